What follows belongs to an exercise in optimizing a design on an open flow for small area, a short achievable clock period and few clock cycles per item; a production flow would make more cautious choices.
At most, simulation tests tie the RTL to the original design; equivalence was not proved.
Runs are listed by start time; runs that overlapped did not see each other's results, and the first one shown may already differ from the original design.
Some runs may be left out. An edit can pass the tests and still lose a function that they never use.
Only the layout flow was run in runs 2 to 4 and 8; the RTL was not checked for function there.
Power figures rest on the tool's default switching activity, not on a simulated workload.

`flow/design.v`:
```
module edge_function (
    input  wire signed [10:0] v0_x,   
    input  wire signed [10:0] v0_y,   
    input  wire signed [10:0] v1_x,   
    input  wire signed [10:0] v1_y,   
    input  wire signed [10:0] px,     
    input  wire signed [10:0] py,     
    output reg signed [21:0]  result  
);
wire signed [10:0] dy = v0_y - v1_y;   
wire signed [10:0] dx = v1_x - v0_x;   
wire signed [21:0] term1 = dy * px;            
wire signed [21:0] term2 = dx * py;            
wire signed [21:0] term3 = v0_x * v1_y;        
wire signed [21:0] term4 = v1_x * v0_y;        
always @(*) begin
    result = term1 + term2 + term3 - term4;
end
endmodule
module rasterizer (
    input  wire        clk,
    input  wire        rst_n,
    input  wire [9:0]  v0_x,
    input  wire [9:0]  v0_y,
    input  wire [9:0]  v1_x,
    input  wire [9:0]  v1_y,
    input  wire [9:0]  v2_x,
    input  wire [9:0]  v2_y,
    input  wire [23:0] color,
    input  wire        start,       
    output reg         busy,        
    output reg         done,        
    output reg  [18:0] fb_addr,
    output reg  [23:0] fb_data,
    output reg         fb_write
);
localparam IDLE       = 3'd0;
localparam CALC_BBOX  = 3'd1;
localparam RASTER     = 3'd2;
localparam WRITE_PIX  = 3'd3;
localparam DONE_STATE = 3'd4;
reg [2:0] state;
reg [9:0] min_x, max_x;
reg [9:0] min_y, max_y;
reg [9:0] curr_x, curr_y;
wire signed [21:0] e0, e1, e2;
wire inside_tri;
wire signed [10:0] sv0_x = {1'b0, v0_x};
wire signed [10:0] sv0_y = {1'b0, v0_y};
wire signed [10:0] sv1_x = {1'b0, v1_x};
wire signed [10:0] sv1_y = {1'b0, v1_y};
wire signed [10:0] sv2_x = {1'b0, v2_x};
wire signed [10:0] sv2_y = {1'b0, v2_y};
wire signed [10:0] scurr_x = {1'b0, curr_x};
wire signed [10:0] scurr_y = {1'b0, curr_y};
edge_function edge0 (
    .v0_x(sv0_x), .v0_y(sv0_y),
    .v1_x(sv1_x), .v1_y(sv1_y),
    .px(scurr_x), .py(scurr_y),
    .result(e0)
);
edge_function edge1 (
    .v0_x(sv1_x), .v0_y(sv1_y),
    .v1_x(sv2_x), .v1_y(sv2_y),
    .px(scurr_x), .py(scurr_y),
    .result(e1)
);
edge_function edge2 (
    .v0_x(sv2_x), .v0_y(sv2_y),
    .v1_x(sv0_x), .v1_y(sv0_y),
    .px(scurr_x), .py(scurr_y),
    .result(e2)
);
assign inside_tri = ((e0 >= 0) && (e1 >= 0) && (e2 >= 0)) ||
                ((e0 <= 0) && (e1 <= 0) && (e2 <= 0));
function [9:0] min3;
    input [9:0] a, b, c;
    begin
        min3 = (a < b) ? ((a < c) ? a : c) : ((b < c) ? b : c);
    end
endfunction
function [9:0] max3;
    input [9:0] a, b, c;
    begin
        max3 = (a > b) ? ((a > c) ? a : c) : ((b > c) ? b : c);
    end
endfunction
function [9:0] clamp_x;
    input [9:0] a;
    begin
        clamp_x = (a > 10'd639) ? 10'd639 : a;
    end
endfunction
function [9:0] clamp_y;
    input [9:0] a;
    begin
        clamp_y = (a > 10'd479) ? 10'd479 : a;
    end
endfunction
always @(posedge clk or negedge rst_n) begin
    if (!rst_n) begin
        state    <= IDLE;
        busy     <= 1'b0;
        done     <= 1'b0;
        fb_write <= 1'b0;
        curr_x   <= 10'd0;
        curr_y   <= 10'd0;
        min_x    <= 10'd0;
        max_x    <= 10'd0;
        min_y    <= 10'd0;
        max_y    <= 10'd0;
        fb_addr  <= 19'd0;
        fb_data  <= 24'd0;
    end else begin
        case (state)
            IDLE: begin
                done <= 1'b0;
                fb_write <= 1'b0;
                if (start) begin
                    busy <= 1'b1;
                    state <= CALC_BBOX;
                end
            end
            CALC_BBOX: begin
                min_x <= clamp_x(min3(v0_x, v1_x, v2_x));
                max_x <= clamp_x(max3(v0_x, v1_x, v2_x));
                min_y <= clamp_y(min3(v0_y, v1_y, v2_y));
                max_y <= clamp_y(max3(v0_y, v1_y, v2_y));
                curr_x <= clamp_x(min3(v0_x, v1_x, v2_x));
                curr_y <= clamp_y(min3(v0_y, v1_y, v2_y));
                state <= RASTER;
            end
            RASTER: begin
                if (inside_tri) begin
                    fb_addr <= curr_y * 10'd640 + curr_x;
                    fb_data <= color;
                    state <= WRITE_PIX;
                end else begin
                    if (curr_x >= max_x) begin
                        curr_x <= min_x;
                        if (curr_y >= max_y) begin
                            state <= DONE_STATE;
                        end else begin
                            curr_y <= curr_y + 10'd1;
                        end
                    end else begin
                        curr_x <= curr_x + 10'd1;
                    end
                end
            end
            WRITE_PIX: begin
                fb_write <= 1'b1;
                if (curr_x >= max_x) begin
                    curr_x <= min_x;
                    if (curr_y >= max_y) begin
                        state <= DONE_STATE;
                    end else begin
                        curr_y <= curr_y + 10'd1;
                        state <= RASTER;
                    end
                end else begin
                    curr_x <= curr_x + 10'd1;
                    state <= RASTER;
                end
            end
            DONE_STATE: begin
                fb_write <= 1'b0;
                busy <= 1'b0;
                done <= 1'b1;
                state <= IDLE;
            end
            default: state <= IDLE;
        endcase
    end
end
endmodule
```
`flow/constraint.sdc`:
```
create_clock -name core_clock -period 16.0 [get_ports {clk}]
set_input_delay 3.2000 -clock core_clock [delete_from_list [all_inputs] [get_ports {clk}]]
set_output_delay 3.2000 -clock core_clock [all_outputs]
set_load 0.01 [all_outputs]
```
`flow/config.mk`:
```
export PLATFORM = sky130hd
export DESIGN_NAME = rasterizer
export DESIGN_NICKNAME = rasterizer
export VERILOG_FILES = /design/flow/design.v
export SDC_FILE = /design/flow/constraint.sdc
export NUM_CORES = 8
export LEC_CHECK = 0
export CAP_MARGIN = 20
export CORE_MARGIN = 2
export CORE_UTILIZATION = 40
export SLEW_MARGIN = 20
```
`flow/run.sh`:
```
#!/bin/bash
# synth_recipe.tcl (not shown) runs the flow's synth.tcl, then flattens the netlist and writes it again
# the make line also repeats each setting of config.mk as NAME=value (left out here)
make -C /OpenROAD-flow-scripts/flow DESIGN_CONFIG=/design/flow/config.mk WORK_HOME=/design/flow/orfs CLKGATE_MAP_FILE= SYNTH_SCRIPT=/design/flow/synth_recipe.tcl finish
```
==> qor.yml, run 1 <==
drive_gt1_share_pct: 9.29
gp_congestion: 0.982
fin_crit_ns: 15.60
die_w_um: 383
grtUsageMet2_pct: 43.4
grtUsageMet3_pct: 3.70
syn_inst: 6344
cts.sinks: 99
synth_area_per_cell_um2: 9.05
netlist_area_um2: 57400
worstSetupStartpointType: "input pin"
wirelength_mm: 191
reg2reg_slack_ns: 6.25
synth-edff-count: 0
grt_pass1_wl_mm: 293
ys_warn_count: 2
synth_most_common_cell: "inv_1"
seqCellArea_um2: 2480
cts_buffers: 9
grt_pass1_vias: 48000
gr-total-overflow: 0
syn_to_final_growth_pct: 13.0
cts_tree: "done"
multi_input_area_um2: 49100
cts_root_buf: "clkbuf_16"
synth_top_area_cell: "fa_1"
insertion_delay_ns: 0.40
path_clk_slew_ns: 0.09
fp.dieH_um: 383
crit_path_max_incr_delay_ns: 0.57
worst_path_most_repeated_cell: "fa_1"
path_delay_family: "adder cells"
met1_usage_pct: 36.0
drtPass1Iterations: 6
initial_core_util_pct: 40.2
crit_path_max_fanout: 7
detailed_place.area_um2: 64200
worst_slew_pin_slew_ns: 1.24
layout.nets: 8794
grt-busiest-layer: "met2"
syn_nets: 8364
finalCritPeriodShare_pct: 97.5
crit_buf_inv: 12
crit_arrival_ns: 15.86
drt_iter0_drc: 2996
end_kind: "flop"
ys_top_cells_by_count: "inv_1 (1363), fa_1 (1235), ha_1 (698)"
grtUsageTotal_pct: 26.5
fmax_mhz: 64.1
clock_skew_ns: 0.0302
critPathKind: "in2reg"
viasPerCell: 5.25
ant_nets: 0
final-setup-viol-count: 0
ys_ff_latch: 99
cp_slowest_cell: "fa_1"
coreArea_um2: 143000
status: "timing/DRC/antenna clean"
netlist.area_leader.share_pct: 43.1
remaining_drc_errors: 0
critPathRequiredTime_ns: 16.26
vias: 45600
h-tree-depth: 3
n_fill_cell: 14000
num_rows: 139
synth-main-ff-cell: "dfrtp_1"
drv_slew: 0
wl_per_cell_um: 22.0
holdCritPathClass: "reg2reg"
synthTopCellsByArea: "fa_1 (43%), ha_1 (15%), inv_1 (8.9%), and2_1 (5.4%), dfrtp_1 (4.3%)"
ys_seq_area_share_pct: 4.31
port_buffers: 132
final_hold_viol_count: 0
final_cell_area_um2: 64900
die_area_um2: 147000
ios: 133
clock_path_buffers: 2
yosysUniqueCellTypes: 74
grt_max_degree: 55
drv_cap: 0
antenna_found_initial: 10
slew_headroom_pct: 17.0
async_flop_share_pct: 100
dpl.hpwl_mm: 164
==> stage by stage <==
stage	setup TNS [ns]	hold WS, ns	instances	setup WS (ns)	util, %
final	0	0.485	8685	0.402	45.4
after global routing	-0.235	0.500	8682	-0.0281	45.4
after CTS	0	0.487	8675	0.00996	45.2
after detailed placement	-27.83	0.467	8654	-0.514	44.9
after global placement	-25.98	0.460	8654	-0.478	44.9
after floorplan	0	0.441	6344	0.291	-
==> routing by layer <==
| metal | routed length, um | up-vias |
|---|---|---|
| li1 | - | 20300 |
| met1 | 81000 | 23400 |
| met2 | 89100 | 1507 |
| met3 | 13000 | 333 |
| met4 | 8310 | 2 |
| met5 | 12 | - |
==> sequential cells by signal (all words and copies together), names as in the netlist <==
name / cells
curr_y: 10
curr_x: 10
min_x: 10
busy: 1
max_x: 10
state: 3
done: 1
fb_write: 1
fb_addr: 19
max_y: 10
fb_data: 24
==> timing repair <==
action,CTS,global route
gates cloned,1,3
resized for setup,14,69
pin swaps,8,45
hold buffers,0,0
setup buffers,4,6
endpoints found under the setup margin,46,66
==> cell type report <==
class                      count  area share (%)
multi-input combinational   4645            75.7
inverter                    1386            8.03
antenna                        3          0.0116
clock inverter                 7           0.137
sequential                    99            3.82
clock buffer                   9           0.347
timing repair buffer         633            8.28
tap                         1903            3.67
==> cells by family (layout without fill, tap and decap cells) <==
| logic type | count (synthesis) | count (layout) | share of synthesized area, % |
|---|---|---|---|
| and+or+nand+nor | 1785 | 1786 | 15.1 |
| muxes | 55 | 55 | 1.06 |
| adders and majority gates | 1933 | 1933 | 58.3 |
| xor gates and xnor gates | 228 | 228 | 3.48 |
| DFF | 99 | 99 | 4.31 |
| other | 0 | 3 | 0 |
| AOI/OAI and AO/OA | 643 | 643 | 7.28 |
| buffers and inverters | 1601 | 2035 | 10.5 |
==> cell usage in the layout (no fill, tap or decap), types with 12 or more instances in the layout <==
master / Yosys / layout
o21a_1: 26 / 26
o21ai_1: 2 / 12
o221ai_1: 13 / 13
mux2_2: 45 / 41
nand3_1: 33 / 33
xor2_1: 73 / 72
buf_12: 0 / 15
nand4_1: 15 / 15
nand2_1: 362 / 362
and3_1: 13 / 13
o211ai_1: 31 / 31
buf_4: 2 / 476
nor3b_1: 13 / 12
ha_1: 698 / 696
dfrtp_1: 99 / 97
clkdlybuf4s50_1: 0 / 125
o22ai_1: 18 / 18
o21bai_1: 26 / 25
nor2b_1: 75 / 74
inv_1: 1363 / 1357
a21boi_0: 16 / 12
nor3_1: 45 / 45
nand2b_1: 40 / 40
clkinv_1: 23 / 21
nand3b_1: 13 / 13
a211oi_1: 16 / 15
or3_1: 17 / 16
nor2_1: 627 / 624
and2_1: 495 / 495
o21ai_0: 131 / 120
xnor2_1: 155 / 154
a31oi_1: 36 / 35
a21o_1: 53 / 53
fa_1: 1235 / 1229
a21oi_1: 168 / 162
==> tightest hold or removal path, stage by stage (launching register included) <==
cell and delay [ns]:
dfrtp_1 0.35, nand2_1 0.05, o31ai_1 0.05
==> worst paths after layout <==
check,depth (start not counted),end,start
min in group asynchronous,1,fb_data[0]$_DFFE_PN0P_,rst_n
min reg2reg,2,max_x[7]$_DFFE_PN0P_,max_x[7]$_DFFE_PN0P_
min,2,max_x[7]$_DFFE_PN0P_,max_x[7]$_DFFE_PN0P_
max,46,curr_x[9]$_DFFE_PN0P_,v0_x[3]
max in group asynchronous,2,curr_x[1]$_DFFE_PN0P_,rst_n
max reg2reg,27,curr_x[9]$_DFFE_PN0P_,curr_x[2]$_DFFE_PN0P_
Testbench counts, summed over its fixed seeds: cycles 1,918,835, triangles 2,400.
Power of run 1 is left out: the tool's default activity adds up to more than one toggle a clock period on the data nets, which glitch-free logic cannot reach.
==> run 2: changes to the inputs <==
==> flow/design.v (replaced) <==
module edge_function (
    input  wire signed [21:0] s,       
    input  wire        [1:0]  op1sel,  
    input  wire signed [10:0] x,       
    input  wire               inv,     
    input  wire               cin,     
    output wire signed [21:0] sum
);
    wire [21:0] a = (op1sel == 2'd0) ? s : (op1sel == 2'd1) ? {s[20:0], 1'b0} : 22'd0;
    wire [21:0] xe = {{11{x[10]}}, x};
    wire [21:0] b = inv ? ~xe : xe;
    wire [22:0] t = {a, 1'b1} + {b, cin};
    assign sum = t[22:1];
endmodule
module rasterizer (
    input  wire        clk,
    input  wire        rst_n,
    input  wire [9:0]  v0_x,
    input  wire [9:0]  v0_y,
    input  wire [9:0]  v1_x,
    input  wire [9:0]  v1_y,
    input  wire [9:0]  v2_x,
    input  wire [9:0]  v2_y,
    input  wire [23:0] color,
    input  wire        start,
    output reg         busy,
    output reg         done,
    output reg  [18:0] fb_addr,
    output reg  [23:0] fb_data,
    output reg         fb_write
);
localparam [3:0] P_IDLE  = 4'd0,
                 P_S1    = 4'd1,
                 P_HORN  = 4'd2,
                 P_BIAS  = 4'd3,
                 P_WALKL = 4'd4,
                 P_WALKU = 4'd5,
                 P_EVAL  = 4'd6,
                 P_SWEEP = 4'd7,
                 P_DOWN  = 4'd8,
                 P_SEEK  = 4'd9;
reg [3:0] phase;
reg signed [10:0] A0, A1, A2, B0, B1, Bn2;
reg signed [21:0] S0, S1, S2;
reg [9:0] x, y, X1, Y1;
reg [3:0] k;
reg       first;
reg [2:0] tsel;      
reg       o;         
reg       d;         
reg       out;       
reg       nomove;    
always @(posedge clk) begin
    fb_data <= color;
    A0  <= {1'b0, v0_y} - {1'b0, v1_y};
    A1  <= {1'b0, v1_y} - {1'b0, v2_y};
    A2  <= {1'b0, v2_y} - {1'b0, v0_y};
    B0  <= {1'b0, v1_x} - {1'b0, v0_x};
    B1  <= {1'b0, v2_x} - {1'b0, v1_x};
    Bn2 <= {1'b0, v2_x} - {1'b0, v0_x};
end
wire zA0 = (A0 == 11'd0);
wire zA1 = (A1 == 11'd0);
wire zA2 = (A2 == 11'd0);
wire lt01 = A0[10] | (zA0 & ~B0[10]);      
wire lt12 = A1[10] | (zA1 & ~B1[10]);      
wire lt20 = A2[10] | (zA2 & Bn2[10]);      
wire t0 = lt01 & ~lt20;
wire t1 = lt12 & ~lt01;
wire t2 = lt20 & ~lt12;
wire mx01 = ~B0[10];                        
wire [9:0] maxx = mx01 ? (B1[10] ? v1_x : v2_x) : (Bn2[10] ? v0_x : v2_x);
wire my01 = A0[10];                         
wire [9:0] maxy = my01 ? (A1[10] ? v2_y : v1_y) : (A2[10] ? v0_y : v2_y);
wire [9:0] maxx_c = (maxx[9] & (maxx[8] | maxx[7])) ? 10'd639 : maxx;
wire [9:0] maxy_c = (maxy[9] | (maxy[8] & maxy[7] & maxy[6] & maxy[5])) ? 10'd479 : maxy;
wire [9:0] xt = ({10{t0}} & v0_x) | ({10{t1}} & v1_x) | ({10{t2}} & v2_x);
wire [9:0] yt = ({10{t0}} & v0_y) | ({10{t1}} & v1_y) | ({10{t2}} & v2_y);
wire [9:0] hb = (B0[9:0] ^ {10{B0[10]}}) | (Bn2[9:0] ^ {10{Bn2[10]}});
reg  [3:0] k0;
always @(*) begin
    k0 = 4'd0;
    if (hb[0]) k0 = 4'd1;
    if (hb[1]) k0 = 4'd2;
    if (hb[2]) k0 = 4'd3;
    if (hb[3]) k0 = 4'd4;
    if (hb[4]) k0 = 4'd5;
    if (hb[5]) k0 = 4'd6;
    if (hb[6]) k0 = 4'd7;
    if (hb[7]) k0 = 4'd8;
    if (hb[8]) k0 = 4'd9;
    if (hb[9]) k0 = 4'd10;
end
wire hb1 = B0[k];
wire hb2 = Bn2[k];
wire [10:0] hm = (hb1 & ~hb2) ? A2 : (~hb1 & hb2) ? A0 : (hb1 & hb2) ? A1 : 11'd0;
wire hneg = (hb1 & hb2) ^ first;
wire op_horn  = (phase == P_HORN);
wire op_bias  = (phase == P_BIAS);
wire op_down  = (phase == P_DOWN);
wire op_up    = (phase == P_WALKU);
wire op_hold  = (phase == P_EVAL);
wire op_left  = (phase == P_WALKL) | (((phase == P_SWEEP) | (phase == P_SEEK)) & ~d);
wire op_right = ((phase == P_SWEEP) | (phase == P_SEEK)) & d;
wire op_a     = op_left | op_right;
wire op_b     = op_down | op_up;
wire [1:0] op1sel = op_horn ? (first ? 2'd2 : 2'd1) : 2'd0;
wire bias_o = S0[21] | S1[21] | S2[21];
wire signed [21:0] T0, T1, T2;
edge_function ef0 (
    .s(S0), .op1sel(op1sel),
    .x(op_a ? A0 : op_b ? B0 : (op_horn & t2) ? hm : 11'd0),
    .inv(op_left | op_up | (op_horn & t2 & hneg) | (op_bias & bias_o)),
    .cin(op_left | op_up | (op_horn & t2 & hneg)),
    .sum(T0));
edge_function ef1 (
    .s(S1), .op1sel(op1sel),
    .x(op_a ? A1 : op_b ? B1 : (op_horn & t0) ? hm : 11'd0),
    .inv(op_left | op_up | (op_horn & t0 & hneg) | (op_bias & bias_o)),
    .cin(op_left | op_up | (op_horn & t0 & hneg)),
    .sum(T1));
edge_function ef2 (
    .s(S2), .op1sel(op1sel),
    .x(op_a ? A2 : op_b ? Bn2 : (op_horn & t1) ? hm : 11'd0),
    .inv(op_left | op_down | (op_horn & t1 & hneg) | (op_bias & bias_o)),
    .cin(op_left | op_down | (op_horn & t1 & hneg)),
    .sum(T2));
wire v0 = T0[21] ^ o;
wire v1 = T1[21] ^ o;
wire v2 = T2[21] ^ o;
wire insT = ~(v0 | v1 | v2);
wire wr0 = A0[10] == o, wr1 = A1[10] == o, wr2 = A2[10] == o;    
wire rT = (v0 & ~zA0 & wr0) | (v1 & ~zA1 & wr1) | (v2 & ~zA2 & wr2);
wire lT = (v0 & ~zA0 & ~wr0) | (v1 & ~zA1 & ~wr1) | (v2 & ~zA2 & ~wr2);
wire zT = (v0 & zA0) | (v1 & zA1) | (v2 & zA2);
wire insS = ((S0[21] ^ o) | (S1[21] ^ o) | (S2[21] ^ o)) == 1'b0;
wire atX1 = (x == X1);
wire atY1 = (y == Y1);
reg en;            
reg [3:0] phase_n;
reg d_n, out_n, fin;
always @(*) begin
    en = 1'b0;
    phase_n = phase;
    d_n = d;
    out_n = out;
    fin = 1'b0;
    case (phase)
        P_IDLE:  if (start) phase_n = P_S1;
        P_S1:    phase_n = P_HORN;
        P_HORN:  begin en = 1'b1; if (k == 4'd0) phase_n = P_BIAS; end
        P_BIAS:  begin
            en = 1'b1; d_n = 1'b1; out_n = 1'b0;
            if (x[9] & (x[8] | x[7])) phase_n = P_WALKL;
            else if (y[9] | (y[8] & y[7] & y[6] & y[5])) phase_n = P_WALKU;
            else phase_n = P_SWEEP;
        end
        P_WALKL: begin
            en = 1'b1;
            if (x == 10'd640) phase_n = (y[9] | (y[8] & y[7] & y[6] & y[5])) ? P_WALKU : P_EVAL;
        end
        P_WALKU: begin
            en = 1'b1;
            if (y == 10'd480) phase_n = P_EVAL;
        end
        P_SWEEP: begin
            if (insT & ~nomove & ~(d & atX1)) en = 1'b1;
            else if (out) begin d_n = ~d; out_n = 1'b0; end
            else if (atY1) fin = 1'b1;
            else phase_n = P_DOWN;
        end
        P_DOWN: begin
            if (atY1) fin = 1'b1;
            else begin
                en = 1'b1;
                if (insT) begin phase_n = P_SWEEP; out_n = 1'b1; end
                else if ((rT & lT) | zT) phase_n = P_DOWN;
                else begin phase_n = P_SEEK; d_n = rT; end
            end
        end
        P_EVAL: begin
            if (insT) phase_n = P_SWEEP;
            else if ((rT & lT) | zT | nomove) phase_n = P_DOWN;
            else begin phase_n = P_SEEK; d_n = rT; end
        end
        P_SEEK: begin
            if (nomove | (d & atX1)) phase_n = P_DOWN;
            else begin
                en = 1'b1;
                if (insT) begin phase_n = P_SWEEP; out_n = 1'b0; end
                else if (zT | (d ? lT : rT)) phase_n = P_DOWN;
            end
        end
        default: phase_n = P_IDLE;
    endcase
    if (fin) phase_n = P_IDLE;
end
wire trav = (phase == P_SWEEP) | (phase == P_DOWN) | (phase == P_SEEK) | (phase == P_EVAL);
always @(posedge clk or negedge rst_n) begin
    if (!rst_n) begin
        phase    <= P_IDLE;
        busy     <= 1'b0;
        done     <= 1'b0;
        fb_write <= 1'b0;
    end else begin
        phase    <= phase_n;
        done     <= fin;
        busy     <= (phase == P_IDLE) ? start : ~fin;
        fb_write <= trav & insS;
    end
end
always @(posedge clk) begin
    fb_addr <= {y, 9'd0} + {2'd0, y, 7'd0} + {9'd0, x};
    d   <= d_n;
    out <= out_n;
    if (en) begin
        S0 <= T0;
        S1 <= T1;
        S2 <= T2;
    end
    case (phase)
        P_S1: begin
            tsel  <= {t2, t1, t0};
            k     <= k0;
            first <= 1'b1;
            x     <= xt;
            y     <= yt;
            X1    <= maxx_c;
            Y1    <= maxy_c;
            nomove <= 1'b0;
        end
        P_HORN: begin
            k <= k - 4'd1;
            first <= 1'b0;
        end
        P_BIAS: begin
            o <= bias_o;
        end
        P_WALKL: x <= x - 10'd1;
        P_WALKU: begin y <= y - 10'd1; nomove <= 1'b1; end
        P_DOWN: if (!atY1) y <= y + 10'd1;
        P_SWEEP, P_SEEK: if (en) x <= d ? x + 10'd1 : x - 10'd1;
        default: ;
    endcase
end
endmodule
==> qor.yml, run 2 <==
antennaDiodeCount: 0  # was 3
crit_buf_inv: 2  # was 12
cts_buffers: 28  # was 9
syn_nets: 2188  # was 8364
path_clk_slew_ns: 0.07  # was 0.09 ns
grt_setup_unrepaired: "no"
reg2reg_to: "S2[2]$_DFFE_PP_"  # was curr_x[9]$_DFFE_PN0P_
syn_to_final_growth_pct: 16.3  # was 13.0%
post-place-ws_ns: 8.02  # was -0.514 ns
finalCritPeriodShare_pct: 49.2  # was 97.5%
clock_path_buffers: 3  # was 2
synth_most_common_cell: "nand2_1"  # was inv_1
layout.nets: 2281  # was 8794
yosysUniqueCellTypes: 94  # was 74
antenna_found_initial: 0  # was 10
layout_commonest_cell: "nand2_1"  # was inv_1
wirelength_mm: 51.7  # was 191 mm
ys_ff_latch: 231  # was 99
ys_warn_count: 1  # was 2
layout.cells.non_filler: 2635  # was 8685
h-tree-depth: 1  # was 3
synth-edff-count: 115  # was 0
die_area_um2: 45500  # was 147000 um^2
netlist_area_um2: 17500  # was 57400 um^2
initial_core_util_pct: 40.6  # was 40.2%
crit_arrival_ns: 8.06  # was 15.86 ns
synthTopCellsByArea: "edfxtp_1 (20%), dfxtp_1 (12%), ha_1 (11%), xnor2_1 (5.1%), nand2_1 (5.0%)"  # was fa_1 (43%), ha_1 (15%), inv_1 (8.9%), and2_1 (5.4%), dfrtp_1 (4.3%)
synth_top_area_cell: "edfxtp_1"  # was fa_1
mostFrequentLayoutCells: "nand2_1 (233), ha_1 (154), clkdlybuf4s50_1 (132), edfxtp_1 (115), a21oi_1 (111)"  # was inv_1 (1357), fa_1 (1229), ha_1 (696), nor2_1 (624), and2_1 (495)
end_kind: "flop"  # unchanged
ios: 133  # unchanged
worstSetupStartpointType: "flop"  # was input pin
worst_slew_pin_slew_ns: 1.05  # was 1.24 ns
grt_pass1_wl_mm: 80.8  # was 293 mm
reg2reg_slack_ns: 8.13  # was 6.25 ns
top_register: "fb_data"  # unchanged
fmax_mhz: 127  # was 64.1 MHz
cts_root_buf: "clkbuf_16"  # unchanged
grt_pass1_vias: 14500  # was 48.0k
insertion_delay_ns: 0.60  # was 0.40 ns
drt_iter0_drc: 1319  # was 2996
viasPerCell: 5.63  # was 5.25
wl_per_cell_um: 19.6  # was 22.0 um
coreArea_um2: 43200  # was 143000 um^2
final-setup-viol-count: 0  # unchanged
reg2regPathDepth: 22  # was 27
num_rows: 76  # was 139
path_delay_family: "compound AO/OA/AOI/OAI gates"  # was adder cells
synth-main-ff-cell: "edfxtp_1"  # was dfrtp_1
ys_seq_area_share_pct: 33.2  # was 4.31%
port_buffers: 132  # unchanged
crit_path_max_incr_delay_ns: 0.78  # was 0.57 ns
fin_crit_ns: 7.87  # was 15.60 ns
drv_slew: 0  # unchanged
slew_headroom_pct: 30.3  # was 17.0%
tns_ns: 0  # unchanged
setup_ws_ns: 8.13  # was 0.402 ns
n_fill_cell: 4212  # was 14.0k
ant_nets: 0  # unchanged
cts_post_setup_buffers_inserted: 0  # was 4
crit_end: "S2[2]$_DFFE_PP_"  # was curr_x[9]$_DFFE_PN0P_
remaining_drc_errors: 0  # unchanged
gr-total-overflow: 0  # unchanged
cts_hold_buffers: 0  # unchanged
drv_cap: 0  # unchanged
fp.dieH_um: 213  # was 383 um
timing.hold.ws_ns: 0.576  # was 0.485 ns
largest_reg_flops: 24  # unchanged
cp_slowest_cell: "edfxtp_1"  # was fa_1
timing.rr.start: "k[0]$_DFFE_PP_"  # was curr_x[2]$_DFFE_PN0P_
netlist.area_leader.share_pct: 19.7  # was 43.1%
grt_max_degree: 75  # was 55
ys_top_cells_by_count: "nand2_1 (233), ha_1 (154), edfxtp_1 (115)"  # was inv_1 (1363), fa_1 (1235), ha_1 (698)
grtUsageTotal_pct: 22.7  # was 26.5%
cts.sinks: 231  # was 99
crit_start: "k[0]$_DFFE_PP_"  # was v0_x[3]
die_w_um: 213  # was 383 um
synth_area_per_cell_um2: 9.05  # about the same
critPathRequiredTime_ns: 16.19  # was 16.26 ns
gp_congestion: 0.920  # was 0.982
crit_path_cell_trace: "mux2i_1, mux4_2, o21a_1, and3_1, nand2_1, o21ai_0, a222oi_1, xor2_1, fa_1, a21o_1, a21oi_1, o21ai_0, a31o_2, a21oi_1, o21ai_0, a221oi_1, xor3_2, nor4_1, a21oi_1, buf_4, o31ai_4, buf_4"
dpl.hpwl_mm: 38.8  # was 164 mm
vias: 14800  # was 45.6k
critPathKind: "reg2reg"  # was in2reg
crit_cells: 22  # was 46
status: "timing/DRC/antenna clean"  # unchanged
crit_path_max_fanout: 66  # was 7
syn_inst: 1935  # was 6344
clock_skew_ns: 0.0411  # was 0.0302 ns
drive_gt1_share_pct: 5.41  # was 9.29%
cts_resized: 0  # was 14
holdCritPathClass: "reg2reg"  # unchanged
final_hold_viol_count: 0  # unchanged
drtPass1Iterations: 8  # was 6
async_flop_share_pct: 3.03  # was 100%
cts_tree: "done"  # unchanged
dp.cells: 2582  # was 8654
run 2: changes by cell type in the layout (fill, tap and decap cells not counted), moves of 115 or more:
cell,change
ha_1,-542
nor2_1,-534
and2_1,-488
buf_4,-460
inv_1,-1249
fa_1,-1217
edfxtp_1,+115
nand2_1,-129
run 2: metal layers:
layer / global-route usage, % / routed length [um]
met1: 29.8 / 22500
met3: 3.65 / 3150
met5: 0 / 0
met2: 37.8 / 24300
met4: 7.81 / 1690
run 2: per-stage QoR:
stage	cell area [um^2]	utilization (%)
3_5_place_dp	19400	44.9
3_3_place_gp	19400	44.9
2_1_floorplan	17500	-
4_1_cts	20300	47.1
5_1_grt	20400	47.2
6_report	20400	47.2
run 2: layout make-up:
cell class | instances | area (um^2) | share of cell area [%]
Sequential cell | 231 | 5810 | 28.5
Multi-Input combinational cell | 1508 | 11000 | 54.0
Clock inverter | 18 | 149 | 0.731
Inverter | 110 | 413 | 2.03
Clock buffer | 34 | 818 | 4.02
Tap cell | 585 | 732 | 3.59
Timing Repair Buffer | 149 | 1460 | 7.15
run 2: kinds of logic after synthesis:
kind of cell               after synthesis  synth area share (%)
and+or+nand+nor                        586                  16.9
AOI/OAI and AO/OA                      512                  20.3
muxes                                   47                  2.96
adders and majority gates              166                  12.4
xor gates and xnor gates               196                  9.98
other                                    1                0.0214
DFF                                    231                  33.2
buffers and inverters                  196                  4.33
run 2: worst min path at each step:
stage	from	to	slack (ns)	cells after the start
final	x[4]$_DFFE_PP_	fb_addr[4]$_DFF_P_	0.58	0
after global routing	x[4]$_DFFE_PP_	fb_addr[4]$_DFF_P_	0.61	0
after global placement	x[4]$_DFFE_PP_	fb_addr[4]$_DFF_P_	0.57	0
after CTS	x[4]$_DFFE_PP_	fb_addr[4]$_DFF_P_	0.58	0
after floorplan	x[2]$_DFFE_PP_	fb_addr[2]$_DFF_P_	0.35	0
after detailed placement	x[1]$_DFFE_PP_	fb_addr[1]$_DFF_P_	0.58	0
Power of run 2 is not shown: the default activity estimate is doubtful for this run.
==> run 3: changes to the inputs <==
==> flow/design.v (replaced) <==
module edge_function (
    input  wire signed [21:0] s,       
    input  wire        [1:0]  op1sel,  
    input  wire signed [11:0] x,       
    input  wire               inv,     
    input  wire               cin,     
    output wire signed [21:0] sum
);
    wire [21:0] a = (op1sel == 2'd0) ? s : (op1sel == 2'd1) ? {s[20:0], 1'b0} : 22'd0;
    wire [21:0] xe = {{10{x[11]}}, x};
    wire [21:0] b = inv ? ~xe : xe;
    wire [22:0] t = {a, 1'b1} + {b, cin};
    assign sum = t[22:1];
endmodule
module rasterizer (
    input  wire        clk,
    input  wire        rst_n,
    input  wire [9:0]  v0_x,
    input  wire [9:0]  v0_y,
    input  wire [9:0]  v1_x,
    input  wire [9:0]  v1_y,
    input  wire [9:0]  v2_x,
    input  wire [9:0]  v2_y,
    input  wire [23:0] color,
    input  wire        start,
    output reg         busy,
    output reg         done,
    output reg  [18:0] fb_addr,
    output reg  [23:0] fb_data,
    output reg         fb_write
);
localparam [2:0] P_IDLE  = 3'd0,
                 P_S1    = 3'd1,
                 P_HORN  = 3'd2,
                 P_BIAS  = 3'd3,
                 P_WALKL = 3'd4,
                 P_WALKU = 3'd5,
                 P_TRAV  = 3'd6;
localparam [2:0] K_SWEEP = 3'd0,    
                 K_OUT   = 3'd1,    
                 K_END   = 3'd2,    
                 K_REV   = 3'd3,    
                 K_SEEK  = 3'd4,    
                 K_DOWN  = 3'd5;    
reg [2:0] phase, kind;
reg signed [10:0] A0, A1, A2, B0, B1, Bn2;
reg signed [21:0] S0, S1, S2;       
reg [9:0] x, y, X1, Y1;
reg [3:0] k;
reg       hb1, hb2, first;          
reg [2:0] tsel;                     
reg       o;                        
reg       d;                        
reg       nomove;                   
reg       atX1, prevX1;
always @(posedge clk) begin
    fb_data <= color;
    A0  <= {1'b0, v0_y} - {1'b0, v1_y};
    A1  <= {1'b0, v1_y} - {1'b0, v2_y};
    A2  <= {1'b0, v2_y} - {1'b0, v0_y};
    B0  <= {1'b0, v1_x} - {1'b0, v0_x};
    B1  <= {1'b0, v2_x} - {1'b0, v1_x};
    Bn2 <= {1'b0, v2_x} - {1'b0, v0_x};
end
wire zA0 = (A0 == 11'd0);
wire zA1 = (A1 == 11'd0);
wire zA2 = (A2 == 11'd0);
wire lt01 = A0[10] | (zA0 & ~B0[10]);      
wire lt12 = A1[10] | (zA1 & ~B1[10]);      
wire lt20 = A2[10] | (zA2 & Bn2[10]);      
wire t0 = lt01 & ~lt20;
wire t1 = lt12 & ~lt01;
wire t2 = lt20 & ~lt12;
wire mx01 = ~B0[10];
wire [9:0] maxx = mx01 ? (B1[10] ? v1_x : v2_x) : (Bn2[10] ? v0_x : v2_x);
wire my01 = A0[10];
wire [9:0] maxy = my01 ? (A1[10] ? v2_y : v1_y) : (A2[10] ? v0_y : v2_y);
wire [9:0] maxx_c = (maxx[9] & (maxx[8] | maxx[7])) ? 10'd639 : maxx;
wire [9:0] maxy_c = (maxy[9] | (maxy[8] & maxy[7] & maxy[6] & maxy[5])) ? 10'd479 : maxy;
wire [9:0] xt = ({10{t0}} & v0_x) | ({10{t1}} & v1_x) | ({10{t2}} & v2_x);
wire [9:0] yt = ({10{t0}} & v0_y) | ({10{t1}} & v1_y) | ({10{t2}} & v2_y);
wire [9:0] hb = (B0[9:0] ^ {10{B0[10]}}) | (Bn2[9:0] ^ {10{Bn2[10]}});
reg  [3:0] k0;
always @(*) begin
    k0 = 4'd0;
    if (hb[0]) k0 = 4'd1;
    if (hb[1]) k0 = 4'd2;
    if (hb[2]) k0 = 4'd3;
    if (hb[3]) k0 = 4'd4;
    if (hb[4]) k0 = 4'd5;
    if (hb[5]) k0 = 4'd6;
    if (hb[6]) k0 = 4'd7;
    if (hb[7]) k0 = 4'd8;
    if (hb[8]) k0 = 4'd9;
    if (hb[9]) k0 = 4'd10;
end
wire [3:0] kn = (phase == P_S1) ? k0 : k - 4'd1;
wire [10:0] hm = (hb1 & ~hb2) ? A2 : (~hb1 & hb2) ? A0 : (hb1 & hb2) ? A1 : 11'd0;
wire hneg = (hb1 & hb2) ^ first;
wire [9:0] xp1 = x + 10'd1;
wire is_trav = (phase == P_TRAV);
wire k_inside = (kind == K_SWEEP) | (kind == K_OUT);
wire blocked  = nomove | (d & atX1);
wire st_fwd  = is_trav & ((k_inside & ~blocked) | ((kind == K_SEEK) & ~blocked));
wire st_rev1 = is_trav & (kind == K_OUT) & blocked & ~nomove;            
wire st_rev2 = is_trav & (kind == K_REV);                                  
wire st_down = is_trav & (((kind == K_SWEEP) & blocked) | (kind == K_END) |
                          (kind == K_DOWN) | ((kind == K_SEEK) & blocked) |
                          ((kind == K_OUT) & nomove));
wire rev_two = ~(~d & prevX1);
wire op_a  = st_fwd | st_rev1 | st_rev2 | (phase == P_WALKL);
wire a_neg = (st_fwd & ~d) | (st_rev1 & d) | (st_rev2 & d) | (phase == P_WALKL);
wire a_two = st_rev2 & rev_two;
wire op_b  = st_down | (phase == P_WALKU);
wire b_neg = (phase == P_WALKU);
wire op_horn = (phase == P_HORN);
wire op_bias = (phase == P_BIAS);
wire [1:0] op1sel = op_horn ? (first ? 2'd2 : 2'd1) : 2'd0;
wire bias_o = S0[21] | S1[21] | S2[21];
function [11:0] opnd;
    input [10:0] a, b, m;
    input opa, two, opb, opm;
    begin
        opnd = opa ? (two ? {a, 1'b0} : {a[10], a}) :
               opb ? {b[10], b} :
               opm ? {m[10], m} : 12'd0;
    end
endfunction
wire [11:0] X0 = opnd(A0, B0,  hm, op_a, a_two, op_b, op_horn & tsel[2]);
wire [11:0] X1v = opnd(A1, B1,  hm, op_a, a_two, op_b, op_horn & tsel[0]);
wire [11:0] X2 = opnd(A2, Bn2, hm, op_a, a_two, op_b, op_horn & tsel[1]);
wire n0 = (op_a & a_neg) | (op_b & b_neg) | (op_horn & tsel[2] & hneg);
wire n1 = (op_a & a_neg) | (op_b & b_neg) | (op_horn & tsel[0] & hneg);
wire n2 = (op_a & a_neg) | (op_b & ~b_neg) | (op_horn & tsel[1] & hneg);
wire bi = op_bias & bias_o;
wire signed [21:0] T0, T1, T2;
edge_function ef0 (.s(S0), .op1sel(op1sel), .x(X0),  .inv(n0 | bi), .cin(n0), .sum(T0));
edge_function ef1 (.s(S1), .op1sel(op1sel), .x(X1v), .inv(n1 | bi), .cin(n1), .sum(T1));
edge_function ef2 (.s(S2), .op1sel(op1sel), .x(X2),  .inv(n2 | bi), .cin(n2), .sum(T2));
wire v0 = T0[21] ^ o;
wire v1 = T1[21] ^ o;
wire v2 = T2[21] ^ o;
wire insT = ~(v0 | v1 | v2);
wire wr0 = A0[10] == o, wr1 = A1[10] == o, wr2 = A2[10] == o;    
wire rT = (v0 & ~zA0 & wr0) | (v1 & ~zA1 & wr1) | (v2 & ~zA2 & wr2);
wire lT = (v0 & ~zA0 & ~wr0) | (v1 & ~zA1 & ~wr1) | (v2 & ~zA2 & ~wr2);
wire zT = (v0 & zA0) | (v1 & zA1) | (v2 & zA2);
wire atY1 = (y == Y1);
wire insS = ((S0[21] ^ o) | (S1[21] ^ o) | (S2[21] ^ o)) == 1'b0;
reg [2:0] phase_n, kind_n;
reg d_n, fin;
always @(*) begin
    phase_n = phase;
    kind_n = kind;
    d_n = d;
    fin = 1'b0;
    case (phase)
        P_IDLE:  if (start) phase_n = P_S1;
        P_S1:    phase_n = P_HORN;
        P_HORN:  if (k == 4'd0) phase_n = P_BIAS;
        P_BIAS:  begin
            d_n = 1'b1;
            kind_n = K_SWEEP;
            if (x[9] & (x[8] | x[7])) phase_n = P_WALKL;
            else if (y[9] | (y[8] & y[7] & y[6] & y[5])) phase_n = P_WALKU;
            else phase_n = P_TRAV;
        end
        P_WALKL, P_WALKU: begin
            if ((phase == P_WALKL) ? (x == 10'd640 && !(y[9] | (y[8] & y[7] & y[6] & y[5])))
                                   : (y == 10'd480)) begin
                phase_n = P_TRAV;
                if (insT) kind_n = K_SWEEP;
                else if ((rT & lT) | zT | nomove | (phase == P_WALKU)) kind_n = K_DOWN;
                else begin kind_n = K_SEEK; d_n = rT; end
            end else if (phase == P_WALKL && x == 10'd640) phase_n = P_WALKU;
        end
        P_TRAV: begin
            if (st_down) begin
                if (atY1) fin = 1'b1;
                else if (insT) kind_n = K_OUT;
                else if ((rT & lT) | zT) kind_n = K_DOWN;
                else begin kind_n = K_SEEK; d_n = rT; end
            end else if (st_rev1 | st_rev2) begin
                d_n = ~d;
                if (insT) kind_n = K_SWEEP;
                else if (atY1) fin = 1'b1;
                else kind_n = K_END;
            end else if (kind == K_SEEK) begin
                if (insT) kind_n = K_SWEEP;
                else if (zT | (d ? lT : rT)) begin
                    if (atY1) fin = 1'b1; else kind_n = K_DOWN;
                end
            end else begin  
                if (!insT) begin
                    if (kind == K_OUT) kind_n = K_REV;
                    else if (atY1) fin = 1'b1;
                    else kind_n = K_END;
                end
            end
        end
        default: phase_n = P_IDLE;
    endcase
    if (fin) phase_n = P_IDLE;
end
wire [9:0] x_n = op_a ? (a_neg ? (a_two ? x - 10'd2 : x - 10'd1) : (a_two ? x + 10'd2 : xp1)) : x;
always @(posedge clk or negedge rst_n) begin
    if (!rst_n) begin
        phase    <= P_IDLE;
        busy     <= 1'b0;
        done     <= 1'b0;
        fb_write <= 1'b0;
    end else begin
        phase    <= phase_n;
        done     <= fin;
        busy     <= (phase == P_IDLE) ? start : ~fin;
        fb_write <= is_trav & insS;
    end
end
always @(posedge clk) begin
    fb_addr <= {y, 9'd0} + {2'd0, y, 7'd0} + {9'd0, x};
    kind <= kind_n;
    d    <= d_n;
    S0 <= T0;
    S1 <= T1;
    S2 <= T2;
    x <= x_n;
    atX1 <= (x_n == X1);
    prevX1 <= atX1;
    X1 <= maxx_c;
    Y1 <= maxy_c;
    tsel <= {t2, t1, t0};
    hb1 <= B0[kn];
    hb2 <= Bn2[kn];
    case (phase)
        P_S1: begin
            k     <= k0;
            first <= 1'b1;
            x     <= xt;
            atX1  <= 1'b0;
            y     <= yt;
            nomove <= 1'b0;
        end
        P_HORN: begin
            k <= k - 4'd1;
            first <= 1'b0;
        end
        P_BIAS: o <= bias_o;
        P_WALKU: begin y <= y - 10'd1; nomove <= 1'b1; end
        P_TRAV: if (st_down) y <= y + 10'd1;
        default: ;
    endcase
end
endmodule
==> qor.yml, run 3 <==
status: "timing/DRC/antenna clean"  # unchanged
drv_slew: 0  # unchanged
final-setup-viol-count: 0  # unchanged
path_delay_family: "simple AND/OR/NAND/NOR gates"  # was compound AO/OA/AOI/OAI gates
dp.cells: 2604  # was 2582
p_sw_w: 0.00109
ios: 133  # unchanged
ys_warn_count: 1  # unchanged
hp-start: "x[6]$_DFF_P_"  # was x[4]$_DFFE_PP_
synth_top_area_cell: "dfxtp_1"  # was edfxtp_1
layout_commonest_cell: "dfxtp_1"  # was nand2_1
power.density_nw_per_um2: 145
critPathRequiredTime_ns: 16.23  # was 16.19 ns
coreArea_um2: 42000  # was 43200 um^2
final_cell_area_um2: 19900  # was 20400 um^2
async_flop_share_pct: 2.51  # was 3.03%
fp.dieH_um: 210  # was 213 um
synth-edff-count: 21  # was 115
cts_post_setup_buffers_inserted: 0  # unchanged
wirelength_mm: 47.7  # was 51.7 mm
die_w_um: 210  # was 213 um
synth_most_common_cell: "dfxtp_1"  # was nand2_1
comb_power_share_pct: 45.2
power_leakage_nw: 9.07
crit_path_cell_trace: "or3b_1, o211ai_2, nand2_1, a31o_2, xnor2_1, ha_1, nand4_1, or4b_2, a21boi_0, a211oi_1, xor2_1, inv_2, and4_1, or2_1, a211o_1, a41oi_1"  # was mux2i_1, mux4_2, o21a_1, and3_1, nand2_1, o21ai_0, a222oi_1, xor2_1, fa_1, a21o_1, a21oi_1, o21ai_0, a31o_2, a21oi_1, o21ai_0, a221oi_1, xor3_2, nor4_1, a21oi_1, buf_4, o31ai_4, buf_4
clock_skew_ns: 0.0119  # was 0.0411 ns
syn_to_final_growth_pct: 16.7  # was 16.3%
gr-total-overflow: 0  # unchanged
gp_congestion: 0.932  # was 0.920
fmax_mhz: 143  # was 127 MHz
ys_top_cells_by_count: "dfxtp_1 (212), nand2_1 (167), ha_1 (156)"  # was nand2_1 (233), ha_1 (154), edfxtp_1 (115)
cts.sinks: 239  # was 231
grt_pass1_wl_mm: 76.2  # was 80.8 mm
num_rows: 75  # was 76
p_seq_share_pct: 30.1
insertion_delay_ns: 0.58  # was 0.60 ns
die_area_um2: 44300  # was 45500 um^2
timing.hold.ws_ns: 0.426  # was 0.576 ns
cts_buffers: 29  # was 28
dpl.hpwl_mm: 37.1  # was 38.8 mm
final_util_pct: 47.3  # was 47.2%
path_clk_slew_ns: 0.06  # was 0.07 ns
yosysUniqueCellTypes: 83  # was 94
reg2reg_to: "kind[0]$_DFFE_PP_"  # was S2[2]$_DFFE_PP_
largest_reg_flops: 24  # unchanged
crit_path_max_incr_delay_ns: 0.80  # was 0.78 ns
finalCritPeriodShare_pct: 43.7  # was 49.2%
worst_slew_pin_slew_ns: 1.19  # was 1.05 ns
reg2reg_slack_ns: 9.01  # was 8.13 ns
fin_crit_ns: 6.99  # was 7.87 ns
drv_cap: 0  # unchanged
vias: 14600  # was 14.8k
top_register: "fb_data"  # unchanged
cp_slowest_cell: "xnor2_1"  # was edfxtp_1
layout.nets: 2351  # was 2281
h-tree-depth: 1  # unchanged
worstSetupStartpointType: "flop"  # unchanged
antennaDiodeCount: 0  # unchanged
synthTopCellsByArea: "dfxtp_1 (25%), ha_1 (11%), xnor2_1 (6.0%), xor2_1 (4.6%), o21ai_0 (4.1%)"  # was edfxtp_1 (20%), dfxtp_1 (12%), ha_1 (11%), xnor2_1 (5.1%), nand2_1 (5.0%)
hold_depth: 0  # unchanged
cts_resized: 0  # unchanged
grtUsageTotal_pct: 21.4  # was 22.7%
reg2regPathDepth: 16  # was 22
mostFrequentLayoutCells: "dfxtp_1 (212), nand2_1 (167), ha_1 (156), o21ai_0 (140), a21oi_1 (135)"  # was nand2_1 (233), ha_1 (154), clkdlybuf4s50_1 (132), edfxtp_1 (115), a21oi_1 (111)
end_kind: "flop"  # unchanged
layout.cells.non_filler: 2657  # was 2635
grt_max_degree: 103  # was 75
final_hold_viol_count: 0  # unchanged
clkPwrFrac_pct: 24.7
critPathKind: "reg2reg"  # unchanged
clock_path_buffers: 3  # unchanged
antenna_found_initial: 0  # unchanged
crit_path_max_fanout: 33  # was 66
syn_inst: 1998  # was 1935
viasPerCell: 5.49  # was 5.63
cts_hold_buffers: 0  # unchanged
cts_tree: "done"  # unchanged
synth-main-ff-cell: "dfxtp_1"  # was edfxtp_1
drive_gt1_share_pct: 5.38  # was 5.41%
cts_root_buf: "clkbuf_16"  # unchanged
ys_seq_area_share_pct: 29.5  # was 33.2%
ant_nets: 0  # unchanged
initial_core_util_pct: 40.6  # about the same
detailed_place.area_um2: 18800  # was 19400 um^2
tns_ns: 0  # unchanged
port_buffers: 132  # unchanged
p_int_w: 0.00178
netlist_area_um2: 17100  # was 17500 um^2
netlist.area_leader.share_pct: 24.9  # was 19.7%
grt_setup_unrepaired: "no"  # unchanged
crit_arrival_ns: 7.22  # was 8.06 ns
whs_endpoint: "fb_addr[6]$_DFF_P_"  # was fb_addr[4]$_DFF_P_
grt_pass1_vias: 14400  # was 14.5k
wl_per_cell_um: 18.0  # was 19.6 um
slew_headroom_pct: 20.2  # was 30.3%
remaining_drc_errors: 0  # unchanged
drt_iter0_drc: 949  # was 1319
drtPass1Iterations: 8  # unchanged
syn_nets: 2253  # was 2188
holdCritPathClass: "reg2reg"  # unchanged
ir_drop_uv: 88.0
timing.rr.start: "phase[2]$_DFFE_PN0P_"  # was k[0]$_DFFE_PP_
ys_ff_latch: 239  # was 231
sw_frac_of_total_pct: 38.0
crit_buf_inv: 1  # was 2
synth_area_per_cell_um2: 8.54  # was 9.05 um^2
[run 3: changes by cell type in the layout (fill, tap and decap cells not counted), sizes merged, moves of 61 or more]
cell    delta
nand2b    +67
nand3b    -61
dfxtp    +103
edfxtp    -94
nand2     -66
[run 3: layout make-up]
type	count	area, um^2
inverter	111	423
clock buffer	39	910
sequential	239	5020
clock inverter	14	139
multi-input combinational	1571	11300
tap	539	674
fill	4109	22100
timing repair buffer	144	1410
[run 3: through the flow]
stage          worst slack [ns]  total power (W)
6_report                   9.01          0.00288
3_5_place_dp               8.99          0.00217
5_1_grt                    8.47          0.00311
3_3_place_gp               9.13          0.00215
2_1_floorplan             10.61          0.00187
4_1_cts                    8.94          0.00290
[run 3: how the worst max path moves through the flow]
| stage | to | start | slack [ns] | cells past startpoint |
|---|---|---|---|---|
| 2_1_floorplan | kind[0]$_DFFE_PP_ | kind[1]$_DFFE_PP_ | 10.61 | 18 |
| 3_3_place_gp | kind[0]$_DFFE_PP_ | phase[2]$_DFFE_PN0P_ | 9.13 | 16 |
| 3_5_place_dp | kind[1]$_DFFE_PP_ | phase[2]$_DFFE_PN0P_ | 8.99 | 16 |
| 4_1_cts | kind[0]$_DFFE_PP_ | phase[2]$_DFFE_PN0P_ | 8.94 | 16 |
| 5_1_grt | kind[0]$_DFFE_PP_ | phase[2]$_DFFE_PN0P_ | 8.47 | 16 |
| 6_report | kind[0]$_DFFE_PP_ | phase[2]$_DFFE_PN0P_ | 9.01 | 16 |
[run 3: metal layers]
metal	routed length [um]	vias to the layer above	track usage [%]
met4	1600	0	7.53
li1	-	7302	-
met1	21600	6727	29.0
met2	21300	458	34.7
met5	0	-	0
met3	3250	101	3.19
[run 3: cell families after synthesis]
| group | count (synthesis) | share of synthesized area, % |
|---|---|---|
| mux | 87 | 5.24 |
| buf+inv | 188 | 4.28 |
| flops | 239 | 29.5 |
| other cells | 1 | 0.0220 |
| xor+xnor | 209 | 11.0 |
| simple gates | 541 | 15.7 |
| fa+ha+maj | 168 | 12.9 |
| compound gates | 565 | 21.4 |
[run 3: power by group through the flow]
stage                     clock, W  combinational, W  sequential (W)
final                     0.000712           0.00130        0.000865
after global routing      0.000749           0.00148        0.000882
after CTS                 0.000725           0.00131        0.000865
after detailed placement         0           0.00129        0.000877
after global placement           0           0.00128        0.000874
after floorplan                  0           0.00103        0.000835
==> run 4: changes to the inputs <==
==> flow/design.v (replaced) <==
module edge_function (
    input  wire [21:0] s,       
    input  wire        dbl,     
    input  wire        clr,     
    input  wire [10:0] a,       
    input  wire [10:0] b,       
    input  wire [10:0] m,       
    input  wire        sa,      
    input  wire        sa2,     
    input  wire        sb,      
    input  wire        sm,      
    input  wire        inv,     
    input  wire        cin,     
    output wire [21:0] sum
);
    wire [21:0] p = clr ? 22'd0 : dbl ? {s[20:0], 1'b0} : s;
    wire [11:0] x = ({12{sa}} & {a[10], a}) | ({12{sa2}} & {a, 1'b0}) |
                    ({12{sb}} & {b[10], b}) | ({12{sm}}  & {m[10], m});
    wire [11:0] q = inv ? ~x : x;
    wire [12:0] lo = {1'b0, p[11:0]} + {1'b0, q} + {12'd0, cin};
    wire c  = lo[12];
    wire qs = q[11];
    wire [9:0] ph = p[21:12];
    wire [9:0] hi = (c & ~qs) ? ph + 10'd1 : (~c & qs) ? ph - 10'd1 : ph;
    assign sum = {hi, lo[11:0]};
endmodule
module rasterizer (
    input  wire        clk,
    input  wire        rst_n,
    input  wire [9:0]  v0_x,
    input  wire [9:0]  v0_y,
    input  wire [9:0]  v1_x,
    input  wire [9:0]  v1_y,
    input  wire [9:0]  v2_x,
    input  wire [9:0]  v2_y,
    input  wire [23:0] color,
    input  wire        start,
    output reg         busy,
    output reg         done,
    output reg  [18:0] fb_addr,
    output reg  [23:0] fb_data,
    output reg         fb_write
);
reg [10:0] A0, A1, A2, B0, B1, Bn2;
reg [5:0]  cA, cB;      
function [6:0] sublo;    
    input [9:0] a, b;
    sublo = {1'b0, a[5:0]} + {1'b0, ~b[5:0]} + 7'd1;
endfunction
function [4:0] subhi;    
    input [9:0] a, b;
    input c;
    subhi = {1'b0, a[9:6]} + {1'b1, ~b[9:6]} + {4'd0, c};
endfunction
wire [6:0] lA0 = sublo(v0_y, v1_y), lA1 = sublo(v1_y, v2_y), lA2 = sublo(v2_y, v0_y);
wire [6:0] lB0 = sublo(v1_x, v0_x), lB1 = sublo(v2_x, v1_x), lB2 = sublo(v2_x, v0_x);
always @(posedge clk) begin
    fb_data <= color;
    A0[5:0] <= lA0[5:0];  cA[0] <= lA0[6];  A0[10:6] <= subhi(v0_y, v1_y, cA[0]);
    A1[5:0] <= lA1[5:0];  cA[1] <= lA1[6];  A1[10:6] <= subhi(v1_y, v2_y, cA[1]);
    A2[5:0] <= lA2[5:0];  cA[2] <= lA2[6];  A2[10:6] <= subhi(v2_y, v0_y, cA[2]);
    B0[5:0] <= lB0[5:0];  cB[0] <= lB0[6];  B0[10:6] <= subhi(v1_x, v0_x, cB[0]);
    B1[5:0] <= lB1[5:0];  cB[1] <= lB1[6];  B1[10:6] <= subhi(v2_x, v1_x, cB[1]);
    Bn2[5:0] <= lB2[5:0]; cB[2] <= lB2[6];  Bn2[10:6] <= subhi(v2_x, v0_x, cB[2]);
end
reg ph_s0, ph_s1, ph_horn, ph_bias, ph_walkl, ph_walku, ph_trav;
reg k_sweep;    
reg k_out;      
reg k_end;      
reg k_rev;      
reg k_seek;     
reg k_down;     
reg s_fwd, s_seek, s_rev, s_down, s_walkl, s_walku;
reg [21:0] S0, S1, S2;              
reg [9:0] x, y, X1, Y1;
reg [3:0] k;
reg       hb1, hb2, first;          
reg       o;                        
reg       d;                        
reg       nomove;                   
reg       atX1;
reg [2:0] wR, wL, zA;               
reg [2:0] c_a, c_a2, c_b, c_m, c_inv, c_cin;
reg       c_dbl, c_clr, c_bias;
wire zA0 = (A0 == 11'd0);
wire zA1 = (A1 == 11'd0);
wire zA2 = (A2 == 11'd0);
wire lt01 = A0[10] | (zA0 & ~B0[10]);      
wire lt12 = A1[10] | (zA1 & ~B1[10]);      
wire lt20 = A2[10] | (zA2 & Bn2[10]);      
wire t0 = lt01 & ~lt20;
wire t1 = lt12 & ~lt01;
wire t2 = lt20 & ~lt12;
wire mx01 = ~B0[10];
wire [9:0] maxx = mx01 ? (B1[10] ? v1_x : v2_x) : (Bn2[10] ? v0_x : v2_x);
wire my01 = A0[10];
wire [9:0] maxy = my01 ? (A1[10] ? v2_y : v1_y) : (A2[10] ? v0_y : v2_y);
wire [9:0] maxx_c = (maxx[9] & (maxx[8] | maxx[7])) ? 10'd639 : maxx;
wire [9:0] maxy_c = (maxy[9] | (maxy[8] & maxy[7] & maxy[6] & maxy[5])) ? 10'd479 : maxy;
wire [9:0] xt = ({10{t0}} & v0_x) | ({10{t1}} & v1_x) | ({10{t2}} & v2_x);
wire [9:0] yt = ({10{t0}} & v0_y) | ({10{t1}} & v1_y) | ({10{t2}} & v2_y);
wire [9:0] hb = (B0[9:0] ^ {10{B0[10]}}) | (Bn2[9:0] ^ {10{Bn2[10]}});
reg  [3:0] k0;
always @(*) begin
    k0 = 4'd0;
    if (hb[0]) k0 = 4'd1;
    if (hb[1]) k0 = 4'd2;
    if (hb[2]) k0 = 4'd3;
    if (hb[3]) k0 = 4'd4;
    if (hb[4]) k0 = 4'd5;
    if (hb[5]) k0 = 4'd6;
    if (hb[6]) k0 = 4'd7;
    if (hb[7]) k0 = 4'd8;
    if (hb[8]) k0 = 4'd9;
    if (hb[9]) k0 = 4'd10;
end
wire [3:0] kn = ph_s1 ? k0 : k - 4'd1;
wire [10:0] hm = ({11{hb1 & ~hb2}} & A2) | ({11{~hb1 & hb2}} & A0) | ({11{hb1 & hb2}} & A1);
wire hneg = (hb1 & hb2) ^ first;
wire bias_o = S0[21] | S1[21] | S2[21];
wire bi = c_bias & bias_o;
wire [21:0] T0, T1, T2;
edge_function ef0 (.s(S0), .dbl(c_dbl), .clr(c_clr), .a(A0), .b(B0),  .m(hm),
    .sa(c_a[0]), .sa2(c_a2[0]), .sb(c_b[0]), .sm(c_m[0] & (hb1 | hb2)),
    .inv(c_inv[0] | (c_m[0] & hneg) | bi), .cin(c_cin[0] | (c_m[0] & hneg)), .sum(T0));
edge_function ef1 (.s(S1), .dbl(c_dbl), .clr(c_clr), .a(A1), .b(B1),  .m(hm),
    .sa(c_a[1]), .sa2(c_a2[1]), .sb(c_b[1]), .sm(c_m[1] & (hb1 | hb2)),
    .inv(c_inv[1] | (c_m[1] & hneg) | bi), .cin(c_cin[1] | (c_m[1] & hneg)), .sum(T1));
edge_function ef2 (.s(S2), .dbl(c_dbl), .clr(c_clr), .a(A2), .b(Bn2), .m(hm),
    .sa(c_a[2]), .sa2(c_a2[2]), .sb(c_b[2]), .sm(c_m[2] & (hb1 | hb2)),
    .inv(c_inv[2] | (c_m[2] & hneg) | bi), .cin(c_cin[2] | (c_m[2] & hneg)), .sum(T2));
wire v0 = T0[21] ^ o;
wire v1 = T1[21] ^ o;
wire v2 = T2[21] ^ o;
wire insT = ~(v0 | v1 | v2);
wire rT = (v0 & wR[0]) | (v1 & wR[1]) | (v2 & wR[2]);
wire lT = (v0 & wL[0]) | (v1 & wL[1]) | (v2 & wL[2]);
wire zT = (v0 & zA[0]) | (v1 & zA[1]) | (v2 & zA[2]);
wire atY1 = (y == Y1);
wire insS = ((S0[21] ^ o) | (S1[21] ^ o) | (S2[21] ^ o)) == 1'b0;
wire [9:0] x_n = s_walkl ? x - 10'd1 :
                 (s_fwd | s_seek | s_rev) ? (c_inv[0] ? (c_a2[0] ? x - 10'd2 : x - 10'd1)
                                                      : (c_a2[0] ? x + 10'd2 : x + 10'd1)) : x;
wire atX1_n = (x_n == X1);
wire ylim = y[9] | (y[8] & y[7] & y[6] & y[5]);
wire walkl_last = ph_walkl & (x == 10'd640);
wire walku_last = ph_walku & (y == 10'd480);
wire walk_done = (walkl_last & ~ylim) | walku_last;
reg nk_sweep, nk_out, nk_end, nk_rev, nk_seek, nk_down, d_n, fin;
always @(*) begin
    nk_sweep = 1'b0; nk_out = 1'b0; nk_end = 1'b0; nk_rev = 1'b0; nk_seek = 1'b0; nk_down = 1'b0;
    d_n = d;
    fin = 1'b0;
    if (ph_bias) begin
        d_n = 1'b1;
        nk_sweep = 1'b1;
    end else if (walk_done) begin
        if (insT) nk_sweep = 1'b1;
        else if ((rT & lT) | zT | nomove | ph_walku) nk_down = 1'b1;
        else begin nk_seek = 1'b1; d_n = rT; end
    end else if (ph_trav) begin
        if (s_down) begin
            if (atY1) fin = 1'b1;
            else if (insT) nk_out = 1'b1;
            else if ((rT & lT) | zT) nk_down = 1'b1;
            else begin nk_seek = 1'b1; d_n = rT; end
        end else if (s_rev) begin
            d_n = ~d;
            if (insT) nk_sweep = 1'b1;
            else if (atY1) fin = 1'b1;
            else nk_end = 1'b1;
        end else if (s_seek) begin
            if (insT) nk_sweep = 1'b1;
            else if (zT | (d ? lT : rT)) begin
                if (atY1) fin = 1'b1; else nk_down = 1'b1;
            end else nk_seek = 1'b1;
        end else begin  
            if (insT) begin nk_sweep = k_sweep; nk_out = k_out; end
            else if (k_out) nk_rev = 1'b1;
            else if (atY1) fin = 1'b1;
            else nk_end = 1'b1;
        end
    end
end
wire nph_s0    = ~busy & start;
wire nph_horn  = ph_s1 | (ph_horn & (k != 4'd0));
wire nph_bias  = ph_horn & (k == 4'd0);
wire bias_wl   = x[9] & (x[8] | x[7]);
wire nph_walkl = (ph_bias & bias_wl) | (ph_walkl & ~(x == 10'd640));
wire nph_walku = (ph_bias & ~bias_wl & ylim) | (walkl_last & ylim) | (ph_walku & ~walku_last);
wire nph_trav  = ((ph_bias & ~bias_wl & ~ylim) | walk_done | ph_trav) & ~fin;
wire nomove_n  = ph_walku | (nomove & ~ph_s1);
wire blocked_n = nomove_n | (d_n & atX1_n);
wire ns_fwd    = nph_trav & (nk_sweep | nk_out | nk_seek) & ~blocked_n;
wire ns_fwdi   = nph_trav & (nk_sweep | nk_out) & ~blocked_n;
wire ns_seek   = nph_trav & nk_seek & ~blocked_n;
wire ns_rev1   = nph_trav & nk_out & blocked_n & ~nomove_n;
wire ns_rev2   = nph_trav & nk_rev;
wire ns_down   = nph_trav & ((nk_sweep & blocked_n) | nk_end | nk_down | (nk_seek & blocked_n) |
                             (nk_out & nomove_n));
wire ns_aneg   = (ns_fwd & ~d_n) | ((ns_rev1 | ns_rev2) & d_n) | nph_walkl;
wire ns_a      = ns_fwd | ns_rev1 | ns_rev2 | nph_walkl;
wire ns_two    = ns_rev2 & ~(~d_n & atX1);
always @(posedge clk or negedge rst_n) begin
    if (!rst_n) begin
        busy     <= 1'b0;
        done     <= 1'b0;
        fb_write <= 1'b0;
        ph_s0 <= 1'b0; ph_s1 <= 1'b0; ph_horn <= 1'b0; ph_bias <= 1'b0;
        ph_walkl <= 1'b0; ph_walku <= 1'b0; ph_trav <= 1'b0;
    end else begin
        done     <= fin;
        busy     <= busy ? ~fin : start;
        fb_write <= ph_trav & insS;
        ph_s0 <= nph_s0; ph_s1 <= ph_s0; ph_horn <= nph_horn; ph_bias <= nph_bias;
        ph_walkl <= nph_walkl; ph_walku <= nph_walku; ph_trav <= nph_trav;
    end
end
always @(posedge clk) begin
    k_sweep <= nk_sweep; k_out <= nk_out; k_end <= nk_end;
    k_rev <= nk_rev; k_seek <= nk_seek; k_down <= nk_down;
    s_fwd  <= ns_fwdi;
    s_seek <= ns_seek;
    s_rev  <= ns_rev1 | ns_rev2;
    s_down <= ns_down;
    s_walkl <= nph_walkl;
    s_walku <= nph_walku;
    c_a   <= {3{ns_a & ~ns_two}};
    c_a2  <= {3{ns_two}};
    c_b   <= {3{ns_down | nph_walku}};
    c_inv <= {3{ns_aneg}} | {ns_down, {2{nph_walku}}};
    c_cin <= {3{ns_aneg}} | {ns_down, {2{nph_walku}}};
    c_m   <= {3{nph_horn}} & {t1, t0, t2};
    c_dbl <= nph_horn & ~ph_s1;
    c_clr <= ph_s1;
    c_bias <= nph_bias;
    fb_addr <= {y, 9'd0} + {2'd0, y, 7'd0} + {9'd0, x};
    d    <= d_n;
    S0 <= T0;
    S1 <= T1;
    S2 <= T2;
    x <= x_n;
    atX1 <= atX1_n;
    X1 <= maxx_c;
    Y1 <= maxy_c;
    hb1 <= B0[kn];
    hb2 <= Bn2[kn];
    nomove <= nomove_n;
    if (ph_bias) begin
        o  <= bias_o;
        wR <= {~zA2 & (A2[10] == bias_o), ~zA1 & (A1[10] == bias_o), ~zA0 & (A0[10] == bias_o)};
        wL <= {~zA2 & (A2[10] != bias_o), ~zA1 & (A1[10] != bias_o), ~zA0 & (A0[10] != bias_o)};
        zA <= {zA2, zA1, zA0};
    end
    if (ph_s1) begin
        k     <= k0;
        x     <= xt;
        atX1  <= 1'b0;
        y     <= yt;
    end
    if (ph_horn) k <= k - 4'd1;
    first <= ph_s1;
    if (s_walku) y <= y - 10'd1;
    if (s_down) y <= y + 10'd1;
end
endmodule
==> qor.yml, run 4 <==
status: "timing/DRC/antenna clean"  # unchanged
grt_setup_unrepaired: "no"  # unchanged
crit_path_max_fanout: 20  # was 33
grt_pass1_wl_mm: 77.7  # was 76.2 mm
drv_cap: 0  # unchanged
worst_slew_pin_slew_ns: 1.06  # was 1.19 ns
final_hold_viol_count: 0  # unchanged
die_area_um2: 45300  # was 44300 um^2
top_register: "fb_data"  # unchanged
ys_seq_area_share_pct: 32.5  # was 29.5%
grt_max_degree: 54  # was 103
syn_nets: 2197  # was 2253
netlist.area_leader.share_pct: 27.0  # was 24.9%
cts_post_setup_buffers_inserted: 0  # unchanged
final-setup-viol-count: 0  # unchanged
cts_buffers: 34  # was 29
end_kind: "flop"  # unchanged
port_buffers: 132  # unchanged
layout.nets: 2289  # was 2351
post-place-ws_ns: 9.61  # was 8.99 ns
m1WireLength_mm: 22.5  # was 21.6 mm
ys_ff_latch: 269  # was 239
critPathRequiredTime_ns: 16.49  # was 16.23 ns
cts_hold_buffers: 0  # unchanged
antenna_found_initial: 0  # unchanged
drv_slew: 0  # unchanged
remaining_drc_errors: 0  # unchanged
wl_per_cell_um: 18.6  # was 18.0 um
final_util_pct: 47.3  # about the same
path_clk_slew_ns: 0.06  # about the same
insertion_delay_ns: 0.55  # was 0.58 ns
finalCritPeriodShare_pct: 40.6  # was 43.7%
synthTopCellsByArea: "dfxtp_1 (27%), ha_1 (8.7%), xnor2_1 (5.6%), mux2i_1 (5.3%), edfxtp_1 (4.1%)"  # was dfxtp_1 (25%), ha_1 (11%), xnor2_1 (6.0%), xor2_1 (4.6%), o21ai_0 (4.1%)
mostFrequentLayoutCells: "dfxtp_1 (233), inv_1 (161), nand2_1 (137), clkdlybuf4s50_1 (132), nor2_1 (130)"  # was dfxtp_1 (212), nand2_1 (167), ha_1 (156), o21ai_0 (140), a21oi_1 (135)
dr_wl_met3_mm: 3.09  # was 3.25 mm
yosysUniqueCellTypes: 96  # was 83
netlist_area_um2: 17400  # was 17100 um^2
cp_slowest_cell: "dfxtp_1"  # was xnor2_1
async_flop_share_pct: 3.72  # was 2.51%
worst_path_most_repeated_cell: "fa_1"
layout.cells.non_filler: 2664  # was 2657
crit_buf_inv: 1  # unchanged
multi_input_area_um2: 10800  # was 11300 um^2
worstSetupStartpointType: "flop"  # unchanged
syn_to_final_growth_pct: 16.7  # about the same
gp_congestion: 0.905  # was 0.932
num_rows: 76  # was 75
viasPerCell: 5.50  # was 5.49
setup_ws_ns: 9.51  # was 9.01 ns
cts_tree: "done"  # unchanged
tns_ns: 0  # unchanged
ios: 133  # unchanged
ys_warn_count: 1  # unchanged
drive_gt1_share_pct: 6.30  # was 5.38%
synth-edff-count: 24  # was 21
synth_most_common_cell: "dfxtp_1"  # unchanged
fin_crit_ns: 6.49  # was 6.99 ns
largest_reg_flops: 24  # unchanged
fmax_mhz: 154  # was 143 MHz
crit_arrival_ns: 6.98  # was 7.22 ns
drt_iter0_drc: 1222  # was 949
drtPass1Iterations: 9  # was 8
seqCellArea_um2: 5680  # was 5020 um^2
grtUsageTotal_pct: 21.9  # was 21.4%
cts_root_buf: "clkbuf_16"  # unchanged
clock_skew_ns: 0.0334  # was 0.0119 ns
top_layer: "met4"  # unchanged
slew_headroom_pct: 29.5  # was 20.2%
h-tree-depth: 2  # was 1
synth_area_per_cell_um2: 8.89  # was 8.54 um^2
ant_nets: 0  # unchanged
fp.dieH_um: 213  # was 210 um
holdCritPathClass: "reg2reg"  # unchanged
crit_path_max_incr_delay_ns: 0.86  # was 0.80 ns
layout_commonest_cell: "dfxtp_1"  # unchanged
coreArea_um2: 43100  # was 42000 um^2
clock_path_buffers: 3  # unchanged
wl_met2_mm: 22.3  # was 21.3 mm
n_fill_cell: 4087  # was 4109
antennaDiodeCount: 0  # unchanged
path_delay_family: "compound AO/OA/AOI/OAI gates"  # was simple AND/OR/NAND/NOR gates
initial_core_util_pct: 40.5  # was 40.6%
syn_inst: 1962  # was 1998
cts.sinks: 269  # was 239
dp.cells: 2603  # was 2604
critPathKind: "reg2reg"  # unchanged
cts_resized: 0  # unchanged
dpl.hpwl_mm: 37.5  # was 37.1 mm
synth_top_area_cell: "dfxtp_1"  # unchanged
grt_pass1_vias: 14100  # was 14.4k
crit_path_cell_trace: "nor2b_1, a22o_1, a222oi_1, xnor2_1, fa_1, fa_1, a21oi_1, nor2_1, o31a_1, a221o_1, mux2i_2, xnor2_4, o221a_1, o22ai_1, o311ai_1, o221ai_1, nand2_1, inv_2, mux2_4, nand3_1"  # was or3b_1, o211ai_2, nand2_1, a31o_2, xnor2_1, ha_1, nand4_1, or4b_2, a21boi_0, a211oi_1, xor2_1, inv_2, and4_1, or2_1, a211o_1, a41oi_1
vias: 14600  # about the same
gr-total-overflow: 0  # unchanged
ys_top_cells_by_count: "dfxtp_1 (235), inv_1 (161), nand2_1 (137)"  # was dfxtp_1 (212), nand2_1 (167), ha_1 (156)
wirelength_mm: 49.5  # was 47.7 mm
die_w_um: 213  # was 210 um
synth-main-ff-cell: "dfxtp_1"  # unchanged
-- run 4: kinds of logic (layout without fill, tap and decap cells) --
kind of cell | after synthesis | count (layout) | synth area share (%)
compound gates | 496 | 496 | 19.4
xor+xnor | 195 | 195 | 10.2
fa+ha+maj | 150 | 150 | 11.8
buf+inv | 254 | 371 | 5.68
flops | 269 | 269 | 32.5
mux | 115 | 115 | 6.94
other cells | 1 | 1 | 0.0215
simple gates | 482 | 482 | 13.4
-- run 4: worst register-to-register path, cell delays in order, from the launching register on --
cell	delay, ns
dfxtp_1	0.86
nor2b_1	0.66
a22o_1	0.30
a222oi_1	0.11
xnor2_1	0.17
fa_1	0.45
fa_1	0.42
a21oi_1	0.19
nor2_1	0.09
o31a_1	0.28
a221o_1	0.44
mux2i_2	0.44
xnor2_4	0.19
o221a_1	0.25
o22ai_1	0.46
o311ai_1	0.22
o221ai_1	0.28
nand2_1	0.13
inv_2	0.10
mux2_4	0.31
nand3_1	0.09
-- run 4: final timing paths --
kind / slack (ns) / end / depth (start not counted) / from
setup / recovery: 9.51 / c_cin[2]$_DFF_P_ / 20 / hb1$_DFF_P_
hold / removal: 0.35 / ph_s1$_DFF_PN0_ / 0 / ph_s0$_DFF_PN0_
setup reg to reg: 9.51 / c_cin[2]$_DFF_P_ / 20 / hb1$_DFF_P_
hold reg to reg: 0.35 / ph_s1$_DFF_PN0_ / 0 / ph_s0$_DFF_PN0_
max in group asynchronous: 12.58 / ph_walku$_DFF_PN0_ / 1 / rst_n
min in group asynchronous: 3.03 / ph_walkl$_DFF_PN0_ / 1 / rst_n
-- run 4: per-stage QoR --
step / hold WS (ns) / instance area (um^2)
floorplan: 0.331 / 17400
global placement: 0.337 / 19300
detailed placement: 0.344 / 19300
CTS: 0.350 / 20400
global route: 0.358 / 20400
finish: 0.348 / 20400
-- run 4: area by class of cell --
class / instances / area share (%)
sequential: 269 / 27.9
inverter: 163 / 3.01
clock buffer: 47 / 4.83
multi-input combinational: 1439 / 53.0
tap: 585 / 3.60
timing repair buffer: 147 / 7.04
clock inverter: 14 / 0.602
-- run 4: layer usage --
| metal | vias up | GRT usage [%] |
|---|---|---|
| met2 | 464 | 35.3 |
| met1 | 6903 | 29.8 |
| li1 | 7179 | - |
| met5 | - | 0 |
| met4 | 0 | 7.81 |
| met3 | 103 | 3.16 |
Power of run 4 is not shown: the default activity estimate is doubtful for this run.
==> run 5: changes to the inputs <==
==> flow/design.v (replaced) <==
module edge_function (
    input  wire        [21:0] s,       
    input  wire               dbl,     
    input  wire               clr,     
    input  wire        [11:0] x,       
    input  wire               inv,     
    input  wire               cin,     
    output wire        [21:0] sum
);
    wire [21:0] a = clr ? 22'd0 : dbl ? {s[20:0], 1'b0} : s;
    wire [11:0] b = inv ? ~x : x;
    wire [12:0] lo = {1'b0, a[11:0]} + {1'b0, b} + {12'd0, cin};
    wire c  = lo[12];
    wire bs = b[11];
    wire [9:0] ahi = a[21:12];
    wire [9:0] hi = (c & ~bs) ? ahi + 10'd1 : (~c & bs) ? ahi - 10'd1 : ahi;
    assign sum = {hi, lo[11:0]};
endmodule
module rasterizer (
    input  wire        clk,
    input  wire        rst_n,
    input  wire [9:0]  v0_x,
    input  wire [9:0]  v0_y,
    input  wire [9:0]  v1_x,
    input  wire [9:0]  v1_y,
    input  wire [9:0]  v2_x,
    input  wire [9:0]  v2_y,
    input  wire [23:0] color,
    input  wire        start,
    output reg         busy,
    output reg         done,
    output reg  [18:0] fb_addr,
    output reg  [23:0] fb_data,
    output reg         fb_write
);
localparam [2:0] P_IDLE  = 3'd0,
                 P_S0    = 3'd1,
                 P_S1    = 3'd2,
                 P_HORN  = 3'd3,
                 P_BIAS  = 3'd4,
                 P_WALKL = 3'd5,
                 P_WALKU = 3'd6,
                 P_TRAV  = 3'd7;
localparam [2:0] K_SWEEP = 3'd0,    
                 K_OUT   = 3'd1,    
                 K_END   = 3'd2,    
                 K_REV   = 3'd3,    
                 K_SEEK  = 3'd4,    
                 K_DOWN  = 3'd5;    
reg [2:0] phase, kind;
reg [10:0] A0, A1, A2, B0, B1, Bn2;
reg [5:0]  cA, cB;      
function [6:0] sublo;    
    input [9:0] a, b;
    sublo = {1'b0, a[5:0]} + {1'b0, ~b[5:0]} + 7'd1;
endfunction
function [4:0] subhi;    
    input [9:0] a, b;
    input c;
    subhi = {1'b0, a[9:6]} + {1'b1, ~b[9:6]} + {4'd0, c};
endfunction
wire [6:0] lA0 = sublo(v0_y, v1_y), lA1 = sublo(v1_y, v2_y), lA2 = sublo(v2_y, v0_y);
wire [6:0] lB0 = sublo(v1_x, v0_x), lB1 = sublo(v2_x, v1_x), lB2 = sublo(v2_x, v0_x);
always @(posedge clk) begin
    fb_data <= color;
    A0[5:0] <= lA0[5:0];  cA[0] <= lA0[6];  A0[10:6] <= subhi(v0_y, v1_y, cA[0]);
    A1[5:0] <= lA1[5:0];  cA[1] <= lA1[6];  A1[10:6] <= subhi(v1_y, v2_y, cA[1]);
    A2[5:0] <= lA2[5:0];  cA[2] <= lA2[6];  A2[10:6] <= subhi(v2_y, v0_y, cA[2]);
    B0[5:0] <= lB0[5:0];  cB[0] <= lB0[6];  B0[10:6] <= subhi(v1_x, v0_x, cB[0]);
    B1[5:0] <= lB1[5:0];  cB[1] <= lB1[6];  B1[10:6] <= subhi(v2_x, v1_x, cB[1]);
    Bn2[5:0] <= lB2[5:0]; cB[2] <= lB2[6];  Bn2[10:6] <= subhi(v2_x, v0_x, cB[2]);
end
reg [21:0] S0, S1, S2;              
reg [9:0] x, y, X1, Y1;
reg [3:0] k;
reg       hb1, hb2, first;          
reg [2:0] tsel;                     
reg       o;                        
reg       d;                        
reg       nomove;                   
reg       atX1, prevX1;
reg       op_a, a_neg, a_two, op_b, b_neg, op_horn, op_bias;
wire zA0 = (A0 == 11'd0);
wire zA1 = (A1 == 11'd0);
wire zA2 = (A2 == 11'd0);
wire lt01 = A0[10] | (zA0 & ~B0[10]);      
wire lt12 = A1[10] | (zA1 & ~B1[10]);      
wire lt20 = A2[10] | (zA2 & Bn2[10]);      
wire t0 = lt01 & ~lt20;
wire t1 = lt12 & ~lt01;
wire t2 = lt20 & ~lt12;
wire mx01 = ~B0[10];
wire [9:0] maxx = mx01 ? (B1[10] ? v1_x : v2_x) : (Bn2[10] ? v0_x : v2_x);
wire my01 = A0[10];
wire [9:0] maxy = my01 ? (A1[10] ? v2_y : v1_y) : (A2[10] ? v0_y : v2_y);
wire [9:0] maxx_c = (maxx[9] & (maxx[8] | maxx[7])) ? 10'd639 : maxx;
wire [9:0] maxy_c = (maxy[9] | (maxy[8] & maxy[7] & maxy[6] & maxy[5])) ? 10'd479 : maxy;
wire [9:0] xt = ({10{t0}} & v0_x) | ({10{t1}} & v1_x) | ({10{t2}} & v2_x);
wire [9:0] yt = ({10{t0}} & v0_y) | ({10{t1}} & v1_y) | ({10{t2}} & v2_y);
wire [9:0] hb = (B0[9:0] ^ {10{B0[10]}}) | (Bn2[9:0] ^ {10{Bn2[10]}});
reg  [3:0] k0;
always @(*) begin
    k0 = 4'd0;
    if (hb[0]) k0 = 4'd1;
    if (hb[1]) k0 = 4'd2;
    if (hb[2]) k0 = 4'd3;
    if (hb[3]) k0 = 4'd4;
    if (hb[4]) k0 = 4'd5;
    if (hb[5]) k0 = 4'd6;
    if (hb[6]) k0 = 4'd7;
    if (hb[7]) k0 = 4'd8;
    if (hb[8]) k0 = 4'd9;
    if (hb[9]) k0 = 4'd10;
end
wire [3:0] kn = (phase == P_S1) ? k0 : k - 4'd1;
wire [10:0] hm = (hb1 & ~hb2) ? A2 : (~hb1 & hb2) ? A0 : (hb1 & hb2) ? A1 : 11'd0;
wire hneg = (hb1 & hb2) ^ first;
wire bias_o = S0[21] | S1[21] | S2[21];
function [11:0] opnd;
    input [10:0] a, b, m;
    input opa, two, opb, opm;
    begin
        opnd = opa ? (two ? {a, 1'b0} : {a[10], a}) :
               opb ? {b[10], b} :
               opm ? {m[10], m} : 12'd0;
    end
endfunction
wire hm0 = op_horn & tsel[2], hm1 = op_horn & tsel[0], hm2 = op_horn & tsel[1];
wire [11:0] X0 = opnd(A0, B0,  hm, op_a, a_two, op_b, hm0);
wire [11:0] X1v = opnd(A1, B1,  hm, op_a, a_two, op_b, hm1);
wire [11:0] X2 = opnd(A2, Bn2, hm, op_a, a_two, op_b, hm2);
wire n0 = (op_a & a_neg) | (op_b & b_neg) | (hm0 & hneg);
wire n1 = (op_a & a_neg) | (op_b & b_neg) | (hm1 & hneg);
wire n2 = (op_a & a_neg) | (op_b & ~b_neg) | (hm2 & hneg);
wire bi = op_bias & bias_o;
wire dbl = op_horn & ~first;
wire clr = op_horn & first;
wire [21:0] T0, T1, T2;
edge_function ef0 (.s(S0), .dbl(dbl), .clr(clr), .x(X0),  .inv(n0 | bi), .cin(n0), .sum(T0));
edge_function ef1 (.s(S1), .dbl(dbl), .clr(clr), .x(X1v), .inv(n1 | bi), .cin(n1), .sum(T1));
edge_function ef2 (.s(S2), .dbl(dbl), .clr(clr), .x(X2),  .inv(n2 | bi), .cin(n2), .sum(T2));
wire v0 = T0[21] ^ o;
wire v1 = T1[21] ^ o;
wire v2 = T2[21] ^ o;
wire insT = ~(v0 | v1 | v2);
wire wr0 = A0[10] == o, wr1 = A1[10] == o, wr2 = A2[10] == o;    
wire rT = (v0 & ~zA0 & wr0) | (v1 & ~zA1 & wr1) | (v2 & ~zA2 & wr2);
wire lT = (v0 & ~zA0 & ~wr0) | (v1 & ~zA1 & ~wr1) | (v2 & ~zA2 & ~wr2);
wire zT = (v0 & zA0) | (v1 & zA1) | (v2 & zA2);
wire atY1 = (y == Y1);
wire insS = ((S0[21] ^ o) | (S1[21] ^ o) | (S2[21] ^ o)) == 1'b0;
wire is_trav  = (phase == P_TRAV);
wire k_inside = (kind == K_SWEEP) | (kind == K_OUT);
wire blocked  = nomove | (d & atX1);
wire st_rev2  = is_trav & (kind == K_REV);
wire st_rev1  = is_trav & (kind == K_OUT) & blocked & ~nomove;
wire st_down  = is_trav & (((kind == K_SWEEP) & blocked) | (kind == K_END) |
                           (kind == K_DOWN) | ((kind == K_SEEK) & blocked) |
                           ((kind == K_OUT) & nomove));
wire [9:0] x_n = op_a ? (a_neg ? (a_two ? x - 10'd2 : x - 10'd1) : (a_two ? x + 10'd2 : x + 10'd1)) : x;
wire atX1_n = (x_n == X1);
reg [2:0] phase_n, kind_n;
reg d_n, fin;
always @(*) begin
    phase_n = phase;
    kind_n = kind;
    d_n = d;
    fin = 1'b0;
    case (phase)
        P_IDLE:  if (start) phase_n = P_S0;
        P_S0:    phase_n = P_S1;
        P_S1:    phase_n = P_HORN;
        P_HORN:  if (k == 4'd0) phase_n = P_BIAS;
        P_BIAS:  begin
            d_n = 1'b1;
            kind_n = K_SWEEP;
            if (x[9] & (x[8] | x[7])) phase_n = P_WALKL;
            else if (y[9] | (y[8] & y[7] & y[6] & y[5])) phase_n = P_WALKU;
            else phase_n = P_TRAV;
        end
        P_WALKL, P_WALKU: begin
            if ((phase == P_WALKL) ? (x == 10'd640 && !(y[9] | (y[8] & y[7] & y[6] & y[5])))
                                   : (y == 10'd480)) begin
                phase_n = P_TRAV;
                if (insT) kind_n = K_SWEEP;
                else if ((rT & lT) | zT | nomove | (phase == P_WALKU)) kind_n = K_DOWN;
                else begin kind_n = K_SEEK; d_n = rT; end
            end else if (phase == P_WALKL && x == 10'd640) phase_n = P_WALKU;
        end
        P_TRAV: begin
            if (st_down) begin
                if (atY1) fin = 1'b1;
                else if (insT) kind_n = K_OUT;
                else if ((rT & lT) | zT) kind_n = K_DOWN;
                else begin kind_n = K_SEEK; d_n = rT; end
            end else if (st_rev1 | st_rev2) begin
                d_n = ~d;
                if (insT) kind_n = K_SWEEP;
                else if (atY1) fin = 1'b1;
                else kind_n = K_END;
            end else if (kind == K_SEEK) begin
                if (insT) kind_n = K_SWEEP;
                else if (zT | (d ? lT : rT)) begin
                    if (atY1) fin = 1'b1; else kind_n = K_DOWN;
                end
            end else begin  
                if (!insT) begin
                    if (kind == K_OUT) kind_n = K_REV;
                    else if (atY1) fin = 1'b1;
                    else kind_n = K_END;
                end
            end
        end
        default: phase_n = P_IDLE;
    endcase
    if (fin) phase_n = P_IDLE;
end
wire nomove_n = (phase == P_WALKU) | (nomove & (phase != P_S1));
wire blocked_n = nomove_n | (d_n & atX1_n);
wire kin_n = (kind_n == K_SWEEP) | (kind_n == K_OUT);
wire trav_n = (phase_n == P_TRAV);
wire fwd_n  = trav_n & (((kin_n | (kind_n == K_SEEK)) & ~blocked_n));
wire rev1_n = trav_n & (kind_n == K_OUT) & blocked_n & ~nomove_n;
wire rev2_n = trav_n & (kind_n == K_REV);
wire down_n = trav_n & (((kind_n == K_SWEEP) & blocked_n) | (kind_n == K_END) |
                        (kind_n == K_DOWN) | ((kind_n == K_SEEK) & blocked_n) |
                        ((kind_n == K_OUT) & nomove_n));
always @(posedge clk or negedge rst_n) begin
    if (!rst_n) begin
        phase    <= P_IDLE;
        busy     <= 1'b0;
        done     <= 1'b0;
        fb_write <= 1'b0;
        op_a     <= 1'b0;
        op_b     <= 1'b0;
        op_horn  <= 1'b0;
        op_bias  <= 1'b0;
    end else begin
        phase    <= phase_n;
        done     <= fin;
        busy     <= (phase == P_IDLE) ? start : ~fin;
        fb_write <= is_trav & insS;
        op_a     <= fwd_n | rev1_n | rev2_n | (phase_n == P_WALKL);
        op_b     <= down_n | (phase_n == P_WALKU);
        op_horn  <= (phase_n == P_HORN);
        op_bias  <= (phase_n == P_BIAS);
    end
end
always @(posedge clk) begin
    a_neg <= (fwd_n & ~d_n) | (rev1_n & d_n) | (rev2_n & d_n) | (phase_n == P_WALKL);
    a_two <= rev2_n & ~(~d_n & atX1);
    b_neg <= (phase_n == P_WALKU);
    fb_addr <= {y, 9'd0} + {2'd0, y, 7'd0} + {9'd0, x};
    kind <= kind_n;
    d    <= d_n;
    S0 <= T0;
    S1 <= T1;
    S2 <= T2;
    x <= x_n;
    atX1 <= atX1_n;
    X1 <= maxx_c;
    Y1 <= maxy_c;
    tsel <= {t2, t1, t0};
    hb1 <= B0[kn];
    hb2 <= Bn2[kn];
    nomove <= nomove_n;
    case (phase)
        P_S1: begin
            k     <= k0;
            first <= 1'b1;
            x     <= xt;
            atX1  <= 1'b0;
            y     <= yt;
        end
        P_HORN: begin
            k <= k - 4'd1;
            first <= 1'b0;
        end
        P_BIAS: o <= bias_o;
        P_WALKU: y <= y - 10'd1;
        P_TRAV: if (op_b) y <= y + 10'd1;
        default: ;
    endcase
end
endmodule
==> qor.yml, run 5 <==
setup_ws_ns: 9.62  # was 9.51 ns
status: "timing/DRC/antenna clean"  # unchanged
ir_drop_uv: 159
cts_post_setup_buffers_inserted: 0  # unchanged
grt_max_degree: 71  # was 54
syn_nets: 2175  # was 2197
fmax_mhz: 157  # was 154 MHz
drive_gt1_share_pct: 6.13  # was 6.30%
ys_ff_latch: 251  # was 269
crit_arrival_ns: 6.80  # was 6.98 ns
wl_per_cell_um: 18.9  # was 18.6 um
power.density_nw_per_um2: 230
largest_reg_flops: 24  # unchanged
clock_path_buffers: 3  # unchanged
grt_setup_unrepaired: "no"  # unchanged
initial_core_util_pct: 40.8  # was 40.5%
coreArea_um2: 42100  # was 43100 um^2
cts_root_buf: "clkbuf_16"  # unchanged
final_util_pct: 47.4  # was 47.3%
worst_slew_pin_slew_ns: 1.02  # was 1.06 ns
grt_pass1_vias: 14000  # was 14.1k
dpl.hpwl_mm: 37.8  # was 37.5 mm
h-tree-depth: 1  # was 2
hold_depth: 0  # unchanged
insertion_delay_ns: 0.59  # was 0.55 ns
synth_most_common_cell: "dfxtp_1"  # unchanged
syn_inst: 1935  # was 1962
cts_hold_buffers: 0  # unchanged
port_buffers: 132  # unchanged
end_kind: "flop"  # unchanged
slew_headroom_pct: 31.8  # was 29.5%
p_seq_share_pct: 24.5
final-setup-viol-count: 0  # unchanged
comb_power_share_pct: 60.1
clock_skew_ns: 0.0217  # was 0.0334 ns
ys_seq_area_share_pct: 30.5  # was 32.5%
synth-edff-count: 16  # was 24
cts_tree: "done"  # unchanged
remaining_drc_errors: 0  # unchanged
antenna_found_initial: 0  # unchanged
synth_area_per_cell_um2: 8.88  # was 8.89 um^2
crit_path_max_incr_delay_ns: 0.65  # was 0.86 ns
synth_top_area_cell: "dfxtp_1"  # unchanged
power_leakage_nw: 8.66
netlist.area_leader.share_pct: 26.2  # was 27.0%
syn_to_final_growth_pct: 16.3  # was 16.7%
viasPerCell: 5.59  # was 5.50
netlist_area_um2: 17200  # was 17400 um^2
p_int_w: 0.00254
crit_path_max_fanout: 70  # was 20
die_w_um: 211  # was 213 um
grt_pass1_wl_mm: 77.1  # was 77.7 mm
drv_slew: 0  # unchanged
post-place-ws_ns: 9.72  # was 9.61 ns
cts.sinks: 251  # was 269
grtUsageTotal_pct: 21.8  # was 21.9%
worst_path_most_repeated_cell: "nand2_1"  # was fa_1
ant_nets: 0  # unchanged
layout.nets: 2272  # was 2289
vias: 14500  # was 14.6k
cts_buffers: 30  # was 34
ys_warn_count: 1  # unchanged
holdCritPathClass: "reg2reg"  # unchanged
critPathKind: "reg2reg"  # unchanged
drv_cap: 0  # unchanged
num_rows: 75  # was 76
critPathRequiredTime_ns: 16.42  # was 16.49 ns
finalCritPeriodShare_pct: 39.9  # was 40.6%
mostFrequentLayoutCells: "dfxtp_1 (224), a21oi_1 (172), inv_1 (156), clkdlybuf4s50_1 (132), ha_1 (126)"  # was dfxtp_1 (233), inv_1 (161), nand2_1 (137), clkdlybuf4s50_1 (132), nor2_1 (130)
clkPwrFrac_pct: 15.4
synthTopCellsByArea: "dfxtp_1 (26%), ha_1 (9.2%), xnor2_1 (6.0%), a21oi_1 (5.0%), xor2_1 (4.0%)"  # was dfxtp_1 (27%), ha_1 (8.7%), xnor2_1 (5.6%), mux2i_1 (5.3%), edfxtp_1 (4.1%)
final_hold_viol_count: 0  # unchanged
drt_iter0_drc: 1385  # was 1222
drtPass1Iterations: 7  # was 9
cts_resized: 0  # unchanged
crit_path_cell_trace: "buf_4, clkinv_1, nor2_1, nand2_1, o21ai_0, xor2_1, fa_1, fa_1, a211oi_1, nor2_1, o211ai_1, a211oi_1, mux2_4, xnor2_2, or4_4, nand2_1, nor4b_1, o32ai_1, nand2_1, nand4_1, o211ai_1"  # was nor2b_1, a22o_1, a222oi_1, xnor2_1, fa_1, fa_1, a21oi_1, nor2_1, o31a_1, a221o_1, mux2i_2, xnor2_4, o221a_1, o22ai_1, o311ai_1, o221ai_1, nand2_1, inv_2, mux2_4, nand3_1
worstSetupStartpointType: "flop"  # unchanged
path_clk_slew_ns: 0.06  # about the same
fp.dieH_um: 211  # was 213 um
n_fill_cell: 4032  # was 4087
top_register: "fb_data"  # unchanged
fin_crit_ns: 6.38  # was 6.49 ns
ys_top_cells_by_count: "dfxtp_1 (225), a21oi_1 (172), inv_1 (156)"  # was dfxtp_1 (235), inv_1 (161), nand2_1 (137)
async_flop_share_pct: 3.98  # was 3.72%
sw_frac_of_total_pct: 44.8
p_sw_w: 0.00206
yosysUniqueCellTypes: 102  # was 96
ios: 133  # unchanged
die_area_um2: 44600  # was 45300 um^2
tns_ns: 0  # unchanged
reg2regPathDepth: 21  # was 20
layout_commonest_cell: "dfxtp_1"  # unchanged
cp_slowest_cell: "o32ai_1"  # was dfxtp_1
gr-total-overflow: 0  # unchanged
gp_congestion: 0.949  # was 0.905
synth-main-ff-cell: "dfxtp_1"  # unchanged
wirelength_mm: 49.1  # was 49.5 mm
-- run 5: cell types whose count changed after synthesis, moves of 12 or more --
cell	before	now
a21oi_1	127	172
a221oi_1	6	28
a222oi_1	43	21
a22o_1	3	45
mux2i_1	92	60
nand2_1	137	109
nor2_1	130	105
o21ai_0	92	80
-- run 5: cell type report --
class | count | area (um^2) | share of cell area (%)
antenna | 1 | 2.50 | 0.0125
clock buffer | 43 | 891 | 4.46
sequential | 251 | 5240 | 26.2
tap | 539 | 674 | 3.38
timing repair buffer | 152 | 1470 | 7.37
multi-input combinational | 1437 | 10900 | 54.8
clock inverter | 13 | 156 | 0.783
inverter | 160 | 606 | 3.03
-- run 5: logic make-up (layout without fill, tap and decap cells) --
family	Yosys count	in the layout	synth area share, %
and+or+nand+nor	445	445	13.5
xor gates and xnor gates	202	202	10.8
other	1	2	0.0218
DFF	251	251	30.5
buffers and inverters	247	368	5.90
adders and majority gates	155	155	12.4
AOI/OAI and AO/OA	557	557	22.2
muxes	77	77	4.69
-- run 5: worst max-delay path, delay by kind of cell (launching register included) --
family / cells / cell delay (ns)
AO/OA/AOI/OAI: 6 / 1.47
multiplexers: 1 / 0.31
flip-flops: 1 / 0.35
adder cells (fa/ha/maj): 2 / 0.89
buffers and inverters: 2 / 1.09
AND/OR/NAND/NOR: 8 / 1.79
XOR/XNOR: 2 / 0.31
-- run 5: final timing paths --
| check | start | endpoint | slack (ns) |
|---|---|---|---|
| max in group asynchronous | rst_n | op_a$_DFF_PN0_ | 12.65 |
| max | op_a$_DFF_PN0_ | op_a$_DFF_PN0_ | 9.62 |
| max reg2reg | op_a$_DFF_PN0_ | op_a$_DFF_PN0_ | 9.62 |
| min in group asynchronous | rst_n | op_horn$_DFF_PN0_ | 2.96 |
| min reg2reg | x[0]$_DFF_P_ | fb_addr[0]$_DFF_P_ | 0.40 |
| min | x[0]$_DFF_P_ | fb_addr[0]$_DFF_P_ | 0.40 |
-- run 5: per-stage QoR --
| stage | hold slack (ns) | cells | total power [W] | cell area (um^2) |
|---|---|---|---|---|
| finish | 0.401 | 2596 | 0.00460 | 20000 |
| global route | 0.431 | 2595 | 0.00500 | 20000 |
| CTS | 0.403 | 2595 | 0.00462 | 20000 |
| detailed placement | 0.396 | 2539 | 0.00388 | 18900 |
| global placement | 0.394 | 2539 | 0.00383 | 18900 |
| floorplan | 0.326 | 1935 | 0.00324 | 17200 |
-- run 5: power groups by stage --
stage               Combinational [W]  Clock (W)  Sequential [W]
global placement              0.00270          0         0.00113
CTS                           0.00277   0.000726         0.00113
global route                  0.00309   0.000750         0.00116
floorplan                     0.00220          0         0.00104
detailed placement            0.00274          0         0.00114
finish                        0.00276   0.000709         0.00113
-- run 5: layer usage --
layer | share of wire (%) | track usage, % | up-vias
met2 | 46 | 36.0 | 437
met3 | 5.9 | 3.11 | 77
met4 | 2.6 | 6.00 | 0
met5 | 0 | 0 | -
met1 | 45 | 29.5 | 6864
li1 | - | - | 7137
Testbench counts for the RTL of run 5, summed over its fixed seeds: cycles 550,682, triangles 2,400.
==> run 6: changes to the inputs <==
==> flow/design.v (replaced) <==
module edge_function (
    input  wire [21:0] s,
    input  wire [10:0] a,
    input  wire [10:0] b,
    input  wire [10:0] m,
    input  wire        sa,      
    input  wire        sa2,     
    input  wire        sb,      
    input  wire        sm,      
    input  wire        inv,     
    input  wire        cin,     
    input  wire        o,       
    output wire [21:0] sum,
    output wire        c,       
    output wire        vc1,     
    output wire        vc0      
);
    wire [11:0] x = ({12{sa}} & {a[10], a}) | ({12{sa2}} & {a, 1'b0}) |
                    ({12{sb}} & {b[10], b}) | ({12{sm}} & {m[10], m});
    wire [11:0] q = {12{inv}} ^ x;
    wire [12:0] lo = {1'b0, s[11:0]} + {1'b0, q} + {12'd0, cin};
    wire qs = q[11];
    wire [9:0] sh = s[21:12];
    wire lc = lo[12];
    wire [9:0] hi = (lc & ~qs) ? sh + 10'd1 : (~lc & qs) ? sh - 10'd1 : sh;
    assign sum = {hi, lo[11:0]};
    wire [11:0] g = s[11:0] & q;
    wire [11:0] p = s[11:0] | q;
    wire [5:0] g1, p1;
    genvar i;
    generate for (i = 0; i < 6; i = i + 1) begin : l1
        assign g1[i] = g[2*i+1] | (p[2*i+1] & g[2*i]);
        assign p1[i] = p[2*i+1] & p[2*i];
    end endgenerate
    wire [2:0] g2, p2;
    generate for (i = 0; i < 3; i = i + 1) begin : l2
        assign g2[i] = g1[2*i+1] | (p1[2*i+1] & g1[2*i]);
        assign p2[i] = p1[2*i+1] & p1[2*i];
    end endgenerate
    wire g3 = g2[2] | (p2[2] & g2[1]) | (p2[2] & p2[1] & g2[0]);
    wire p3 = p2[2] & p2[1] & p2[0];
    assign c = g3 | (p3 & cin);
    wire one = &sh;
    wire zer = ~|sh;
    assign vc1 = o ^ (qs ? sh[9] : (sh[9] & ~one));
    assign vc0 = o ^ (qs ? (sh[9] | zer) : sh[9]);
endmodule
module late_sel #(parameter N = 1) (
    input  wire [2:0]   c,
    input  wire [2:0]   vc1,
    input  wire [2:0]   vc0,
    input  wire [2:0]   wR,       
    input  wire [2:0]   wL,       
    input  wire [2:0]   zA,       
    input  wire         d,
    input  wire         sdl,      
    input  wire         ssk,      
    input  wire [N-1:0] f_in,
    input  wire [N-1:0] f_c,
    input  wire [N-1:0] f_r,
    input  wire [N-1:0] f_l,
    output wire [N-1:0] f
);
    wire [2:0] v = (c & vc1) | (~c & vc0);
    wire ins = ~|v;
    wire r = |(v & wR);
    wire l = |(v & wL);
    wire z = |(v & zA);
    wire cf = (sdl & ((r & l) | z)) | (ssk & (z | (d ? l : r)));
    assign f = ins ? f_in : cf ? f_c : r ? f_r : f_l;
endmodule
module rasterizer (
    input  wire        clk,
    input  wire        rst_n,
    input  wire [9:0]  v0_x,
    input  wire [9:0]  v0_y,
    input  wire [9:0]  v1_x,
    input  wire [9:0]  v1_y,
    input  wire [9:0]  v2_x,
    input  wire [9:0]  v2_y,
    input  wire [23:0] color,
    input  wire        start,
    output reg         busy,
    output reg         done,
    output reg  [18:0] fb_addr,
    output reg  [23:0] fb_data,
    output reg         fb_write
);
reg [10:0] A0, A1, A2, B0, B1, Bn2;
reg [5:0]  cA, cB;      
function [6:0] sublo;    
    input [9:0] a, b;
    sublo = {1'b0, a[5:0]} + {1'b0, ~b[5:0]} + 7'd1;
endfunction
function [4:0] subhi;    
    input [9:0] a, b;
    input c;
    subhi = {1'b0, a[9:6]} + {1'b1, ~b[9:6]} + {4'd0, c};
endfunction
wire [6:0] lA0 = sublo(v0_y, v1_y), lA1 = sublo(v1_y, v2_y), lA2 = sublo(v2_y, v0_y);
wire [6:0] lB0 = sublo(v1_x, v0_x), lB1 = sublo(v2_x, v1_x), lB2 = sublo(v2_x, v0_x);
always @(posedge clk) begin
    fb_data <= color;
    A0[5:0] <= lA0[5:0];  cA[0] <= lA0[6];  A0[10:6] <= subhi(v0_y, v1_y, cA[0]);
    A1[5:0] <= lA1[5:0];  cA[1] <= lA1[6];  A1[10:6] <= subhi(v1_y, v2_y, cA[1]);
    A2[5:0] <= lA2[5:0];  cA[2] <= lA2[6];  A2[10:6] <= subhi(v2_y, v0_y, cA[2]);
    B0[5:0] <= lB0[5:0];  cB[0] <= lB0[6];  B0[10:6] <= subhi(v1_x, v0_x, cB[0]);
    B1[5:0] <= lB1[5:0];  cB[1] <= lB1[6];  B1[10:6] <= subhi(v2_x, v1_x, cB[1]);
    Bn2[5:0] <= lB2[5:0]; cB[2] <= lB2[6];  Bn2[10:6] <= subhi(v2_x, v0_x, cB[2]);
end
reg ph_s0, ph_s1, ph_horn, ph_bias, ph_walkl, ph_walku, ph_trav;
reg k_sweep;    
reg k_out;      
reg k_end;      
reg k_rev;      
reg k_seek;     
reg k_down;     
reg s_fwd, s_seek, s_rev, s_down;
reg o_sa, o_sa2, o_sb, o_neg01, o_neg2;
reg [2:0] o_sm;
reg [21:0] S0, S1, S2;              
reg [9:0] x, y, X1, Y1;
reg [3:0] k;
reg [10:0] hm;                      
reg       o;                        
reg       d;                        
reg       nomove;                   
reg       atX1;
reg [2:0] wR, wL, zA;               
wire zA0 = (A0 == 11'd0);
wire zA1 = (A1 == 11'd0);
wire zA2 = (A2 == 11'd0);
wire lt01 = A0[10] | (zA0 & ~B0[10]);      
wire lt12 = A1[10] | (zA1 & ~B1[10]);      
wire lt20 = A2[10] | (zA2 & Bn2[10]);      
wire t0 = lt01 & ~lt20;
wire t1 = lt12 & ~lt01;
wire t2 = lt20 & ~lt12;
wire mx01 = ~B0[10];
wire [9:0] maxx = mx01 ? (B1[10] ? v1_x : v2_x) : (Bn2[10] ? v0_x : v2_x);
wire my01 = A0[10];
wire [9:0] maxy = my01 ? (A1[10] ? v2_y : v1_y) : (A2[10] ? v0_y : v2_y);
wire [9:0] maxx_c = (maxx[9] & (maxx[8] | maxx[7])) ? 10'd639 : maxx;
wire [9:0] maxy_c = (maxy[9] | (maxy[8] & maxy[7] & maxy[6] & maxy[5])) ? 10'd479 : maxy;
wire [9:0] xt = ({10{t0}} & v0_x) | ({10{t1}} & v1_x) | ({10{t2}} & v2_x);
wire [9:0] yt = ({10{t0}} & v0_y) | ({10{t1}} & v1_y) | ({10{t2}} & v2_y);
wire [9:0] hb = (B0[9:0] ^ {10{B0[10]}}) | (Bn2[9:0] ^ {10{Bn2[10]}});
reg  [3:0] k0;
always @(*) begin
    k0 = 4'd0;
    if (hb[0]) k0 = 4'd1;
    if (hb[1]) k0 = 4'd2;
    if (hb[2]) k0 = 4'd3;
    if (hb[3]) k0 = 4'd4;
    if (hb[4]) k0 = 4'd5;
    if (hb[5]) k0 = 4'd6;
    if (hb[6]) k0 = 4'd7;
    if (hb[7]) k0 = 4'd8;
    if (hb[8]) k0 = 4'd9;
    if (hb[9]) k0 = 4'd10;
end
wire [3:0] kn = ph_s1 ? k0 : k - 4'd1;
wire nb1 = B0[kn], nb2 = Bn2[kn];
wire nhneg = (nb1 & nb2) ^ ph_s1;
wire [10:0] nhm = ({11{nb1 & ~nb2}} & A2) | ({11{~nb1 & nb2}} & A0) | ({11{nb1 & nb2}} & A1);
wire bias_o = S0[21] | S1[21] | S2[21];
wire cb = ~bias_o;
wire c01 = ph_bias ? cb : o_neg01;
wire c2  = ph_bias ? cb : o_neg2;
wire [21:0] T0, T1, T2;
wire [2:0] cc, vc1, vc0;
edge_function ef0 (.s(S0), .a(A0), .b(B0), .m(hm), .sa(o_sa), .sa2(o_sa2), .sb(o_sb), .sm(o_sm[0]),
    .inv(o_neg01), .cin(c01), .o(o), .sum(T0), .c(cc[0]), .vc1(vc1[0]), .vc0(vc0[0]));
edge_function ef1 (.s(S1), .a(A1), .b(B1), .m(hm), .sa(o_sa), .sa2(o_sa2), .sb(o_sb), .sm(o_sm[1]),
    .inv(o_neg01), .cin(c01), .o(o), .sum(T1), .c(cc[1]), .vc1(vc1[1]), .vc0(vc0[1]));
edge_function ef2 (.s(S2), .a(A2), .b(Bn2), .m(hm), .sa(o_sa), .sa2(o_sa2), .sb(o_sb), .sm(o_sm[2]),
    .inv(o_neg2), .cin(c2), .o(o), .sum(T2), .c(cc[2]), .vc1(vc1[2]), .vc0(vc0[2]));
wire insS = ((S0[21] ^ o) | (S1[21] ^ o) | (S2[21] ^ o)) == 1'b0;
wire atY1 = (y == Y1);
wire s_a = o_sa | o_sa2;
wire [9:0] x_n = s_a ? (o_neg01 ? (o_sa2 ? x - 10'd2 : x - 10'd1) : (o_sa2 ? x + 10'd2 : x + 10'd1)) : x;
wire atX1_n = (x_n == X1);
wire ylim = y[9] | (y[8] & y[7] & y[6] & y[5]);
wire walkl_last = ph_walkl & (x == 10'd640);
wire walku_last = ph_walku & (y == 10'd480);
wire walk_done = (walkl_last & ~ylim) | walku_last;
wire bias_wl   = x[9] & (x[8] | x[7]);
wire nph_s0    = ~busy & start;
wire nph_horn  = ph_s1 | (ph_horn & (k != 4'd0));
wire nph_bias  = ph_horn & (k == 4'd0);
wire nph_walkl = (ph_bias & bias_wl) | (ph_walkl & ~(x == 10'd640));
wire nph_walku = (ph_bias & ~bias_wl & ylim) | (walkl_last & ylim) | (ph_walku & ~walku_last);
wire nomove_n  = ph_walku | (nomove & ~ph_s1);
localparam NF = 18;
wire hn = nph_horn & nhneg;
function [NF-1:0] nxt;
    input hin, hcf, hr;
    reg nk_sweep, nk_out, nk_end, nk_rev, nk_seek, nk_down, d_n, fin, ntrav;
    reg blocked_n, ns_fwdi, ns_seek, ns_rev1, ns_rev2, ns_down, ns_aneg, ns_two;
    begin
        nk_sweep = 1'b0; nk_out = 1'b0; nk_end = 1'b0; nk_rev = 1'b0; nk_seek = 1'b0; nk_down = 1'b0;
        d_n = d;
        fin = 1'b0;
        if (ph_bias) begin
            d_n = 1'b1;
            nk_sweep = 1'b1;
        end else if (walk_done) begin
            if (hin) nk_sweep = 1'b1;
            else if (hcf | nomove | ph_walku) nk_down = 1'b1;
            else begin nk_seek = 1'b1; d_n = hr; end
        end else if (ph_trav) begin
            if (s_down) begin
                if (atY1) fin = 1'b1;
                else if (hin) nk_out = 1'b1;
                else if (hcf) nk_down = 1'b1;
                else begin nk_seek = 1'b1; d_n = hr; end
            end else if (s_rev) begin
                d_n = ~d;
                if (hin) nk_sweep = 1'b1;
                else if (atY1) fin = 1'b1;
                else nk_end = 1'b1;
            end else if (s_seek) begin
                if (hin) nk_sweep = 1'b1;
                else if (hcf) begin
                    if (atY1) fin = 1'b1; else nk_down = 1'b1;
                end else nk_seek = 1'b1;
            end else begin
                if (hin) begin nk_sweep = k_sweep; nk_out = k_out; end
                else if (k_out) nk_rev = 1'b1;
                else if (atY1) fin = 1'b1;
                else nk_end = 1'b1;
            end
        end
        ntrav = ((ph_bias & ~bias_wl & ~ylim) | walk_done | ph_trav) & ~fin;
        blocked_n = nomove_n | (d_n & atX1_n);
        ns_fwdi = ntrav & (nk_sweep | nk_out) & ~blocked_n;
        ns_seek = ntrav & nk_seek & ~blocked_n;
        ns_rev1 = ntrav & nk_out & blocked_n & ~nomove_n;
        ns_rev2 = ntrav & nk_rev;
        ns_down = ntrav & ((nk_sweep & blocked_n) | nk_end | nk_down | (nk_seek & blocked_n) |
                           (nk_out & nomove_n));
        ns_aneg = ((ns_fwdi | ns_seek) & ~d_n) | ((ns_rev1 | ns_rev2) & d_n) | nph_walkl;
        ns_two  = ns_rev2 & ~(~d_n & atX1);
        nxt = {ns_aneg | nph_walku | hn | nph_bias,
               ns_aneg | ns_down | hn | nph_bias,
               ntrav, fin, d_n,
               nk_down, nk_seek, nk_rev, nk_end, nk_out, nk_sweep,
               ns_fwdi, ns_seek, ns_rev1 | ns_rev2, ns_down,
               (ns_fwdi | ns_seek | ns_rev1 | ns_rev2 | nph_walkl) & ~ns_two,
               ns_two,
               ns_down | nph_walku};
    end
endfunction
wire [NF-1:0] f;
late_sel #(.N(NF)) ls (.c(cc), .vc1(vc1), .vc0(vc0), .wR(wR), .wL(wL), .zA(zA), .d(d),
    .sdl(s_down | walk_done), .ssk(s_seek & ph_trav),
    .f_in(nxt(1'b1, 1'b0, 1'b0)), .f_c(nxt(1'b0, 1'b1, 1'b0)),
    .f_r(nxt(1'b0, 1'b0, 1'b1)), .f_l(nxt(1'b0, 1'b0, 1'b0)), .f(f));
wire n_trav = f[15], fin = f[14], d_n = f[13];
always @(posedge clk or negedge rst_n) begin
    if (!rst_n) begin
        busy     <= 1'b0;
        done     <= 1'b0;
        fb_write <= 1'b0;
        ph_s0 <= 1'b0; ph_s1 <= 1'b0; ph_horn <= 1'b0; ph_bias <= 1'b0;
        ph_walkl <= 1'b0; ph_walku <= 1'b0; ph_trav <= 1'b0;
    end else begin
        done     <= fin;
        busy     <= busy ? ~fin : start;
        fb_write <= ph_trav & insS;
        ph_s0 <= nph_s0; ph_s1 <= ph_s0; ph_horn <= nph_horn; ph_bias <= nph_bias;
        ph_walkl <= nph_walkl; ph_walku <= nph_walku; ph_trav <= n_trav;
    end
end
always @(posedge clk) begin
    {k_down, k_seek, k_rev, k_end, k_out, k_sweep} <= f[12:7];
    {s_fwd, s_seek, s_rev, s_down} <= f[6:3];
    o_sa  <= f[2];
    o_sa2 <= f[1];
    o_sb  <= f[0];
    o_neg01 <= f[17];
    o_neg2  <= f[16];
    o_sm  <= {3{nph_horn & (nb1 | nb2)}} & {t1, t0, t2};
    d     <= d_n;
    fb_addr <= {y, 9'd0} + {2'd0, y, 7'd0} + {9'd0, x};
    if (ph_s1) begin
        S0 <= 22'd0; S1 <= 22'd0; S2 <= 22'd0;
    end else if (ph_horn & (k != 4'd0)) begin
        S0 <= {T0[20:0], 1'b0}; S1 <= {T1[20:0], 1'b0}; S2 <= {T2[20:0], 1'b0};
    end else begin
        S0 <= T0; S1 <= T1; S2 <= T2;
    end
    x <= x_n;
    atX1 <= atX1_n;
    X1 <= maxx_c;
    Y1 <= maxy_c;
    nomove <= nomove_n;
    hm <= nhm;
    if (ph_bias) begin
        o  <= bias_o;
        wR <= {~zA2 & (A2[10] == bias_o), ~zA1 & (A1[10] == bias_o), ~zA0 & (A0[10] == bias_o)};
        wL <= {~zA2 & (A2[10] != bias_o), ~zA1 & (A1[10] != bias_o), ~zA0 & (A0[10] != bias_o)};
        zA <= {zA2, zA1, zA0};
    end
    if (ph_s1) begin
        k     <= k0;
        x     <= xt;
        atX1  <= 1'b0;
        y     <= yt;
    end
    if (ph_horn) k <= k - 4'd1;
    if (ph_walku) y <= y - 10'd1;
    if (s_down) y <= y + 10'd1;
end
endmodule
==> qor.yml, run 6 <==
worstSetupStartpointType: "flop"  # unchanged
grtUsageTotal_pct: 23.4  # was 21.8%
vias: 16100  # was 14.5k
remaining_drc_errors: 0  # unchanged
drv_slew: 0  # unchanged
h-tree-depth: 2  # was 1
cts_resized: 0  # unchanged
grt_pass1_wl_mm: 88.1  # was 77.1 mm
insertion_delay_ns: 0.55  # was 0.59 ns
fp.dieH_um: 219  # was 211 um
comb_power_share_pct: 52.8  # was 60.1%
drv_cap: 0  # unchanged
post-place-ws_ns: 10.14  # was 9.72 ns
finalCritPeriodShare_pct: 37.0  # was 39.9%
clock_path_buffers: 3  # unchanged
status: "timing/DRC/antenna clean"  # unchanged
syn_to_final_growth_pct: 16.2  # was 16.3%
crit_arrival_ns: 6.35  # was 6.80 ns
synth_xor_xnor_area_share_pct: 9.08  # was 10.8%
ys_warn_count: 1  # unchanged
clkPwrFrac_pct: 19.3  # was 15.4%
synth_top_family_by_area: "compound AO/OA/AOI/OAI gates"  # unchanged
power_leakage_nw: 9.33  # was 8.66 nW
worst_slew_pin_slew_ns: 1.03  # was 1.02 ns
mostFrequentLayoutCells: "dfxtp_1 (237), inv_1 (229), nand2_1 (214), ha_1 (159), nor2_1 (145)"  # was dfxtp_1 (224), a21oi_1 (172), inv_1 (156), clkdlybuf4s50_1 (132), ha_1 (126)
cts_buffers: 34  # was 30
wl_per_cell_um: 19.1  # was 18.9 um
gp_congestion: 0.945  # was 0.949
drt_iter0_drc: 1301  # was 1385
holdCritPathClass: "reg2reg"  # unchanged
critPathRequiredTime_ns: 16.43  # was 16.42 ns
drtPass1Iterations: 7  # unchanged
synth-adder-area-share_pct: 13.7  # was 12.4%
coreArea_um2: 45400  # was 42100 um^2
port_buffers: 132  # unchanged
antenna_found_initial: 1  # was 0
timing.hold.ws_ns: 0.358  # was 0.401 ns
grt_setup_unrepaired: "no"  # unchanged
drive_gt1_share_pct: 5.14  # was 6.13%
die_area_um2: 47800  # was 44600 um^2
cts_hold_buffers: 0  # unchanged
netlist.area_leader.share_pct: 25.9  # was 26.2%
sw_frac_of_total_pct: 43.5  # was 44.8%
ir_drop_uv: 120  # was 159 uV
dpl.hpwl_mm: 41.8  # was 37.8 mm
layout.cells.non_filler: 2913  # was 2596
ios: 133  # unchanged
synthTopCellsByArea: "dfxtp_1 (26%), ha_1 (11%), xnor2_1 (5.8%), inv_1 (4.7%), nand2_1 (4.4%)"  # was dfxtp_1 (26%), ha_1 (9.2%), xnor2_1 (6.0%), a21oi_1 (5.0%), xor2_1 (4.0%)
yosysUniqueCellTypes: 88  # was 102
grt_max_degree: 60  # was 71
cts_post_setup_buffers_inserted: 0  # unchanged
synth-main-ff-cell: "dfxtp_1"  # unchanged
ys_seq_area_share_pct: 31.1  # was 30.5%
largest_reg_flops: 24  # unchanged
num_rows: 78  # was 75
synth_top_area_cell: "dfxtp_1"  # unchanged
power.density_nw_per_um2: 197  # was 230 nW/um^2
fmax_mhz: 169  # was 157 MHz
power_w: 0.00421  # was 0.00460 W
async_flop_share_pct: 3.68  # was 3.98%
fin_crit_ns: 5.92  # was 6.38 ns
end_kind: "flop"  # unchanged
cts_root_buf: "clkbuf_16"  # unchanged
netlist_area_um2: 18400  # was 17200 um^2
grt_pass1_vias: 16300  # was 14.0k
initial_core_util_pct: 40.6  # was 40.8%
wirelength_mm: 55.5  # was 49.1 mm
path_clk_slew_ns: 0.06  # about the same
ys_top_cells_by_count: "dfxtp_1 (238), inv_1 (229), nand2_1 (215)"  # was dfxtp_1 (225), a21oi_1 (172), inv_1 (156)
final_hold_viol_count: 0  # unchanged
syn_inst: 2203  # was 1935
gr-total-overflow: 0  # unchanged
clock_skew_ns: 0.0222  # was 0.0217 ns
synth_most_common_cell: "dfxtp_1"  # unchanged
cts_tree: "done"  # unchanged
p_sw_w: 0.00183  # was 0.00206 W
synth-edff-count: 24  # was 16
antennaDiodeCount: 0  # was 1
critPathKind: "reg2reg"  # unchanged
synth-simple-area-share_pct: 16.9  # was 13.5%
die_w_um: 219  # was 211 um
ys_ff_latch: 272  # was 251
viasPerCell: 5.53  # was 5.59
dp.cells: 2854  # was 2539
layout_commonest_cell: "dfxtp_1"  # unchanged
p_int_w: 0.00238  # was 0.00254 W
n_fill_cell: 4400  # was 4032
cts.sinks: 272  # was 251
synth.area.mux_share_pct: 3.61  # was 4.69%
p_seq_share_pct: 27.9  # was 24.5%
slew_headroom_pct: 30.7  # was 31.8%
crit_path_max_fanout: 23  # was 70
synth_area_per_cell_um2: 8.36  # was 8.88 um^2
synth_compound_area_share_pct: 18.8  # was 22.2%
setup_ws_ns: 10.08  # was 9.62 ns
layout.nets: 2562  # was 2272
final-setup-viol-count: 0  # unchanged
ant_nets: 0  # unchanged
tns_ns: 0  # unchanged
syn_nets: 2475  # was 2175
top_register: "fb_data"  # unchanged
-- run 6: cells by family (layout without fill, tap and decap cells) --
kind of cell               count (synthesis)  count (layout)
adders and majority gates                186             186
other                                      1               1
AOI/OAI and AO/OA                        524             524
muxes                                     60              60
DFF                                      272             272
buffers and inverters                    328             438
xor gates and xnor gates                 188             188
and+or+nand+nor                          644             644
-- run 6: layout make-up --
type	instances	area (um^2)	share of cell area, %
multi-input combinational	1603	11400	53.5
sequential	272	5740	26.8
timing repair buffer	147	1430	6.70
clock buffer	41	928	4.34
inverter	232	873	4.08
tap	600	751	3.51
clock inverter	18	231	1.08
-- run 6: per-layer routing --
layer	track usage (%)	vias to the layer above	share of wire, %
met5	0	-	0
met4	10.8	0	4.1
met3	3.30	129	6.0
met2	38.1	559	45
met1	30.7	7596	45
li1	-	7817	-
-- run 6: power by group through the flow --
stage	clock, W	sequential [W]	combinational (W)
2_1_floorplan	0	0.00106	0.00173
3_3_place_gp	0	0.00118	0.00215
3_5_place_dp	0	0.00118	0.00220
4_1_cts	0.000834	0.00117	0.00222
5_1_grt	0.000861	0.00120	0.00251
6_report	0.000815	0.00117	0.00222
-- run 6: path summary, 6_finish.rpt --
| check | end | from | depth (start not counted) | slack, ns |
|---|---|---|---|---|
| max in group asynchronous | ph_s1$_DFF_PN0_ | rst_n | 1 | 12.36 |
| hold reg to reg | ph_s1$_DFF_PN0_ | ph_s0$_DFF_PN0_ | 0 | 0.36 |
| setup / recovery | o_neg2$_DFF_P_ | o_neg01$_DFF_P_ | 16 | 10.08 |
| hold / removal | ph_s1$_DFF_PN0_ | ph_s0$_DFF_PN0_ | 0 | 0.36 |
| min in group asynchronous | busy$_DFF_PN0_ | rst_n | 1 | 3.11 |
| setup reg to reg | o_neg2$_DFF_P_ | o_neg01$_DFF_P_ | 16 | 10.08 |
-- run 6: critical path: stages (launching register included) --
cell and delay, ns:
dfxtp_1 0.86, inv_2 0.54, xnor2_2 0.56, inv_1 0.19, ha_1 0.24, or4_1 0.44
nand2b_1 0.17, a311oi_1 0.26, a2111oi_0 0.15, nor4_2 0.51, nor2_1 0.16, and3_1 0.21
a21oi_1 0.51, inv_1 0.30, a311oi_1 0.31, o311ai_1 0.15, or2_1 0.23
-- run 6: metrics by stage --
| stage | area (um^2) | utilization, % |
|---|---|---|
| 2_1_floorplan | 18400 | - |
| 3_3_place_gp | 20200 | 44.6 |
| 3_5_place_dp | 20200 | 44.6 |
| 4_1_cts | 21400 | 47.1 |
| 5_1_grt | 21400 | 47.2 |
| 6_report | 21400 | 47.2 |
Testbench counts for the RTL of run 6, summed over its fixed seeds: cycles 550,682, triangles 2,400.
==> run 7: changes to the inputs <==
--- a/flow/config.mk
+++ b/flow/config.mk
@@ -9,3 +9,3 @@
 export CORE_MARGIN = 2
 export CORE_UTILIZATION = 40
-export SLEW_MARGIN = 20
+export SLEW_MARGIN = 70
==> qor.yml, run 7 <==
fin_crit_ns: 5.26  # was 5.92 ns
critPathRequiredTime_ns: 16.43  # about the same
drtPass1Iterations: 7  # unchanged
synth_most_common_cell: "dfxtp_1"  # unchanged
cts_buffers: 34  # unchanged
power_w: 0.00420  # was 0.00421 W
ys_top_cells_by_count: "dfxtp_1 (238), inv_1 (229), nand2_1 (215)"  # unchanged
critPathKind: "reg2reg"  # unchanged
met1_usage_pct: 31.0  # was 30.7%
layout.cells.non_filler: 2934  # was 2913
drive_gt1_share_pct: 7.50  # was 5.14%
grt_setup_unrepaired: "no"  # unchanged
timing.rr.start: "o_sa$_DFF_P_"  # was o_neg01$_DFF_P_
power_leakage_nw: 9.39  # was 9.33 nW
h-tree-depth: 2  # unchanged
hp-start: "ph_s0$_DFF_PN0_"  # unchanged
hold_depth: 0  # unchanged
coreArea_um2: 45400  # unchanged
syn_to_final_growth_pct: 17.9  # was 16.2%
grtUsageMet2_pct: 38.4  # was 38.1%
final_hold_viol_count: 0  # unchanged
layout.nets: 2581  # was 2562
clock_skew_ns: 0.0204  # was 0.0222 ns
cts_resized: 0  # unchanged
gp_congestion: 0.945  # unchanged
ys_ff_latch: 272  # unchanged
drt_iter0_drc: 1239  # was 1301
syn_nets: 2475  # unchanged
syn_inst: 2203  # unchanged
worstSetupStartpointType: "flop"  # unchanged
layout_commonest_cell: "inv_1"  # was dfxtp_1
antenna_found_initial: 1  # unchanged
holdCritPathClass: "reg2reg"  # unchanged
power.density_nw_per_um2: 194  # was 197 nW/um^2
cts_hold_buffers: 0  # unchanged
reg2reg_to: "o_neg2$_DFF_P_"  # unchanged
yosysUniqueCellTypes: 88  # unchanged
crit_path_max_fanout: 42  # was 23
path_clk_slew_ns: 0.06  # about the same
grt_pass1_vias: 16300  # about the same
dp.cells: 2867  # was 2854
whs_endpoint: "ph_s1$_DFF_PN0_"  # unchanged
crit_arrival_ns: 5.69  # was 6.35 ns
antennaDiodeCount: 0  # unchanged
dpl.hpwl_mm: 42.1  # was 41.8 mm
vias: 16200  # was 16.1k
reg2regPathDepth: 19  # was 16
die_area_um2: 47800  # unchanged
wirelength_mm: 55.8  # was 55.5 mm
synth_area_per_cell_um2: 8.36  # unchanged
largest_reg_flops: 24  # unchanged
top_register: "fb_data"  # unchanged
fmax_mhz: 190  # was 169 MHz
finalCritPeriodShare_pct: 32.9  # was 37.0%
drv_slew: 0  # unchanged
ys_warn_count: 1  # unchanged
tns_ns: 0  # unchanged
grtUsageMet3_pct: 3.55  # was 3.30%
grt-busiest-layer: "met2"  # unchanged
viasPerCell: 5.54  # was 5.53
wl_per_cell_um: 19.0  # was 19.1 um
synth_top_area_cell: "dfxtp_1"  # unchanged
remaining_drc_errors: 0  # unchanged
ys_seq_area_share_pct: 31.1  # unchanged
initial_core_util_pct: 40.6  # unchanged
cts_tree: "done"  # unchanged
ios: 133  # unchanged
end_kind: "flop"  # unchanged
netlist.area_leader.share_pct: 25.9  # unchanged
die_w_um: 219  # unchanged
mostFrequentLayoutCells: "inv_1 (229), dfxtp_1 (220), nand2_1 (210), ha_1 (159), nor2_1 (144)"  # was dfxtp_1 (237), inv_1 (229), nand2_1 (214), ha_1 (159), nor2_1 (145)
netlist_area_um2: 18400  # unchanged
grt_max_degree: 60  # unchanged
ant_nets: 0  # unchanged
grtUsageTotal_pct: 23.6  # was 23.4%
async_flop_share_pct: 3.68  # unchanged
cts_root_buf: "clkbuf_16"  # unchanged
synthTopCellsByArea: "dfxtp_1 (26%), ha_1 (11%), xnor2_1 (5.8%), inv_1 (4.7%), nand2_1 (4.4%)"  # unchanged
final-setup-viol-count: 0  # unchanged
cts.sinks: 272  # unchanged
reg2reg_slack_ns: 10.74  # was 10.08 ns
gr-total-overflow: 0  # unchanged
crit_start: "o_sa$_DFF_P_"  # was o_neg01$_DFF_P_
cts_post_setup_buffers_inserted: 0  # unchanged
insertion_delay_ns: 0.55  # about the same
ir_drop_uv: 118  # was 120 uV
drv_cap: 0  # unchanged
fp.dieH_um: 219  # unchanged
num_rows: 78  # unchanged
status: "timing/DRC/antenna clean"  # unchanged
port_buffers: 132  # unchanged
clock_path_buffers: 3  # unchanged
synth-edff-count: 24  # unchanged
synth-main-ff-cell: "dfxtp_1"  # unchanged
grt_pass1_wl_mm: 88.8  # was 88.1 mm
[run 7: cell counts after synthesis]
Identical to the previous run, type by type.
[run 7: logic make-up (layout without fill, tap and decap cells)]
kind of cell             Yosys count  after routing  synth area share, %
buffers and inverters            328            459                 6.78
AND/OR/NAND/NOR                  644            644                 16.9
flip-flops                       272            272                 31.1
multiplexers                      60             60                 3.61
XOR/XNOR                         188            188                 9.08
adder cells (fa/ha/maj)          186            186                 13.7
AO/OA/AOI/OAI                    524            524                 18.8
other                              1              1               0.0204
[run 7: worst max-delay path: stages, from the launching register on]
cell       delay (ns)
dfxtp_1          0.31
buf_6            0.19
or2_1            0.40
a21o_1           0.30
xnor2_4          0.32
inv_1            0.17
ha_1             0.24
or4_1            0.43
nand2b_1         0.16
a311oi_1         0.31
a2111oi_2        0.09
buf_1            0.13
nor4_4           0.41
nor2_1           0.15
and3_1           0.22
a21oi_2          0.33
inv_1            0.23
a311oi_1         0.30
o311ai_1         0.17
or2_1            0.23
[run 7: worst max path at each step]
stage	cells past startpoint	to	slack (ns)
finish	19	o_neg2$_DFF_P_	10.74
CTS	19	o_neg2$_DFF_P_	10.75
global route	19	o_neg2$_DFF_P_	10.40
detailed placement	9	B0[5]$_DFF_P_	10.71
global placement	16	o_neg2$_DFF_P_	10.45
floorplan	19	o_sb$_DFF_P_	11.23
[run 7: routing by layer]
layer | wire length, um | vias up
met1 | 25300 | 7704
met2 | 25200 | 553
met4 | 2190 | 2
met3 | 3080 | 123
met5 | 13 | -
li1 | - | 7863
[run 7: final cells by class]
type	count	area, um^2
fillers	4456	23700
repair buffers	166	1580
well taps	600	751
multi-input cells	1603	11700
clock buffers	46	927
clock inverters	15	124
inverters	232	878
flip-flops and latches	272	5770
[run 7: where the power goes]
part	leakage [nW]	internal (W)	total [W]	switching (W)
Clock	0.504	0.000427	0.000744	0.000317
Sequential	2.35	0.000920	0.00119	0.000269
Combinational	6.53	0.00100	0.00227	0.00127
[run 7: stage by stage]
step | util [%] | hold slack, ns | cell area [um^2] | setup slack, ns
after floorplan | - | 0.329 | 18400 | 11.23
after global placement | 44.6 | 0.337 | 20200 | 10.45
after detailed placement | 45.3 | 0.347 | 20600 | 10.71
after CTS | 47.6 | 0.357 | 21600 | 10.75
after global routing | 47.8 | 0.356 | 21700 | 10.40
final | 47.8 | 0.351 | 21700 | 10.74
==> run 8: changes to the inputs <==
--- a/flow/design.v
+++ b/flow/design.v
@@ -50,23 +50,11 @@
     input  wire [2:0]   vc1,
     input  wire [2:0]   vc0,
-    input  wire [2:0]   wR,       
-    input  wire [2:0]   wL,       
-    input  wire [2:0]   zA,       
-    input  wire         d,
-    input  wire         sdl,      
-    input  wire         ssk,      
     input  wire [N-1:0] f_in,
-    input  wire [N-1:0] f_c,
-    input  wire [N-1:0] f_r,
-    input  wire [N-1:0] f_l,
+    input  wire [N-1:0] f_out,
     output wire [N-1:0] f
 );
     wire [2:0] v = (c & vc1) | (~c & vc0);
     wire ins = ~|v;
-    wire r = |(v & wR);
-    wire l = |(v & wL);
-    wire z = |(v & zA);
-    wire cf = (sdl & ((r & l) | z)) | (ssk & (z | (d ? l : r)));
-    assign f = ins ? f_in : cf ? f_c : r ? f_r : f_l;
+    assign f = ins ? f_in : f_out;
 endmodule
 module rasterizer (
@@ -115,8 +103,10 @@
 reg k_rev;      
 reg k_seek;     
+reg k_srev;     
 reg k_down;     
-reg s_fwd, s_seek, s_rev, s_down;
+reg s_fwd, s_seek, s_rev, s_srev, s_down;
 reg o_sa, o_sa2, o_sb, o_neg01, o_neg2;
 reg [2:0] o_sm;
+reg g;
 reg [21:0] S0, S1, S2;              
 reg [9:0] x, y, X1, Y1;
@@ -176,5 +166,11 @@
 edge_function ef2 (.s(S2), .a(A2), .b(Bn2), .m(hm), .sa(o_sa), .sa2(o_sa2), .sb(o_sb), .sm(o_sm[2]),
     .inv(o_neg2), .cin(c2), .o(o), .sum(T2), .c(cc[2]), .vc1(vc1[2]), .vc0(vc0[2]));
-wire insS = ((S0[21] ^ o) | (S1[21] ^ o) | (S2[21] ^ o)) == 1'b0;
+wire [2:0] vS = {S2[21], S1[21], S0[21]} ^ {3{o}};
+wire insS = ~|vS;
+wire rS = |(vS & wR);
+wire lS = |(vS & wL);
+wire zS = |(vS & zA);
+wire cfS = (rS & lS) | zS;           
+wire wdS = d ? lS : rS;              
 wire atY1 = (y == Y1);
 wire s_a = o_sa | o_sa2;
@@ -192,13 +188,15 @@
 wire nph_walku = (ph_bias & ~bias_wl & ylim) | (walkl_last & ylim) | (ph_walku & ~walku_last);
 wire nomove_n  = ph_walku | (nomove & ~ph_s1);
-localparam NF = 18;
+localparam NF = 20;
 wire hn = nph_horn & nhneg;
 function [NF-1:0] nxt;
-    input hin, hcf, hr;
-    reg nk_sweep, nk_out, nk_end, nk_rev, nk_seek, nk_down, d_n, fin, ntrav;
-    reg blocked_n, ns_fwdi, ns_seek, ns_rev1, ns_rev2, ns_down, ns_aneg, ns_two;
+    input hin;
+    reg nk_sweep, nk_out, nk_end, nk_rev, nk_seek, nk_srev, nk_down, d_n, g_n, fin, ntrav;
+    reg blocked_n, ns_fwd, ns_seek, ns_rev1, ns_rev2, ns_srev, ns_down, ns_aneg, ns_two;
     begin
-        nk_sweep = 1'b0; nk_out = 1'b0; nk_end = 1'b0; nk_rev = 1'b0; nk_seek = 1'b0; nk_down = 1'b0;
+        nk_sweep = 1'b0; nk_out = 1'b0; nk_end = 1'b0; nk_rev = 1'b0; nk_seek = 1'b0;
+        nk_srev = 1'b0; nk_down = 1'b0;
         d_n = d;
+        g_n = 1'b0;
         fin = 1'b0;
         if (ph_bias) begin
@@ -206,13 +204,15 @@
             nk_sweep = 1'b1;
         end else if (walk_done) begin
-            if (hin) nk_sweep = 1'b1;
-            else if (hcf | nomove | ph_walku) nk_down = 1'b1;
-            else begin nk_seek = 1'b1; d_n = hr; end
+            if (hin) begin nk_sweep = 1'b1; d_n = 1'b1; end
+            else begin nk_seek = 1'b1; d_n = 1'b0; g_n = 1'b1; end
         end else if (ph_trav) begin
             if (s_down) begin
                 if (atY1) fin = 1'b1;
                 else if (hin) nk_out = 1'b1;
-                else if (hcf) nk_down = 1'b1;
-                else begin nk_seek = 1'b1; d_n = hr; end
+                else begin
+                    nk_seek = 1'b1;
+                    if (d & (nomove | atX1)) begin d_n = 1'b0; g_n = 1'b0; end
+                    else begin d_n = ~d; g_n = 1'b1; end
+                end
             end else if (s_rev) begin
                 d_n = ~d;
@@ -220,9 +220,14 @@
                 else if (atY1) fin = 1'b1;
                 else nk_end = 1'b1;
-            end else if (s_seek) begin
+            end else if (s_srev) begin
+                d_n = ~d;
                 if (hin) nk_sweep = 1'b1;
-                else if (hcf) begin
+                else nk_seek = 1'b1;
+            end else if (s_seek) begin
+                if (cfS | (wdS & ~g)) begin
                     if (atY1) fin = 1'b1; else nk_down = 1'b1;
-                end else nk_seek = 1'b1;
+                end else if (wdS) nk_srev = 1'b1;
+                else if (hin) nk_sweep = 1'b1;
+                else nk_seek = 1'b1;
             end else begin
                 if (hin) begin nk_sweep = k_sweep; nk_out = k_out; end
@@ -234,28 +239,25 @@
         ntrav = ((ph_bias & ~bias_wl & ~ylim) | walk_done | ph_trav) & ~fin;
         blocked_n = nomove_n | (d_n & atX1_n);
-        ns_fwdi = ntrav & (nk_sweep | nk_out) & ~blocked_n;
+        ns_fwd  = ntrav & (nk_sweep | nk_out) & ~blocked_n;
         ns_seek = ntrav & nk_seek & ~blocked_n;
         ns_rev1 = ntrav & nk_out & blocked_n & ~nomove_n;
         ns_rev2 = ntrav & nk_rev;
+        ns_srev = ntrav & nk_srev & ~(~d_n & atX1);
         ns_down = ntrav & ((nk_sweep & blocked_n) | nk_end | nk_down | (nk_seek & blocked_n) |
-                           (nk_out & nomove_n));
-        ns_aneg = ((ns_fwdi | ns_seek) & ~d_n) | ((ns_rev1 | ns_rev2) & d_n) | nph_walkl;
-        ns_two  = ns_rev2 & ~(~d_n & atX1);
+                           (nk_out & nomove_n) | (nk_srev & ~d_n & atX1));
+        ns_aneg = ((ns_fwd | ns_seek) & ~d_n) | ((ns_rev1 | ns_rev2 | ns_srev) & d_n) | nph_walkl;
+        ns_two  = (ns_rev2 & ~(~d_n & atX1)) | ns_srev;
         nxt = {ns_aneg | nph_walku | hn | nph_bias,
                ns_aneg | ns_down | hn | nph_bias,
-               ntrav, fin, d_n,
-               nk_down, nk_seek, nk_rev, nk_end, nk_out, nk_sweep,
-               ns_fwdi, ns_seek, ns_rev1 | ns_rev2, ns_down,
-               (ns_fwdi | ns_seek | ns_rev1 | ns_rev2 | nph_walkl) & ~ns_two,
-               ns_two,
-               ns_down | nph_walku};
+               ntrav, fin, d_n, g_n,
+               nk_down, nk_srev, nk_seek, nk_rev, nk_end, nk_out, nk_sweep,
+               ns_fwd, ns_seek, ns_rev1 | ns_rev2, ns_srev, ns_down,
+               (ns_fwd | ns_seek | ns_rev1 | ns_rev2 | nph_walkl) & ~ns_two,
+               ns_two};
     end
 endfunction
 wire [NF-1:0] f;
-late_sel #(.N(NF)) ls (.c(cc), .vc1(vc1), .vc0(vc0), .wR(wR), .wL(wL), .zA(zA), .d(d),
-    .sdl(s_down | walk_done), .ssk(s_seek & ph_trav),
-    .f_in(nxt(1'b1, 1'b0, 1'b0)), .f_c(nxt(1'b0, 1'b1, 1'b0)),
-    .f_r(nxt(1'b0, 1'b0, 1'b1)), .f_l(nxt(1'b0, 1'b0, 1'b0)), .f(f));
-wire n_trav = f[15], fin = f[14], d_n = f[13];
+late_sel #(.N(NF)) ls (.c(cc), .vc1(vc1), .vc0(vc0), .f_in(nxt(1'b1)), .f_out(nxt(1'b0)), .f(f));
+wire n_trav = f[17], fin = f[16], d_n = f[15];
 always @(posedge clk or negedge rst_n) begin
     if (!rst_n) begin
@@ -274,11 +276,12 @@
 end
 always @(posedge clk) begin
-    {k_down, k_seek, k_rev, k_end, k_out, k_sweep} <= f[12:7];
-    {s_fwd, s_seek, s_rev, s_down} <= f[6:3];
-    o_sa  <= f[2];
-    o_sa2 <= f[1];
-    o_sb  <= f[0];
-    o_neg01 <= f[17];
-    o_neg2  <= f[16];
+    g <= f[14];
+    {k_down, k_srev, k_seek, k_rev, k_end, k_out, k_sweep} <= f[13:7];
+    {s_fwd, s_seek, s_rev, s_srev, s_down} <= f[6:2];
+    o_sa  <= f[1];
+    o_sa2 <= f[0];
+    o_sb  <= f[2] | nph_walku;
+    o_neg01 <= f[19];
+    o_neg2  <= f[18];
     o_sm  <= {3{nph_horn & (nb1 | nb2)}} & {t1, t0, t2};
     d     <= d_n;
--- a/flow/config.mk
+++ b/flow/config.mk
@@ -8,4 +8,4 @@
 export CAP_MARGIN = 20
 export CORE_MARGIN = 2
-export CORE_UTILIZATION = 40
+export CORE_UTILIZATION = 60
 export SLEW_MARGIN = 70
==> qor.yml, run 8 <==
status: "timing/DRC/antenna clean"  # unchanged
antennaDiodeCount: 0  # unchanged
synth_xor_xnor_area_share_pct: 7.69  # was 9.08%
drtPass1Iterations: 9  # was 7
syn_nets: 2576  # was 2475
num_rows: 65  # was 78
wl_per_cell_um: 20.0  # was 19.0 um
cp_slowest_cell: "clkdlybuf4s50_1"  # was or4_1
die_area_um2: 33700  # was 47800 um^2
gp_congestion: 0.988  # was 0.945
synth-adder-area-share_pct: 13.1  # was 13.7%
crit_end: "S1[18]$_SDFF_PP0_"  # was o_neg2$_DFF_P_
crit_path_max_incr_delay_ns: 0.59  # was 0.43 ns
largest_reg_flops: 24  # unchanged
worstSetupStartpointType: "flop"  # unchanged
synthTopCellsByArea: "dfxtp_1 (25%), ha_1 (10%), xnor2_1 (4.9%), inv_1 (4.4%), edfxtp_1 (3.7%)"  # was dfxtp_1 (26%), ha_1 (11%), xnor2_1 (5.8%), inv_1 (4.7%), nand2_1 (4.4%)
clock_path_buffers: 3  # unchanged
wirelength_mm: 56.4  # was 55.8 mm
grt_pass1_wl_mm: 89.0  # was 88.8 mm
vias: 17600  # was 16.2k
drv_slew: 0  # unchanged
synth.area.mux_share_pct: 2.38  # was 3.61%
ys_top_cells_by_count: "dfxtp_1 (240), inv_1 (224), nand2_1 (171)"  # was dfxtp_1 (238), inv_1 (229), nand2_1 (215)
crit_arrival_ns: 5.31  # was 5.69 ns
dpl.hpwl_mm: 41.7  # was 42.1 mm
grtUsageTotal_pct: 32.9  # was 23.6%
drive_gt1_share_pct: 8.42  # was 7.50%
synth-main-ff-cell: "dfxtp_1"  # unchanged
coreArea_um2: 31600  # was 45400 um^2
reg2regPathDepth: 17  # was 19
reg2reg_to: "S1[18]$_SDFF_PP0_"  # was o_neg2$_DFF_P_
syn_to_final_growth_pct: 16.5  # was 17.9%
cts_buffers: 34  # unchanged
synth_top_family_by_area: "compound AO/OA/AOI/OAI gates"  # unchanged
timing.rr.start: "o_sa$_DFF_P_"  # unchanged
ys_ff_latch: 274  # was 272
clock_skew_ns: 0.0220  # was 0.0204 ns
reg2reg_slack_ns: 11.08  # was 10.74 ns
synth_area_per_cell_um2: 8.39  # was 8.36 um^2
final-setup-viol-count: 0  # unchanged
grt_max_degree: 59  # was 60
cts_post_setup_buffers_inserted: 0  # unchanged
async_flop_share_pct: 3.65  # was 3.68%
yosysUniqueCellTypes: 102  # was 88
drv_cap: 0  # unchanged
synth-simple-area-share_pct: 18.3  # was 16.9%
final_hold_viol_count: 0  # unchanged
gr-total-overflow: 0  # unchanged
fmax_mhz: 203  # was 190 MHz
crit_path_max_fanout: 46  # was 42
synth_top_area_cell: "dfxtp_1"  # unchanged
die_w_um: 183  # was 219 um
cts.sinks: 274  # was 272
cts_root_buf: "clkbuf_16"  # unchanged
end_kind: "flop"  # unchanged
viasPerCell: 6.24  # was 5.54
crit_start: "o_sa$_DFF_P_"  # unchanged
ys_seq_area_share_pct: 29.9  # was 31.1%
grt_setup_unrepaired: "no"  # unchanged
ios: 133  # unchanged
fp.dieH_um: 183  # was 219 um
h-tree-depth: 2  # unchanged
initial_core_util_pct: 61.1  # was 40.6%
crit_path_cell_trace: "buf_6, a222oi_1, clkdlybuf4s50_1, xnor2_1, inv_1, fa_1, fa_1, nand2b_1, a21boi_0, o21ai_0, a211o_1, nand3b_1, clkbuf_2, nand4_1, o22ai_1, xnor2_1, o22ai_1"  # was buf_6, or2_1, a21o_1, xnor2_4, inv_1, ha_1, or4_1, nand2b_1, a311oi_1, a2111oi_2, buf_1, nor4_4, nor2_1, and3_1, a21oi_2, inv_1, a311oi_1, o311ai_1, or2_1
path_clk_slew_ns: 0.06  # about the same
fin_crit_ns: 4.92  # was 5.26 ns
netlist_area_um2: 19300  # was 18400 um^2
holdCritPathClass: "reg2reg"  # unchanged
top_register: "fb_data"  # unchanged
layout_commonest_cell: "dfxtp_1"  # was inv_1
remaining_drc_errors: 0  # unchanged
critPathKind: "reg2reg"  # unchanged
cts_resized: 0  # unchanged
port_buffers: 132  # unchanged
synth-edff-count: 24  # unchanged
mostFrequentLayoutCells: "dfxtp_1 (222), inv_1 (221), nand2_1 (168), ha_1 (160), nor2_1 (141)"  # was inv_1 (229), dfxtp_1 (220), nand2_1 (210), ha_1 (159), nor2_1 (144)
netlist.area_leader.share_pct: 24.9  # was 25.9%
layout.nets: 2672  # was 2581
drt_iter0_drc: 1637  # was 1239
insertion_delay_ns: 0.53  # was 0.55 ns
finalCritPeriodShare_pct: 30.8  # was 32.9%
synth_compound_area_share_pct: 21.9  # was 18.8%
cts_tree: "done"  # unchanged
ant_nets: 0  # unchanged
antenna_found_initial: 0  # was 1
critPathRequiredTime_ns: 16.39  # was 16.43 ns
cts_hold_buffers: 0  # unchanged
synth_most_common_cell: "dfxtp_1"  # unchanged
tns_ns: 0  # unchanged
ys_warn_count: 1  # unchanged
syn_inst: 2303  # was 2203
grt_pass1_vias: 17000  # was 16.3k
n_fill_cell: 2503  # was 4456
==> run 8: cell count changes in the layout (fill, tap and decap cells not counted), sizes merged, moves of 17 or more <==
| cell | before | now |
|---|---|---|
| o211ai | 6 | 30 |
| nor3 | 43 | 60 |
| or3 | 9 | 33 |
| nand3 | 48 | 69 |
| nand2 | 215 | 171 |
==> run 8: logic make-up after synthesis <==
| family | Yosys count |
|---|---|
| DFF | 274 |
| and+or+nand+nor | 697 |
| AOI/OAI and AO/OA | 606 |
| buffers and inverters | 332 |
| muxes | 45 |
| other | 1 |
| xor gates and xnor gates | 162 |
| adders and majority gates | 186 |
==> run 8: how the worst min path moves through the flow <==
stage	from	end	slack, ns	cells past startpoint
floorplan	x[3]$_DFF_P_	fb_addr[3]$_DFF_P_	0.33	0
global placement	ph_s0$_DFF_PN0_	ph_s1$_DFF_PN0_	0.33	0
detailed placement	ph_s0$_DFF_PN0_	ph_s1$_DFF_PN0_	0.34	0
CTS	ph_s0$_DFF_PN0_	ph_s1$_DFF_PN0_	0.36	0
global route	ph_s0$_DFF_PN0_	ph_s1$_DFF_PN0_	0.38	0
finish	ph_s0$_DFF_PN0_	ph_s1$_DFF_PN0_	0.35	0
==> run 8: cell type report <==
cell class	instances	area, um^2	share of cell area, %
Timing Repair Buffer	165	1540	6.82
Inverter	227	860	3.82
Clock inverter	14	179	0.795
Sequential cell	274	5820	25.8
Multi-Input combinational cell	1697	12600	55.9
Tap cell	402	503	2.23
Clock buffer	45	1030	4.56
==> run 8: critical path: cells and delay by family (launching register included) <==
kind                     cells  cell delay [ns]
XOR/XNOR                     2             0.35
adder cells (fa/ha/maj)      2             0.87
AND/OR/NAND/NOR              3             0.56
buffers and inverters        4             1.14
flip-flops                   1             0.31
AO/OA/AOI/OAI                6             1.53
==> run 8: layer usage <==
metal / routed length, um / vias to the layer above / share of wire (%) / track usage [%]
met5: 0 / - / 0 / 0
met4: 2540 / 0 / 4.5 / 13.7
met3: 3650 / 158 / 6.5 / 4.77
met2: 26200 / 711 / 46 / 55.4
met1: 24100 / 8368 / 43 / 42.4
li1: - / 8390 / - / -
==> run 8: stage by stage <==
step,cell area [um^2],cells,setup slack (ns),hold slack (ns),util [%]
after global routing,22500,2824,10.92,0.378,71.2
after global placement,20800,2743,10.87,0.333,65.7
final,22500,2824,11.08,0.355,71.2
after CTS,22300,2816,11.32,0.357,70.6
after detailed placement,21100,2757,10.86,0.339,66.8
after floorplan,19300,2303,11.61,0.326,-
Power of run 8 is not shown: the default activity estimate is doubtful for this run.
==> run 9: changes to the inputs <==
--- a/flow/design.v
+++ b/flow/design.v
@@ -25,20 +25,5 @@
     wire [9:0] hi = (lc & ~qs) ? sh + 10'd1 : (~lc & qs) ? sh - 10'd1 : sh;
     assign sum = {hi, lo[11:0]};
-    wire [11:0] g = s[11:0] & q;
-    wire [11:0] p = s[11:0] | q;
-    wire [5:0] g1, p1;
-    genvar i;
-    generate for (i = 0; i < 6; i = i + 1) begin : l1
-        assign g1[i] = g[2*i+1] | (p[2*i+1] & g[2*i]);
-        assign p1[i] = p[2*i+1] & p[2*i];
-    end endgenerate
-    wire [2:0] g2, p2;
-    generate for (i = 0; i < 3; i = i + 1) begin : l2
-        assign g2[i] = g1[2*i+1] | (p1[2*i+1] & g1[2*i]);
-        assign p2[i] = p1[2*i+1] & p1[2*i];
-    end endgenerate
-    wire g3 = g2[2] | (p2[2] & g2[1]) | (p2[2] & p2[1] & g2[0]);
-    wire p3 = p2[2] & p2[1] & p2[0];
-    assign c = g3 | (p3 & cin);
+    assign c = lc;
     wire one = &sh;
     wire zer = ~|sh;
==> qor.yml, run 9 <==
num_rows: 62  # was 65
port_buffers: 132  # unchanged
setup_ws_ns: 11.27  # was 11.08 ns
layout.nets: 2320  # was 2672
cts_hold_buffers: 0  # unchanged
comb_power_share_pct: 46.9
layout_commonest_cell: "dfxtp_1"  # unchanged
cts_root_buf: "clkbuf_16"  # unchanged
syn_nets: 2199  # was 2576
cts_buffers: 31  # was 34
drv_slew: 0  # unchanged
final-setup-viol-count: 0  # unchanged
synth-edff-count: 24  # unchanged
die_w_um: 174  # was 183 um
mostFrequentLayoutCells: "dfxtp_1 (231), nand2_1 (177), inv_1 (147), xnor2_1 (134), clkdlybuf4s50_1 (133)"  # was dfxtp_1 (222), inv_1 (221), nand2_1 (168), ha_1 (160), nor2_1 (141)
path_clk_slew_ns: 0.06  # about the same
worstSetupStartpointType: "input pin"  # was flop
p_seq_share_pct: 33.2
dpl.hpwl_mm: 35.9  # was 41.7 mm
cts_resized: 0  # unchanged
clock_skew_ns: 0.0123  # was 0.0220 ns
remaining_drc_errors: 0  # unchanged
cp_slowest_cell: "clkdlybuf4s50_1"  # unchanged
insertion_delay_ns: 0.57  # was 0.53 ns
crit_arrival_ns: 5.22  # was 5.31 ns
grtUsageMet3_pct: 6.36  # was 4.77%
crit_buf_inv: 2  # was 4
drv_cap: 0  # unchanged
crit_path_max_fanout: 5  # was 46
async_flop_share_pct: 3.65  # unchanged
drive_gt1_share_pct: 8.16  # was 8.42%
viasPerCell: 6.13  # was 6.24
ant_nets: 0  # unchanged
fin_crit_ns: 4.73  # was 4.92 ns
synth_most_common_cell: "dfxtp_1"  # unchanged
largest_reg_flops: 24  # unchanged
tns_ns: 0  # unchanged
coreArea_um2: 28600  # was 31600 um^2
grt_max_degree: 59  # unchanged
syn_inst: 1965  # was 2303
fmax_mhz: 211  # was 203 MHz
clkPwrFrac_pct: 19.9
n_fill_cell: 2250  # was 2503
grt_pass1_wl_mm: 75.9  # was 89.0 mm
drt_iter0_drc: 1259  # was 1637
grtUsageTotal_pct: 30.8  # was 32.9%
end_kind: "flop"  # unchanged
synth_top_area_cell: "dfxtp_1"  # unchanged
vias: 15300  # was 17.6k
netlist_area_um2: 17400  # was 19300 um^2
p_sw_w: 0.00134
worst_slew_pin_slew_ns: 0.517
synth_area_per_cell_um2: 8.86  # was 8.39 um^2
clock_path_buffers: 3  # unchanged
grt_pass1_vias: 14800  # was 17.0k
critPathKind: "in2reg"  # was reg2reg
grt_setup_unrepaired: "no"  # unchanged
ys_seq_area_share_pct: 33.2  # was 29.9%
gr-total-overflow: 0  # unchanged
power.density_nw_per_um2: 164
syn_to_final_growth_pct: 17.3  # was 16.5%
critPathRequiredTime_ns: 16.49  # was 16.39 ns
synthTopCellsByArea: "dfxtp_1 (28%), ha_1 (8.7%), xnor2_1 (6.8%), edfxtp_1 (4.1%), nand2_1 (3.9%)"  # was dfxtp_1 (25%), ha_1 (10%), xnor2_1 (4.9%), inv_1 (4.4%), edfxtp_1 (3.7%)
met1_usage_pct: 39.1  # was 42.4%
cts_tree: "done"  # unchanged
crit_path_max_incr_delay_ns: 0.64  # was 0.59 ns
drtPass1Iterations: 7  # was 9
wl_per_cell_um: 19.4  # was 20.0 um
post-place-ws_ns: 10.74  # was 10.86 ns
antennaDiodeCount: 0  # unchanged
top_register: "fb_data"  # unchanged
wirelength_mm: 48.4  # was 56.4 mm
final_hold_viol_count: 0  # unchanged
holdCritPathClass: "reg2reg"  # unchanged
gp_congestion: 0.918  # was 0.988
ios: 133  # unchanged
initial_core_util_pct: 60.8  # was 61.1%
finalCritPeriodShare_pct: 29.6  # was 30.8%
fp.dieH_um: 174  # was 183 um
ys_ff_latch: 274  # unchanged
synth-main-ff-cell: "dfxtp_1"  # unchanged
power_leakage_nw: 8.54
die_area_um2: 30400  # was 33700 um^2
slew_headroom_pct: 65.6
p_int_w: 0.00201
cts_post_setup_buffers_inserted: 0  # unchanged
antenna_found_initial: 0  # unchanged
netlist.area_leader.share_pct: 27.6  # was 24.9%
grt-busiest-layer: "met2"  # unchanged
crit_path_cell_trace: "clkdlybuf4s50_1, inv_1, ha_1, nor2b_1, o21ai_0, nand2b_1, a21o_1, a21oi_1, xnor2_1"  # was buf_6, a222oi_1, clkdlybuf4s50_1, xnor2_1, inv_1, fa_1, fa_1, nand2b_1, a21boi_0, o21ai_0, a211o_1, nand3b_1, clkbuf_2, nand4_1, o22ai_1, xnor2_1, o22ai_1
status: "timing/DRC/antenna clean"  # unchanged
ys_warn_count: 1  # unchanged
path_delay_family: "buffers and inverters"  # was compound AO/OA/AOI/OAI gates
grtUsageMet2_pct: 50.9  # was 55.4%
sw_frac_of_total_pct: 40.0
cts.sinks: 274  # unchanged
ir_drop_uv: 134
h-tree-depth: 1  # was 2
yosysUniqueCellTypes: 102  # unchanged
ys_top_cells_by_count: "dfxtp_1 (240), nand2_1 (179), inv_1 (148)"  # was dfxtp_1 (240), inv_1 (224), nand2_1 (171)
-- run 9: layout make-up --
| class | instances | area (um^2) | area share (%) |
|---|---|---|---|
| clock buffer | 47 | 866 | 4.24 |
| sequential | 274 | 5800 | 28.4 |
| inverter | 151 | 567 | 2.78 |
| multi-input combinational | 1455 | 11000 | 53.8 |
| tap | 384 | 480 | 2.35 |
| timing repair buffer | 173 | 1640 | 8.02 |
| clock inverter | 9 | 72.6 | 0.356 |
-- run 9: worst register-to-register path: cells and delay by family (launching register included) --
| kind | cells | cell delay, ns |
|---|---|---|
| flops | 1 | 0.44 |
| compound gates | 9 | 2.12 |
| xor+xnor | 1 | 0.16 |
| fa+ha+maj | 1 | 0.33 |
| simple gates | 3 | 0.94 |
| buf+inv | 1 | 0.60 |
-- run 9: kinds of logic (layout without fill, tap and decap cells) --
logic type                 Yosys count  count (layout)  synth area share [%]
DFF                                274             274                  33.2
xor gates and xnor gates           189             189                  9.80
AOI/OAI and AO/OA                  519             519                  20.9
and+or+nand+nor                    550             550                  15.8
adders and majority gates          147             147                  11.7
buffers and inverters              236             380                  5.38
muxes                               49              49                  3.25
other                                1               1                0.0215
-- run 9: metrics by stage --
stage                     utilization, %  std cells  total power (W)  hold WS [ns]  cell area [um^2]
after CTS                           70.5       2483          0.00330         0.358             20200
after floorplan                        -       1965          0.00221         0.329             17400
after global placement              66.2       2409          0.00255         0.334             18900
final                               71.3       2493          0.00334         0.354             20400
after global routing                71.3       2493          0.00356         0.362             20400
after detailed placement            67.2       2427          0.00263         0.345             19200
-- run 9: path summary, 6_finish.rpt --
kind,startpoint,depth (start not counted),to,slack (ns)
min reg2reg,ph_s0$_DFF_PN0_,0,ph_s1$_DFF_PN0_,0.35
max reg2reg,o_sb$_DFF_P_,15,busy$_DFF_PN0_,11.29
min,ph_s0$_DFF_PN0_,0,ph_s1$_DFF_PN0_,0.35
min in group asynchronous,rst_n,1,fb_write$_DFF_PN0_,2.52
max in group asynchronous,rst_n,1,ph_bias$_DFF_PN0_,13.22
max,v0_x[1],9,Bn2[5]$_DFF_P_,11.27
-- run 9: power by group through the flow --
stage / Combinational (W) / Clock [W] / Sequential (W)
global placement: 0.00144 / 0 / 0.00111
finish: 0.00157 / 0.000667 / 0.00111
detailed placement: 0.00151 / 0 / 0.00111
CTS: 0.00153 / 0.000674 / 0.00110
global route: 0.00173 / 0.000701 / 0.00113
floorplan: 0.00118 / 0 / 0.00103
-- run 9: metal layers --
layer / share of wire [%] / up-vias
met5: 0 / -
met4: 4.2 / 0
met3: 7.7 / 147
met2: 46 / 642
met1: 42 / 7219
li1: - / 7269
Testbench counts for the RTL of run 9, summed over its fixed seeds: cycles 554,091, triangles 2,400.
==> run 10: changes to the inputs <==
--- a/flow/config.mk
+++ b/flow/config.mk
@@ -9,3 +9,5 @@
 export CORE_MARGIN = 2
 export CORE_UTILIZATION = 60
+export CTS_CLUSTER_DIAMETER = 80
+export CTS_CLUSTER_SIZE = 25
 export SLEW_MARGIN = 70
==> qor.yml, run 10 <==
coreArea_um2: 28600  # unchanged
ys_ff_latch: 274  # unchanged
synth-edff-count: 24  # unchanged
crit_path_max_fanout: 5  # unchanged
die_area_um2: 30400  # unchanged
drv_cap: 0  # unchanged
fp.dieH_um: 174  # unchanged
critPathKind: "in2reg"  # unchanged
grtUsageTotal_pct: 30.3  # was 30.8%
wl_per_cell_um: 19.3  # was 19.4 um
die_w_um: 174  # unchanged
worstSetupStartpointType: "input pin"  # unchanged
ios: 133  # unchanged
fmax_mhz: 209  # was 211 MHz
port_buffers: 132  # unchanged
finalCritPeriodShare_pct: 30.0  # was 29.6%
ir_drop_uv: 140  # was 134 uV
wirelength_mm: 47.5  # was 48.4 mm
insertion_delay_ns: 0.54  # was 0.57 ns
async_flop_share_pct: 3.65  # unchanged
power_leakage_nw: 8.35  # was 8.54 nW
top_register: "fb_data"  # unchanged
netlist.area_leader.share_pct: 27.6  # unchanged
p_int_w: 0.00182  # was 0.00201 W
grt_max_degree: 59  # unchanged
drt_iter0_drc: 1312  # was 1259
gr-total-overflow: 0  # unchanged
critPathRequiredTime_ns: 16.45  # was 16.49 ns
p_seq_share_pct: 35.3  # was 33.2%
power.density_nw_per_um2: 156  # was 164 nW/um^2
holdCritPathClass: "reg2reg"  # unchanged
drtPass1Iterations: 9  # was 7
grt_pass1_vias: 14500  # was 14.8k
mostFrequentLayoutCells: "dfxtp_1 (230), nand2_1 (177), inv_1 (147), xnor2_1 (134), clkdlybuf4s50_1 (134)"  # was dfxtp_1 (231), nand2_1 (177), inv_1 (147), xnor2_1 (134), clkdlybuf4s50_1 (133)
syn_nets: 2199  # unchanged
cts_tree: "done"  # unchanged
synth-main-ff-cell: "dfxtp_1"  # unchanged
synth_most_common_cell: "dfxtp_1"  # unchanged
clock_path_buffers: 3  # unchanged
antenna_found_initial: 0  # unchanged
syn_inst: 1965  # unchanged
gp_congestion: 0.918  # unchanged
cts_root_buf: "clkbuf_16"  # unchanged
cts_hold_buffers: 0  # unchanged
synth_top_area_cell: "dfxtp_1"  # unchanged
seqCellArea_um2: 5800  # about the same
comb_power_share_pct: 49.8  # was 46.9%
end_kind: "flop"  # unchanged
drive_gt1_share_pct: 7.39  # was 8.16%
layout.nets: 2309  # was 2320
tns_ns: 0  # unchanged
sw_frac_of_total_pct: 41.7  # was 40.0%
h-tree-depth: 1  # unchanged
path_clk_slew_ns: 0.09  # was 0.06 ns
grt_setup_unrepaired: "no"  # unchanged
fin_crit_ns: 4.79  # was 4.73 ns
cts_resized: 0  # unchanged
cts_buffers: 17  # was 31
final_hold_viol_count: 0  # unchanged
yosysUniqueCellTypes: 102  # unchanged
cts_post_setup_buffers_inserted: 0  # unchanged
ys_seq_area_share_pct: 33.2  # unchanged
grt_pass1_wl_mm: 74.6  # was 75.9 mm
largest_reg_flops: 24  # unchanged
synth_area_per_cell_um2: 8.86  # unchanged
clock_skew_ns: 0.0363  # was 0.0123 ns
netlist_area_um2: 17400  # unchanged
vias: 15200  # was 15.3k
final-setup-viol-count: 0  # unchanged
synthTopCellsByArea: "dfxtp_1 (28%), ha_1 (8.7%), xnor2_1 (6.8%), edfxtp_1 (4.1%), nand2_1 (3.9%)"  # unchanged
viasPerCell: 6.15  # was 6.13
layout_commonest_cell: "dfxtp_1"  # unchanged
crit_arrival_ns: 5.25  # was 5.22 ns
multi_input_area_um2: 11000  # about the same
initial_core_util_pct: 60.8  # unchanged
remaining_drc_errors: 0  # unchanged
ys_warn_count: 1  # unchanged
ant_nets: 0  # unchanged
layout.cells.non_filler: 2469  # was 2493
n_fill_cell: 2324  # was 2250
p_sw_w: 0.00130  # was 0.00134 W
antennaDiodeCount: 0  # unchanged
syn_to_final_growth_pct: 14.9  # was 17.3%
dp.cells: 2427  # unchanged
clkPwrFrac_pct: 14.9  # was 19.9%
ys_top_cells_by_count: "dfxtp_1 (240), nand2_1 (179), inv_1 (148)"  # unchanged
drv_slew: 0  # unchanged
status: "timing/DRC/antenna clean"  # unchanged
dpl.hpwl_mm: 35.9  # unchanged
cts.sinks: 274  # unchanged
num_rows: 62  # unchanged
[run 10: cell counts after synthesis]
No cell type changed its count.
[run 10: power by group through the flow]
stage / registers (W) / clock network [W] / logic, W
2_1_floorplan: 0.00103 / 0 / 0.00118
3_3_place_gp: 0.00111 / 0 / 0.00144
3_5_place_dp: 0.00111 / 0 / 0.00151
4_1_cts: 0.00110 / 0.000474 / 0.00152
5_1_grt: 0.00113 / 0.000495 / 0.00172
6_report: 0.00111 / 0.000465 / 0.00156
[run 10: cell type report]
class	count	area share, %
flip-flops and latches	274	29.0
repair buffers	176	8.28
inverters	151	2.83
clock inverters	10	0.463
clock buffers	19	2.17
well taps	384	2.40
multi-input cells	1455	54.8
[run 10: worst max-delay path, stage by stage]
cell             delay (ns)
clkdlybuf4s50_1        0.64
inv_1                  0.12
ha_1                   0.32
nor2b_1                0.13
o21ai_0                0.22
nand2b_1               0.12
a21o_1                 0.19
a21oi_1                0.17
xnor2_1                0.13
[run 10: per-stage QoR]
step	cell area [um^2]	utilization, %	hold WS [ns]	power [W]	setup slack, ns
floorplan	17400	-	0.329	0.00221	11.31
global placement	18900	66.2	0.334	0.00255	10.86
detailed placement	19200	67.2	0.345	0.00263	10.74
CTS	19800	69.1	0.366	0.00310	11.26
global route	20000	69.8	0.372	0.00334	11.07
finish	20000	69.8	0.362	0.00313	11.21
[run 10: final timing paths]
kind,from,endpoint,slack [ns],depth (start not counted)
setup reg to reg,o_sm[0]$_DFF_P_,busy$_DFF_PN0_,11.31,15
setup / recovery,v0_x[1],Bn2[5]$_DFF_P_,11.21,9
hold / removal,ph_s0$_DFF_PN0_,ph_s1$_DFF_PN0_,0.36,0
hold reg to reg,ph_s0$_DFF_PN0_,ph_s1$_DFF_PN0_,0.36,0
min in group asynchronous,rst_n,ph_horn$_DFF_PN0_,2.53,1
max in group asynchronous,rst_n,ph_bias$_DFF_PN0_,13.18,1
[run 10: cells by family after synthesis]
family / count (synthesis) / share of synthesized area, %
AO/OA/AOI/OAI: 519 / 20.9
XOR/XNOR: 189 / 9.80
adder cells (fa/ha/maj): 147 / 11.7
buffers and inverters: 236 / 5.38
flip-flops: 274 / 33.2
multiplexers: 49 / 3.25
other: 1 / 0.0215
AND/OR/NAND/NOR: 550 / 15.8
[run 10: per-layer routing]
metal / part of all wire [%] / up-vias / track usage [%] / wire length [um]
met5: 0 / - / 0 / 0
met2: 46 / 622 / 50.1 / 21700
met1: 43 / 7183 / 39.6 / 20400
met3: 7.4 / 131 / 5.31 / 3500
li1: - / 7245 / - / -
met4: 3.9 / 0 / 11.2 / 1850
==> run 11: changes to the inputs <==
==> flow/flow/run.sh (new file) <==
#!/bin/bash
# Layout flow: the standard flow, with the smallest buffer cell used
# for the port buffers. Each tool's output is logged by standard.sh; this
# script's own output goes to run.log.
set -e
exec > run.log 2>&1
echo "export BUFFER_PORTS_ARGS = -buffer_cell sky130_fd_sc_hd__buf_1" >> "$FLOW_CONFIG"
cat "$FLOW_CONFIG"
bash standard.sh
==> flow/standard.sh (new file) <==
#!/bin/bash
# synth_recipe.tcl (not shown) runs the flow's synth.tcl, then flattens the netlist and writes it again
# the make line also repeats each setting of config.mk as NAME=value (left out here)
make -C /OpenROAD-flow-scripts/flow DESIGN_CONFIG=/design/flow/config.mk WORK_HOME=/design/flow/orfs CLKGATE_MAP_FILE= SYNTH_SCRIPT=/design/flow/synth_recipe.tcl "${@:-finish}"
--- a/flow/config.mk
+++ b/flow/config.mk
@@ -9,5 +9,4 @@
 export CORE_MARGIN = 2
 export CORE_UTILIZATION = 60
-export CTS_CLUSTER_DIAMETER = 80
-export CTS_CLUSTER_SIZE = 25
 export SLEW_MARGIN = 70
+export BUFFER_PORTS_ARGS = -buffer_cell sky130_fd_sc_hd__buf_1
removed: flow/run.sh
==> qor.yml, run 11 <==
clock_skew_ns: 0.0176  # was 0.0363 ns
cts_tree: "done"  # unchanged
fp.dieH_um: 174  # unchanged
finalCritPeriodShare_pct: 30.8  # was 30.0%
worstSetupStartpointType: "flop"  # was input pin
sw_frac_of_total_pct: 40.2  # was 41.7%
met1_usage_pct: 41.6  # was 39.6%
ys_warn_count: 1  # unchanged
crit_arrival_ns: 5.38  # was 5.25 ns
gp_congestion: 0.914  # was 0.918
crit_path_cell_trace: "buf_4, a222oi_1, clkdlybuf4s50_1, xor2_1, fa_1, fa_1, nor2b_1, o31a_1, o21ai_1, a21oi_4, nand3_1, o22ai_1, nor4_4, or3_1, a31oi_2, a21oi_1"  # was clkdlybuf4s50_1, inv_1, ha_1, nor2b_1, o21ai_0, nand2b_1, a21o_1, a21oi_1, xnor2_1
crit_end: "busy$_DFF_PN0_"  # was Bn2[5]$_DFF_P_
insertion_delay_ns: 0.58  # was 0.54 ns
reg2reg_to: "busy$_DFF_PN0_"  # unchanged
ios: 133  # unchanged
layout.nets: 2329  # was 2309
power.density_nw_per_um2: 171  # was 156 nW/um^2
die_w_um: 174  # unchanged
syn_inst: 1965  # unchanged
path_clk_slew_ns: 0.06  # was 0.09 ns
die_area_um2: 30400  # unchanged
tns_ns: 0  # unchanged
initial_core_util_pct: 60.8  # unchanged
top_register: "fb_data"  # unchanged
comb_power_share_pct: 45.6  # was 49.8%
antenna_found_initial: 0  # unchanged
gr-total-overflow: 0  # unchanged
ys_seq_area_share_pct: 33.2  # unchanged
yosysUniqueCellTypes: 102  # unchanged
grt_max_degree: 64  # was 59
cts_post_setup_buffers_inserted: 0  # unchanged
async_flop_share_pct: 3.65  # unchanged
p_seq_share_pct: 32.8  # was 35.3%
drive_gt1_share_pct: 8.40  # was 7.39%
grtUsageMet3_pct: 4.11  # was 5.31%
grtUsageTotal_pct: 31.3  # was 30.3%
final_hold_viol_count: 0  # unchanged
drt_iter0_drc: 1357  # was 1312
grt_pass1_vias: 14800  # was 14.5k
netlist_area_um2: 17400  # unchanged
critPathRequiredTime_ns: 16.44  # was 16.45 ns
vias: 15300  # was 15.2k
port_buffers: 132  # unchanged
end_kind: "flop"  # unchanged
synth-edff-count: 24  # unchanged
ir_drop_uv: 104  # was 140 uV
largest_reg_flops: 24  # unchanged
clock_path_buffers: 3  # unchanged
layout_commonest_cell: "dfxtp_1"  # unchanged
grtUsageMet2_pct: 51.7  # was 50.1%
ant_nets: 0  # unchanged
drv_cap: 0  # unchanged
cts_hold_buffers: 0  # unchanged
crit_start: "o_sa$_DFF_P_"  # was v0_x[1]
clkPwrFrac_pct: 21.6  # was 14.9%
ys_top_cells_by_count: "dfxtp_1 (240), nand2_1 (179), inv_1 (148)"  # unchanged
synth-main-ff-cell: "dfxtp_1"  # unchanged
critPathKind: "reg2reg"  # was in2reg
num_rows: 62  # unchanged
drv_slew: 0  # unchanged
wirelength_mm: 48.5  # was 47.5 mm
status: "timing/DRC/antenna clean"  # unchanged
synth_top_area_cell: "dfxtp_1"  # unchanged
remaining_drc_errors: 0  # unchanged
cts.sinks: 274  # unchanged
synth_area_per_cell_um2: 8.86  # unchanged
h-tree-depth: 1  # unchanged
timing.rr.start: "o_sa$_DFF_P_"  # was o_sm[0]$_DFF_P_
crit_cells: 16  # was 9
syn_nets: 2199  # unchanged
cts_buffers: 30  # was 17
n_fill_cell: 2337  # was 2324
viasPerCell: 6.12  # was 6.15
netlist.area_leader.share_pct: 27.6  # unchanged
synthTopCellsByArea: "dfxtp_1 (28%), ha_1 (8.7%), xnor2_1 (6.8%), edfxtp_1 (4.1%), nand2_1 (3.9%)"  # unchanged
p_int_w: 0.00201  # was 0.00182 W
wl_per_cell_um: 19.4  # was 19.3 um
cts_root_buf: "clkbuf_16"  # unchanged
dpl.hpwl_mm: 35.8  # was 35.9 mm
antennaDiodeCount: 0  # unchanged
power_leakage_nw: 8.24  # was 8.35 nW
drtPass1Iterations: 8  # was 9
coreArea_um2: 28600  # unchanged
cts_resized: 0  # unchanged
syn_to_final_growth_pct: 13.3  # was 14.9%
crit_path_max_fanout: 40  # was 5
holdCritPathClass: "reg2reg"  # unchanged
crit_path_max_incr_delay_ns: 0.59  # was 0.64 ns
final-setup-viol-count: 0  # unchanged
final_util_pct: 68.9  # was 69.8%
cp_slowest_cell: "clkdlybuf4s50_1"  # unchanged
grt-busiest-layer: "met2"  # unchanged
worst_path_most_repeated_cell: "fa_1"
reg2regPathDepth: 16  # was 15
reg2reg_slack_ns: 11.06  # was 11.31 ns
p_sw_w: 0.00136  # was 0.00130 W
fmax_mhz: 203  # was 209 MHz
ys_ff_latch: 274  # unchanged
grt_setup_unrepaired: "no"  # unchanged
path_delay_family: "compound AO/OA/AOI/OAI gates"  # was buffers and inverters
crit_buf_inv: 2  # unchanged
fin_crit_ns: 4.94  # was 4.79 ns
mostFrequentLayoutCells: "dfxtp_1 (229), nand2_1 (177), inv_1 (148), buf_1 (146), xnor2_1 (134)"  # was dfxtp_1 (230), nand2_1 (177), inv_1 (147), xnor2_1 (134), clkdlybuf4s50_1 (134)
grt_pass1_wl_mm: 77.1  # was 74.6 mm
synth_most_common_cell: "dfxtp_1"  # unchanged
-- run 11: how the worst min path moves through the flow --
| stage | start | endpoint | slack [ns] | depth (start not counted) |
|---|---|---|---|---|
| after detailed placement | ph_s0$_DFF_PN0_ | ph_s1$_DFF_PN0_ | 0.34 | 0 |
| after global placement | ph_s0$_DFF_PN0_ | ph_s1$_DFF_PN0_ | 0.33 | 0 |
| after global routing | ph_s0$_DFF_PN0_ | ph_s1$_DFF_PN0_ | 0.38 | 0 |
| after floorplan | x[3]$_DFF_P_ | fb_addr[3]$_DFF_P_ | 0.33 | 0 |
| final | ph_s0$_DFF_PN0_ | ph_s1$_DFF_PN0_ | 0.36 | 0 |
| after CTS | ph_s0$_DFF_PN0_ | ph_s1$_DFF_PN0_ | 0.36 | 0 |
-- run 11: power groups by stage --
| stage | sequential (W) | clock (W) | combinational [W] |
|---|---|---|---|
| 4_1_cts | 0.00110 | 0.000736 | 0.00150 |
| 3_5_place_dp | 0.00111 | 0 | 0.00148 |
| 3_3_place_gp | 0.00111 | 0 | 0.00141 |
| 5_1_grt | 0.00113 | 0.000759 | 0.00171 |
| 2_1_floorplan | 0.00103 | 0 | 0.00118 |
| 6_report | 0.00110 | 0.000728 | 0.00154 |
-- run 11: stage by stage --
step / worst slack [ns] / power [W] / cells / hold WS, ns / cell area (um^2)
3_3_place_gp: 11.03 / 0.00252 / 2411 / 0.335 / 18100
3_5_place_dp: 11.16 / 0.00259 / 2432 / 0.339 / 18400
4_1_cts: 11.23 / 0.00333 / 2488 / 0.362 / 19500
6_report: 11.06 / 0.00337 / 2503 / 0.356 / 19700
2_1_floorplan: 11.31 / 0.00221 / 1965 / 0.329 / 17400
5_1_grt: 10.78 / 0.00359 / 2503 / 0.378 / 19700
-- run 11: routing by layer --
metal | wire length, um | share of wire [%]
met5 | 0 | 0
met4 | 2070 | 4.3
met3 | 3360 | 6.9
met2 | 22200 | 46
met1 | 20900 | 43
-- run 11: cell type report --
type / instances / area, um^2 / share of cell area, %
Inverter: 151 / 567 / 2.87
Clock inverter: 15 / 195 / 0.990
Multi-Input combinational cell: 1455 / 11000 / 55.6
Timing Repair Buffer: 183 / 873 / 4.43
Tap cell: 384 / 480 / 2.44
Clock buffer: 41 / 842 / 4.27
Sequential cell: 274 / 5800 / 29.4
-- run 11: cell families (layout without fill, tap and decap cells) --
family          count (synthesis)  count (layout)  synth area share [%]
simple gates                  550             550                  15.8
fa+ha+maj                     147             147                  11.7
other cells                     1               1                0.0215
compound gates                519             519                  20.9
xor+xnor                      189             189                  9.80
mux                            49              49                  3.25
buf+inv                       236             390                  5.38
flops                         274             274                  33.2
==> run 12: changes to the inputs <==
==> flow/flow/run.sh (replaced) <==
#!/bin/bash
# Layout flow: the standard flow (standard.sh). Synthesis runs unchanged;
# for the layout steps after it, two settings are added to config.mk:
#  - the port buffers use the smallest buffer cell (buf_1);
#  - the resizer does not use the clkdlybuf4s* delay buffers.
# ORFS logs each step under orfs/logs; make's output goes to synth.log and
# layout.log in the work folder.
set -euo pipefail
bash standard.sh synth > synth.log 2>&1
cat >> "$FLOW_CONFIG" <<'EOC'
export BUFFER_PORTS_ARGS = -buffer_cell sky130_fd_sc_hd__buf_1
export DONT_USE_CELLS = sky130_fd_sc_hd__clkdlybuf4s15_1 sky130_fd_sc_hd__clkdlybuf4s15_2 sky130_fd_sc_hd__clkdlybuf4s18_1 sky130_fd_sc_hd__clkdlybuf4s18_2 sky130_fd_sc_hd__clkdlybuf4s25_1 sky130_fd_sc_hd__clkdlybuf4s25_2 sky130_fd_sc_hd__clkdlybuf4s50_1 sky130_fd_sc_hd__clkdlybuf4s50_2
EOC
bash standard.sh > layout.log 2>&1
--- a/flow/config.mk
+++ b/flow/config.mk
@@ -11,2 +11,3 @@
 export SLEW_MARGIN = 70
 export BUFFER_PORTS_ARGS = -buffer_cell sky130_fd_sc_hd__buf_1
+export DONT_USE_CELLS = sky130_fd_sc_hd__clkdlybuf4s15_1 sky130_fd_sc_hd__clkdlybuf4s15_2 sky130_fd_sc_hd__clkdlybuf4s18_1 sky130_fd_sc_hd__clkdlybuf4s18_2 sky130_fd_sc_hd__clkdlybuf4s25_1 sky130_fd_sc_hd__clkdlybuf4s25_2 sky130_fd_sc_hd__clkdlybuf4s50_1 sky130_fd_sc_hd__clkdlybuf4s50_2
==> qor.yml, run 12 <==
synth_area_per_cell_um2: 8.86  # unchanged
fp.dieH_um: 174  # unchanged
critPathKind: "reg2reg"  # unchanged
p_int_w: 0.00199  # was 0.00201 W
port_buffers: 132  # unchanged
crit_path_cell_trace: "a222oi_1, xor2_1, fa_1, fa_1, nor2b_1, o31a_1, o21ai_0, a21oi_2, nand3_1, o22ai_1, nor4_4, or3_1, a31oi_2, a21oi_1"  # was buf_4, a222oi_1, clkdlybuf4s50_1, xor2_1, fa_1, fa_1, nor2b_1, o31a_1, o21ai_1, a21oi_4, nand3_1, o22ai_1, nor4_4, or3_1, a31oi_2, a21oi_1
cts_resized: 0  # unchanged
end_kind: "flop"  # unchanged
drv_cap: 0  # unchanged
viasPerCell: 6.08  # was 6.12
clock_path_buffers: 3  # unchanged
finalCritPeriodShare_pct: 27.5  # was 30.8%
sw_frac_of_total_pct: 40.8  # was 40.2%
synth-main-ff-cell: "dfxtp_1"  # unchanged
ys_top_cells_by_count: "dfxtp_1 (240), nand2_1 (179), inv_1 (148)"  # unchanged
yosysUniqueCellTypes: 102  # unchanged
ys_ff_latch: 274  # unchanged
antenna_found_initial: 0  # unchanged
grt_pass1_vias: 14700  # was 14.8k
cts.sinks: 274  # unchanged
critPathRequiredTime_ns: 16.43  # was 16.44 ns
post-place-ws_ns: 11.10  # was 11.16 ns
ios: 133  # unchanged
final_hold_viol_count: 0  # unchanged
fin_crit_ns: 4.41  # was 4.94 ns
grt_pass1_wl_mm: 77.6  # was 77.1 mm
clock_skew_ns: 0.0235  # was 0.0176 ns
netlist_area_um2: 17400  # unchanged
synth_top_area_cell: "dfxtp_1"  # unchanged
drive_gt1_share_pct: 9.07  # was 8.40%
insertion_delay_ns: 0.57  # was 0.58 ns
die_area_um2: 30400  # unchanged
dpl.hpwl_mm: 37.2  # was 35.8 mm
remaining_drc_errors: 0  # unchanged
syn_inst: 1965  # unchanged
ant_nets: 0  # unchanged
top_register: "fb_data"  # unchanged
async_flop_share_pct: 3.65  # unchanged
layout.nets: 2317  # was 2329
fmax_mhz: 227  # was 203 MHz
h-tree-depth: 1  # unchanged
gp_congestion: 1.01  # was 0.914
synthTopCellsByArea: "dfxtp_1 (28%), ha_1 (8.7%), xnor2_1 (6.8%), edfxtp_1 (4.1%), nand2_1 (3.9%)"  # unchanged
num_rows: 62  # unchanged
antennaDiodeCount: 0  # unchanged
cts_tree: "done"  # unchanged
crit_arrival_ns: 4.84  # was 5.38 ns
worst_path_most_repeated_cell: "fa_1"  # unchanged
grtUsageTotal_pct: 31.7  # was 31.3%
cts_buffers: 30  # unchanged
drt_iter0_drc: 1564  # was 1357
drv_slew: 0  # unchanged
cts_hold_buffers: 0  # unchanged
setup_ws_ns: 11.59  # was 11.06 ns
path_clk_slew_ns: 0.06  # about the same
worstSetupStartpointType: "flop"  # unchanged
wirelength_mm: 49.2  # was 48.5 mm
die_w_um: 174  # unchanged
ys_warn_count: 1  # unchanged
vias: 15100  # was 15.3k
final-setup-viol-count: 0  # unchanged
grt_setup_unrepaired: "no"  # unchanged
gr-total-overflow: 0  # unchanged
clkPwrFrac_pct: 21.5  # was 21.6%
ys_seq_area_share_pct: 33.2  # unchanged
ir_drop_uv: 114  # was 104 uV
cts_post_setup_buffers_inserted: 0  # unchanged
cts_root_buf: "clkbuf_16"  # unchanged
largest_reg_flops: 24  # unchanged
synth_most_common_cell: "dfxtp_1"  # unchanged
comb_power_share_pct: 44.9  # was 45.6%
grt_max_degree: 60  # was 64
cp_slowest_cell: "a222oi_1"  # was clkdlybuf4s50_1
crit_path_max_incr_delay_ns: 0.52  # was 0.59 ns
syn_nets: 2199  # unchanged
crit_path_max_fanout: 20  # was 40
p_seq_share_pct: 33.6  # was 32.8%
wl_per_cell_um: 19.8  # was 19.4 um
drtPass1Iterations: 9  # was 8
synth-edff-count: 24  # unchanged
coreArea_um2: 28600  # unchanged
netlist.area_leader.share_pct: 27.6  # unchanged
power.density_nw_per_um2: 171  # about the same
initial_core_util_pct: 60.8  # unchanged
status: "timing/DRC/antenna clean"  # unchanged
p_sw_w: 0.00137  # was 0.00136 W
holdCritPathClass: "reg2reg"  # unchanged
power_leakage_nw: 8.19  # was 8.24 nW
tns_ns: 0  # unchanged
syn_to_final_growth_pct: 12.8  # was 13.3%
layout_commonest_cell: "dfxtp_1"  # unchanged
mostFrequentLayoutCells: "dfxtp_1 (226), nand2_1 (177), inv_1 (147), buf_1 (139), xnor2_1 (134)"  # was dfxtp_1 (229), nand2_1 (177), inv_1 (148), buf_1 (146), xnor2_1 (134)
[run 12: final timing paths]
check / from / end / slack, ns / cells after the start
hold reg to reg: ph_s0$_DFF_PN0_ / ph_s1$_DFF_PN0_ / 0.37 / 0
min in group asynchronous: rst_n / ph_walku$_DFF_PN0_ / 2.51 / 1
hold / removal: ph_s0$_DFF_PN0_ / ph_s1$_DFF_PN0_ / 0.37 / 0
setup / recovery: o_sa$_DFF_P_ / busy$_DFF_PN0_ / 11.59 / 14
max in group asynchronous: rst_n / ph_bias$_DFF_PN0_ / 13.24 / 1
setup reg to reg: o_sa$_DFF_P_ / busy$_DFF_PN0_ / 11.59 / 14
[run 12: per-stage QoR]
| stage | power, W | util [%] | cell area [um^2] | hold WS [ns] | cells |
|---|---|---|---|---|---|
| after floorplan | 0.00221 | - | 17400 | 0.329 | 1965 |
| after global placement | 0.00252 | 63.1 | 18100 | 0.334 | 2407 |
| after detailed placement | 0.00260 | 64.4 | 18400 | 0.377 | 2426 |
| after CTS | 0.00332 | 68.1 | 19500 | 0.380 | 2482 |
| after global routing | 0.00358 | 68.6 | 19600 | 0.382 | 2491 |
| final | 0.00335 | 68.6 | 19600 | 0.374 | 2491 |
[run 12: cell families (layout without fill, tap and decap cells)]
logic type | after synthesis | after routing | synth area share (%)
fa+ha+maj | 147 | 147 | 11.7
compound gates | 519 | 519 | 20.9
other cells | 1 | 1 | 0.0215
mux | 49 | 49 | 3.25
simple gates | 550 | 550 | 15.8
xor+xnor | 189 | 189 | 9.80
flops | 274 | 274 | 33.2
buf+inv | 236 | 378 | 5.38
[run 12: critical path: cells and delay by family, from the launching register on]
family / cells / cell delay [ns]
AO/OA/AOI/OAI: 7 / 1.91
flip-flops: 1 / 0.43
AND/OR/NAND/NOR: 4 / 0.87
adder cells (fa/ha/maj): 2 / 0.89
XOR/XNOR: 1 / 0.17
[run 12: area by class of cell]
class | instances | area (um^2)
clock buffer | 36 | 857
clock inverter | 20 | 193
fill | 2340 | 9000
inverter | 151 | 569
multi-input combinational | 1455 | 11000
sequential | 274 | 5810
tap | 384 | 480
timing repair buffer | 171 | 719
[run 12: power groups by stage]
stage | Clock (W) | Sequential (W) | Combinational (W)
floorplan | 0 | 0.00103 | 0.00118
global placement | 0 | 0.00113 | 0.00140
detailed placement | 0 | 0.00113 | 0.00147
CTS | 0.000729 | 0.00112 | 0.00148
global route | 0.000755 | 0.00115 | 0.00168
finish | 0.000722 | 0.00113 | 0.00151
[run 12: metal layers]
layer / up-vias / GRT usage [%] / part of all wire (%)
li1: 7251 / - / -
met1: 7119 / 42.3 / 44
met2: 638 / 52.4 / 46
met3: 130 / 4.35 / 6.6
met4: 0 / 11.4 / 4.2
met5: - / 0 / 0
==> run 13: changes to the inputs <==
--- a/flow/config.mk
+++ b/flow/config.mk
@@ -9,4 +9,6 @@
 export CORE_MARGIN = 2
 export CORE_UTILIZATION = 60
+export CTS_CLUSTER_DIAMETER = 80
+export CTS_CLUSTER_SIZE = 25
 export SLEW_MARGIN = 70
 export BUFFER_PORTS_ARGS = -buffer_cell sky130_fd_sc_hd__buf_1
==> qor.yml, run 13 <==
synth_compound_area_share_pct: 20.9  # unchanged
cp_slowest_cell: "ha_1"  # was a222oi_1
setup_ws_ns: 11.57  # was 11.59 ns
gp_congestion: 1.01  # unchanged
ys_warn_count: 1  # unchanged
seqCellArea_um2: 5810  # unchanged
ys_seq_area_share_pct: 33.2  # unchanged
final_hold_viol_count: 0  # unchanged
syn_inst: 1965  # unchanged
insertion_delay_ns: 0.53  # was 0.57 ns
tns_ns: 0  # unchanged
mostFrequentLayoutCells: "dfxtp_1 (226), nand2_1 (177), inv_1 (147), buf_1 (139), xnor2_1 (134)"  # unchanged
sw_frac_of_total_pct: 42.4  # was 40.8%
power.density_nw_per_um2: 163  # was 171 nW/um^2
largest_reg_flops: 24  # unchanged
dpl.hpwl_mm: 37.2  # unchanged
synth_top_area_cell: "dfxtp_1"  # unchanged
crit_end: "B0[5]$_DFF_P_"  # was busy$_DFF_PN0_
cts_resized: 0  # unchanged
remaining_drc_errors: 0  # unchanged
path_delay_family: "compound AO/OA/AOI/OAI gates"  # unchanged
layout.nets: 2304  # was 2317
ios: 133  # unchanged
antenna_found_initial: 0  # unchanged
cts.sinks: 274  # unchanged
crit_path_max_incr_delay_ns: 0.30  # was 0.52 ns
timing.rr.start: "o_sa$_DFF_P_"  # unchanged
cts_tree: "done"  # unchanged
cts_post_setup_buffers_inserted: 0  # unchanged
synthTopCellsByArea: "dfxtp_1 (28%), ha_1 (8.7%), xnor2_1 (6.8%), edfxtp_1 (4.1%), nand2_1 (3.9%)"  # unchanged
netlist.area_leader.share_pct: 27.6  # unchanged
p_seq_share_pct: 36.0  # was 33.6%
fin_crit_ns: 4.43  # was 4.41 ns
n_fill_cell: 2387  # was 2340
final-setup-viol-count: 0  # unchanged
crit_arrival_ns: 4.85  # was 4.84 ns
reg2reg_slack_ns: 11.61  # was 11.59 ns
grt_max_degree: 60  # unchanged
drtPass1Iterations: 7  # was 9
p_int_w: 0.00180  # was 0.00199 W
wirelength_mm: 48.7  # was 49.2 mm
syn_to_final_growth_pct: 10.1  # was 12.8%
synth-main-ff-cell: "dfxtp_1"  # unchanged
synth.area.mux_share_pct: 3.25  # unchanged
clkPwrFrac_pct: 15.9  # was 21.5%
crit_path_max_fanout: 5  # was 20
status: "timing/DRC/antenna clean"  # unchanged
coreArea_um2: 28600  # unchanged
async_flop_share_pct: 3.65  # unchanged
comb_power_share_pct: 48.1  # was 44.9%
netlist_area_um2: 17400  # unchanged
synth_top_family_by_area: "compound AO/OA/AOI/OAI gates"  # unchanged
viasPerCell: 6.10  # was 6.08
syn_nets: 2199  # unchanged
initial_core_util_pct: 60.8  # unchanged
multi_input_area_um2: 11000  # unchanged
crit_buf_inv: 2  # was 0
crit_path_cell_trace: "buf_1, inv_1, ha_1, nor2b_1, o21ai_0, nand2b_1, a21o_1, a21oi_1, xnor2_1"  # was a222oi_1, xor2_1, fa_1, fa_1, nor2b_1, o31a_1, o21ai_0, a21oi_2, nand3_1, o22ai_1, nor4_4, or3_1, a31oi_2, a21oi_1
clock_path_buffers: 3  # unchanged
drv_cap: 0  # unchanged
h-tree-depth: 1  # unchanged
reg2reg_to: "busy$_DFF_PN0_"  # unchanged
synth_xor_xnor_area_share_pct: 9.80  # unchanged
die_area_um2: 30400  # unchanged
worstSetupStartpointType: "input pin"  # was flop
grtUsageTotal_pct: 31.5  # was 31.7%
die_w_um: 174  # unchanged
ys_ff_latch: 274  # unchanged
critPathKind: "in2reg"  # was reg2reg
layout_commonest_cell: "dfxtp_1"  # unchanged
ys_top_cells_by_count: "dfxtp_1 (240), nand2_1 (179), inv_1 (148)"  # unchanged
end_kind: "flop"  # unchanged
path_clk_slew_ns: 0.09  # was 0.06 ns
ant_nets: 0  # unchanged
power_leakage_nw: 7.97  # was 8.19 nW
clock_skew_ns: 0.0266  # was 0.0235 ns
grt_setup_unrepaired: "no"  # unchanged
reg2regPathDepth: 14  # unchanged
grt_pass1_wl_mm: 77.1  # was 77.6 mm
yosysUniqueCellTypes: 102  # unchanged
gr-total-overflow: 0  # unchanged
cts_buffers: 18  # was 30
cts_root_buf: "clkbuf_16"  # unchanged
antennaDiodeCount: 0  # unchanged
port_buffers: 132  # unchanged
finalCritPeriodShare_pct: 27.7  # was 27.5%
wl_per_cell_um: 19.8  # about the same
synth-simple-area-share_pct: 15.8  # unchanged
fp.dieH_um: 174  # unchanged
holdCritPathClass: "reg2reg"  # unchanged
synth-adder-area-share_pct: 11.7  # unchanged
drv_slew: 0  # unchanged
ir_drop_uv: 113  # was 114 uV
synth_most_common_cell: "dfxtp_1"  # unchanged
crit_start: "v0_x[1]"  # was o_sa$_DFF_P_
grt_pass1_vias: 14500  # was 14.7k
synth_area_per_cell_um2: 8.86  # unchanged
drt_iter0_drc: 1520  # was 1564
critPathRequiredTime_ns: 16.43  # about the same
vias: 15000  # was 15.1k
post-place-ws_ns: 11.10  # unchanged
top_register: "fb_data"  # unchanged
fmax_mhz: 226  # was 227 MHz
cts_hold_buffers: 0  # unchanged
p_sw_w: 0.00133  # was 0.00137 W
num_rows: 62  # unchanged
synth-edff-count: 24  # unchanged
drive_gt1_share_pct: 7.83  # was 9.07%
crit_cells: 9  # was 14
-- run 13: how the worst min path moves through the flow --
stage               startpoint            endpoint  slack, ns  cells past startpoint
2_1_floorplan     x[3]$_DFF_P_  fb_addr[3]$_DFF_P_       0.33                      0
3_3_place_gp   ph_s0$_DFF_PN0_     ph_s1$_DFF_PN0_       0.33                      0
6_report       ph_s0$_DFF_PN0_     ph_s1$_DFF_PN0_       0.38                      0
4_1_cts        ph_s0$_DFF_PN0_     ph_s1$_DFF_PN0_       0.39                      0
3_5_place_dp   ph_s0$_DFF_PN0_     ph_s1$_DFF_PN0_       0.38                      0
5_1_grt        ph_s0$_DFF_PN0_     ph_s1$_DFF_PN0_       0.39                      0
-- run 13: power groups by stage --
stage,Combinational [W],Clock (W),Sequential (W)
2_1_floorplan,0.00118,0,0.00103
3_3_place_gp,0.00140,0,0.00113
3_5_place_dp,0.00147,0,0.00113
4_1_cts,0.00148,0.000504,0.00112
5_1_grt,0.00167,0.000528,0.00115
6_report,0.00150,0.000497,0.00112
-- run 13: layout make-up --
type	count	area share [%]
Sequential cell	274	30.3
Clock inverter	9	0.535
Multi-Input combinational cell	1455	57.4
Clock buffer	22	2.54
Inverter	151	2.97
Timing Repair Buffer	170	3.73
Tap cell	384	2.51
-- run 13: routing by layer --
layer | global-route usage, % | vias up | wire length, um | part of all wire [%]
met5 | 0 | - | 0 | 0
met2 | 53.1 | 570 | 22800 | 47
met3 | 3.17 | 97 | 3020 | 6.2
met4 | 9.91 | 0 | 1500 | 3.1
li1 | - | 7224 | - | -
met1 | 42.7 | 7141 | 21400 | 44
-- run 13: cells by family after synthesis --
kind of cell,after synthesis
fa+ha+maj,147
mux,49
other cells,1
flops,274
compound gates,519
buf+inv,236
simple gates,550
xor+xnor,189
-- run 13: worst reg2reg max path, delay by kind of cell (launching register included) --
kind            cells  cell delay, ns
compound gates      7            1.94
xor+xnor            1            0.16
fa+ha+maj           2            0.90
flops               1            0.44
simple gates        4            0.88
-- run 13: metrics by stage --
| step | utilization [%] | instances | cell area (um^2) | hold WS (ns) | total power [W] |
|---|---|---|---|---|---|
| after floorplan | - | 1965 | 17400 | 0.329 | 0.00221 |
| after global placement | 63.1 | 2407 | 18100 | 0.334 | 0.00252 |
| after detailed placement | 64.4 | 2426 | 18400 | 0.377 | 0.00260 |
| after CTS | 66.5 | 2457 | 19000 | 0.392 | 0.00310 |
| after global routing | 66.9 | 2465 | 19200 | 0.394 | 0.00335 |
| final | 66.9 | 2465 | 19200 | 0.382 | 0.00312 |
==> run 14: changes to the inputs <==
--- a/flow/config.mk
+++ b/flow/config.mk
@@ -8,5 +8,5 @@
 export CAP_MARGIN = 20
 export CORE_MARGIN = 2
-export CORE_UTILIZATION = 60
+export CORE_UTILIZATION = 65
 export CTS_CLUSTER_DIAMETER = 80
 export CTS_CLUSTER_SIZE = 25
==> qor.yml, run 14 <==
netlist.area_leader.share_pct: 27.6  # unchanged
cts_resized: 0  # unchanged
antenna_found_initial: 0  # unchanged
met1_usage_pct: 45.4  # was 42.7%
crit_path_max_fanout: 24  # was 5
gr-total-overflow: 0  # unchanged
tns_ns: 0  # unchanged
yosysUniqueCellTypes: 102  # unchanged
grtUsageTotal_pct: 33.6  # was 31.5%
h-tree-depth: 1  # unchanged
vias: 15200  # was 15.0k
grtUsageMet3_pct: 5.01  # was 3.17%
synthTopCellsByArea: "dfxtp_1 (28%), ha_1 (8.7%), xnor2_1 (6.8%), edfxtp_1 (4.1%), nand2_1 (3.9%)"  # unchanged
ys_warn_count: 1  # unchanged
wl_per_cell_um: 20.0  # was 19.8 um
drive_gt1_share_pct: 7.75  # was 7.83%
synth-main-ff-cell: "dfxtp_1"  # unchanged
ys_ff_latch: 274  # unchanged
critPathRequiredTime_ns: 16.44  # was 16.43 ns
end_kind: "flop"  # unchanged
drv_slew: 0  # unchanged
syn_to_final_growth_pct: 9.58  # was 10.1%
viasPerCell: 6.27  # was 6.10
synth-edff-count: 24  # unchanged
grt_max_degree: 49  # was 60
port_buffers: 132  # unchanged
clock_skew_ns: 0.0374  # was 0.0266 ns
gp_congestion: 1.03  # was 1.01
timing.rr.start: "o_sa2$_DFF_P_"  # was o_sa$_DFF_P_
netlist_area_um2: 17400  # unchanged
power_leakage_nw: 7.97  # about the same
crit_arrival_ns: 4.93  # was 4.85 ns
final_hold_viol_count: 0  # unchanged
hp-start: "ph_s0$_DFF_PN0_"  # unchanged
cts_hold_buffers: 0  # unchanged
coreArea_um2: 26200  # was 28600 um^2
cts_root_buf: "clkbuf_16"  # unchanged
ios: 133  # unchanged
mostFrequentLayoutCells: "dfxtp_1 (229), nand2_1 (177), inv_1 (148), buf_1 (143), xnor2_1 (133)"  # was dfxtp_1 (226), nand2_1 (177), inv_1 (147), buf_1 (139), xnor2_1 (134)
grt_pass1_vias: 14600  # was 14.5k
grt_pass1_wl_mm: 76.4  # was 77.1 mm
cts_post_setup_buffers_inserted: 0  # unchanged
crit_start: "o_sa2$_DFF_P_"  # was v0_x[1]
drt_iter0_drc: 1592  # was 1520
fin_crit_ns: 4.50  # was 4.43 ns
power.density_nw_per_um2: 162  # was 163 nW/um^2
grt-busiest-layer: "met2"  # unchanged
top_register: "fb_data"  # unchanged
finalCritPeriodShare_pct: 28.1  # was 27.7%
dp.cells: 2389  # was 2426
grtUsageMet2_pct: 55.7  # was 53.1%
layout.nets: 2316  # was 2304
async_flop_share_pct: 3.65  # unchanged
syn_inst: 1965  # unchanged
fp.dieH_um: 168  # was 174 um
largest_reg_flops: 24  # unchanged
final-setup-viol-count: 0  # unchanged
remaining_drc_errors: 0  # unchanged
worstSetupStartpointType: "flop"  # was input pin
synth_top_area_cell: "dfxtp_1"  # unchanged
status: "timing/DRC/antenna clean"  # unchanged
fmax_mhz: 222  # was 226 MHz
syn_nets: 2199  # unchanged
clock_path_buffers: 3  # unchanged
layout_commonest_cell: "dfxtp_1"  # unchanged
dpl.hpwl_mm: 37.2  # about the same
ys_top_cells_by_count: "dfxtp_1 (240), nand2_1 (179), inv_1 (148)"  # unchanged
path_clk_slew_ns: 0.10  # was 0.09 ns
n_fill_cell: 2071  # was 2387
drtPass1Iterations: 8  # was 7
layout.cells.non_filler: 2426  # was 2465
cts.sinks: 274  # unchanged
die_w_um: 168  # was 174 um
ys_seq_area_share_pct: 33.2  # unchanged
holdCritPathClass: "reg2reg"  # unchanged
cts_tree: "done"  # unchanged
antennaDiodeCount: 0  # unchanged
insertion_delay_ns: 0.53  # about the same
synth_most_common_cell: "dfxtp_1"  # unchanged
synth_area_per_cell_um2: 8.86  # unchanged
wirelength_mm: 48.6  # was 48.7 mm
cts_buffers: 16  # was 18
ir_drop_uv: 118  # was 113 uV
grt_setup_unrepaired: "no"  # unchanged
die_area_um2: 28100  # was 30400 um^2
initial_core_util_pct: 66.4  # was 60.8%
drv_cap: 0  # unchanged
critPathKind: "reg2reg"  # was in2reg
ant_nets: 0  # unchanged
num_rows: 59  # was 62
run 14: kinds of logic (layout without fill, tap and decap cells):
logic type / Yosys count / in the layout / share of synthesized area (%)
AND/OR/NAND/NOR: 550 / 550 / 15.8
AO/OA/AOI/OAI: 519 / 519 / 20.9
flip-flops: 274 / 274 / 33.2
buffers and inverters: 236 / 362 / 5.38
XOR/XNOR: 189 / 189 / 9.80
adder cells (fa/ha/maj): 147 / 147 / 11.7
multiplexers: 49 / 49 / 3.25
other: 1 / 1 / 0.0215
run 14: power by group:
group / switching (W) / internal, W / leakage [nW]
sequential: 0.000227 / 0.000902 / 2.36
combinational: 0.000840 / 0.000667 / 5.37
clock: 0.000248 / 0.000205 / 0.246
run 14: per-layer routing:
metal  share of wire (%)  wire length (um)
met1                  43             20800
met2                  46             22200
met3                 8.0              3880
met4                 3.5              1710
met5                   0                 0
run 14: layout make-up:
type	instances	area, um^2	area share (%)
Timing Repair Buffer	184	807	4.23
Sequential cell	274	5800	30.4
Clock inverter	8	63.8	0.335
Multi-Input combinational cell	1455	11000	57.5
Inverter	151	569	2.99
Tap cell	335	419	2.20
Clock buffer	19	443	2.32
run 14: worst max-delay path: stages, from the launching register on:
cell	delay [ns]
dfxtp_2	0.57
buf_2	0.45
a221oi_1	0.18
xnor2_1	0.28
ha_1	0.36
a211oi_1	0.35
a21oi_1	0.12
a21oi_1	0.34
a21o_1	0.20
and2_1	0.31
a31oi_2	0.20
and4_4	0.25
nor2_4	0.29
mux2i_1	0.33
nand4bb_1	0.17
run 14: path summary, 6_finish.rpt:
check | endpoint | slack (ns) | cells past startpoint
setup / recovery | o_neg2$_DFF_P_ | 11.50 | 14
hold / removal | ph_s1$_DFF_PN0_ | 0.35 | 0
setup reg to reg | o_neg2$_DFF_P_ | 11.50 | 14
hold reg to reg | ph_s1$_DFF_PN0_ | 0.35 | 0
max in group asynchronous | ph_s1$_DFF_PN0_ | 13.14 | 1
min in group asynchronous | ph_bias$_DFF_PN0_ | 2.56 | 1
run 14: per-stage QoR:
| step | setup WS [ns] | power [W] | hold WS, ns | cell area [um^2] | util [%] |
|---|---|---|---|---|---|
| after floorplan | 11.31 | 0.00221 | 0.329 | 17400 | - |
| after global placement | 10.89 | 0.00251 | 0.336 | 18000 | 68.8 |
| after detailed placement | 11.07 | 0.00260 | 0.338 | 18400 | 70.2 |
| after CTS | 11.46 | 0.00304 | 0.359 | 18900 | 72.1 |
| after global routing | 11.17 | 0.00330 | 0.369 | 19100 | 72.8 |
| final | 11.50 | 0.00309 | 0.355 | 19100 | 72.8 |
==> run 15: changes to the inputs <==
--- a/flow/config.mk
+++ b/flow/config.mk
@@ -8,5 +8,5 @@
 export CAP_MARGIN = 20
 export CORE_MARGIN = 2
-export CORE_UTILIZATION = 65
+export CORE_UTILIZATION = 55
 export CTS_CLUSTER_DIAMETER = 80
 export CTS_CLUSTER_SIZE = 25
==> qor.yml, run 15 <==
syn_nets: 2199  # unchanged
cts_post_setup_buffers_inserted: 0  # unchanged
power_leakage_nw: 8.08  # was 7.97 nW
syn_inst: 1965  # unchanged
cts_buffers: 20  # was 16
dp.cells: 2453  # was 2389
tns_ns: 0  # unchanged
p_int_w: 0.00184  # was 0.00177 W
cp_slowest_cell: "dfxtp_2"  # unchanged
final-setup-viol-count: 0  # unchanged
path_clk_slew_ns: 0.08  # was 0.10 ns
ios: 133  # unchanged
yosysUniqueCellTypes: 102  # unchanged
gp_congestion: 0.980  # was 1.03
mostFrequentLayoutCells: "dfxtp_1 (226), nand2_1 (177), inv_1 (148), buf_1 (138), xnor2_1 (133)"  # was dfxtp_1 (229), nand2_1 (177), inv_1 (148), buf_1 (143), xnor2_1 (133)
grtUsageTotal_pct: 28.9  # was 33.6%
wl_per_cell_um: 19.5  # was 20.0 um
worst_path_most_repeated_cell: "fa_1"  # was a21oi_1
ant_nets: 0  # unchanged
crit_path_max_fanout: 21  # was 24
antennaDiodeCount: 0  # unchanged
status: "timing/DRC/antenna clean"  # unchanged
sw_frac_of_total_pct: 42.0  # was 42.6%
vias: 14900  # was 15.2k
drt_iter0_drc: 1178  # was 1592
num_rows: 65  # was 59
holdCritPathClass: "reg2reg"  # unchanged
coreArea_um2: 31400  # was 26200 um^2
ir_drop_uv: 125  # was 118 uV
reg2regPathDepth: 15  # was 14
die_area_um2: 33100  # was 28100 um^2
wirelength_mm: 48.6  # about the same
largest_reg_flops: 24  # unchanged
port_buffers: 132  # unchanged
p_sw_w: 0.00133  # was 0.00132 W
grt_setup_unrepaired: "no"  # unchanged
synthTopCellsByArea: "dfxtp_1 (28%), ha_1 (8.7%), xnor2_1 (6.8%), edfxtp_1 (4.1%), nand2_1 (3.9%)"  # unchanged
power_w: 0.00317  # was 0.00309 W
crit_path_max_incr_delay_ns: 0.54  # was 0.57 ns
final_cell_area_um2: 19300  # was 19100 um^2
netlist_area_um2: 17400  # unchanged
clock_skew_ns: 0.0215  # was 0.0374 ns
layout.nets: 2311  # was 2316
clock_path_buffers: 3  # unchanged
crit_path_cell_trace: "buf_2, a222oi_1, xnor2_1, fa_1, fa_1, nor2b_1, o31a_1, a21oi_1, a211oi_2, a31oi_1, a31oi_2, nor4_4, nor2_4, mux2i_1, nand4bb_1"  # was buf_2, a221oi_1, xnor2_1, ha_1, a211oi_1, a21oi_1, a21oi_1, a21o_1, and2_1, a31oi_2, and4_4, nor2_4, mux2i_1, nand4bb_1
end_kind: "flop"  # unchanged
synth-main-ff-cell: "dfxtp_1"  # unchanged
cts_root_buf: "clkbuf_16"  # unchanged
synth_area_per_cell_um2: 8.86  # unchanged
top_register: "fb_data"  # unchanged
detailed_place.area_um2: 18500  # was 18400 um^2
critPathKind: "reg2reg"  # unchanged
drtPass1Iterations: 8  # unchanged
final_hold_viol_count: 0  # unchanged
fp.dieH_um: 182  # was 168 um
layout_commonest_cell: "dfxtp_1"  # unchanged
cts.sinks: 274  # unchanged
insertion_delay_ns: 0.54  # was 0.53 ns
remaining_drc_errors: 0  # unchanged
antenna_found_initial: 0  # unchanged
final_util_pct: 61.6  # was 72.8%
clkPwrFrac_pct: 17.4  # was 14.7%
comb_power_share_pct: 47.2  # was 48.8%
worstSetupStartpointType: "flop"  # unchanged
synth-edff-count: 24  # unchanged
initial_core_util_pct: 55.4  # was 66.4%
power.density_nw_per_um2: 164  # was 162 nW/um^2
drv_slew: 0  # unchanged
synth_most_common_cell: "dfxtp_1"  # unchanged
drive_gt1_share_pct: 8.37  # was 7.75%
layout.cells.non_filler: 2493  # was 2426
drv_cap: 0  # unchanged
viasPerCell: 5.98  # was 6.27
netlist.area_leader.share_pct: 27.6  # unchanged
grt_max_degree: 41  # was 49
dpl.hpwl_mm: 37.4  # was 37.2 mm
cts_resized: 0  # unchanged
cts_hold_buffers: 0  # unchanged
ys_ff_latch: 274  # unchanged
ys_warn_count: 1  # unchanged
fmax_mhz: 223  # was 222 MHz
die_w_um: 182  # was 168 um
ys_seq_area_share_pct: 33.2  # unchanged
gr-total-overflow: 0  # unchanged
syn_to_final_growth_pct: 11.1  # was 9.58%
h-tree-depth: 1  # unchanged
fin_crit_ns: 4.48  # was 4.50 ns
finalCritPeriodShare_pct: 28.0  # was 28.1%
async_flop_share_pct: 3.65  # unchanged
hold_depth: 0  # unchanged
synth_top_area_cell: "dfxtp_1"  # unchanged
grt_pass1_vias: 14200  # was 14.6k
critPathRequiredTime_ns: 16.46  # was 16.44 ns
crit_arrival_ns: 4.94  # was 4.93 ns
p_seq_share_pct: 35.4  # was 36.5%
ys_top_cells_by_count: "dfxtp_1 (240), nand2_1 (179), inv_1 (148)"  # unchanged
grt_pass1_wl_mm: 76.5  # was 76.4 mm
cts_tree: "done"  # unchanged
==> run 15: cell counts after synthesis <==
Identical to the previous run, type by type.
==> run 15: per-layer routing <==
metal / vias up / track usage, % / routed length, um
met5: - / 0 / 0
met4: 0 / 9.03 / 1680
met3: 110 / 4.31 / 2720
met2: 522 / 47.9 / 21900
met1: 7013 / 38.9 / 22200
li1: 7256 / - / -
==> run 15: layout make-up <==
| cell class | instances | area [um^2] |
|---|---|---|
| clock buffer | 23 | 533 |
| inverter | 151 | 569 |
| timing repair buffer | 175 | 773 |
| fill | 2746 | 12100 |
| sequential | 274 | 5800 |
| multi-input combinational | 1455 | 11000 |
| clock inverter | 13 | 159 |
| tap | 402 | 503 |
==> run 15: final timing paths <==
kind	slack (ns)	to	from
max in group asynchronous	13.17	ph_horn$_DFF_PN0_	rst_n
min	0.36	ph_s1$_DFF_PN0_	ph_s0$_DFF_PN0_
max reg2reg	11.52	o_neg2$_DFF_P_	o_sa$_DFF_P_
min reg2reg	0.36	ph_s1$_DFF_PN0_	ph_s0$_DFF_PN0_
min in group asynchronous	2.55	busy$_DFF_PN0_	rst_n
max	11.52	o_neg2$_DFF_P_	o_sa$_DFF_P_
==> run 15: logic make-up (layout without fill, tap and decap cells) <==
group / after synthesis / count (layout) / synth area share [%]
XOR/XNOR: 189 / 189 / 9.80
flip-flops: 274 / 274 / 33.2
buffers and inverters: 236 / 362 / 5.38
adder cells (fa/ha/maj): 147 / 147 / 11.7
AO/OA/AOI/OAI: 519 / 519 / 20.9
AND/OR/NAND/NOR: 550 / 550 / 15.8
other: 1 / 1 / 0.0215
multiplexers: 49 / 49 / 3.25
==> run 15: worst max-delay path, delay by kind of cell, from the launching register on <==
| kind | cells | cell delay (ns) |
|---|---|---|
| muxes | 1 | 0.33 |
| AOI/OAI and AO/OA | 6 | 1.38 |
| DFF | 1 | 0.54 |
| and+or+nand+nor | 4 | 0.71 |
| adders and majority gates | 2 | 0.85 |
| buffers and inverters | 1 | 0.40 |
| xor gates and xnor gates | 1 | 0.19 |
==> run 15: metrics by stage <==
stage	worst slack (ns)	hold slack (ns)
after global routing	11.18	0.364
after global placement	10.81	0.334
after detailed placement	11.08	0.340
after floorplan	11.31	0.329
final	11.52	0.360
after CTS	11.37	0.362
==> run 15: power groups by stage <==
stage	clock network (W)	registers, W	logic [W]
2_1_floorplan	0	0.00103	0.00118
3_3_place_gp	0	0.00112	0.00140
3_5_place_dp	0	0.00113	0.00147
4_1_cts	0.000566	0.00111	0.00148
5_1_grt	0.000590	0.00114	0.00167
6_report	0.000552	0.00112	0.00150

==> what the ideal ports hide <==
No port has a modelled driver above. Below, the same layouts with a new extraction and two added sets of constraints. Step 1: set_driving_cell puts a clkbuf_16 on clk and a buf_2 on each other input, an assumption about the parent block. Step 2, shift: input delay + t, output delay - t, t = (earliest + latest rising clock arrival at the registers) / 2. This alone moves slack from input paths to output paths. Three values: ideal ports, drivers, drivers and shift; two values: the first two.
run | t, ns | setup slack, ns | clock arrival spread, ns
run 1 | 0.447 | 0.402 / 0.433 / -0.014 | 0.030 / 0.031
run 2 | 0.633 | 8.128 / 8.128 / 8.128 | 0.041 / 0.041
run 3 | 0.622 | 9.009 / 9.009 / 9.009 | 0.012 / 0.012
run 4 | 0.591 | 9.511 / 9.511 / 9.511 | 0.034 / 0.033
run 5 | 0.637 | 9.621 / 9.621 / 9.621 | 0.025 / 0.025
run 6 | 0.595 | 10.076 / 10.076 / 10.076 | 0.022 / 0.023
run 7 | 0.595 | 10.738 / 10.738 / 10.690 | 0.021 / 0.021
run 8 | 0.572 | 11.078 / 11.078 / 10.808 | 0.024 / 0.023
run 9 | 0.612 | 11.267 / 11.241 / 10.686 | 0.014 / 0.014
run 10 | 0.571 | 11.207 / 11.236 / 10.665 | 0.036 / 0.036
run 11 | 0.623 | 11.065 / 11.065 / 11.065 | 0.018 / 0.017
run 12 | 0.614 | 11.595 / 11.595 / 11.047 | 0.024 / 0.024
run 13 | 0.567 | 11.575 / 11.605 / 11.039 | 0.026 / 0.027
run 14 | 0.551 | 11.505 / 11.505 / 11.079 | 0.038 / 0.038
run 15 | 0.587 | 11.521 / 11.521 / 11.073 | 0.021 / 0.021
Met with ideal ports but missed after step 2: setup timing in run 1. The setup slack of run 9, which loses most, moves by -0.026 ns with the drivers and by -0.581 ns with both steps.
